From an optimization exercise on the open Yosys and OpenROAD flow, aimed at small area; shortcuts taken in it are not production practice. Where RTL was checked, it was by simulation tests only, not by an equivalence proof against the original. Runs are listed by start time; runs that overlapped did not see each other's results, and the first one shown may already differ from the original design. The series may have gaps, and a smaller design here may also do less where the tests do not look. No functional check of the RTL was part of run 4. The clock cells of runs 6 to 9, 11, 13 to 16 and 18 come from the design's own scripts or RTL, not from TritonCTS. No driver is modelled on the clock port, so clock power and skew are understated where the tree is cut down; a real chip needs a root buffer or a tree.

## config.mk

```make
export PLATFORM = sky130hd
export DESIGN_NAME = temp
export DESIGN_NICKNAME = temp
export VERILOG_FILES = /design/flow/design.v
export SDC_FILE = /design/flow/constraint.sdc
export NUM_CORES = 4
export LEC_CHECK = 0
export CAP_MARGIN = 20
export CORE_MARGIN = 2
export CORE_UTILIZATION = 40
export SLEW_MARGIN = 20
```

## constraint.sdc

```tcl
create_clock -name core_clock -period 10.0 [get_ports {clk}]
set_input_delay 2.0000 -clock core_clock [delete_from_list [all_inputs] [get_ports {clk}]]
set_output_delay 2.0000 -clock core_clock [all_outputs]
set_load 0.01 [all_outputs]
```

## design.v

```verilog
`timescale 1ns/1ps
module temp(clk, rst_n, sda_i, sda_o, sda_oe, scl, out_led, arrange);
    input clk;
    input rst_n;
    input sda_i;
    output sda_o;
    output sda_oe;
    output scl;
    output [7:0] out_led;
    output [7:0] arrange;
    wire [15:0] adc;
    wire [15:0] in_num;
    temp_sensor ts(clk, rst_n, scl, sda_i, sda_o, sda_oe, adc[15:8], adc[7:0]);
    convert bc(adc, in_num);
    num_top nt(clk, rst_n, in_num, out_led, arrange);
endmodule
`timescale 1ns/1ps
module temp_sensor(clk,rst_n,scl,sda_i,sda_o,sda_oe,read_data,read_data1);
input clk,rst_n;
output scl;
input sda_i;
output sda_o;
output sda_oe;
output [7:0] read_data;
output [7:0] read_data1;
reg scl;
reg clk_out;
reg [32:0] counter;
always@(posedge clk or negedge rst_n)
begin
	if(!rst_n)
		begin
			clk_out <= 1'b0;
			counter <= 33'd0;
		end
	else if(counter == 9)
		begin
			clk_out <= ~clk_out;
			counter<=1'b0;
		end
	else counter <= counter + 1;
end
wire clk_out_rise = (counter == 9) && !clk_out;
wire clk_out_fall = (counter == 9) && clk_out;
always@(posedge clk or negedge rst_n)
	if(!rst_n)
		scl <= 1'b1;
	else if(clk_out_rise)
		scl <= ~scl;
parameter  ready = 4'd0;
parameter  idle  = 4'd1;
parameter  start  = 4'd2;
parameter  add1  = 4'd3;
parameter  add2  = 4'd4;
parameter  idle1  = 4'd5;
parameter  wait1 = 4'd6;
parameter  add3  = 4'd7;
parameter  add4  = 4'd8;
parameter  add5 = 4'd9;
parameter  stop  = 4'd10;
parameter  stop1 = 4'd11;
reg[3:0] state;  
reg sda_r;   
reg sda_link;  
reg [3:0] num; 
reg [7:0] mid_buf;
reg [7:0] read_data;
reg [7:0] read_data1;
reg [31:0] counter1;
always @ (posedge clk or negedge rst_n)
begin
	if(!rst_n)
	begin
		sda_r <= 1'b1;
		sda_link <= 1'b0;
		state <= ready;
		num <= 4'd0;
		read_data <= 8'b0000_0000;
		read_data1 <= 8'b0000_0000;
		mid_buf <= 8'b0000_0000;
		counter1 <= 32'd0;
	end
	else if(clk_out_fall)
		case (state)
			ready:
				if(counter1==32'd999)
					begin
						state <=idle;
						counter1 <= 32'd0;
						sda_link <= 1'b0;
					end
				else
					begin
						counter1 <= counter1 + 1'd1;
						state <= ready;
					end
			idle:
				begin
					sda_link <= 1'b1;
					state <= start;mid_buf <= 8'b10010111;
				end
			start:
				if(scl)
					begin
						sda_r <= 1'b0;
						state <= add1;
					end
				else
					state <= start;
			add1:
				begin
					if(!scl)
						begin
							if(num == 4'd8)
							begin
							num <= 4'd0;
							sda_link <= 1'b0;
							state <= add2;
							end
						     else
									begin
									   state <= add1;
									    num <= num+1'd1;
									case (num)
									4'd0: sda_r <= mid_buf[7];
									4'd1: sda_r <= mid_buf[6];
									4'd2: sda_r <= mid_buf[5];
									4'd3: sda_r <= mid_buf[4];
									4'd4: sda_r <= mid_buf[3];
									4'd5: sda_r <= mid_buf[2];
									4'd6: sda_r <= mid_buf[1];
									4'd7: sda_r <= mid_buf[0];
									default:  ;
									endcase
									end
							end
				     else state <= add1;
					end
				add2:begin state <= add4;end
					add4:begin
							if(num<=4'd7)
								begin
									state <= add4;
									if(scl)
									begin
									num <= num+1'd1;
									 case (num)
									 4'd0: read_data[7] <= sda_i;
									 4'd1: read_data[6] <= sda_i;
									 4'd2: read_data[5] <= sda_i;
									 4'd3: read_data[4] <= sda_i;
									 4'd4: read_data[3] <= sda_i;
									 4'd5: read_data[2] <= sda_i;
									 4'd6: read_data[1] <= sda_i;
									 4'd7: read_data[0] <= sda_i;
									 default:  ;
									endcase
									end
								end
							else if((!scl) && (num==4'd8))
								begin
								num <= 4'd0;
								sda_r <= 1'b0;
								state <= add3;
								sda_link <= 1'b1;
								end
							else begin state <= add4;end
						end
					add3:begin state <= add5;end
					add5:begin
							if(num<=4'd7)
								begin
									state <= add5;
									sda_link <= 1'b0;
									if(scl)
									begin
									num <= num+1'd1;
									 case (num)
									 4'd0: read_data1[7] <= sda_i;
									 4'd1: read_data1[6] <= sda_i;
									 4'd2: read_data1[5] <= sda_i;
									 4'd3: read_data1[4] <= sda_i;
									 4'd4: read_data1[3] <= sda_i;
									 4'd5: read_data1[2] <= sda_i;
									 4'd6: read_data1[1] <= sda_i;
									 4'd7: read_data1[0] <= sda_i;
									 default:  ;
									endcase
									end
								end
							else if((!scl) && (num==4'd8))
								begin
								num <= 4'd0;
								state <= wait1;
								sda_r <= 1'b1;
						      sda_link <= 1'b1;
								end
							else state <= add5;
						end
						wait1:state <=stop;
					stop: if(!scl) begin sda_r <= 1'b0;state <= stop1;end
							else state <= stop;
					stop1:if(scl)begin sda_r <= 1'b1;state <= ready;end
			endcase
end
assign sda_o = sda_r;
assign sda_oe = sda_link;
endmodule
`timescale 1ns/1ps
module convert(adc,bcd);
    input [15:0] adc;
    output [15:0] bcd;
    reg [15:0] t1;
    reg [15:0] t2;
    reg [15:0] t3;
    reg [15:0] t4;
    always @*
    begin
     t1=adc/128;
     t2=t1/10;
     t3[15:12]=t2[3:0];
     t2=t1%10;
     t3[11:8]=t2[3:0];
     t4=adc[7:0]/10;
     t3[7:4]=t4[3:0];
     t4=adc[7:0]%10;
     t3[3:0]=t4[3:0];
    end
    assign bcd=t3;
endmodule
`timescale 1ns/1ps
module num_top(clk,rst_n,in_num,out_led,arrange);
    input clk;
    input rst_n;
    input [15:0] in_num;
    wire [1:0] count;
    wire sclk_rise;
    output [7:0] out_led;
    output [7:0] arrange;
    clock_div ucd(clk, rst_n, sclk_rise);
    counter uc(clk, rst_n, sclk_rise, count);
    num un(count, in_num, out_led, arrange);
endmodule
`timescale 1ns/1ps
module clock_div(clk,rst_n,clk_sys_rise);
    input clk;
    input rst_n;
    output clk_sys_rise;
    reg clk_sys;
    reg[25:0] div_counter;
    always @(posedge clk or negedge rst_n) begin
        if (!rst_n) begin
            clk_sys <= 1'b0;
            div_counter <= 26'd0;
        end
        else if (div_counter > 124) begin
            clk_sys <= ~clk_sys;
            div_counter <= 0;
        end
        else begin
            div_counter <= div_counter+1;
        end
    end
    assign clk_sys_rise = (div_counter > 124) && !clk_sys;
endmodule
`timescale 1ns/1ps
module counter(clk, rst_n, en, count);
    input clk;
    input rst_n;
    input en;
    output reg[1:0] count;
    always @(posedge clk or negedge rst_n)
        if (!rst_n)
            count <= 2'd0;
        else if (en)
            count <= count+1;
endmodule
`timescale 1ns/1ps
module num(c_digit, in_num, out_led, arrange);
    input [1:0] c_digit;
    input [15:0] in_num;
    output reg [7:0] out_led;
    output reg [7:0] arrange;
    reg [3:0] temp;
    always@*
        case(c_digit)
            2'b00:
            begin
                temp = in_num[3:0];
                arrange = 8'b1111_1110;
                out_led[0] = 1;
            end
            2'b01:
            begin
                temp = in_num[7:4];
                arrange = 8'b1111_1101;
                out_led[0] = 1;
            end
            2'b10:
            begin
                temp = in_num[11:8];
                arrange = 8'b1111_1011;
                out_led[0] = 0;
            end
            default:
            begin
                temp = in_num[15:12];
                arrange = 8'b1111_0111;
                out_led[0] = 1;
            end
        endcase
    always @*
        case(temp)
            4'b0000: out_led[7:1] = 7'b0000_001;
            4'b0001: out_led[7:1] = 7'b1001_111;
            4'b0010: out_led[7:1] = 7'b0010_010;
            4'b0011: out_led[7:1] = 7'b0000_110;
            4'b0100: out_led[7:1] = 7'b1001_100;
            4'b0101: out_led[7:1] = 7'b0100_100;
            4'b0110: out_led[7:1] = 7'b0100_000;
            4'b0111: out_led[7:1] = 7'b0001_111;
            4'b1000: out_led[7:1] = 7'b0000_000;
            4'b1001: out_led[7:1] = 7'b0001_100;
            default: out_led[7:1] = 7'b1111_111;
        endcase
endmodule
```

## run.sh

```bash
#!/bin/bash
# synth_recipe.tcl (not shown) runs the flow's synth.tcl, then flattens the netlist and writes it again
# the make line also repeats each setting of config.mk as NAME=value (left out here)
make -C /OpenROAD-flow-scripts/flow DESIGN_CONFIG=/design/flow/config.mk WORK_HOME=/design/flow/orfs CLKGATE_MAP_FILE= SYNTH_SCRIPT=/design/flow/synth_recipe.tcl finish
```

==> results.toml, run 1 <==
[detailed_routing]
drc_errors = 0
routed_wl_mm = 14.4
first_iter_violations = 346
ant_nets = 0
vias = 5520
drt-pass1-iter-count = 4
viasPerCell = 5.30
post_drt_wl_per_cell_microns = 13.8

[logic_synthesis]
syn_inst = 774
avgSynthCellArea_sq_um = 9.48
ys.flop_type = "dfrtp_1"
synth_edf_count = 0
yosys_warnings = 5
synthArstFlopShare = 1.00
synth_seq_area_share = 0.420
ys_seq_elements = 123
syn_area_sq_um = 7340
yosys.cell_types.count = 77

[die]
ios = 22
rows = 49
dieArea_sq_um = 19400
start_util = 0.408
die_w_microns = 139
fp.dieH_microns = 139
core_sq_um = 18000

[placement]
portBuffers = 17
routabilityCongestion = 0.860
dp_hpwl_mm = 10.1
place_area_sq_um = 7720

[worst_setup_path]
cp-endpoint = "out_led[2]"
rr_startpoint = "ts.counter[1]$_DFF_PN0_"
startpoint = "nt.uc.count[0]$_DFFE_PN0P_"
cp_cell_sequence = "inv_1 > ha_1 > mux2_2 > o22ai_1 > o2bb2ai_1 > or4_4 > o22a_1 > o221a_4 > ha_1 > a21oi_1 > nand3_1 > a221oi_1 > a31oi_1 > nand3_1 > xnor2_1 > a21oi_1 > inv_1 > ha_1 > inv_1 > mux2i_1 > a2bb2oi_1 > clkdlybuf4s50_1"
start_kind = "register"
critPathArrivalTime_ps = 6530
worstReg2RegEnd = "ts.counter1[28]$_DFFE_PN0P_"
critPathKind = "reg2out"
reg2reg_slack_ps = 6820
cpPeakStageDelay_ps = 830
worstPathRequired_ps = 8000
endpoint_kind = "output pin"
path_max_fanout = 23
worst_path_max_delay_cell = "ha_1"
r2r_cells = 11

[clock_network]
clk_path_buf_depth = 2
cts.sinks = 123
post_cts_resize_count = 0
postCtsHoldBufs = 0
cts_made_buffers = 17
clock_latency_ps = 420
htreeDepth = 4
path_clk_slew_ps = 60
post_cts_buffers = 0
cts_tree = "built"
cts_root_buffer = "clkbuf_16"

[grt]
grt_first_pass_wirelength_mm = 25.1
grt_start_max_net_pins = 69
grt_overflow = 0
grtUsageTotal = 0.155
antenna_found_initial = 0
grt_pass1_vias = 5208

[outcome]
status = "no timing/DRC/antenna violations"

[layout]
fin_util = 0.460
diodes = 0
layout.nets = 826
syn_to_final_growth_pct = 12.7
final_area_sq_um = 8270
drive_gt1_frac = 0.0973

[hold_path]
min_path_type = "reg2reg"

[timing]
slew_violations = 0
max_slew_margin = 0.334
post-route-period-util = 0.853
timing.hold.ws_ps = 468
rsz0062_at_grt = "no"
fin_crit_ps = 8530
setup_viol = 0
hold_viol = 0
tightestPinTransition_ps = 999
timing.fmax_mhz = 117
fin_setup_tns_ps = 0
skew_ps = 15.9

[flow_run]
drv_cap = 0
-- per-layer routing --
layer / wire (microns) / share of wire / vias to the layer above / track usage
met1: 7450 / 0.52 / 2652 / 0.225
li1: - / - / 2789 / -
met3: 385 / 0.027 / 8 / 0.0341
met2: 6460 / 0.45 / 71 / 0.233
met4: 116 / 0.0081 / 0 / 0.0463
met5: 0 / 0 / - / 0
-- final cells by class --
cell class,instances,area [sq um]
well taps,229,287
repair buffers,20,190
inverters,29,109
clock buffers,18,439
flip-flops and latches,123,3080
fillers,1740,9700
multi-input cells,608,4050
clock inverters,14,113
-- worst min-delay path by stage --
stage / from / endpoint / slack, ps / cells past startpoint
3_3_place_gp: nt.ucd.clk_sys$_DFFE_PN0N_ / nt.ucd.clk_sys$_DFFE_PN0N_ / 450 / 1
5_1_grt: ts.mid_buf[0]$_DFFE_PN0P_ / ts.mid_buf[0]$_DFFE_PN0P_ / 500 / 1
4_1_cts: ts.counter1[31]$_DFFE_PN0P_ / ts.counter1[31]$_DFFE_PN0P_ / 470 / 1
2_1_floorplan: nt.ucd.clk_sys$_DFFE_PN0N_ / nt.ucd.clk_sys$_DFFE_PN0N_ / 430 / 1
6_report: ts.counter1[31]$_DFFE_PN0P_ / ts.counter1[31]$_DFFE_PN0P_ / 470 / 1
3_5_place_dp: nt.ucd.clk_sys$_DFFE_PN0N_ / nt.ucd.clk_sys$_DFFE_PN0N_ / 450 / 1
-- logic make-up after synthesis --
kind of cell | synth area share
simple gates | 0.208
fa+ha+maj | 0.0409
flops | 0.420
compound gates | 0.123
mux | 0.0679
other cells | 0.00102
buf+inv | 0.0384
xor+xnor | 0.101
-- layout by cell type (no fill, tap or decap), types with 21 or more instances in the layout --
cell / synthesis / layout
nand2_1: 82 / 82
conb_1: 2 / 22
ha_1: 24 / 24
nand3_1: 43 / 43
inv_1: 28 / 28
xor2_1: 29 / 29
o21ai_0: 24 / 24
a21oi_1: 21 / 21
dfrtp_1: 121 / 121
xnor2_1: 53 / 53
mux2_2: 28 / 28
nor2_1: 66 / 66
-- sequential cells by signal, indices dropped and copies added, names as in the netlist --
name,count
ts.clk_out,1
ts.read_data,8
ts.num,4
nt.ucd.div_counter,26
ts.counter1,32
ts.counter,33
ts.read_data1,8
ts.sda_r,1
nt.ucd.clk_sys,1
ts.sda_link,1
ts.scl,1
nt.uc.count,2
ts.state,4
ts.mid_buf,1
-- per-stage QoR --
stage | std cells | setup slack (ps)
floorplan | 794 | 3440
global placement | 1009 | 2070
detailed placement | 1009 | 1940
CTS | 1041 | 1490
global route | 1041 | 910
finish | 1041 | 1470
-- critical path, delay by kind of cell, from the launching register on --
family / cells / cell delay [ps]
AOI/OAI and AO/OA: 9 / 2040
adders and majority gates: 3 / 1280
buffers and inverters: 4 / 930
and+or+nand+nor: 3 / 840
muxes: 2 / 500
DFF: 1 / 410
xor gates and xnor gates: 1 / 100
-- cell usage after synthesis (all sizes together) (3+ instances only) --
cell / n / share of area
and2: 8 / 0.0068
and3: 15 / 0.013
o211a: 3 / 0.0041
nand2b: 7 / 0.0060
clkbuf: 17 / 0.0087
o22ai: 7 / 0.0060
nand4b: 4 / 0.0048
nor3: 18 / 0.012
nand2: 82 / 0.042
buf: 17 / 0.015
nor2b: 7 / 0.0060
a22oi: 5 / 0.0051
o2111ai: 4 / 0.0048
nor4b: 3 / 0.0036
and4: 3 / 0.0036
xor2: 29 / 0.035
a31oi: 8 / 0.0068
nand4: 19 / 0.016
nor4: 18 / 0.015
mux2i: 17 / 0.025
ha: 24 / 0.041
nand3b: 4 / 0.0041
xnor2: 53 / 0.063
inv: 29 / 0.015
a2bb2oi: 5 / 0.0060
dfrtp: 121 / 0.41
mux2: 28 / 0.043
nor2: 66 / 0.034
nand3: 43 / 0.029
a211oi: 5 / 0.0058
or2: 3 / 0.0029
o21ai: 29 / 0.022
a31o: 4 / 0.0048
o211ai: 6 / 0.0061
a21oi: 21 / 0.014
Power of run 1 is not shown: the default activity estimate is doubtful for this run.
==> run 2: changes to the inputs <==
==> design.v (replaced) <==
`timescale 1ns/1ps
module temp(clk, rst_n, sda_i, sda_o, sda_oe, scl, out_led, arrange);
    input clk;
    input rst_n;
    input sda_i;
    output sda_o;
    output sda_oe;
    output scl;
    output [7:0] out_led;
    output [7:0] arrange;
    reg [1:0] p;
    reg [2:0] q;
    reg [5:0] d;
    reg [9:0] n;
    reg [1:0] count;
    reg scl, sda_r, sda_link;
    reg [7:0] rd0, rd1;
    wire q4   = q[2] & ~q[1];           
    wire p1   = ~p[1] & p[0];           
    wire p3   = p[1] & ~p[0];           
    wire step = q4 & p3;                
    wire tog  = q4 & p1;                
    wire odd  = scl;                    
    wire d62  = (d == 6'b100000);       
    wire cinc = d62 & p1;               
    wire wrap = (n == 10'd528);
    always @(posedge clk or negedge rst_n)
        if (!rst_n) begin
            p <= 2'b00;
            q <= 3'b000;
            d <= 6'b000001;
            count <= 2'd0;
            scl <= 1'b1;
            n <= 10'd10;
        end else begin
            p <= {p[0], ~p[1]};
            q <= {q[1:0], ~(q[2] | q[1])};
            d <= {d[4:0], d[5] ^ d[4]};
            if (cinc) count <= count + 2'd1;
            if (tog) scl <= ~scl;
            if (step & odd) n <= wrap ? 10'd0 : n + 10'd1;
        end
    always @(posedge clk or negedge rst_n)
        if (!rst_n) begin
            sda_r <= 1'b1;
            sda_link <= 1'b0;
        end else if (step) begin
            if (!odd) begin
                case (n)
                    10'd510: sda_link <= 1'b1;
                    10'd511: sda_r <= 1'b1;
                    10'd512: sda_r <= 1'b0;
                    10'd513: sda_r <= 1'b0;
                    10'd514: sda_r <= 1'b1;
                    10'd515: sda_r <= 1'b0;
                    10'd516: sda_r <= 1'b1;
                    10'd517: sda_r <= 1'b1;
                    10'd518: sda_r <= 1'b1;
                    10'd519: sda_link <= 1'b0;
                    10'd528: begin sda_r <= 1'b0; sda_link <= 1'b1; end
                    10'd0:   sda_link <= 1'b0;
                    10'd8:   begin sda_r <= 1'b1; sda_link <= 1'b1; end
                    10'd9:   sda_r <= 1'b0;
                    default: ;
                endcase
            end else begin
                case (n)
                    10'd509: sda_link <= 1'b0;
                    10'd510: sda_r <= 1'b0;
                    10'd9:   sda_r <= 1'b1;
                    default: ;
                endcase
            end
        end
    wire rd_en = step & odd;
    wire in0 = (n[9:3] == 7'd65);
    wire in1 = (n[9:3] == 7'd0);
    integer k;
    always @(posedge clk or negedge rst_n)
        if (!rst_n) begin
            rd0 <= 8'd0;
            rd1 <= 8'd0;
        end else if (rd_en) begin
            for (k = 0; k < 8; k = k + 1) begin
                if (in0 && n[2:0] == 7 - k) rd0[k] <= sda_i;
                if (in1 && n[2:0] == 7 - k) rd1[k] <= sda_i;
            end
        end
    assign sda_o = sda_r;
    assign sda_oe = sda_link;
    wire [8:0] x = count[1] ? {rd0, rd1[7]} : {1'b0, rd1};
    function [3:0] dstep;    
        input [3:0] t;
        case (t)
            4'd0: dstep = 4'b0000;
            4'd1: dstep = 4'b0001;
            4'd2: dstep = 4'b0010;
            4'd3: dstep = 4'b0011;
            4'd4: dstep = 4'b0100;
            4'd5: dstep = 4'b1000;
            4'd6: dstep = 4'b1001;
            4'd7: dstep = 4'b1010;
            4'd8: dstep = 4'b1011;
            4'd9: dstep = 4'b1100;
            default: dstep = 4'bxxxx;
        endcase
    endfunction
    wire [7:0] y = x[8:1];
    wire [3:0] s5 = dstep({1'b0, y[7:5]});
    wire [3:0] s4 = dstep({s5[2:0], y[4]});
    wire [3:0] s3 = dstep({s4[2:0], y[3]});
    wire [3:0] s2 = dstep({s3[2:0], y[2]});
    wire [3:0] s1 = dstep({s2[2:0], y[1]});
    wire [3:0] s0 = dstep({s1[2:0], y[0]});
    wire [7:0] yq = {4'd0, s3[3], s2[3], s1[3], s0[3]};
    wire [2:0] yr = s0[2:0];
    wire [3:0] dig = count[0] ? yq[3:0] : {yr[2:0], x[0]};
    reg [6:0] seg;
    always @*
        case (dig)
            4'd0: seg = 7'b0000001;
            4'd1: seg = 7'b1001111;
            4'd2: seg = 7'b0010010;
            4'd3: seg = 7'b0000110;
            4'd4: seg = 7'b1001100;
            4'd5: seg = 7'b0100100;
            4'd6: seg = 7'b0100000;
            4'd7: seg = 7'b0001111;
            4'd8: seg = 7'b0000000;
            4'd9: seg = 7'b0001100;
            default: seg = 7'b1111111;
        endcase
    assign out_led = {seg, count != 2'd2};
    assign arrange = ~(8'd1 << count);
endmodule
--- a/config.mk
+++ b/config.mk
@@ -5,6 +5,7 @@
 export SDC_FILE = /design/flow/constraint.sdc
 export NUM_CORES = 4
 export LEC_CHECK = 0
+export ABC_AREA = 1
 export CAP_MARGIN = 20
 export CORE_MARGIN = 2
 export CORE_UTILIZATION = 40
==> run 2 against run 1 <==
Compared with the run above:
- register-to-register slack improved by 1000 ps
- fmax grew 43%
- non-clock buffer count shrank 1
- routed wire length is 60% lower
- worst hold slack lost 110 ps
- cell area decreased by 61%
- first-iteration DRC count fell by 73%
- largest cell class unchanged
- synthesized area is 60% lower
- highest routed layer unchanged
- sequential cell count fell by 81
- critical endpoint is now out_led[1]
==> results.toml, run 2 <==
[timing]
slew_violations = 0
post-route-period-util = 0.597
skew_ps = 6.34
rsz0062_at_grt = "no"
setup_viol = 0
timing.fmax_mhz = 167
tightestPinTransition_ps = 911
max_slew_margin = 0.393
fin_crit_ps = 5970
hold_viol = 0
fin_setup_tns_ps = 0

[worst_setup_path]
cpMostUsedCell = "nand2_1"
path_buf_inv = 5
startpoint = "count[1]$_DFFE_PN0P_"
worst_path_max_delay_cell = "dfrtp_1"
critPathArrivalTime_ps = 3970
path_max_fanout = 17
cpPeakStageDelay_ps = 670
worstPathRequired_ps = 8000
start_kind = "register"
endpoint_kind = "output pin"
rr_startpoint = "q[1]$_DFF_PN0_"
reg2reg_slack_ps = 7860
cpLargestDelayFamily = "simple AND/OR/NAND/NOR gates"
critPathKind = "reg2out"

[logic_synthesis]
syn_inst = 385
synth_compound_area_frac = 0.124
synth_top_family_by_area = "simple AND/OR/NAND/NOR gates"
syn_area_sq_um = 2920
avgSynthCellArea_sq_um = 7.58
synthTopCellsByCount = "59 x nand2_1, 55 x inv_1, 37 x dfrtp_1"
synth.area.top_cells = "dfrtp_1 32%, nand2_1 7.6%, inv_1 7.1%"
synthArstFlopShare = 1.00
synthDominantCellAreaShare = 0.317
synth_seq_area_share = 0.363
synth-simple-area-share = 0.317
yosysTopAreaCell = "dfrtp_1"
synthMuxAreaShare = 0
ys.flop_type = "dfrtp_1"
yosys_warnings = 1
yosys.cell_types.count = 36
synthXorXnorAreaFrac = 0.0180
ys_seq_elements = 42
synth_most_common_cell = "nand2_1"
synth_edf_count = 0
synth-adder-area-share = 0.0686

[placement]
routabilityCongestion = 0.914
dp_hpwl_mm = 4.38
portBuffers = 17

[layout]
final_common_cell = "nand2_1"
largestRegisters = "n (10), rd0 (8), rd1 (8)"
top_register = "n"
largest_reg_flops = 10
final.fill_count = 729
drive_gt1_frac = 0.173
diodes = 0
syn_to_final_growth_pct = 12.0
layout.nets = 422
final_cell_mix = "59 x nand2_1, 55 x inv_1, 37 x dfrtp_1, 30 x nor2_1, 30 x nand3_1"

[clock_network]
htreeDepth = 2
clock_latency_ps = 290
cts_tree = "built"
cts.sinks = 42
post_cts_buffers = 0
path_clk_slew_ps = 80
cts_made_buffers = 5
clk_path_buf_depth = 2
post_cts_resize_count = 0
postCtsHoldBufs = 0
cts_root_buffer = "clkbuf_8"

[die]
start_util = 0.409
fp.dieH_microns = 89.4
die_w_microns = 89.4
rows = 31
dieArea_sq_um = 7990
core_sq_um = 7140
ios = 22

[detailed_routing]
vias = 2447
post_drt_wl_per_cell_microns = 11.4
drc_errors = 0
first_iter_violations = 95
routed_wl_mm = 5.76
route.met2.wl_mm = 2.73
routed.top_layer = "met4"
wl_met3_microns = 172
ant_nets = 0
drt-pass1-iter-count = 4
viasPerCell = 4.86
m1WireLength_mm = 2.77

[flow_run]
drv_cap = 0

[hold_path]
hp-start = "q[0]$_DFF_PN0_"
min_path_type = "reg2reg"

[grt]
antenna_found_initial = 0
grtUsageTotal = 0.158
grt_start_max_net_pins = 43
grt_overflow = 0
grt_first_pass_wirelength_mm = 10.0
grt_pass1_vias = 2265

[outcome]
status = "no timing/DRC/antenna violations"
## run 2: cell count changes after synthesis, sizes merged, moves of 16 or more
cell   previous run  this run
xor2             29         6
xnor2            53         0
o21ai            29        13
dfrtp           121        37
nor2             66        39
mux2             28         0
inv              29        65
mux2i            17         0
## run 2: per-layer routing
layer | track usage | up-vias
met4 | 0.0488 | 0
met1 | 0.206 | 1124
li1 | - | 1278
met2 | 0.267 | 36
met3 | 0.0268 | 9
met5 | 0 | -
## run 2: stage by stage
step | utilization | instances | instance area (sq um) | hold slack (ps) | setup WS, ps
global placement | 0.444 | 495 | 3170 | 334 | 4470
global route | 0.458 | 503 | 3270 | 360 | 3560
detailed placement | 0.444 | 495 | 3170 | 347 | 4340
CTS | 0.458 | 503 | 3270 | 359 | 4000
finish | 0.458 | 503 | 3270 | 356 | 4030
floorplan | - | 388 | 2930 | 331 | 5330
## run 2: final timing paths
kind / endpoint / cells past startpoint
worst max register to register: rd0[3]$_DFFE_PN0P_ / 9
max in group asynchronous: rd0[7]$_DFFE_PN0P_ / 1
worst max-delay path: out_led[1] / 25
min in group asynchronous: q[0]$_DFF_PN0_ / 1
worst min register to register: q[1]$_DFF_PN0_ / 0
worst min-delay path: q[1]$_DFF_PN0_ / 0
## run 2: layout make-up
class / count / area [sq um] / area share
inverter: 66 / 248 / 0.0759
tap: 99 / 124 / 0.0379
multi-input combinational: 269 / 1560 / 0.478
sequential: 42 / 1060 / 0.324
clock inverter: 2 / 12.5 / 0.00383
timing repair buffer: 19 / 180 / 0.0552
clock buffer: 6 / 82.6 / 0.0253
## run 2: kinds of logic (layout without fill, tap and decap cells)
family	after synthesis	after routing
other cells	1	4
compound gates	62	62
fa+ha+maj	16	16
xor+xnor	6	6
buf+inv	77	93
flops	42	42
simple gates	181	181
Power of run 2 is not shown: the default activity estimate is doubtful for this run.
==> run 3: changes to the inputs <==
==> flow/run.sh (new file) <==
#!/bin/bash
# Own layout flow: the standard ORFS flow, with one change in synthesis:
# the final ABC technology mapping uses an area-oriented script (flow/abc_map.script)
# instead of ORFS's abc_area/abc_speed script. Everything else (registers, their
# names and cells, flattening, renaming, floorplan, placement, CTS, routing) is the
# standard flow, run through standard.sh.
set -euo pipefail
work=$(pwd)
abc_script=$work/flow/abc_map.script
{
    head -n 1 synth_recipe.tcl
    cat <<TCL
proc abc {args} {
    set i [lsearch -exact \$args -script]
    if {\$i >= 0} { set args [lreplace \$args [expr {\$i + 1}] [expr {\$i + 1}] $abc_script] }
    yosys abc {*}\$args
}
TCL
    tail -n +2 synth_recipe.tcl
} > own_synth.tcl
bash standard.sh SYNTH_SCRIPT=$work/own_synth.tcl finish > flow_make.log 2>&1
cp orfs/logs/*/temp/base/1_2_yosys.log synth_yosys.log 2>/dev/null || true
==> flow/abc_map.script (new file) <==
strash
balance
rewrite
refactor
balance
rewrite
rewrite -z
balance
refactor -z
rewrite -z
balance
dch -f
amap
topo
==> standard.sh (new file) <==
#!/bin/bash
# synth_recipe.tcl (not shown) runs the flow's synth.tcl, then flattens the netlist and writes it again
# the make line also repeats each setting of config.mk as NAME=value (left out here)
make -C /OpenROAD-flow-scripts/flow DESIGN_CONFIG=/design/flow/config.mk WORK_HOME=/design/flow/orfs CLKGATE_MAP_FILE= SYNTH_SCRIPT=/design/flow/synth_recipe.tcl "${@:-finish}"
removed: run.sh
==> run 3 against run 2 <==
Compared with the run above:
- setup slack got worse by 2000 ps
- sequential cell count stayed put
- global-route usage up 0.15 points
- routed wire length down 6.5%
- fmax is 25% lower
- utilization grew 2.7 points
- critical path depth stayed put
- count of clock-buffer cells in the layout fell by 1
- highest routed layer unchanged
==> results.toml, run 3 <==
[outcome]
status = "no timing/DRC/antenna violations"

[worst_setup_path]
start_kind = "register"
critPathArrivalTime_ps = 5920
critPathKind = "reg2out"
cp-endpoint = "out_led[3]"
worstPathRequired_ps = 8000
startpoint = "count[1]$_DFFE_PN0P_"
worst_path_max_delay_cell = "dfrtp_1"
path_max_fanout = 12
rr_startpoint = "q[1]$_DFF_PN0_"
cpPeakStageDelay_ps = 560
r2r_cells = 8
worstReg2RegEnd = "n[8]$_DFFE_PN0P_"
cpMostUsedCell = "o21ai_0"
reg2reg_slack_ps = 7450
endpoint_kind = "output pin"

[logic_synthesis]
yosys_warnings = 1
ys.flop_type = "dfrtp_1"
synthTopCellsByCount = "61 x nor2_1, 41 x clkinv_1, 37 x dfrtp_1"
yosysTopAreaCell = "dfrtp_1"
synth_edf_count = 0
synth_most_common_cell = "nor2_1"
avgSynthCellArea_sq_um = 7.93
synthDominantCellAreaShare = 0.367
synth.area.top_cells = "dfrtp_1 37%, nor2_1 9.1%, ha_1 7.9%"
synth_seq_area_share = 0.419
synthArstFlopShare = 1.00
syn_area_sq_um = 2520
syn_inst = 318
yosys.cell_types.count = 31
ys_seq_elements = 42

[die]
ios = 22
die_w_microns = 83.4
core_sq_um = 5990
rows = 28
start_util = 0.421
fp.dieH_microns = 83.4
dieArea_sq_um = 6960

[grt]
met2_usage = 0.268
grt_first_pass_wirelength_mm = 9.30
grt_overflow = 0
grt_start_max_net_pins = 43
grtUsageTotal = 0.159
grt_pass1_vias = 2070
use_met3 = 0.0239
antenna_found_initial = 0
grt_busiest_layer = "met2"
gr-usage-met1 = 0.212

[layout]
final_cell_mix = "61 x nor2_1, 41 x clkinv_1, 37 x dfrtp_1, 30 x o21ai_0, 27 x a21oi_1"
diodes = 0
syn_to_final_growth_pct = 15.0
final_common_cell = "nor2_1"
layout.nets = 360
top_register = "n"
drive_gt1_frac = 0.0439
fin_util = 0.484
largest_reg_flops = 10
final_area_sq_um = 2900
largestRegisters = "n (10), rd0 (8), rd1 (8)"

[timing]
rsz0062_at_grt = "no"
skew_ps = 5.00
tightestPinTransition_ps = 925
slew_violations = 0
post-route-period-util = 0.792
timing.fmax_mhz = 126
fin_setup_tns_ps = 0
max_slew_margin = 0.383
timing.hold.ws_ps = 364
setup_viol = 0
hold_viol = 0
fin_crit_ps = 7920

[detailed_routing]
first_iter_violations = 96
drt-pass1-iter-count = 4
viasPerCell = 5.32
drc_errors = 0
ant_nets = 0
vias = 2218
routed_wl_mm = 5.38
post_drt_wl_per_cell_microns = 12.9

[placement]
routabilityCongestion = 0.853
dp_hpwl_mm = 3.92
portBuffers = 17
place_area_sq_um = 2760

[clock_network]
cts.sinks = 42
postCtsHoldBufs = 0
post_cts_buffers = 0
clock_latency_ps = 300
post_cts_resize_count = 0
path_clk_slew_ps = 80
clk_path_buf_depth = 2
cts_root_buffer = "clkbuf_8"
cts_tree = "built"
cts_made_buffers = 5
htreeDepth = 2

[hold_path]
min_path_type = "reg2reg"

[flow_run]
drv_cap = 0
==> run 3: changes by cell type after synthesis, moves of 12 or more <==
cell / previous run / this run
nand2_1: 59 / 23
inv_1: 55 / 0
nor2_1: 30 / 61
clkinv_1: 1 / 41
o21ai_0: 10 / 30
nand3_1: 30 / 10
a31oi_1: 16 / 4
nand2_2: 19 / 0
o22ai_1: 2 / 17
==> run 3: cell type report <==
cell class,instances,area [sq um]
fillers,578,3090
multi-input cells,233,1280
flip-flops and latches,42,1060
repair buffers,18,173
inverters,41,154
well taps,75,93.8
clock buffers,5,68.8
clock inverters,3,68.8
==> run 3: how the worst min path moves through the flow <==
stage                                 to  cells past startpoint  slack (ps)           start
after floorplan           q[1]$_DFF_PN0_                      0         330  q[0]$_DFF_PN0_
after global placement    q[1]$_DFF_PN0_                      0         340  q[0]$_DFF_PN0_
after detailed placement  q[1]$_DFF_PN0_                      0         340  q[0]$_DFF_PN0_
after CTS                 q[1]$_DFF_PN0_                      0         370  q[0]$_DFF_PN0_
after global routing      q[1]$_DFF_PN0_                      0         380  q[0]$_DFF_PN0_
final                     q[1]$_DFF_PN0_                      0         360  q[0]$_DFF_PN0_
==> run 3: worst max-delay path: cells and delay by family (launching register included) <==
family | cells | cell delay (ps)
fa+ha+maj | 1 | 240
simple gates | 8 | 1200
compound gates | 10 | 2100
buf+inv | 6 | 1530
flops | 1 | 560
==> run 3: kinds of logic (layout without fill, tap and decap cells) <==
| logic type | Yosys count | in the layout | share of synthesized area |
|---|---|---|---|
| flip-flops | 42 | 42 | 0.419 |
| buffers and inverters | 46 | 67 | 0.0759 |
| adder cells (fa/ha/maj) | 16 | 16 | 0.0794 |
| other | 1 | 4 | 0.00149 |
| AND/OR/NAND/NOR | 121 | 121 | 0.212 |
| AO/OA/AOI/OAI | 92 | 92 | 0.212 |
==> run 3: metrics by stage <==
| step | cells | setup WS, ps |
|---|---|---|
| after floorplan | 321 | 3580 |
| after global placement | 409 | 2700 |
| after detailed placement | 409 | 2410 |
| after CTS | 417 | 2060 |
| after global routing | 417 | 1370 |
| final | 417 | 2080 |
==> run 3: metal layers <==
metal | vias to the layer above | part of all wire
li1 | 1159 | -
met1 | 1009 | 0.49
met2 | 44 | 0.47
met3 | 6 | 0.027
met4 | 0 | 0.012
met5 | - | 0
Power of run 3 is not shown: the default activity estimate is doubtful for this run.
==> run 4: changes to the inputs <==
==> design.v (replaced) <==
`timescale 1ns/1ps
module temp(clk, rst_n, sda_i, sda_o, sda_oe, scl, out_led, arrange);
    input clk;
    input rst_n;
    input sda_i;
    output sda_o;
    output sda_oe;
    output scl;
    output [7:0] out_led;
    output [7:0] arrange;
    reg [1:0] p;
    reg [2:0] q;
    reg [5:0] d;
    reg [9:0] n;
    reg [1:0] count;
    reg scl, sda_r, sda_link;
    reg [7:0] rd0, rd1;
    wire q4   = q[2] & ~q[1];           
    wire p1   = ~p[1] & p[0];           
    wire p3   = p[1] & ~p[0];           
    wire step = q4 & p3;                
    wire tog  = q4 & p1;                
    wire odd  = scl;                    
    wire inc  = step & odd;
    wire cinc = (d == 6'b100000) & p1;  
    wire [10:0] nx = {1'b0, n} + inc;
    always @(posedge clk or negedge rst_n)
        if (!rst_n) begin
            p <= 2'b00;
            q <= 3'b000;
            d <= 6'b000000;
            count <= 2'd0;
            scl <= 1'b1;
            n <= 10'd506;
        end else begin
            p <= {p[0], ~p[1]};
            q <= {q[1:0], ~(q[2] | q[1])};
            d <= {d[4:0], ~(d[5] ^ d[4])};
            count <= count + cinc;
            scl <= scl ^ tog;
            n <= nx[9:0] | (nx[10] ? 10'd495 : 10'd0);
        end
    always @(posedge clk or negedge rst_n)
        if (!rst_n) begin
            sda_r <= 1'b1;
            sda_link <= 1'b0;
        end else if (step) begin
            if (!odd) begin
                case (n)
                    10'd1006: sda_link <= 1'b1;
                    10'd1007: sda_r <= 1'b1;
                    10'd1008: sda_r <= 1'b0;
                    10'd1009: sda_r <= 1'b0;
                    10'd1010: sda_r <= 1'b1;
                    10'd1011: sda_r <= 1'b0;
                    10'd1012: sda_r <= 1'b1;
                    10'd1013: sda_r <= 1'b1;
                    10'd1014: sda_r <= 1'b1;
                    10'd1015: sda_link <= 1'b0;
                    10'd495: begin sda_r <= 1'b0; sda_link <= 1'b1; end
                    10'd496: sda_link <= 1'b0;
                    10'd504: begin sda_r <= 1'b1; sda_link <= 1'b1; end
                    10'd505: sda_r <= 1'b0;
                    default: ;
                endcase
            end else begin
                case (n)
                    10'd1005: sda_link <= 1'b0;
                    10'd1006: sda_r <= 1'b0;
                    10'd505: sda_r <= 1'b1;
                    default: ;
                endcase
            end
        end
    wire in0 = (n[9:3] == 7'b1111111);
    wire in1 = (n[9:3] == 7'b0111110);
    genvar k;
    generate
        for (k = 0; k < 8; k = k + 1) begin : g_rd
            wire hit = inc & (n[2:0] == 7 - k);
            always @(posedge clk or negedge rst_n)
                if (!rst_n) begin
                    rd0[k] <= 1'b0;
                    rd1[k] <= 1'b0;
                end else begin
                    if (hit & in0) rd0[k] <= sda_i;
                    if (hit & in1) rd1[k] <= sda_i;
                end
        end
    endgenerate
    assign sda_o = sda_r;
    assign sda_oe = sda_link;
    wire [7:0] y = count[1] ? rd0 : {1'b0, rd1[7:1]};
    wire lo = count[1] ? rd1[7] : rd1[0];
    function [3:0] dstep;
        input [2:0] r;
        input b;
        reg qb;
        begin
            qb = r[2] | (r[1] & (r[0] | b));
            dstep = {qb, r[1] & ~r[0] & ~b | r[2] & b,
                         r[0] & (~r[1] | b) | r[2] & ~b,
                         b ^ qb};
        end
    endfunction
    wire [3:0] s5 = dstep({1'b0, y[7:6]}, y[5]);
    wire [3:0] s4 = dstep(s5[2:0], y[4]);
    wire [3:0] s3 = dstep(s4[2:0], y[3]);
    wire [3:0] s2 = dstep(s3[2:0], y[2]);
    wire [3:0] s1 = dstep(s2[2:0], y[1]);
    wire [3:0] s0 = dstep(s1[2:0], y[0]);
    wire [3:0] dig = count[0] ? {s3[3], s2[3], s1[3], s0[3]} : {s0[2:0], lo};
    reg [6:0] seg;
    always @*
        case (dig)
            4'd0: seg = 7'b0000001;
            4'd1: seg = 7'b1001111;
            4'd2: seg = 7'b0010010;
            4'd3: seg = 7'b0000110;
            4'd4: seg = 7'b1001100;
            4'd5: seg = 7'b0100100;
            4'd6: seg = 7'b0100000;
            4'd7: seg = 7'b0001111;
            4'd8: seg = 7'b0000000;
            4'd9: seg = 7'b0001100;
            default: seg = 7'b1111111;
        endcase
    assign out_led = {seg, ~(count[1] & ~count[0])};
    assign arrange = {4'b1111, ~(4'b0001 << count)};
endmodule
==> flow/run.sh (replaced) <==
#!/bin/bash
# Own layout flow: the standard ORFS flow (standard.sh) with three changes:
#  1. synthesis: the final ABC technology mapping uses an area-oriented script
#     (flow/abc_map.script) instead of ORFS's abc_area/abc_speed script; the
#     rest of synthesis (registers, names, flattening, renaming) is unchanged;
#  2. port buffers are the smallest buffer (buf_1) instead of ORFS's default;
#  3. clock tree: no dummy loads, small clock buffers, large sink clusters.
# Each tool's full output stays in orfs/logs/ (one log per step) and make's
# output in flow_make.log.
set -euo pipefail
work=$(pwd)
abc_script=$work/flow/abc_map.script
{
    head -n 1 synth_recipe.tcl
    cat <<TCL
proc abc {args} {
    set i [lsearch -exact \$args -script]
    if {\$i >= 0} { set args [lreplace \$args [expr {\$i + 1}] [expr {\$i + 1}] $abc_script] }
    puts "own flow: abc {*}\$args"
    yosys abc {*}\$args
}
TCL
    tail -n +2 synth_recipe.tcl
} > own_synth.tcl
export BUFFER_PORTS_ARGS="-buffer_cell sky130_fd_sc_hd__buf_1"
export CTS_ARGS="-sink_clustering_enable -repair_clock_nets -dont_use_dummy_load -buf_list {sky130_fd_sc_hd__clkbuf_4 sky130_fd_sc_hd__clkbuf_8} -sink_clustering_size 50 -sink_clustering_max_diameter 300"
bash standard.sh SYNTH_SCRIPT=$work/own_synth.tcl finish > flow_make.log 2>&1
--- a/config.mk
+++ b/config.mk
@@ -5,7 +5,6 @@
 export SDC_FILE = /design/flow/constraint.sdc
 export NUM_CORES = 4
 export LEC_CHECK = 0
-export ABC_AREA = 1
 export CAP_MARGIN = 20
 export CORE_MARGIN = 2
 export CORE_UTILIZATION = 40
==> run 4 against run 3 <==
Compared with the run above:
- still clean
- die area is 4.7% lower
- global-route usage up 0.99 points
- count of clock-buffer cells in the layout stayed put
- critical path depth grew 2
- first-iteration DRC count down 53%
- worst hold slack lost 10 ps
- synthesized area decreased by 4.9%
- sequential cell count stayed put
- largest cell class unchanged
==> results.toml, run 4 <==
[worst_setup_path]
cp-endpoint = "out_led[3]"
start_kind = "register"
worstReg2RegEnd = "n[1]$_DFF_PN1_"
reg2reg_slack_ps = 6960
critPathKind = "reg2out"
rr_startpoint = "q[1]$_DFF_PN0_"
endpoint_kind = "output pin"
worstPathRequired_ps = 8000
r2r_cells = 13
startpoint = "count[1]$_DFF_PN0_"
path_max_fanout = 12
critPathArrivalTime_ps = 5590

[die]
core_sq_um = 5850
fp.dieH_microns = 81.4
die_w_microns = 81.4
dieArea_sq_um = 6630
rows = 28
ios = 22
start_util = 0.410

[grt]
grt_pass1_vias = 1984
gr-usage-met1 = 0.211
grt_start_max_net_pins = 43
grtUsageTotal = 0.169
antenna_found_initial = 0
met2_usage = 0.295
grt_busiest_layer = "met2"
use_met3 = 0.0308
grt_first_pass_wirelength_mm = 8.70
grt_overflow = 0

[detailed_routing]
drt-pass1-iter-count = 4
post_drt_wl_per_cell_microns = 12.3
first_iter_violations = 45
vias = 2074
routed_wl_mm = 4.90
drc_errors = 0
ant_nets = 0
viasPerCell = 5.21

[placement]
dp_hpwl_mm = 3.72
routabilityCongestion = 0.855
portBuffers = 17

[clock_network]
cts.sinks = 42
htreeDepth = 2
postCtsHoldBufs = 0
cts_made_buffers = 5
clk_path_buf_depth = 2
post_cts_buffers = 0
path_clk_slew_ps = 90
cts_root_buffer = "clkbuf_8"
cts_tree = "built"
post_cts_resize_count = 0
clock_latency_ps = 290

[layout]
layout.nets = 337
syn_to_final_growth_pct = 8.40
drive_gt1_frac = 0.0464
final.fill_count = 603
top_register = "n"
final_common_cell = "nor2_1"
ff_latch_area_sq_um = 1060
final_cell_mix = "72 x nor2_1, 37 x clkinv_1, 33 x dfrtp_1, 26 x a21oi_1, 23 x o21ai_0"
largestRegisters = "n (10), rd0 (8), rd1 (8)"
diodes = 0
largest_reg_flops = 10
multiInputGateArea_sq_um = 1170

[timing]
setup_viol = 0
slew_violations = 0
timing.fmax_mhz = 132
skew_ps = 22.2
hold_viol = 0
max_slew_margin = 0.404
rsz0062_at_grt = "no"
fin_crit_ps = 7590
tightestPinTransition_ps = 895
fin_setup_tns_ps = 0
post-route-period-util = 0.759

[logic_synthesis]
synth_edf_count = 0
synth.area.top_cells = "dfrtp_1 34%, nor2_1 11%, dfstp_2 9.9%"
synth-simple-area-share = 0.239
synth-adder-area-share = 0.0469
ys_seq_elements = 42
synthDominantCellAreaShare = 0.344
avgSynthCellArea_sq_um = 7.92
yosys_warnings = 1
synthMuxAreaShare = 0
syn_inst = 303
synthTopCellsByCount = "72 x nor2_1, 37 x clkinv_1, 33 x dfrtp_1"
synth_most_common_cell = "nor2_1"
synthArstFlopShare = 1.00
yosysTopAreaCell = "dfrtp_1"
synth_seq_area_share = 0.443
synth_top_family_by_area = "simple AND/OR/NAND/NOR gates"
synth_compound_area_frac = 0.196
yosys.cell_types.count = 33
syn_area_sq_um = 2400
synthXorXnorAreaFrac = 0
ys.flop_type = "dfrtp_1"

[hold_path]
min_path_type = "reg2reg"

[flow_run]
drv_cap = 0

[outcome]
status = "no timing/DRC/antenna violations"
-- run 4: changes by cell type in the layout (fill, tap and decap cells not counted), sizes merged, moves of 7 or more --
cell,delta
ha,-7
buf,+15
clkdlybuf4s50,-16
o21ai,-7
nor2,+11
o22ai,-7
-- run 4: kinds of logic (layout without fill, tap and decap cells) --
logic type	Yosys count	in the layout
flops	42	42
simple gates	130	130
buf+inv	42	59
other cells	1	4
compound gates	79	79
fa+ha+maj	9	9
-- run 4: per-layer routing --
metal	vias up	routed length (microns)
li1	1091	-
met1	951	2340
met2	28	2320
met3	4	165
met4	0	71
met5	-	0
-- run 4: stage by stage --
step | utilization | area (sq um) | hold slack, ps | instances | setup WS (ps)
after floorplan | - | 2410 | 331 | 306 | 3460
final | 0.444 | 2600 | 354 | 398 | 2410
after global routing | 0.444 | 2600 | 369 | 398 | 1590
after global placement | 0.433 | 2530 | 334 | 393 | 3030
after detailed placement | 0.433 | 2530 | 341 | 393 | 2750
after CTS | 0.444 | 2600 | 357 | 398 | 2390
-- run 4: area by class of cell --
type,count,share of cell area
clock buffer,5,0.0265
timing repair buffer,17,0.0250
inverter,37,0.0534
sequential,42,0.409
tap,75,0.0361
multi-input combinational,222,0.450
-- run 4: critical path: stages (launching register included) --
cell	delay [ps]
dfrtp_1	540
clkinv_1	340
o21ai_0	310
nand2_1	110
o21ai_0	230
nor2_1	60
a21oi_1	190
nor2_1	60
o21ai_0	270
nor2_1	70
a21oi_1	200
nor2b_1	70
o21ai_0	300
nor2_1	70
a21oi_1	210
a21oi_1	100
nor2_1	170
nor2_1	60
a21oi_1	220
nor2_1	60
o21ai_0	270
a21oi_1	120
o22ai_1	330
clkinv_1	210
ha_1	220
nor2b_1	150
o22ai_1	170
buf_1	170
-- run 4: worst min path at each step --
stage	startpoint	endpoint	slack [ps]	cells after the start
floorplan	q[0]$_DFF_PN0_	q[1]$_DFF_PN0_	330	0
global placement	q[0]$_DFF_PN0_	q[1]$_DFF_PN0_	330	0
detailed placement	q[0]$_DFF_PN0_	q[1]$_DFF_PN0_	340	0
CTS	q[0]$_DFF_PN0_	q[1]$_DFF_PN0_	360	0
global route	q[0]$_DFF_PN0_	q[1]$_DFF_PN0_	370	0
finish	q[0]$_DFF_PN0_	q[1]$_DFF_PN0_	350	0
Power of run 4 is not shown: the default activity estimate is doubtful for this run.
==> run 5: changes to the inputs <==
--- a/design.v
+++ b/design.v
@@ -20,10 +20,12 @@
     wire p3   = p[1] & ~p[0];           
     wire step = q4 & p3;                
     wire tog  = q4 & p1;                
-    wire odd  = scl;                    
-    wire inc  = step & odd;
+    wire inc  = step & scl;             
     wire cinc = (d == 6'b100000) & p1;  
-    wire [10:0] nx = {1'b0, n} + inc;
+    wire act  = n[9];
+    wire [4:0] a = n[4:0];
+    wire last = n[9] & n[4] & n[3] & n[2];      
+    wire [9:0] nx = n + inc;
     always @(posedge clk or negedge rst_n)
         if (!rst_n) begin
             p <= 2'b00;
@@ -31,60 +33,39 @@
             d <= 6'b000000;
             count <= 2'd0;
             scl <= 1'b1;
-            n <= 10'd506;
+            n <= 10'd12;
         end else begin
             p <= {p[0], ~p[1]};
             q <= {q[1:0], ~(q[2] | q[1])};
             d <= {d[4:0], ~(d[5] ^ d[4])};
             count <= count + cinc;
             scl <= scl ^ tog;
-            n <= nx[9:0] | (nx[10] ? 10'd495 : 10'd0);
+            n <= nx & ~({last, 4'b0000, last, 3'b000, last} & {10{inc}});
         end
+    wire link_a = ~a[4] & (~a[3] | ~(a[2] | a[1] | a[0]))
+                | a[4] & (a[3] & a[2] | a[3] & a[1] & a[0] | ~a[3] & ~a[2] & a[1] & ~a[0]);
+    wire sda_z = act & (a[1] & ~a[2] & ~a[3] | a[2] & ~a[1] & a[0]
+                        | ~a[3] & ~a[2] & ~a[1] & ~a[0] & scl | a[3] & a[2] & ~scl);
     always @(posedge clk or negedge rst_n)
         if (!rst_n) begin
             sda_r <= 1'b1;
             sda_link <= 1'b0;
-        end else if (step) begin
-            if (!odd) begin
-                case (n)
-                    10'd1006: sda_link <= 1'b1;
-                    10'd1007: sda_r <= 1'b1;
-                    10'd1008: sda_r <= 1'b0;
-                    10'd1009: sda_r <= 1'b0;
-                    10'd1010: sda_r <= 1'b1;
-                    10'd1011: sda_r <= 1'b0;
-                    10'd1012: sda_r <= 1'b1;
-                    10'd1013: sda_r <= 1'b1;
-                    10'd1014: sda_r <= 1'b1;
-                    10'd1015: sda_link <= 1'b0;
-                    10'd495: begin sda_r <= 1'b0; sda_link <= 1'b1; end
-                    10'd496: sda_link <= 1'b0;
-                    10'd504: begin sda_r <= 1'b1; sda_link <= 1'b1; end
-                    10'd505: sda_r <= 1'b0;
-                    default: ;
-                endcase
-            end else begin
-                case (n)
-                    10'd1005: sda_link <= 1'b0;
-                    10'd1006: sda_r <= 1'b0;
-                    10'd505: sda_r <= 1'b1;
-                    default: ;
-                endcase
-            end
+        end else begin
+            if (step) sda_r <= ~sda_z;
+            if (step & act) sda_link <= link_a;
+            else if (inc & n == 10'd511) sda_link <= 1'b0;
         end
-    wire in0 = (n[9:3] == 7'b1111111);
-    wire in1 = (n[9:3] == 7'b0111110);
+    wire rd_en = inc & act;
     genvar k;
     generate
         for (k = 0; k < 8; k = k + 1) begin : g_rd
-            wire hit = inc & (n[2:0] == 7 - k);
             always @(posedge clk or negedge rst_n)
                 if (!rst_n) begin
                     rd0[k] <= 1'b0;
                     rd1[k] <= 1'b0;
                 end else begin
-                    if (hit & in0) rd0[k] <= sda_i;
-                    if (hit & in1) rd1[k] <= sda_i;
+                    if (rd_en & a == 17 - k) rd0[k] <= sda_i;
+                    if (rd_en & a == 26 - k) rd1[k] <= sda_i;
                 end
         end
     endgenerate
==> run 5 against run 4 <==
Compared with the run above:
- still clean
- die area shrank 5.6%
- fmax shrank 1.5%
- worst hold slack gained 0.99 ps
- routed wire length shrank 8.5%
- largest cell class unchanged
- final cell count shrank 8.0%
- via count shrank 7.6%
- global-route usage shrank 1.4 points
- register-to-register slack gained 590 ps
- critical path depth is the same
- cell area shrank 5.6%
- first-iteration DRC count grew to 2.6 times the previous value
- count of clock-buffer cells in the layout is the same
==> results.toml, run 5 <==
[logic_synthesis]
synth_seq_area_share = 0.468
ys_seq_elements = 42
syn_area_sq_um = 2260
yosys.cell_types.count = 33
synthDominantCellAreaShare = 0.421
synth.area.top_cells = "dfrtp_1 42%, nor2_1 11%, a21oi_1 6.0%"
syn_inst = 274
synthTopCellsByCount = "64 x nor2_1, 38 x dfrtp_1, 30 x clkinv_1"
ys.flop_type = "dfrtp_1"
yosys_warnings = 1
yosysTopAreaCell = "dfrtp_1"
synthArstFlopShare = 1.00
avgSynthCellArea_sq_um = 8.24
synth_most_common_cell = "nor2_1"
synth_edf_count = 0

[grt]
grt_pass1_vias = 1691
grt_start_max_net_pins = 43
antenna_found_initial = 0
grt_overflow = 0
grt_first_pass_wirelength_mm = 7.80
grtUsageTotal = 0.155

[worst_setup_path]
start_kind = "register"
cpLargestDelayFamily = "compound AO/OA/AOI/OAI gates"
r2r_cells = 10
worstPathRequired_ps = 8000
reg2reg_slack_ps = 7550
worstReg2RegEnd = "n[4]$_DFF_PN0_"
critPathArrivalTime_ps = 5700
cpMostUsedCell = "nor2_1"
worst_path_max_delay_cell = "dfrtp_1"
endpoint_kind = "output pin"
path_buf_inv = 3
rr_startpoint = "q[1]$_DFF_PN0_"
critPathKind = "reg2out"
path_max_fanout = 12
cpPeakStageDelay_ps = 540

[flow_run]
drv_cap = 0

[timing]
max_slew_margin = 0.401
hold_viol = 0
slew_violations = 0
setup_viol = 0
rsz0062_at_grt = "no"
timing.fmax_mhz = 130
tightestPinTransition_ps = 898
post-route-period-util = 0.770
skew_ps = 27.8
fin_setup_tns_ps = 0
fin_crit_ps = 7700

[clock_network]
post_cts_buffers = 0
path_clk_slew_ps = 90
postCtsHoldBufs = 0
clk_path_buf_depth = 2
cts_root_buffer = "clkbuf_8"
post_cts_resize_count = 0
cts.sinks = 42
cts_made_buffers = 5
cts_tree = "built"
htreeDepth = 2
clock_latency_ps = 290

[placement]
routabilityCongestion = 0.853
dp_hpwl_mm = 3.36
placed_cells_incl_taps = 361
portBuffers = 17

[die]
ios = 22
core_sq_um = 5470
rows = 27
die_w_microns = 79.1
fp.dieH_microns = 79.1
dieArea_sq_um = 6260
start_util = 0.412

[layout]
diodes = 0
drive_gt1_frac = 0.0340
largest_reg_flops = 10
ff_latch_area_sq_um = 1060
top_register = "n"
final_cell_mix = "64 x nor2_1, 38 x dfrtp_1, 30 x clkinv_1, 27 x a21oi_1, 21 x o21ai_0"
final.fill_count = 584
layout.cells.non_filler = 366
multiInputGateArea_sq_um = 1060
layout.nets = 308
syn_to_final_growth_pct = 8.76
largestRegisters = "n (10), rd0 (8), rd1 (8)"
final_common_cell = "nor2_1"

[hold_path]
min_path_type = "reg2reg"
hold_path_depth = 0
hp-start = "q[0]$_DFF_PN0_"
hold-path-endpoint = "q[1]$_DFF_PN0_"

[outcome]
status = "no timing/DRC/antenna violations"

[detailed_routing]
ant_nets = 0
viasPerCell = 5.24
post_drt_wl_per_cell_microns = 12.2
vias = 1917
drt-pass1-iter-count = 4
first_iter_violations = 119
routed_wl_mm = 4.48
drc_errors = 0
[run 5: cell types whose count changed in the layout (fill, tap and decap cells not counted), moves of 3 or more]
| cell | change |
|---|---|
| o221ai_1 | -3 |
| or3_1 | -4 |
| nor2_1 | -8 |
| dfstp_2 | -5 |
| nand2_1 | -4 |
| clkinv_1 | -7 |
| or4_1 | -3 |
| dfrtp_1 | +5 |
[run 5: metrics by stage]
step | util | hold WS, ps | area [sq um] | setup slack (ps)
CTS | 0.449 | 355 | 2450 | 2380
detailed placement | 0.436 | 345 | 2390 | 2700
finish | 0.449 | 355 | 2450 | 2300
global route | 0.449 | 359 | 2450 | 1570
floorplan | - | 331 | 2270 | 3490
global placement | 0.436 | 333 | 2390 | 2850
[run 5: logic make-up (layout without fill, tap and decap cells)]
kind of cell / after synthesis / count (layout) / synth area share
AOI/OAI and AO/OA: 76 / 76 / 0.201
adders and majority gates: 9 / 9 / 0.0499
xor gates and xnor gates: 1 / 1 / 0.00388
other: 1 / 4 / 0.00166
and+or+nand+nor: 110 / 110 / 0.210
DFF: 42 / 42 / 0.468
buffers and inverters: 35 / 52 / 0.0665
[run 5: cell type report]
type / count / area share
repair buffers: 17 / 0.0265
multi-input cells: 200 / 0.433
inverters: 30 / 0.0459
well taps: 72 / 0.0367
clock buffers: 5 / 0.0280
flip-flops and latches: 42 / 0.430
[run 5: worst max path at each step]
stage	slack, ps	endpoint	cells after the start	from
floorplan	3490	out_led[2]	26	count[1]$_DFF_PN0_
global placement	2850	out_led[7]	29	count[1]$_DFF_PN0_
detailed placement	2700	out_led[2]	29	count[1]$_DFF_PN0_
CTS	2380	out_led[2]	29	count[1]$_DFF_PN0_
global route	1570	out_led[7]	27	count[1]$_DFF_PN0_
finish	2300	out_led[2]	27	count[1]$_DFF_PN0_
[run 5: routing by layer]
metal	vias to the layer above	part of all wire	track usage
li1	990	-	-
met3	6	0.038	0.0307
met5	-	0	0
met2	48	0.44	0.229
met4	0	0.014	0.0431
met1	873	0.51	0.231
Power of run 5 is not shown: the default activity estimate is doubtful for this run.
==> run 6: changes to the inputs <==
==> flow/run.sh (replaced) <==
#!/bin/bash
# Own layout flow: the standard ORFS flow (standard.sh) with these changes:
#  1. synthesis: the final ABC technology mapping uses an area-oriented script
#     (flow/abc_map.script) instead of ORFS's abc_area/abc_speed script; the
#     rest of synthesis (registers, names, flattening, renaming) is unchanged;
#  2. port buffers are the smallest buffer (buf_1) instead of ORFS's default;
#  3. clock tree: built by flow/cts_hook.tcl (a PRE_CTS hook) as a few clock
#     buffers driven by the clock port, each driving a group of nearby
#     register clock pins, in place of TritonCTS's H-tree with dummy loads.
# Each tool's full output stays in orfs/logs/ (one log per step) and make's
# output in flow_make.log.
set -euo pipefail
work=$(pwd)
abc_script=$work/flow/abc_map.script
{
    head -n 1 synth_recipe.tcl
    cat <<TCL
proc abc {args} {
    set i [lsearch -exact \$args -script]
    if {\$i >= 0} { set args [lreplace \$args [expr {\$i + 1}] [expr {\$i + 1}] $abc_script] }
    puts "own flow: abc {*}\$args"
    yosys abc {*}\$args
}
TCL
    tail -n +2 synth_recipe.tcl
} > own_synth.tcl
export BUFFER_PORTS_ARGS="-buffer_cell sky130_fd_sc_hd__buf_1"
export PRE_CTS_TCL=$work/flow/cts_hook.tcl
export OWN_CLOCK_BUFFER=${OWN_CLOCK_BUFFER:-sky130_fd_sc_hd__clkbuf_8}
export OWN_CLOCK_GROUPS=${OWN_CLOCK_GROUPS:-3}
bash standard.sh SYNTH_SCRIPT=$work/own_synth.tcl finish > flow_make.log 2>&1
==> flow/cts_hook.tcl (new file) <==
# Clock tree for a small design: the clock port drives OWN_CLOCK_GROUPS clock
# buffers (OWN_CLOCK_BUFFER) directly, each at the centre of its group of
# register clock pins; the groups split the pins by x (or y) position. This
# replaces TritonCTS's H-tree, which puts a root buffer above leaf buffers of
# at most 15 sinks each and adds dummy loads.
set cts_block [ord::get_db_block]
set cts_port_net [[$cts_block findBTerm clk] getNet]
set cts_master [[ord::get_db] findMaster $::env(OWN_CLOCK_BUFFER)]
set cts_k $::env(OWN_CLOCK_GROUPS)
set cts_pins {}
set cts_xs {}
set cts_ys {}
foreach it [$cts_port_net getITerms] {
  set box [[$it getInst] getBBox]
  set x [expr {([$box xMin] + [$box xMax]) / 2}]
  set y [expr {([$box yMin] + [$box yMax]) / 2}]
  lappend cts_pins [list $it $x $y]
  lappend cts_xs $x
  lappend cts_ys $y
}
set cts_xs [lsort -integer $cts_xs]
set cts_ys [lsort -integer $cts_ys]
set cts_dx [expr {[lindex $cts_xs end] - [lindex $cts_xs 0]}]
set cts_dy [expr {[lindex $cts_ys end] - [lindex $cts_ys 0]}]
set cts_axis [expr {$cts_dx >= $cts_dy ? 1 : 2}]
set cts_pins [lsort -integer -index $cts_axis $cts_pins]
set cts_n [llength $cts_pins]
for {set g 0} {$g < $cts_k} {incr g} {
  set lo [expr {$g * $cts_n / $cts_k}]
  set hi [expr {($g + 1) * $cts_n / $cts_k - 1}]
  set buf [odb::dbInst_create $cts_block $cts_master clkbuf_own_$g]
  set net [odb::dbNet_create $cts_block clknet_own_$g]
  $net setSigType CLOCK
  set sx 0
  set sy 0
  foreach p [lrange $cts_pins $lo $hi] {
    lassign $p it x y
    set sx [expr {$sx + $x}]
    set sy [expr {$sy + $y}]
    $it disconnect
    $it connect $net
  }
  set m [expr {$hi - $lo + 1}]
  [$buf findITerm A] connect $cts_port_net
  [$buf findITerm X] connect $net
  $buf setLocation [expr {$sx / $m}] [expr {$sy / $m}]
  $buf setPlacementStatus PLACED
  puts "own flow: clock buffer clkbuf_own_$g ($::env(OWN_CLOCK_BUFFER)) drives $m clock pins"
}
set_propagated_clock [all_clocks]
proc clock_tree_synthesis {args} {
  puts "own flow: clock_tree_synthesis skipped, clock tree built by the PRE_CTS hook"
}
==> run 6 against run 5 <==
Compared with the run above:
- register-to-register slack barely moved
- synthesized cell count unchanged
- synthesized area did not move
- fmax increased by 1.5%
- global-route usage decreased by 0.68 points
- clock skew is 25 ps lower
- critical path depth is the same
- cell area down 1.1%
- worst hold slack got worse by 2.7 ps
- critical endpoint unchanged
- largest cell class unchanged
==> results.toml, run 6 <==
[grt]
grt_pass1_vias = 1699
grtUsageTotal = 0.148
grt_first_pass_wirelength_mm = 7.84
grt_start_max_net_pins = 43
grt_overflow = 0
antenna_found_initial = 0

[timing]
timing.fmax_mhz = 132
max_slew_margin = 0.405
fin_crit_ps = 7590
hold_viol = 0
slew_violations = 0
skew_ps = 2.37
post-route-period-util = 0.759
setup_viol = 0
tightestPinTransition_ps = 893
fin_setup_tns_ps = 0
rsz0062_at_grt = "no"

[layout]
drive_gt1_frac = 0.0274
top_register = "n"
layout.nets = 306
final_common_cell = "nor2_1"
largestRegisters = "n (10), rd0 (8), rd1 (8)"
syn_to_final_growth_pct = 7.54
diodes = 0
final.fill_count = 584
final_cell_mix = "64 x nor2_1, 38 x dfrtp_1, 30 x clkinv_1, 27 x a21oi_1, 21 x o21ai_0"
largest_reg_flops = 10

[worst_setup_path]
path_max_fanout = 12
critPathKind = "reg2out"
endpoint_kind = "output pin"
start_kind = "register"
critPathArrivalTime_ps = 5590
reg2reg_slack_ps = 7560
worstPathRequired_ps = 8000

[logic_synthesis]
syn_area_sq_um = 2260
yosys.cell_types.count = 33
synthArstFlopShare = 1.00
synthTopCellsByCount = "64 x nor2_1, 38 x dfrtp_1, 30 x clkinv_1"
ys.flop_type = "dfrtp_1"
synth_edf_count = 0
avgSynthCellArea_sq_um = 8.24
syn_inst = 274
synth_seq_area_share = 0.468
synth.area.top_cells = "dfrtp_1 42%, nor2_1 11%, a21oi_1 6.0%"
yosysTopAreaCell = "dfrtp_1"
ys_seq_elements = 42
synthDominantCellAreaShare = 0.421
yosys_warnings = 1
synth_most_common_cell = "nor2_1"

[flow_run]
drv_cap = 0

[clock_network]
clock_latency_ps = 150
path_clk_slew_ps = 90
post_cts_resize_count = 0
postCtsHoldBufs = 0
post_cts_buffers = 0

[die]
dieArea_sq_um = 6260
start_util = 0.412
rows = 27
core_sq_um = 5470
ios = 22
die_w_microns = 79.1
fp.dieH_microns = 79.1

[detailed_routing]
post_drt_wl_per_cell_microns = 12.2
drc_errors = 0
first_iter_violations = 97
routed_wl_mm = 4.45
drt-pass1-iter-count = 4
ant_nets = 0
vias = 1895
viasPerCell = 5.21

[placement]
portBuffers = 17
routabilityCongestion = 0.853
dp_hpwl_mm = 3.36

[outcome]
status = "no timing/DRC/antenna violations"

[hold_path]
min_path_type = "reg2reg"
run 6: layout make-up:
class	instances	area, sq um	area share
Multi-Input combinational cell	200	1060	0.438
Sequential cell	42	1060	0.435
Inverter	30	113	0.0464
Tap cell	72	90.1	0.0371
Timing Repair Buffer	17	65.1	0.0268
Buffer	3	41.3	0.0170
run 6: stage by stage:
step / utilization / cell area [sq um] / hold slack [ps] / std cells / worst slack, ps
detailed placement: 0.436 / 2390 / 345 / 361 / 2700
global placement: 0.436 / 2390 / 333 / 361 / 2850
finish: 0.444 / 2430 / 352 / 364 / 2410
floorplan: - / 2270 / 331 / 277 / 3490
CTS: 0.444 / 2430 / 355 / 364 / 2500
global route: 0.444 / 2430 / 358 / 364 / 1680
run 6: worst max-delay path, stage by stage (launching register included):
cell and delay (ps):
dfrtp_1 550, clkinv_1 350, o21ai_0 300, nand2_1 110, o21ai_0 230, nor2_1 60
a21oi_1 200, nor2_1 60, o21ai_0 290, nor2_1 70, a21oi_1 230, nor2b_1 70
o21ai_0 270, nor2_1 70, a21oi_1 220, a21oi_1 100, nor2_1 180, nor2_1 60
a21oi_1 210, nor2_1 50, o21ai_0 310, a21oi_1 130, o22ai_1 340, clkinv_1 240
ha_1 220, nor2b_1 150, o21ai_0 180, buf_1 180
run 6: worst paths after layout:
kind,endpoint,depth (start not counted),startpoint
setup / recovery,out_led[2],27,count[1]$_DFF_PN0_
hold / removal,q[1]$_DFF_PN0_,0,q[0]$_DFF_PN0_
setup reg to reg,n[4]$_DFF_PN0_,10,q[1]$_DFF_PN0_
hold reg to reg,q[1]$_DFF_PN0_,0,q[0]$_DFF_PN0_
max in group asynchronous,rd0[7]$_DFFE_PN0P_,1,rst_n
min in group asynchronous,n[0]$_DFF_PN0_,1,rst_n
run 6: logic make-up (layout without fill, tap and decap cells):
kind of cell | Yosys count | in the layout | share of synthesized area
other cells | 1 | 4 | 0.00166
xor+xnor | 1 | 1 | 0.00388
compound gates | 76 | 76 | 0.201
simple gates | 110 | 110 | 0.210
fa+ha+maj | 9 | 9 | 0.0499
buf+inv | 35 | 50 | 0.0665
flops | 42 | 42 | 0.468
run 6: metal layers:
layer	routed length [microns]	share of wire	track usage	up-vias
li1	-	-	-	983
met1	2270	0.51	0.235	856
met2	1940	0.44	0.231	49
met3	168	0.038	0.00568	7
met4	68	0.015	0.0190	0
met5	0	0	0	-
Power of run 6 is not shown: the default activity estimate is doubtful for this run.
==> run 7: changes to the inputs <==
--- a/design.v
+++ b/design.v
@@ -53,7 +53,7 @@
         end else begin
             if (step) sda_r <= ~sda_z;
             if (step & act) sda_link <= link_a;
-            else if (inc & n == 10'd511) sda_link <= 1'b0;
+            else if (~n[9] & nx[9]) sda_link <= 1'b0;    
         end
     wire rd_en = inc & act;
     genvar k;
--- a/flow/run.sh
+++ b/flow/run.sh
@@ -1,7 +1,8 @@
 #!/bin/bash
 # Own layout flow: the standard ORFS flow (standard.sh) with these changes:
 #  1. synthesis: the final ABC technology mapping uses an area-oriented script
-#     (flow/abc_map.script) instead of ORFS's abc_area/abc_speed script; the
+#     (flow/abc_map.script: &deepsyn, then dch and amap) instead of ORFS's
+#     abc_area/abc_speed script; the
 #     rest of synthesis (registers, names, flattening, renaming) is unchanged;
 #  2. port buffers are the smallest buffer (buf_1) instead of ORFS's default;
 #  3. clock tree: built by flow/cts_hook.tcl (a PRE_CTS hook) as a few clock
==> flow/abc_map.script (replaced) <==
strash
&get -n
&deepsyn -T 60
&put
dch -f
amap
topo
==> run 7 against run 6 <==
Compared with the run above:
- first-iteration DRC count shrank 3.1%
- setup slack improved by 440 ps
- routed wire length fell by 3.6%
- global-route usage fell by 0.50 points
- register-to-register slack lost 370 ps
- largest cell class is now sequential cells
- highest routed layer unchanged
- critical path depth grew 1
- final cell count is 0.82% higher
- via count fell by 5.3%
- worst hold slack gained 0.60 ps
- synthesized area fell by 0.83%
- clock skew up 6.7 ps
==> results.toml, run 7 <==
[layout]
layout.cells.non_filler = 367
layout.nets = 309
largestRegisters = "n (10), rd0 (8), rd1 (8)"
drive_gt1_frac = 0.0271
syn_to_final_growth_pct = 7.60
final_area_sq_um = 2410
final_common_cell = "nor2_1"
top_register = "n"
diodes = 0
final_cell_mix = "60 x nor2_1, 38 x dfrtp_1, 36 x clkinv_1, 30 x nand2_1, 24 x o21ai_0"
largest_reg_flops = 10

[placement]
routabilityCongestion = 0.805
dp_hpwl_mm = 3.33
place_area_sq_um = 2370
placed_cells_incl_taps = 364
portBuffers = 17

[logic_synthesis]
synth.area.top_cells = "dfrtp_1 42%, nor2_1 10%, clkinv_1 6.0%"
syn_area_sq_um = 2240
yosysTopAreaCell = "dfrtp_1"
synth_seq_area_share = 0.472
yosys_warnings = 1
synth_edf_count = 0
synthDominantCellAreaShare = 0.425
ys_seq_elements = 42
synth_most_common_cell = "nor2_1"
ys.flop_type = "dfrtp_1"
yosys.cell_types.count = 32
avgSynthCellArea_sq_um = 8.08
syn_inst = 277
synthArstFlopShare = 1.00
synthTopCellsByCount = "60 x nor2_1, 38 x dfrtp_1, 36 x clkinv_1"

[worst_setup_path]
r2r_cells = 13
endpoint_kind = "output pin"
worst_path_max_delay_cell = "dfrtp_1"
critPathKind = "reg2out"
critPathArrivalTime_ps = 5150
worstReg2RegEnd = "n[9]$_DFF_PN0_"
cpLargestDelayFamily = "simple AND/OR/NAND/NOR gates"
cpMostUsedCell = "nor2_1"
path_max_fanout = 13
path_buf_inv = 5
reg2reg_slack_ps = 7190
cpPeakStageDelay_ps = 540
worstPathRequired_ps = 8000
start_kind = "register"
rr_startpoint = "q[1]$_DFF_PN0_"

[grt]
grt_pass1_vias = 1640
grtUsageTotal = 0.143
antenna_found_initial = 0
grt_first_pass_wirelength_mm = 7.44
grt_start_max_net_pins = 43
grt_overflow = 0

[detailed_routing]
first_iter_violations = 94
drc_errors = 0
routed_wl_mm = 4.29
ant_nets = 0
vias = 1794
drt-pass1-iter-count = 4
post_drt_wl_per_cell_microns = 11.7
viasPerCell = 4.89

[timing]
fin_setup_tns_ps = 0
skew_ps = 9.05
setup_viol = 0
fin_crit_ps = 7150
max_slew_margin = 0.394
rsz0062_at_grt = "no"
tightestPinTransition_ps = 909
hold_viol = 0
timing.fmax_mhz = 140
slew_violations = 0
post-route-period-util = 0.715

[clock_network]
post_cts_resize_count = 0
post_cts_buffers = 0
path_clk_slew_ps = 90
clock_latency_ps = 150
postCtsHoldBufs = 0

[hold_path]
hold-path-endpoint = "q[1]$_DFF_PN0_"
min_path_type = "reg2reg"
hold_path_depth = 0
hp-start = "q[0]$_DFF_PN0_"

[die]
core_sq_um = 5440
dieArea_sq_um = 6210
start_util = 0.412
die_w_microns = 78.8
rows = 27
fp.dieH_microns = 78.8
ios = 22

[flow_run]
drv_cap = 0

[outcome]
status = "no timing/DRC/antenna violations"
[run 7: kinds of logic (layout without fill, tap and decap cells)]
logic type      Yosys count  count (layout)  synth area share
simple gates            117             117             0.219
compound gates           67              67             0.181
flops                    42              42             0.472
buf+inv                  41              56            0.0771
fa+ha+maj                 9               9            0.0503
other cells               1               4           0.00168
[run 7: how the worst max path moves through the flow]
stage | from | end | slack [ps] | cells after the start
6_report | count[1]$_DFF_PN0_ | out_led[4] | 2850 | 28
2_1_floorplan | count[1]$_DFF_PN0_ | out_led[4] | 3680 | 27
3_3_place_gp | count[1]$_DFF_PN0_ | out_led[4] | 3240 | 28
4_1_cts | count[1]$_DFF_PN0_ | out_led[4] | 2840 | 28
5_1_grt | count[1]$_DFF_PN0_ | out_led[4] | 2040 | 28
3_5_place_dp | count[1]$_DFF_PN0_ | out_led[4] | 3030 | 28
[run 7: through the flow]
stage               utilization  setup slack (ps)  hold slack (ps)
finish                    0.443              2850              353
global route              0.443              2040              359
CTS                       0.443              2840              356
detailed placement        0.435              3030              345
global placement          0.435              3240              333
floorplan                     -              3680              331
[run 7: metal layers]
layer	up-vias	global-route usage	part of all wire
met5	-	0	0
met3	4	0.00455	0.023
li1	969	-	-
met1	791	0.216	0.52
met4	0	0.0140	0.013
met2	30	0.239	0.45
[run 7: cell type report]
type | count | area (sq um)
multi-input combinational | 197 | 1020
fill | 549 | 3030
sequential | 42 | 1060
inverter | 36 | 135
timing repair buffer | 17 | 65.1
tap | 72 | 90.1
buffer | 3 | 41.3
Power of run 7 is not shown: the default activity estimate is doubtful for this run.
==> run 8: changes to the inputs <==
--- a/config.mk
+++ b/config.mk
@@ -7,5 +7,5 @@
 export LEC_CHECK = 0
 export CAP_MARGIN = 20
 export CORE_MARGIN = 2
-export CORE_UTILIZATION = 40
+export CORE_UTILIZATION = 65
 export SLEW_MARGIN = 20
==> run 8 against run 7 <==
Compared with the run above:
- final cell count shrank 7.1%
- register-to-register slack gained 30 ps
- global-route usage grew 9.3 points
- die area shrank 37%
- via count grew 4.3%
- sequential share of layout area grew 0.60 points
- largest cell class unchanged
==> results.toml, run 8 <==
[detailed_routing]
viasPerCell = 5.49
vias = 1871
first_iter_violations = 181
post_drt_wl_per_cell_microns = 12.2
ant_nets = 0
routed_wl_mm = 4.15
drt-pass1-iter-count = 5
drc_errors = 0

[logic_synthesis]
synthArstFlopShare = 1.00
ys.flop_type = "dfrtp_1"
synthDominantCellAreaShare = 0.425
ys_seq_elements = 42
yosysTopAreaCell = "dfrtp_1"
synth_most_common_cell = "nor2_1"
avgSynthCellArea_sq_um = 8.08
syn_inst = 277
synth.area.top_cells = "dfrtp_1 42%, nor2_1 10%, clkinv_1 6.0%"
synth_seq_area_share = 0.472
synth_edf_count = 0
synthTopCellsByCount = "60 x nor2_1, 38 x dfrtp_1, 36 x clkinv_1"
yosys_warnings = 1
syn_area_sq_um = 2240
yosys.cell_types.count = 32

[placement]
routabilityCongestion = 0.831
placed_cells_incl_taps = 338
place_ws_ps = 3000
portBuffers = 17
dp_hpwl_mm = 3.29

[timing]
fin_crit_ps = 7210
layout_setup_ws_ps = 2790
post-route-period-util = 0.721
max_slew_margin = 0.416
slew_violations = 0
rsz0062_at_grt = "no"
fin_setup_tns_ps = 0
skew_ps = 2.33
timing.hold.ws_ps = 369
tightestPinTransition_ps = 876
timing.fmax_mhz = 139
setup_viol = 0
hold_viol = 0

[worst_setup_path]
path_max_fanout = 13
reg2reg_slack_ps = 7220
worstReg2RegEnd = "n[9]$_DFF_PN0_"
worst_path_max_delay_cell = "dfrtp_1"
cpPeakStageDelay_ps = 540
r2r_cells = 13
cp-endpoint = "out_led[4]"
startpoint = "count[1]$_DFF_PN0_"
worstPathRequired_ps = 8000
critPathKind = "reg2out"
rr_startpoint = "q[1]$_DFF_PN0_"
cpMostUsedCell = "nor2_1"
critPathArrivalTime_ps = 5210
endpoint_kind = "output pin"
start_kind = "register"

[die]
ios = 22
fp.dieH_microns = 62.7
dieArea_sq_um = 3930
rows = 21
start_util = 0.676
die_w_microns = 62.7
core_sq_um = 3310

[layout]
largestRegisters = "n (10), rd0 (8), rd1 (8)"
final.fill_count = 281
multiInputGateArea_sq_um = 1020
layout.nets = 309
largest_reg_flops = 10
ff_latch_area_sq_um = 1060
drive_gt1_frac = 0.0271
layout.cells.non_filler = 341
diodes = 0
syn_to_final_growth_pct = 6.15
top_register = "n"
final_common_cell = "nor2_1"
final_cell_mix = "60 x nor2_1, 38 x dfrtp_1, 36 x clkinv_1, 30 x nand2_1, 24 x o21ai_0"

[grt]
grtUsageTotal = 0.236
grt_pass1_vias = 1800
grt_first_pass_wirelength_mm = 7.77
antenna_found_initial = 0
grt_overflow = 0
grt_start_max_net_pins = 43

[flow_run]
drv_cap = 0

[clock_network]
post_cts_resize_count = 0
path_clk_slew_ps = 80
post_cts_buffers = 0
postCtsHoldBufs = 0
clock_latency_ps = 140

[outcome]
status = "no timing/DRC/antenna violations"

[hold_path]
min_path_type = "reg2reg"
[run 8: cell families after synthesis]
family	synth area share
AND/OR/NAND/NOR	0.219
flip-flops	0.472
buffers and inverters	0.0771
AO/OA/AOI/OAI	0.181
other	0.00168
adder cells (fa/ha/maj)	0.0503
[run 8: worst min path at each step]
stage,from,to,slack (ps),cells after the start
finish,q[0]$_DFF_PN0_,q[1]$_DFF_PN0_,370,0
global route,q[0]$_DFF_PN0_,q[1]$_DFF_PN0_,380,0
CTS,d[2]$_DFF_PN0_,d[3]$_DFF_PN0_,380,0
detailed placement,q[0]$_DFF_PN0_,q[1]$_DFF_PN0_,350,0
global placement,q[0]$_DFF_PN0_,q[1]$_DFF_PN0_,340,0
floorplan,q[0]$_DFF_PN0_,q[1]$_DFF_PN0_,330,0
[run 8: per-stage QoR]
stage / area, sq um / utilization
2_1_floorplan: 2250 / -
3_3_place_gp: 2330 / 0.705
3_5_place_dp: 2330 / 0.705
4_1_cts: 2380 / 0.718
5_1_grt: 2380 / 0.718
6_report: 2380 / 0.718
[run 8: metal layers]
metal	vias up	share of wire	routed length [microns]	track usage
li1	974	-	-	-
met1	856	0.48	1990	0.329
met2	35	0.47	1970	0.425
met3	6	0.029	122	0.0108
met4	0	0.016	68	0.0306
met5	-	0	0	0
[run 8: layout make-up]
cell class,instances,share of cell area
plain buffers,3,0.0174
inverters,36,0.0569
well taps,46,0.0242
multi-input cells,197,0.430
repair buffers,17,0.0274
flip-flops and latches,42,0.444
[run 8: worst max-delay path: cells and delay by family (launching register included)]
family	cells	cell delay [ps]
adder cells (fa/ha/maj)	1	340
buffers and inverters	5	950
AND/OR/NAND/NOR	14	1680
AO/OA/AOI/OAI	8	1560
flip-flops	1	540
Power of run 8 is not shown: the default activity estimate is doubtful for this run.
==> run 9: changes to the inputs <==
--- a/flow/run.sh
+++ b/flow/run.sh
@@ -7,7 +7,8 @@
 #  2. port buffers are the smallest buffer (buf_1) instead of ORFS's default;
 #  3. clock tree: built by flow/cts_hook.tcl (a PRE_CTS hook) as a few clock
 #     buffers driven by the clock port, each driving a group of nearby
-#     register clock pins, in place of TritonCTS's H-tree with dummy loads.
+#     register clock pins, in place of TritonCTS's H-tree with dummy loads;
+#  4. constant outputs share synthesis's tie cell (no repair_tie_fanout).
 # Each tool's full output stays in orfs/logs/ (one log per step) and make's
 # output in flow_make.log.
 set -euo pipefail
@@ -28,5 +29,6 @@
 export BUFFER_PORTS_ARGS="-buffer_cell sky130_fd_sc_hd__buf_1"
 export PRE_CTS_TCL=$work/flow/cts_hook.tcl
 export OWN_CLOCK_BUFFER=${OWN_CLOCK_BUFFER:-sky130_fd_sc_hd__clkbuf_8}
-export OWN_CLOCK_GROUPS=${OWN_CLOCK_GROUPS:-3}
+export OWN_CLOCK_GROUPS=${OWN_CLOCK_GROUPS:-2}
+export SKIP_REPAIR_TIE_FANOUT=1
 bash standard.sh SYNTH_SCRIPT=$work/own_synth.tcl finish > flow_make.log 2>&1
==> run 9 against run 8 <==
Compared with the run above:
- still clean on timing, DRC and antenna
- die area is the same
- register-to-register slack improved by 60 ps
- via count grew 0.11%
- sequential share of layout area is 0.47 points higher
- first-iteration DRC count is 16% lower
- fmax down 0.55%
- global-route usage down 1.2 points
- cell area is 1.1% lower
- final cell count fell by 1.2%
- clock skew is 5.9 ps higher
==> results.toml, run 9 <==
[placement]
routabilityCongestion = 0.840
dp_hpwl_mm = 3.25
portBuffers = 17
place_ws_ps = 3000

[die]
core_sq_um = 3310
fp.dieH_microns = 62.7
rows = 21
die_w_microns = 62.7
start_util = 0.676
dieArea_sq_um = 3930
ios = 22

[logic_synthesis]
syn_inst = 277
synthDominantCellAreaShare = 0.425
synth_most_common_cell = "nor2_1"
synthTopCellsByCount = "60 x nor2_1, 38 x dfrtp_1, 36 x clkinv_1"
yosys_warnings = 1
ys_seq_elements = 42
synth_edf_count = 0
synth.area.top_cells = "dfrtp_1 42%, nor2_1 10%, clkinv_1 6.0%"
synth_seq_area_share = 0.472
avgSynthCellArea_sq_um = 8.08
yosys.cell_types.count = 32
ys.flop_type = "dfrtp_1"
yosysTopAreaCell = "dfrtp_1"
syn_area_sq_um = 2240
synthArstFlopShare = 1.00

[hold_path]
hold_path_depth = 0
hold-path-endpoint = "q[1]$_DFF_PN0_"
hp-start = "q[0]$_DFF_PN0_"
min_path_type = "reg2reg"

[outcome]
status = "no timing/DRC/antenna violations"

[worst_setup_path]
reg2reg_slack_ps = 7280
start_kind = "register"
cpMostUsedCell = "nor2_1"
worst_path_max_delay_cell = "dfrtp_1"
r2r_cells = 13
endpoint_kind = "output pin"
rr_startpoint = "q[1]$_DFF_PN0_"
cpPeakStageDelay_ps = 540
critPathKind = "reg2out"
worstReg2RegEnd = "n[9]$_DFF_PN0_"
worstPathRequired_ps = 8000
critPathArrivalTime_ps = 5250
path_max_fanout = 13

[layout]
top_register = "n"
layout.nets = 305
diodes = 0
final.fill_count = 289
final_common_cell = "nor2_1"
largest_reg_flops = 10
largestRegisters = "n (10), rd0 (8), rd1 (8)"
syn_to_final_growth_pct = 5.03
final_cell_mix = "60 x nor2_1, 38 x dfrtp_1, 36 x clkinv_1, 30 x nand2_1, 24 x o21ai_0"
drive_gt1_frac = 0.0241

[flow_run]
drv_cap = 0

[detailed_routing]
viasPerCell = 5.56
ant_nets = 0
vias = 1873
post_drt_wl_per_cell_microns = 12.1
drc_errors = 0
drt-pass1-iter-count = 4
first_iter_violations = 152
routed_wl_mm = 4.07

[timing]
timing.hold.ws_ps = 368
fin_setup_tns_ps = 0
timing.fmax_mhz = 138
tightestPinTransition_ps = 871
fin_crit_ps = 7250
hold_viol = 0
post-route-period-util = 0.725
setup_viol = 0
layout_setup_ws_ps = 2750
rsz0062_at_grt = "no"
slew_violations = 0
skew_ps = 8.20
max_slew_margin = 0.419

[grt]
antenna_found_initial = 0
grt_pass1_vias = 1776
grtUsageTotal = 0.225
grt_overflow = 0
grt_start_max_net_pins = 43
grt_first_pass_wirelength_mm = 7.45

[clock_network]
postCtsHoldBufs = 0
clock_latency_ps = 170
path_clk_slew_ps = 120
post_cts_resize_count = 0
post_cts_buffers = 0
## run 9: layout make-up
cell class,count,area (sq um),area share
Inverter,36,135,0.0575
Sequential cell,42,1060,0.449
Timing Repair Buffer,17,65.1,0.0277
Buffer,2,27.5,0.0117
Tap cell,46,57.6,0.0245
Multi-Input combinational cell,194,1010,0.429
## run 9: stage by stage
step,instances,utilization,cell area [sq um]
4_1_cts,337,0.710,2350
6_report,337,0.710,2350
2_1_floorplan,277,-,2240
3_3_place_gp,335,0.702,2320
5_1_grt,337,0.710,2350
3_5_place_dp,335,0.702,2320
## run 9: worst max-delay path by stage
stage	from	end	slack, ps
6_report	count[1]$_DFF_PN0_	out_led[4]	2750
5_1_grt	count[1]$_DFF_PN0_	out_led[4]	1950
4_1_cts	count[1]$_DFF_PN0_	out_led[4]	2770
3_5_place_dp	count[1]$_DFF_PN0_	out_led[4]	3000
3_3_place_gp	count[1]$_DFF_PN0_	out_led[4]	3220
2_1_floorplan	count[1]$_DFF_PN0_	out_led[4]	3680
## run 9: kinds of logic after synthesis
logic type / after synthesis / synth area share
simple gates: 117 / 0.219
other cells: 1 / 0.00168
buf+inv: 41 / 0.0771
flops: 42 / 0.472
fa+ha+maj: 9 / 0.0503
compound gates: 67 / 0.181
## run 9: metal layers
metal,share of wire,routed length (microns),global-route usage
met2,0.49,2000,0.410
met5,0,0,0
met3,0.023,93,0.0144
met1,0.47,1930,0.301
met4,0.013,52,0.0361
## run 9: worst max-delay path, delay by kind of cell (launching register included)
kind | cells | cell delay, ps
simple gates | 14 | 1700
compound gates | 8 | 1570
buf+inv | 5 | 930
flops | 1 | 540
fa+ha+maj | 1 | 340
Power of run 9 is not shown: the default activity estimate is doubtful for this run.
==> run 10: changes to the inputs <==
--- a/config.mk
+++ b/config.mk
@@ -7,5 +7,5 @@
 export LEC_CHECK = 0
 export CAP_MARGIN = 20
 export CORE_MARGIN = 2
-export CORE_UTILIZATION = 65
+export CORE_UTILIZATION = 85
 export SLEW_MARGIN = 20
==> run 10 against run 9 <==
Compared with the run above:
- the run now fails in global placement without I/O (3_1_place_gp_skip_io)
- synthesized area unchanged
- synthesized cell count unchanged
==> results.toml, run 10 <==
[die]
rows = 18
die_w_microns = 55.3
start_util = 0.904
fp.dieH_microns = 55.3

[outcome]
tool.error = "[ERROR GPL-0301] Utilization 102.599 % exceeds 100%."
stop_stage = "global placement without I/O (3_1_place_gp_skip_io)"
status = "stopped before the end"

[logic_synthesis]
synth_seq_area_share = 0.472
synthArstFlopShare = 1.00
syn_inst = 277
synthDominantCellAreaShare = 0.425
syn_area_sq_um = 2240
synth.area.top_cells = "dfrtp_1 42%, nor2_1 10%, clkinv_1 6.0%"
ys_seq_elements = 42
synthTopCellsByCount = "60 x nor2_1, 38 x dfrtp_1, 36 x clkinv_1"
yosysTopAreaCell = "dfrtp_1"
synth_most_common_cell = "nor2_1"
ys.flop_type = "dfrtp_1"
yosys_warnings = 1
synth_edf_count = 0
yosys.cell_types.count = 32
avgSynthCellArea_sq_um = 8.08
[run 10: cell counts after synthesis]
Identical to the previous run, type by type.
[run 10: kinds of logic after synthesis]
kind of cell | share of synthesized area
AO/OA/AOI/OAI | 0.181
adder cells (fa/ha/maj) | 0.0503
buffers and inverters | 0.0771
flip-flops | 0.472
other | 0.00168
AND/OR/NAND/NOR | 0.219
==> run 11: changes to the inputs <==
--- a/config.mk
+++ b/config.mk
@@ -7,5 +7,5 @@
 export LEC_CHECK = 0
 export CAP_MARGIN = 20
 export CORE_MARGIN = 2
-export CORE_UTILIZATION = 85
+export CORE_UTILIZATION = 75
 export SLEW_MARGIN = 20
==> run 11 against run 10 <==
Compared with the run above:
- the run now finishes clean
- synthesized area unchanged
- synthesized cell count unchanged
==> results.toml, run 11 <==
[layout]
fin_util = 0.831
syn_to_final_growth_pct = 4.19
top_register = "n"
final_common_cell = "nor2_1"
drive_gt1_frac = 0.0241
final_area_sq_um = 2330
final_cell_mix = "60 x nor2_1, 38 x dfrtp_1, 36 x clkinv_1, 30 x nand2_1, 24 x o21ai_0"
largestRegisters = "n (10), rd0 (8), rd1 (8)"
ff_latch_area_sq_um = 1060
final.fill_count = 190
layout.nets = 305
multiInputGateArea_sq_um = 1010
diodes = 0
largest_reg_flops = 10

[outcome]
status = "no timing/DRC/antenna violations"

[logic_synthesis]
syn_area_sq_um = 2240
ys_seq_elements = 42
syn_inst = 277
avgSynthCellArea_sq_um = 8.08
synthArstFlopShare = 1.00
synth_seq_area_share = 0.472
synth_most_common_cell = "nor2_1"
synth_edf_count = 0
yosysTopAreaCell = "dfrtp_1"
ys.flop_type = "dfrtp_1"
synthTopCellsByCount = "60 x nor2_1, 38 x dfrtp_1, 36 x clkinv_1"
synth.area.top_cells = "dfrtp_1 42%, nor2_1 10%, clkinv_1 6.0%"
synthDominantCellAreaShare = 0.425
yosys.cell_types.count = 32
yosys_warnings = 1

[detailed_routing]
drc_errors = 0
first_iter_violations = 157
routed_wl_mm = 4.41
drt-pass1-iter-count = 15
post_drt_wl_per_cell_microns = 13.7
vias = 1921
viasPerCell = 5.97
ant_nets = 0

[grt]
grt_first_pass_wirelength_mm = 7.36
grtUsageTotal = 0.269
grt_busiest_layer = "met2"
met2_usage = 0.475
grt_start_max_net_pins = 43
grt_pass1_vias = 1723
gr-usage-met1 = 0.386
antenna_found_initial = 0
use_met3 = 0.00879
grt_overflow = 0

[die]
rows = 19
core_sq_um = 2810
dieArea_sq_um = 3440
fp.dieH_microns = 58.6
start_util = 0.798
ios = 22
die_w_microns = 58.6

[clock_network]
path_clk_slew_ps = 120
post_cts_resize_count = 0
postCtsHoldBufs = 0
clock_latency_ps = 170
post_cts_buffers = 0

[worst_setup_path]
worst_path_max_delay_cell = "dfrtp_1"
critPathKind = "reg2out"
worstPathRequired_ps = 8000
cpMostUsedCell = "nor2_1"
critPathArrivalTime_ps = 5440
path_max_fanout = 13
reg2reg_slack_ps = 7120
endpoint_kind = "output pin"
cpPeakStageDelay_ps = 550
start_kind = "register"

[timing]
timing.hold.ws_ps = 371
timing.fmax_mhz = 134
skew_ps = 6.98
hold_viol = 0
max_slew_margin = 0.422
slew_violations = 0
rsz0062_at_grt = "no"
fin_crit_ps = 7440
setup_viol = 0
tightestPinTransition_ps = 867
fin_setup_tns_ps = 0
post-route-period-util = 0.744

[placement]
place_area_sq_um = 2300
portBuffers = 17
routabilityCongestion = 0.892
dp_hpwl_mm = 3.37

[flow_run]
drv_cap = 0

[hold_path]
min_path_type = "reg2reg"
## run 11: cell counts after synthesis
Identical to the previous run, type by type.
## run 11: path summary, 6_finish.rpt
path,from,endpoint,cells past startpoint
setup reg to reg,q[1]$_DFF_PN0_,n[9]$_DFF_PN0_,13
hold reg to reg,q[0]$_DFF_PN0_,q[1]$_DFF_PN0_,0
hold / removal,q[0]$_DFF_PN0_,q[1]$_DFF_PN0_,0
setup / recovery,count[1]$_DFF_PN0_,out_led[4],28
min in group asynchronous,rst_n,d[2]$_DFF_PN0_,1
max in group asynchronous,rst_n,n[7]$_DFF_PN0_,1
## run 11: routing by layer
layer / share of wire / vias up
li1: - / 966
met1: 0.46 / 877
met2: 0.48 / 69
met3: 0.042 / 9
met4: 0.013 / 0
met5: 0 / -
## run 11: final cells by class
type                    instances  area share
repair buffers                 17      0.0279
inverters                      36      0.0579
flip-flops and latches         42       0.453
well taps                      31      0.0166
multi-input cells             194       0.433
plain buffers                   2      0.0118
## run 11: metrics by stage
step / instances / setup WS (ps)
2_1_floorplan: 277 / 3680
3_3_place_gp: 320 / 3260
3_5_place_dp: 320 / 2900
4_1_cts: 322 / 2690
5_1_grt: 322 / 1910
6_report: 322 / 2560
## run 11: cells by family after synthesis
kind of cell               count (synthesis)  synth area share
other                                      1           0.00168
AOI/OAI and AO/OA                         67             0.181
DFF                                       42             0.472
buffers and inverters                     41            0.0771
and+or+nand+nor                          117             0.219
adders and majority gates                  9            0.0503
## run 11: worst max-delay path: cells and delay by family, from the launching register on
kind                     cells  cell delay [ps]
buffers and inverters        5              940
AND/OR/NAND/NOR             14             1630
flip-flops                   1              550
AO/OA/AOI/OAI                8             1820
adder cells (fa/ha/maj)      1              340
Power of run 11 is not shown: the default activity estimate is doubtful for this run.
==> run 12: changes to the inputs <==
--- a/flow/run.sh
+++ b/flow/run.sh
@@ -2,8 +2,8 @@
 # Own layout flow: the standard ORFS flow (standard.sh) with these changes:
 #  1. synthesis: the final ABC technology mapping uses an area-oriented script
 #     (flow/abc_map.script: &deepsyn, then dch and amap) instead of ORFS's
-#     abc_area/abc_speed script; the
-#     rest of synthesis (registers, names, flattening, renaming) is unchanged;
+#     abc_area/abc_speed script; the rest of synthesis (registers, their
+#     names and cells, flattening, renaming) is unchanged;
 #  2. port buffers are the smallest buffer (buf_1) instead of ORFS's default;
 #  3. clock tree: built by flow/cts_hook.tcl (a PRE_CTS hook) as a few clock
 #     buffers driven by the clock port, each driving a group of nearby
@@ -28,7 +28,8 @@
 } > own_synth.tcl
 export BUFFER_PORTS_ARGS="-buffer_cell sky130_fd_sc_hd__buf_1"
 export PRE_CTS_TCL=$work/flow/cts_hook.tcl
-export OWN_CLOCK_BUFFER=${OWN_CLOCK_BUFFER:-sky130_fd_sc_hd__clkbuf_8}
-export OWN_CLOCK_GROUPS=${OWN_CLOCK_GROUPS:-2}
+export OWN_CLOCK_BUFFER=sky130_fd_sc_hd__clkbuf_8
+export OWN_CLOCK_MAX_GROUPS=4
+export OWN_CLOCK_MAX_SLEW_NS=0.112
 export SKIP_REPAIR_TIE_FANOUT=1
 bash standard.sh SYNTH_SCRIPT=$work/own_synth.tcl finish > flow_make.log 2>&1
==> flow/cts_hook.tcl (replaced) <==
set cts_block [ord::get_db_block]
set cts_port_net [[$cts_block findBTerm clk] getNet]
set cts_master [[ord::get_db] findMaster $::env(OWN_CLOCK_BUFFER)]
set cts_pins {}
foreach it [$cts_port_net getITerms] {
  set box [[$it getInst] getBBox]
  lappend cts_pins [list $it [expr {([$box xMin] + [$box xMax]) / 2}] [expr {([$box yMin] + [$box yMax]) / 2}]]
}
set cts_made {}

proc cts_build {k axis} {
  global cts_block cts_port_net cts_master cts_pins cts_made
  set pins [lsort -integer -index $axis $cts_pins]
  set n [llength $pins]
  for {set g 0} {$g < $k} {incr g} {
    set lo [expr {$g * $n / $k}]
    set hi [expr {($g + 1) * $n / $k - 1}]
    set buf [odb::dbInst_create $cts_block $cts_master clkbuf_own_$g]
    set net [odb::dbNet_create $cts_block clknet_own_$g]
    $net setSigType CLOCK
    set sx 0
    set sy 0
    foreach p [lrange $pins $lo $hi] {
      lassign $p it x y
      set sx [expr {$sx + $x}]
      set sy [expr {$sy + $y}]
      $it disconnect
      $it connect $net
    }
    set m [expr {$hi - $lo + 1}]
    [$buf findITerm A] connect $cts_port_net
    [$buf findITerm X] connect $net
    $buf setLocation [expr {$sx / $m}] [expr {$sy / $m}]
    $buf setPlacementStatus PLACED
    lappend cts_made [list $buf $net]
  }
}

proc cts_undo {} {
  global cts_port_net cts_made
  foreach bn $cts_made {
    lassign $bn buf net
    foreach it [$net getITerms] {
      if {[$it getInst] ne $buf} {
        $it disconnect
        $it connect $cts_port_net
      }
    }
    odb::dbInst_destroy $buf
    odb::dbNet_destroy $net
  }
  set cts_made {}
}

proc cts_worst_slew {} {
  global cts_pins
  estimate_parasitics -placement
  set worst 0.0
  foreach p $cts_pins {
    set it [lindex $p 0]
    set pin [get_pins [[$it getInst] getName]/[[$it getMTerm] getName]]
    foreach prop {slew_max_rise slew_max_fall} {
      set s [get_property $pin $prop]
      if {$s > $worst} { set worst $s }
    }
  }
  return $worst
}

set_propagated_clock [all_clocks]
set cts_done 0
for {set k 1} {$k <= $::env(OWN_CLOCK_MAX_GROUPS) && !$cts_done} {incr k} {
  set best {}
  foreach axis {1 2} {
    cts_build $k $axis
    set s [cts_worst_slew]
    puts "own flow: $k clock buffer(s), split on [lindex {- x y} $axis]: worst clock-pin slew $s"
    cts_undo
    if {$best eq {} || $s < [lindex $best 1]} { set best [list $axis $s] }
  }
  if {[lindex $best 1] <= $::env(OWN_CLOCK_MAX_SLEW_NS) || $k == $::env(OWN_CLOCK_MAX_GROUPS)} {
    cts_build $k [lindex $best 0]
    puts "own flow: kept $k clock buffer(s) $::env(OWN_CLOCK_BUFFER), split on [lindex {- x y} [lindex $best 0]], slew [cts_worst_slew]"
    set cts_done 1
  }
}
proc clock_tree_synthesis {args} {
  puts "own flow: clock_tree_synthesis skipped, clock tree built by the PRE_CTS hook"
}
--- a/config.mk
+++ b/config.mk
@@ -7,5 +7,5 @@
 export LEC_CHECK = 0
 export CAP_MARGIN = 20
 export CORE_MARGIN = 2
-export CORE_UTILIZATION = 75
+export CORE_UTILIZATION = 65
 export SLEW_MARGIN = 20
==> run 12 against run 11 <==
Compared with the run above:
- the run now fails in clock tree synthesis (4_1_cts)
- synthesized area unchanged
- synthesized cell count unchanged
==> results.toml, run 12 <==
[outcome]
status = "stopped before the end"
stop_stage = "clock tree synthesis (4_1_cts)"
tool.error = "Error: cts.tcl, 6 can't read \"cts_pins\": no such variable"

[die]
fp.dieH_microns = 62.7
start_util = 0.676
rows = 21
ios = 22
die_w_microns = 62.7

[logic_synthesis]
yosys_warnings = 1
synthDominantCellAreaShare = 0.425
synthTopCellsByCount = "60 x nor2_1, 38 x dfrtp_1, 36 x clkinv_1"
ys_seq_elements = 42
synthXorXnorAreaFrac = 0
synthArstFlopShare = 1.00
synth-adder-area-share = 0.0503
synth_compound_area_frac = 0.181
yosysTopAreaCell = "dfrtp_1"
synth_top_family_by_area = "simple AND/OR/NAND/NOR gates"
synth_most_common_cell = "nor2_1"
syn_area_sq_um = 2240
avgSynthCellArea_sq_um = 8.08
ys.flop_type = "dfrtp_1"
synthMuxAreaShare = 0
synth_seq_area_share = 0.472
syn_inst = 277
synth-simple-area-share = 0.219
yosys.cell_types.count = 32
synth.area.top_cells = "dfrtp_1 42%, nor2_1 10%, clkinv_1 6.0%"
synth_edf_count = 0

[placement]
dp_hpwl_mm = 3.25
portBuffers = 17
routabilityCongestion = 0.840
run 12: cell counts after synthesis:
Identical to the previous run, type by type.
run 12: logic make-up after synthesis:
kind of cell               count (synthesis)
AOI/OAI and AO/OA                         67
DFF                                       42
and+or+nand+nor                          117
adders and majority gates                  9
other                                      1
buffers and inverters                     41
run 12: how the worst max path moves through the flow:
stage	start	endpoint	slack, ps
floorplan	count[1]$_DFF_PN0_	out_led[4]	3680
global placement	count[1]$_DFF_PN0_	out_led[4]	3220
detailed placement	count[1]$_DFF_PN0_	out_led[4]	3000
run 12: per-stage QoR:
step | setup slack (ps) | area, sq um | hold slack [ps] | std cells | utilization
global placement | 3220 | 2320 | 343 | 335 | 0.702
detailed placement | 3000 | 2320 | 338 | 335 | 0.702
floorplan | 3680 | 2240 | 331 | 277 | -
==> run 13: changes to the inputs <==
--- a/flow/run.sh
+++ b/flow/run.sh
@@ -5,7 +5,7 @@
 #     abc_area/abc_speed script; the rest of synthesis (registers, their
 #     names and cells, flattening, renaming) is unchanged;
 #  2. port buffers are the smallest buffer (buf_1) instead of ORFS's default;
-#  3. clock tree: built by flow/cts_hook.tcl (a PRE_CTS hook) as a few clock
+#  3. clock tree: built by flow/cts_hook.tcl (a PRE_CTS hook) as a few
 #     buffers driven by the clock port, each driving a group of nearby
 #     register clock pins, in place of TritonCTS's H-tree with dummy loads;
 #  4. constant outputs share synthesis's tie cell (no repair_tie_fanout).
@@ -28,8 +28,7 @@
 } > own_synth.tcl
 export BUFFER_PORTS_ARGS="-buffer_cell sky130_fd_sc_hd__buf_1"
 export PRE_CTS_TCL=$work/flow/cts_hook.tcl
-export OWN_CLOCK_BUFFER=sky130_fd_sc_hd__clkbuf_8
-export OWN_CLOCK_MAX_GROUPS=4
-export OWN_CLOCK_MAX_SLEW_NS=0.112
+export OWN_CLOCK_CHOICES="{sky130_fd_sc_hd__clkbuf_8 2} {sky130_fd_sc_hd__buf_4 4} {sky130_fd_sc_hd__buf_8 2} {sky130_fd_sc_hd__buf_6 3} {sky130_fd_sc_hd__clkbuf_8 3} {sky130_fd_sc_hd__clkbuf_8 4}"
+export OWN_CLOCK_MAX_SLEW_NS=0.110
 export SKIP_REPAIR_TIE_FANOUT=1
 bash standard.sh SYNTH_SCRIPT=$work/own_synth.tcl finish > flow_make.log 2>&1
==> flow/cts_hook.tcl (replaced) <==

# groups of pins: strips along axis 1 (x) or 2 (y), or a 2 x 2 grid (axis 3)
proc cts_groups {k axis} {
  global cts_pins
  if {$axis == 3} {
    set out {}
    foreach half [cts_groups 2 1] {
      set pins [lsort -integer -index 2 $half]
      set n [llength $pins]
      lappend out [lrange $pins 0 [expr {$n / 2 - 1}]] [lrange $pins [expr {$n / 2}] end]
    }
    return $out
  }
  set pins [lsort -integer -index $axis $cts_pins]
  set n [llength $pins]
  set out {}
  for {set g 0} {$g < $k} {incr g} {
    lappend out [lrange $pins [expr {$g * $n / $k}] [expr {($g + 1) * $n / $k - 1}]]
  }
  return $out
}

proc cts_build {cell k axis} {
  global cts_block cts_port_net cts_made
  set master [[ord::get_db] findMaster $cell]
  set g 0
  foreach grp [cts_groups $k $axis] {
    set buf [odb::dbInst_create $cts_block $master clkbuf_own_$g]
    set net [odb::dbNet_create $cts_block clknet_own_$g]
    $net setSigType CLOCK
    set sx 0
    set sy 0
    foreach p $grp {
      lassign $p it x y
      set sx [expr {$sx + $x}]
      set sy [expr {$sy + $y}]
      $it disconnect
      $it connect $net
    }
    set m [llength $grp]
    [$buf findITerm A] connect $cts_port_net
    [$buf findITerm X] connect $net
    $buf setLocation [expr {$sx / $m}] [expr {$sy / $m}]
    $buf setPlacementStatus PLACED
    lappend cts_made [list $buf $net]
    incr g
  }
}

proc cts_undo {} {
  global cts_port_net cts_made
  foreach bn $cts_made {
    lassign $bn buf net
    foreach it [$net getITerms] {
      if {[$it getInst] ne $buf} {
        $it disconnect
        $it connect $cts_port_net
      }
    }
    odb::dbInst_destroy $buf
    odb::dbNet_destroy $net
  }
  set cts_made {}
}

proc cts_worst_slew {} {
  global cts_pins
  estimate_parasitics -placement
  set worst 0.0
  foreach p $cts_pins {
    set it [lindex $p 0]
    set pin [get_pins [[$it getInst] getName]/[[$it getMTerm] getName]]
    foreach prop {slew_max_rise slew_max_fall} {
      set s [get_property $pin $prop]
      if {$s > $worst} { set worst $s }
    }
  }
  return $worst
}

proc clock_tree_synthesis {args} {
  puts "own flow: clock_tree_synthesis skipped, clock tree built by the PRE_CTS hook"
}

# The hook is sourced inside a proc, so the state lives in globals.
proc cts_own_main {} {
  global cts_block cts_port_net cts_pins cts_made
  set cts_block [ord::get_db_block]
  set cts_port_net [[$cts_block findBTerm clk] getNet]
  set cts_pins {}
  foreach it [$cts_port_net getITerms] {
    set box [[$it getInst] getBBox]
    lappend cts_pins [list $it [expr {([$box xMin] + [$box xMax]) / 2}] [expr {([$box yMin] + [$box yMax]) / 2}]]
  }
  set cts_made {}
  set_propagated_clock [all_clocks]
  set cts_best {}
  foreach choice $::env(OWN_CLOCK_CHOICES) {
    lassign $choice cell k
    set axes [expr {$k == 4 ? {1 2 3} : {1 2}}]
    if {$k == 1} { set axes {1} }
    set ok 0
    foreach axis $axes {
      cts_build $cell $k $axis
      set s [cts_worst_slew]
      cts_undo
      puts "own flow: $k x $cell, split [lindex {- x y grid} $axis]: worst clock-pin slew $s"
      if {$cts_best eq {} || $s < [lindex $cts_best 3]} { set cts_best [list $cell $k $axis $s] }
      if {$s <= $::env(OWN_CLOCK_MAX_SLEW_NS)} {
        set cts_best [list $cell $k $axis $s]
        set ok 1
        break
      }
    }
    if {$ok} { break }
  }
  lassign $cts_best cell k axis s
  cts_build $cell $k $axis
  puts "own flow: kept $k x $cell, split [lindex {- x y grid} $axis], worst clock-pin slew [cts_worst_slew]"
}
cts_own_main
==> run 13 against run 12 <==
Compared with the run above:
- the run now finishes clean
- synthesized area stayed put
- synthesized cell count stayed put
==> results.toml, run 13 <==
[grt]
antenna_found_initial = 0
grt_start_max_net_pins = 43
grt_pass1_vias = 1773
grt_overflow = 0
grt_first_pass_wirelength_mm = 7.51
grtUsageTotal = 0.226

[clock_network]
postCtsHoldBufs = 0
post_cts_buffers = 0
post_cts_resize_count = 0
clock_latency_ps = 140
path_clk_slew_ps = 100

[detailed_routing]
drt-pass1-iter-count = 4
vias = 1884
ant_nets = 0
post_drt_wl_per_cell_microns = 12.2
routed_wl_mm = 4.13
viasPerCell = 5.56
drc_errors = 0
first_iter_violations = 168

[timing]
rsz0062_at_grt = "no"
setup_viol = 0
post-route-period-util = 0.722
hold_viol = 0
fin_crit_ps = 7220
slew_violations = 0
timing.fmax_mhz = 139
max_slew_margin = 0.419
skew_ps = 9.70
fin_setup_tns_ps = 0
tightestPinTransition_ps = 872

[die]
fp.dieH_microns = 62.7
core_sq_um = 3310
ios = 22
start_util = 0.676
die_w_microns = 62.7
dieArea_sq_um = 3930
rows = 21

[worst_setup_path]
worstPathRequired_ps = 8000
cpMostUsedCell = "nor2_1"
start_kind = "register"
path_max_fanout = 13
r2r_cells = 13
endpoint_kind = "output pin"
rr_startpoint = "q[1]$_DFF_PN0_"
worst_path_max_delay_cell = "dfrtp_1"
reg2reg_slack_ps = 7290
critPathArrivalTime_ps = 5220
worstReg2RegEnd = "n[9]$_DFF_PN0_"
critPathKind = "reg2out"
cpPeakStageDelay_ps = 530

[hold_path]
hold_path_depth = 0
hold-path-endpoint = "q[1]$_DFF_PN0_"
min_path_type = "reg2reg"
hp-start = "q[0]$_DFF_PN0_"

[layout]
layout.nets = 307
final_common_cell = "nor2_1"
largest_reg_flops = 10
drive_gt1_frac = 0.0307
largestRegisters = "n (10), rd0 (8), rd1 (8)"
diodes = 0
final.fill_count = 293
final_cell_mix = "60 x nor2_1, 38 x dfrtp_1, 36 x clkinv_1, 30 x nand2_1, 24 x o21ai_0"
syn_to_final_growth_pct = 5.14
top_register = "n"

[logic_synthesis]
yosys_warnings = 1
synth_most_common_cell = "nor2_1"
synth_seq_area_share = 0.472
ys_seq_elements = 42
syn_area_sq_um = 2240
yosysTopAreaCell = "dfrtp_1"
synth.area.top_cells = "dfrtp_1 42%, nor2_1 10%, clkinv_1 6.0%"
syn_inst = 277
ys.flop_type = "dfrtp_1"
synthArstFlopShare = 1.00
synthDominantCellAreaShare = 0.425
synth_edf_count = 0
synthTopCellsByCount = "60 x nor2_1, 38 x dfrtp_1, 36 x clkinv_1"
yosys.cell_types.count = 32
avgSynthCellArea_sq_um = 8.08

[outcome]
status = "no timing/DRC/antenna violations"

[placement]
dp_hpwl_mm = 3.25
portBuffers = 17
routabilityCongestion = 0.840

[flow_run]
drv_cap = 0
-- run 13: cell counts after synthesis --
No cell type changed its count.
-- run 13: layer usage --
| metal | routed length [microns] | share of wire | GRT usage | up-vias |
|---|---|---|---|---|
| li1 | - | - | - | 968 |
| met1 | 1970 | 0.48 | 0.312 | 885 |
| met2 | 2020 | 0.49 | 0.410 | 28 |
| met3 | 113 | 0.027 | 0.0144 | 3 |
| met4 | 32 | 0.0077 | 0.0250 | 0 |
| met5 | 0 | 0 | 0 | - |
-- run 13: cell families (layout without fill, tap and decap cells) --
group	Yosys count	in the layout	share of synthesized area
flip-flops	42	42	0.472
AND/OR/NAND/NOR	117	117	0.219
adder cells (fa/ha/maj)	9	9	0.0503
other	1	1	0.00168
AO/OA/AOI/OAI	67	67	0.181
buffers and inverters	41	57	0.0771
-- run 13: layout make-up --
type / instances / area (sq um) / share of cell area
Timing Repair Buffer: 17 / 65.1 / 0.0276
Buffer: 4 / 30.0 / 0.0128
Tap cell: 46 / 57.6 / 0.0245
Sequential cell: 42 / 1060 / 0.449
Inverter: 36 / 135 / 0.0574
Multi-Input combinational cell: 194 / 1010 / 0.429
-- run 13: metrics by stage --
stage,cells,util,instance area [sq um],setup WS (ps),hold WS (ps)
3_3_place_gp,335,0.702,2320,3220,343
2_1_floorplan,277,-,2240,3680,331
5_1_grt,339,0.711,2350,2000,388
3_5_place_dp,335,0.702,2320,3000,338
4_1_cts,339,0.711,2350,2810,365
6_report,339,0.711,2350,2780,366
-- run 13: worst max-delay path by stage --
stage	from	to	slack, ps	depth (start not counted)
2_1_floorplan	count[1]$_DFF_PN0_	out_led[4]	3680	27
3_3_place_gp	count[1]$_DFF_PN0_	out_led[4]	3220	28
3_5_place_dp	count[1]$_DFF_PN0_	out_led[4]	3000	28
4_1_cts	count[1]$_DFF_PN0_	out_led[4]	2810	28
5_1_grt	count[1]$_DFF_PN0_	out_led[4]	2000	28
6_report	count[1]$_DFF_PN0_	out_led[4]	2780	28
-- run 13: critical path: cells and delay by family, from the launching register on --
family / cells / cell delay (ps)
simple gates: 14 / 1700
compound gates: 8 / 1570
fa+ha+maj: 1 / 340
buf+inv: 5 / 930
flops: 1 / 530
Power of run 13 is not shown: the default activity estimate is doubtful for this run.
==> run 14: changes to the inputs <==
--- a/design.v
+++ b/design.v
@@ -91,21 +91,16 @@
     wire [3:0] s1 = dstep(s2[2:0], y[1]);
     wire [3:0] s0 = dstep(s1[2:0], y[0]);
     wire [3:0] dig = count[0] ? {s3[3], s2[3], s1[3], s0[3]} : {s0[2:0], lo};
-    reg [6:0] seg;
-    always @*
-        case (dig)
-            4'd0: seg = 7'b0000001;
-            4'd1: seg = 7'b1001111;
-            4'd2: seg = 7'b0010010;
-            4'd3: seg = 7'b0000110;
-            4'd4: seg = 7'b1001100;
-            4'd5: seg = 7'b0100100;
-            4'd6: seg = 7'b0100000;
-            4'd7: seg = 7'b0001111;
-            4'd8: seg = 7'b0000000;
-            4'd9: seg = 7'b0001100;
-            default: seg = 7'b1111111;
-        endcase
+    wire [3:0] v = dig;
+    wire blank = v[3] & (v[2] | v[1]);
+    wire [6:0] seg;
+    assign seg[6] = blank | ~v[3] & ~v[1] & (v[2] ^ v[0]);                  
+    assign seg[5] = blank | v[2] & (v[1] ^ v[0]);                           
+    assign seg[4] = blank | ~v[2] & v[1] & ~v[0];                           
+    assign seg[3] = blank | ~v[1] & (v[2] ^ v[0]) | v[2] & v[1] & v[0];     
+    assign seg[2] = v[0] | blank | v[2] & ~v[1];                            
+    assign seg[1] = blank | ~v[3] & ~v[2] & (v[1] | v[0]) | v[2] & v[1] & v[0];  
+    assign seg[0] = blank | ~v[3] & ~v[2] & ~v[1] | v[2] & v[1] & v[0];     
     assign out_led = {seg, ~(count[1] & ~count[0])};
     assign arrange = {4'b1111, ~(4'b0001 << count)};
 endmodule
--- a/flow/run.sh
+++ b/flow/run.sh
@@ -1,9 +1,10 @@
 #!/bin/bash
 # Own layout flow: the standard ORFS flow (standard.sh) with these changes:
-#  1. synthesis: the final ABC technology mapping uses an area-oriented script
-#     (flow/abc_map.script: &deepsyn, then dch and amap) instead of ORFS's
-#     abc_area/abc_speed script; the rest of synthesis (registers, their
-#     names and cells, flattening, renaming) is unchanged;
+#  1. synthesis: the final ABC technology mapping is run with each of the
+#     area-oriented scripts flow/abc_map*.script (&deepsyn or rewriting, then
+#     dch and amap) in place of ORFS's abc_area/abc_speed script, and the one
+#     giving the smallest cell area is kept; the rest of synthesis (registers,
+#     their names and cells, flattening, renaming) is unchanged;
 #  2. port buffers are the smallest buffer (buf_1) instead of ORFS's default;
 #  3. clock tree: built by flow/cts_hook.tcl (a PRE_CTS hook) as a few
 #     buffers driven by the clock port, each driving a group of nearby
@@ -13,15 +14,28 @@
 # output in flow_make.log.
 set -euo pipefail
 work=$(pwd)
-abc_script=$work/flow/abc_map.script
+scripts=$(ls $work/flow/abc_map*.script | tr '\n' ' ')
 {
     head -n 1 synth_recipe.tcl
     cat <<TCL
 proc abc {args} {
     set i [lsearch -exact \$args -script]
-    if {\$i >= 0} { set args [lreplace \$args [expr {\$i + 1}] [expr {\$i + 1}] $abc_script] }
-    puts "own flow: abc {*}\$args"
-    yosys abc {*}\$args
+    set lib [lindex \$args [expr {[lsearch -exact \$args -liberty] + 1}]]
+    yosys design -save own_pre_abc
+    set best {}
+    foreach scr {$scripts} {
+        yosys design -load own_pre_abc
+        yosys abc {*}[lreplace \$args [expr {\$i + 1}] [expr {\$i + 1}] \$scr]
+        yosys tee -q -o $work/own_abc_stat.txt stat -liberty \$lib
+        set f [open $work/own_abc_stat.txt]
+        regexp {Chip area for module[^:]*: ([0-9.]+)} [read \$f] -> area
+        close \$f
+        puts "own flow: abc script \$scr: area \$area"
+        if {\$best eq {} || \$area < [lindex \$best 1]} { set best [list \$scr \$area] }
+    }
+    yosys design -load own_pre_abc
+    puts "own flow: kept abc script [lindex \$best 0] (area [lindex \$best 1])"
+    yosys abc {*}[lreplace \$args [expr {\$i + 1}] [expr {\$i + 1}] [lindex \$best 0]]
 }
 TCL
     tail -n +2 synth_recipe.tcl
==> flow/abc_map1.script (new file) <==
strash
&get -n
&deepsyn -S 1 -T 60
&put
dch -f
amap
topo
==> flow/abc_map2.script (new file) <==
strash
&get -n
&deepsyn -S 2 -T 60
&put
dch -f
amap
strash
dch -f
amap
topo
==> flow/abc_map3.script (new file) <==
strash
&get -n
&deepsyn -S 3 -T 60
&put
dch -f
amap
topo
==> flow/abc_map4.script (new file) <==
strash
balance
rewrite
refactor
balance
rewrite
rewrite -z
balance
refactor -z
rewrite -z
balance
dch -f
amap
topo
removed: flow/abc_map.script
==> run 14 against run 13 <==
Compared with the run above:
- via count shrank 6.2%
- sequential cell count is the same
- sequential share of layout area is 2.0 points higher
- die area is 4.1% lower
- utilization increased by 1.5 points
- largest cell class unchanged
==> results.toml, run 14 <==
[grt]
grt_start_max_net_pins = 43
met2_usage = 0.404
grtUsageTotal = 0.231
use_met3 = 0.0168
gr-usage-met1 = 0.328
grt_overflow = 0
antenna_found_initial = 0
grt_first_pass_wirelength_mm = 6.83
grt_busiest_layer = "met2"
grt_pass1_vias = 1643

[clock_network]
postCtsHoldBufs = 0
path_clk_slew_ps = 100
clock_latency_ps = 140
post_cts_resize_count = 0
post_cts_buffers = 0

[timing]
tightestPinTransition_ps = 898
layout_setup_ws_ps = 2060
skew_ps = 11.1
slew_violations = 0
fin_crit_ps = 7940
setup_viol = 0
hold_viol = 0
fin_setup_tns_ps = 0
post-route-period-util = 0.794
max_slew_margin = 0.402
timing.fmax_mhz = 126
rsz0062_at_grt = "no"

[detailed_routing]
post_drt_wl_per_cell_microns = 12.1
drt-pass1-iter-count = 4
routed_wl_mm = 3.84
first_iter_violations = 79
drc_errors = 0
ant_nets = 0
vias = 1767
viasPerCell = 5.57

[layout]
syn_to_final_growth_pct = 5.26
final.fill_count = 265
final_area_sq_um = 2250
drive_gt1_frac = 0.0330
top_register = "n"
largestRegisters = "n (10), rd0 (8), rd1 (8)"
final_common_cell = "nor2_1"
multiInputGateArea_sq_um = 946
largest_reg_flops = 10
layout.cells.non_filler = 317
diodes = 0
layout.nets = 283
ff_latch_area_sq_um = 1060
final_cell_mix = "57 x nor2_1, 38 x dfrtp_1, 27 x clkinv_1, 26 x a21oi_1"

[die]
die_w_microns = 61.4
rows = 20
core_sq_um = 3100
dieArea_sq_um = 3770
fp.dieH_microns = 61.4
start_util = 0.690
ios = 22

[logic_synthesis]
synth_seq_area_share = 0.493
yosys_warnings = 1
synth_most_common_cell = "nor2_1"
synth_edf_count = 0
yosys.cell_types.count = 35
synthArstFlopShare = 1.00
yosysTopAreaCell = "dfrtp_1"
synth.area.top_cells = "dfrtp_1 44%, nor2_1 10%, a21oi_1 6.1%"
synthTopCellsByCount = "57 x nor2_1, 38 x dfrtp_1, 27 x clkinv_1"
ys_seq_elements = 42
synthDominantCellAreaShare = 0.444
syn_area_sq_um = 2140
syn_inst = 257
avgSynthCellArea_sq_um = 8.33
ys.flop_type = "dfrtp_1"

[worst_setup_path]
path_max_fanout = 12
worstPathRequired_ps = 8000
cpPeakStageDelay_ps = 580
endpoint_kind = "output pin"
worst_path_max_delay_cell = "dfrtp_1"
cpMostUsedCell = "o21ai_0"
critPathArrivalTime_ps = 5940
critPathKind = "reg2out"
start_kind = "register"

[placement]
place_area_sq_um = 2220
routabilityCongestion = 0.829
place_ws_ps = 2290
placed_cells_incl_taps = 313
portBuffers = 17
dp_hpwl_mm = 2.93

[hold_path]
min_path_type = "reg2reg"

[outcome]
status = "no timing/DRC/antenna violations"

[flow_run]
drv_cap = 0
## run 14: layout make-up
| cell class | instances | share of cell area |
|---|---|---|
| well taps | 44 | 0.0244 |
| plain buffers | 4 | 0.0133 |
| repair buffers | 17 | 0.0289 |
| inverters | 27 | 0.0450 |
| multi-input cells | 183 | 0.420 |
| flip-flops and latches | 42 | 0.469 |
## run 14: logic make-up after synthesis
kind of cell / after synthesis / synth area share
AND/OR/NAND/NOR: 105 / 0.211
buffers and inverters: 32 / 0.0649
flip-flops: 42 / 0.493
other: 1 / 0.00175
AO/OA/AOI/OAI: 72 / 0.200
adder cells (fa/ha/maj): 5 / 0.0292
## run 14: worst paths after layout
kind	start	to	slack [ps]	cells past startpoint
max in group asynchronous	rst_n	d[3]$_DFF_PN0_	7450	1
worst max-delay path	count[1]$_DFF_PN0_	out_led[2]	2060	27
min in group asynchronous	rst_n	p[0]$_DFF_PN0_	1970	1
worst max register to register	q[1]$_DFF_PN0_	sda_link$_DFFE_PN0P_	7520	12
worst min-delay path	q[0]$_DFF_PN0_	q[1]$_DFF_PN0_	360	0
worst min register to register	q[0]$_DFF_PN0_	q[1]$_DFF_PN0_	360	0
## run 14: through the flow
| stage | hold slack [ps] | utilization |
|---|---|---|
| 2_1_floorplan | 331 | - |
| 3_3_place_gp | 341 | 0.717 |
| 3_5_place_dp | 340 | 0.717 |
| 4_1_cts | 362 | 0.726 |
| 5_1_grt | 377 | 0.726 |
| 6_report | 360 | 0.726 |
## run 14: worst max-delay path: cells and delay by family (launching register included)
| kind | cells | cell delay (ps) |
|---|---|---|
| buffers and inverters | 3 | 670 |
| AND/OR/NAND/NOR | 10 | 1310 |
| AO/OA/AOI/OAI | 14 | 3270 |
| flip-flops | 1 | 580 |
## run 14: metal layers
metal  vias up  wire length, microns
met5         -                     0
met2        29                  1790
li1        918                     -
met3         3                   117
met4         0                    38
met1       817                  1900
Power of run 14 is not shown: the default activity estimate is doubtful for this run.
==> run 15: changes to the inputs <==
--- a/design.v
+++ b/design.v
@@ -25,7 +25,15 @@
     wire act  = n[9];
     wire [4:0] a = n[4:0];
     wire last = n[9] & n[4] & n[3] & n[2];      
-    wire [9:0] nx = n + inc;
+    wire [9:0] carry;
+    assign carry[0] = inc;
+    genvar c;
+    generate
+        for (c = 1; c < 10; c = c + 1) begin : g_carry
+            assign carry[c] = carry[c - 1] & n[c - 1];
+        end
+    endgenerate
+    wire [9:0] nx = n ^ carry;
     always @(posedge clk or negedge rst_n)
         if (!rst_n) begin
             p <= 2'b00;
@@ -53,7 +61,7 @@
         end else begin
             if (step) sda_r <= ~sda_z;
             if (step & act) sda_link <= link_a;
-            else if (~n[9] & nx[9]) sda_link <= 1'b0;    
+            else if (carry[9] & ~n[9]) sda_link <= 1'b0;    
         end
     wire rd_en = inc & act;
     genvar k;
--- a/flow/run.sh
+++ b/flow/run.sh
@@ -31,11 +31,13 @@
         regexp {Chip area for module[^:]*: ([0-9.]+)} [read \$f] -> area
         close \$f
         puts "own flow: abc script \$scr: area \$area"
-        if {\$best eq {} || \$area < [lindex \$best 1]} { set best [list \$scr \$area] }
+        if {\$best eq {} || \$area < [lindex \$best 1]} {
+            set best [list \$scr \$area]
+            yosys design -save own_best_abc
+        }
     }
-    yosys design -load own_pre_abc
-    puts "own flow: kept abc script [lindex \$best 0] (area [lindex \$best 1])"
-    yosys abc {*}[lreplace \$args [expr {\$i + 1}] [expr {\$i + 1}] [lindex \$best 0]]
+    yosys design -load own_best_abc
+    puts "own flow: kept the result of abc script [lindex \$best 0] (area [lindex \$best 1])"
 }
 TCL
     tail -n +2 synth_recipe.tcl
==> flow/abc_map5.script (new file) <==
strash
&get -n
&deepsyn -S 4 -T 60
&put
dch -f
amap
topo
==> run 15 against run 14 <==
Compared with the run above:
- synthesized area is 0.18% lower
- synthesized cell count is 4.3% lower
- cell area shrank 0.17%
- setup slack gained 430 ps
- fmax increased by 5.7%
- largest cell class unchanged
- final cell count decreased by 3.5%
- clock skew rose by 2.0 ps
- worst hold slack got worse by 3.5 ps
- register-to-register slack got worse by 290 ps
- highest routed layer unchanged
- sequential cell count did not move
- critical path depth fell by 2
- die area is 0.16% lower
==> results.toml, run 15 <==
[layout]
largestRegisters = "n (10), rd0 (8), rd1 (8)"
layout.nets = 279
diodes = 0
final_common_cell = "nor2_1"
drive_gt1_frac = 0.0344
largest_reg_flops = 10
top_register = "n"
final_cell_mix = "43 x nor2_1, 38 x dfrtp_1, 31 x clkinv_1, 31 x o21ai_0, 21 x nand2_1"
syn_to_final_growth_pct = 5.27
ff_latch_area_sq_um = 1060
multiInputGateArea_sq_um = 927
final_area_sq_um = 2250
final.fill_count = 259

[logic_synthesis]
synthArstFlopShare = 1.00
ys_seq_elements = 42
synthTopCellsByCount = "43 x nor2_1, 38 x dfrtp_1, 31 x clkinv_1, 31 x o21ai_0, 21 x nand2_1"
synth.area.top_cells = "dfrtp_1 44%, nor2_1 7.6%, o21ai_0 7.3%"
synthDominantCellAreaShare = 0.445
yosys.cell_types.count = 27
synth_most_common_cell = "nor2_1"
yosysTopAreaCell = "dfrtp_1"
syn_area_sq_um = 2140
synth_edf_count = 0
avgSynthCellArea_sq_um = 8.69
ys.flop_type = "dfrtp_1"
synth_seq_area_share = 0.494
yosys_warnings = 1
syn_inst = 246

[placement]
routabilityCongestion = 0.882
place_ws_ps = 2660
portBuffers = 17
dp_hpwl_mm = 3.00
place_area_sq_um = 2220

[timing]
rsz0062_at_grt = "no"
timing.hold.ws_ps = 357
hold_viol = 0
slew_violations = 0
fin_setup_tns_ps = 0
layout_setup_ws_ps = 2490
setup_viol = 0
max_slew_margin = 0.408
fin_crit_ps = 7510
skew_ps = 13.1
timing.fmax_mhz = 133
tightestPinTransition_ps = 887
post-route-period-util = 0.751

[grt]
grtUsageTotal = 0.222
grt_overflow = 0
grt_first_pass_wirelength_mm = 6.42
antenna_found_initial = 0
grt_pass1_vias = 1530
grt_start_max_net_pins = 43

[worst_setup_path]
cpPeakStageDelay_ps = 640
endpoint_kind = "output pin"
critPathArrivalTime_ps = 5510
critPathKind = "reg2out"
cpMostUsedCell = "o21ai_0"
start_kind = "register"
path_buf_inv = 5
worstPathRequired_ps = 8000
cpLargestDelayFamily = "compound AO/OA/AOI/OAI gates"
path_max_fanout = 12
worst_path_max_delay_cell = "o32ai_1"

[die]
fp.dieH_microns = 61.3
core_sq_um = 3100
start_util = 0.689
rows = 20
die_w_microns = 61.3
ios = 22
dieArea_sq_um = 3760

[detailed_routing]
drc_errors = 0
first_iter_violations = 93
post_drt_wl_per_cell_microns = 12.5
ant_nets = 0
routed_wl_mm = 3.82
drt-pass1-iter-count = 5
viasPerCell = 5.56
vias = 1700

[clock_network]
post_cts_buffers = 0
clock_latency_ps = 140
path_clk_slew_ps = 100
postCtsHoldBufs = 0
post_cts_resize_count = 0

[outcome]
status = "no timing/DRC/antenna violations"

[flow_run]
drv_cap = 0

[hold_path]
min_path_type = "reg2reg"
run 15: worst paths after layout:
kind	from	slack [ps]	endpoint	cells past startpoint
max	count[1]$_DFF_PN0_	2490	out_led[1]	25
min in group asynchronous	rst_n	1970	n[4]$_DFF_PN0_	1
max reg2reg	q[1]$_DFF_PN0_	7230	sda_link$_DFFE_PN0P_	15
min	q[0]$_DFF_PN0_	360	q[1]$_DFF_PN0_	0
max in group asynchronous	rst_n	7470	d[1]$_DFF_PN0_	1
min reg2reg	q[0]$_DFF_PN0_	360	q[1]$_DFF_PN0_	0
run 15: layout make-up:
type,count,share of cell area
Buffer,4,0.0133
Timing Repair Buffer,17,0.0289
Inverter,31,0.0517
Sequential cell,42,0.469
Tap cell,44,0.0245
Multi-Input combinational cell,168,0.412
run 15: cells by family (layout without fill, tap and decap cells):
kind of cell | after synthesis | in the layout | synth area share
flip-flops | 42 | 42 | 0.494
AO/OA/AOI/OAI | 68 | 68 | 0.187
buffers and inverters | 36 | 52 | 0.0720
other | 1 | 1 | 0.00175
adder cells (fa/ha/maj) | 12 | 12 | 0.0703
AND/OR/NAND/NOR | 87 | 87 | 0.174
run 15: layer usage:
layer / vias to the layer above / routed length, microns / part of all wire / global-route usage
met1: 775 / 1850 / 0.48 / 0.323
met4: 0 / 62 / 0.016 / 0.0426
met3: 6 / 151 / 0.040 / 0.0147
met2: 46 / 1760 / 0.46 / 0.375
li1: 873 / - / - / -
met5: - / 0 / 0 / 0
run 15: stage by stage:
stage / cells / utilization
global placement: 302 / 0.715
global route: 306 / 0.725
CTS: 306 / 0.725
detailed placement: 302 / 0.715
floorplan: 246 / -
finish: 306 / 0.725
Power of run 15 is not shown: the default activity estimate is doubtful for this run.
==> run 16: changes to the inputs <==
==> flow/abc_map6.script (new file) <==
strash
&get -n
&deepsyn -S 5 -T 60
&put
dch -f
amap
strash
dch -f
amap
topo
==> flow/abc_map7.script (new file) <==
strash
&get -n
&deepsyn -S 6 -T 60
&put
dch -f
amap
strash
dch -f
amap
topo
==> flow/abc_map8.script (new file) <==
strash
&get -n
&deepsyn -S 7 -T 60
&put
dch -f
amap
topo
==> run 16 against run 15 <==
Compared with the run above:
- still clean on timing, DRC and antenna
- clock skew down 3.2 ps
- synthesized area shrank 0.41%
- via count decreased by 2.9%
- utilization is 0.30 points higher
- routed wire length shrank 4.5%
==> results.toml, run 16 <==
[detailed_routing]
vias = 1650
drt-pass1-iter-count = 4
viasPerCell = 5.46
first_iter_violations = 84
ant_nets = 0
drc_errors = 0
routed_wl_mm = 3.65
post_drt_wl_per_cell_microns = 12.1

[layout]
final_common_cell = "nor2_1"
drive_gt1_frac = 0.0349
final.fill_count = 256
fin_util = 0.728
layout.nets = 275
diodes = 0
syn_to_final_growth_pct = 5.29
final_cell_mix = "48 x nor2_1, 38 x dfrtp_1, 30 x o21ai_0, 29 x clkinv_1, 16 x buf_1"
largestRegisters = "n (10), rd0 (8), rd1 (8)"
top_register = "n"
largest_reg_flops = 10

[worst_setup_path]
cpPeakStageDelay_ps = 560
endpoint_kind = "output pin"
start_kind = "register"
path_max_fanout = 12
worstReg2RegEnd = "sda_link$_DFFE_PN0P_"
critPathKind = "reg2out"
cpMostUsedCell = "o21ai_0"
reg2reg_slack_ps = 7200
worst_path_max_delay_cell = "dfrtp_1"
cpLargestDelayFamily = "compound AO/OA/AOI/OAI gates"
startpoint = "count[1]$_DFF_PN0_"
worstPathRequired_ps = 8000
r2r_cells = 16
rr_startpoint = "q[1]$_DFF_PN0_"
path_buf_inv = 6
critPathArrivalTime_ps = 5570

[timing]
slew_violations = 0
post-route-period-util = 0.757
fin_setup_tns_ps = 0
timing.fmax_mhz = 132
fin_crit_ps = 7570
hold_viol = 0
max_slew_margin = 0.410
tightestPinTransition_ps = 884
rsz0062_at_grt = "no"
setup_viol = 0
skew_ps = 9.89

[logic_synthesis]
yosys_warnings = 1
syn_area_sq_um = 2130
synth_edf_count = 0
syn_inst = 242
ys_seq_elements = 42
synth_seq_area_share = 0.496
yosysTopAreaCell = "dfrtp_1"
synthTopCellsByCount = "48 x nor2_1, 38 x dfrtp_1, 30 x o21ai_0"
synth.area.top_cells = "dfrtp_1 45%, nor2_1 8.5%, ha_1 7.1%"
avgSynthCellArea_sq_um = 8.79
ys.flop_type = "dfrtp_1"
synthArstFlopShare = 1.00
yosys.cell_types.count = 28
synthDominantCellAreaShare = 0.447
synth_most_common_cell = "nor2_1"

[hold_path]
min_path_type = "reg2reg"
hp-start = "q[0]$_DFF_PN0_"
hold-path-endpoint = "q[1]$_DFF_PN0_"
hold_path_depth = 0

[outcome]
status = "no timing/DRC/antenna violations"

[die]
fp.dieH_microns = 61.2
core_sq_um = 3080
die_w_microns = 61.2
rows = 20
dieArea_sq_um = 3750
ios = 22
start_util = 0.691

[flow_run]
drv_cap = 0

[grt]
grt_pass1_vias = 1452
grt_start_max_net_pins = 43
grtUsageTotal = 0.210
antenna_found_initial = 0
grt_first_pass_wirelength_mm = 6.07
grt_overflow = 0

[clock_network]
post_cts_buffers = 0
post_cts_resize_count = 0
path_clk_slew_ps = 100
postCtsHoldBufs = 0
clock_latency_ps = 140

[placement]
dp_hpwl_mm = 2.85
routabilityCongestion = 0.854
portBuffers = 17
-- run 16: changes by cell type in the layout (fill, tap and decap cells not counted), moves of 2 or more --
cell,before,now
nor2_1,43,48
clkinv_1,31,29
o31ai_1,3,0
or2_0,1,4
nand3_1,5,3
a21oi_1,13,15
nand2_1,21,12
-- run 16: layout make-up --
class | instances | area [sq um] | share of cell area
flip-flops and latches | 42 | 1060 | 0.471
multi-input cells | 166 | 926 | 0.413
inverters | 29 | 109 | 0.0486
repair buffers | 17 | 65.1 | 0.0290
well taps | 44 | 55.1 | 0.0246
plain buffers | 4 | 30.0 | 0.0134
-- run 16: logic make-up after synthesis --
group,after synthesis,share of synthesized area
buffers and inverters,34,0.0688
adder cells (fa/ha/maj),12,0.0705
flip-flops,42,0.496
AND/OR/NAND/NOR,85,0.175
other,1,0.00176
AO/OA/AOI/OAI,68,0.188
-- run 16: through the flow --
step	setup WS [ps]	cells	hold WS (ps)	instance area (sq um)
floorplan	3430	242	331	2130
detailed placement	2610	298	338	2210
global placement	2790	298	332	2210
global route	1800	302	376	2240
finish	2430	302	371	2240
CTS	2430	302	369	2240
-- run 16: routing by layer --
layer | vias up | share of wire | global-route usage
met3 | 5 | 0.040 | 0.0105
met1 | 748 | 0.48 | 0.303
li1 | 865 | - | -
met5 | - | 0 | 0
met4 | 0 | 0.016 | 0.0311
met2 | 32 | 0.46 | 0.363
-- run 16: how the worst max path moves through the flow --
stage / to / depth (start not counted)
6_report: out_led[6] / 27
5_1_grt: out_led[7] / 25
4_1_cts: out_led[7] / 25
3_5_place_dp: out_led[7] / 25
3_3_place_gp: out_led[7] / 25
2_1_floorplan: out_led[6] / 26
-- run 16: worst register-to-register path, cell delays in order (launching register included) --
cell and delay, ps:
dfrtp_1 400, nand2b_1 160, nor3_1 260, clkinv_1 140, nor2_1 110, ha_1 150, ha_1 140, ha_1 140
ha_1 150, ha_1 150, ha_1 140, ha_1 140, ha_1 140, ha_1 160, clkinv_1 70, o21ai_0 140
o32ai_1 90
Power of run 16 is not shown: the default activity estimate is doubtful for this run.
==> run 17: changes to the inputs <==
==> run.sh (new file) <==
#!/bin/bash
# synth_recipe.tcl (not shown) runs the flow's synth.tcl, then flattens the netlist and writes it again
# the make line also repeats each setting of config.mk as NAME=value (left out here)
make -C /OpenROAD-flow-scripts/flow DESIGN_CONFIG=/design/flow/config.mk WORK_HOME=/design/flow/orfs CLKGATE_MAP_FILE= SYNTH_SCRIPT=/design/flow/synth_recipe.tcl finish
--- a/config.mk
+++ b/config.mk
@@ -5,7 +5,8 @@
 export SDC_FILE = /design/flow/constraint.sdc
 export NUM_CORES = 4
 export LEC_CHECK = 0
+export ABC_AREA = 1
 export CAP_MARGIN = 20
 export CORE_MARGIN = 2
-export CORE_UTILIZATION = 65
+export CORE_UTILIZATION = 40
 export SLEW_MARGIN = 20
removed: flow/run.sh
removed: flow/abc_map1.script
removed: flow/abc_map2.script
removed: flow/abc_map3.script
removed: flow/abc_map4.script
removed: flow/abc_map5.script
removed: flow/abc_map6.script
removed: flow/abc_map7.script
removed: flow/abc_map8.script
removed: flow/cts_hook.tcl
removed: standard.sh
==> run 17 against run 16 <==
Compared with the run above:
- first-iteration DRC count is 29% lower
- routed wire length is 23% higher
- final cell count is 32% higher
- fmax is 28% higher
- sequential cell count stayed put
- setup slack better by 1700 ps
- cell area is 22% higher
- worst hold slack worse by 15 ps
- die area is 82% higher
- synthesized area is 16% higher
- critical path depth is 2 lower
- clock skew is 3.4 ps lower
- critical endpoint is now out_led[2]
==> results.toml, run 17 <==
[logic_synthesis]
ys.flop_type = "dfrtp_1"
yosys.cell_types.count = 38
ys_seq_elements = 42
synthDominantCellAreaShare = 0.386
synth_edf_count = 0
avgSynthCellArea_sq_um = 8.02
yosysTopAreaCell = "dfrtp_1"
synth_seq_area_share = 0.429
yosys_warnings = 1
syn_area_sq_um = 2460
synthArstFlopShare = 1.00
syn_inst = 307
synthTopCellsByCount = "69 x nand2_1, 38 x dfrtp_1, 35 x inv_1"
synth.area.top_cells = "dfrtp_1 39%, nand2_1 11%, ha_1 6.1%"
synth_most_common_cell = "nand2_1"

[clock_network]
path_clk_slew_ps = 70
postCtsHoldBufs = 0
cts_tree = "built"
cts_root_buffer = "clkbuf_8"
cts_made_buffers = 5
htreeDepth = 2
post_cts_resize_count = 0
clk_path_buf_depth = 2
post_cts_buffers = 0
clock_latency_ps = 280
cts.sinks = 42

[detailed_routing]
post_drt_wl_per_cell_microns = 11.2
routed_wl_mm = 4.49
vias = 1903
viasPerCell = 4.76
drc_errors = 0
ant_nets = 0
drt-pass1-iter-count = 4
first_iter_violations = 60

[placement]
routabilityCongestion = 0.812
dp_hpwl_mm = 3.50
place_area_sq_um = 2670
portBuffers = 17

[worst_setup_path]
cpLargestDelayFamily = "simple AND/OR/NAND/NOR gates"
worstPathRequired_ps = 8000
critPathArrivalTime_ps = 3910
endpoint_kind = "output pin"
start_kind = "register"
critPathKind = "reg2out"
cpPeakStageDelay_ps = 720
path_buf_inv = 1
cpMostUsedCell = "nand2_1"
path_max_fanout = 19
worst_path_max_delay_cell = "dfrtp_1"

[layout]
final_common_cell = "nand2_1"
top_register = "n"
final_cell_mix = "69 x nand2_1, 38 x dfrtp_1, 35 x inv_1, 24 x nand3_1, 23 x nor2_1"
largestRegisters = "n (10), rd0 (8), rd1 (8)"
final_area_sq_um = 2740
layout.nets = 340
drive_gt1_frac = 0.126
fin_util = 0.463
largest_reg_flops = 10
syn_to_final_growth_pct = 11.3
diodes = 0

[timing]
setup_viol = 0
max_slew_margin = 0.407
tightestPinTransition_ps = 889
hold_viol = 0
fin_setup_tns_ps = 0
post-route-period-util = 0.591
timing.fmax_mhz = 169
skew_ps = 6.48
fin_crit_ps = 5910
rsz0062_at_grt = "no"
timing.hold.ws_ps = 356
slew_violations = 0

[die]
die_w_microns = 82.5
ios = 22
rows = 28
fp.dieH_microns = 82.5
dieArea_sq_um = 6800
core_sq_um = 5920
start_util = 0.416

[grt]
grt_start_max_net_pins = 43
grt_first_pass_wirelength_mm = 8.00
grt_overflow = 0
antenna_found_initial = 0
grt_pass1_vias = 1856
grtUsageTotal = 0.151

[flow_run]
drv_cap = 0

[hold_path]
min_path_type = "reg2reg"

[outcome]
status = "no timing/DRC/antenna violations"
[run 17: area by class of cell]
class,count,area (sq um)
Timing Repair Buffer,17,165
Tap cell,75,93.8
Multi-Input combinational cell,218,1190
Inverter,41,156
Clock buffer,7,76.3
Fill cell,591,3180
Sequential cell,42,1060
[run 17: logic make-up after synthesis]
logic type,count (synthesis),synth area share
buffers and inverters,50,0.0909
adder cells (fa/ha/maj),12,0.0609
other,1,0.00152
AND/OR/NAND/NOR,154,0.297
flip-flops,42,0.429
XOR/XNOR,2,0.00711
AO/OA/AOI/OAI,46,0.114
[run 17: worst paths after layout]
kind / startpoint / endpoint / slack, ps / depth (start not counted)
worst max-delay path: count[1]$_DFF_PN0_ / out_led[2] / 4090 / 25
worst min-delay path: q[0]$_DFF_PN0_ / q[1]$_DFF_PN0_ / 360 / 0
worst max register to register: q[2]$_DFF_PN0_ / n[9]$_DFF_PN0_ / 7190 / 15
worst min register to register: q[0]$_DFF_PN0_ / q[1]$_DFF_PN0_ / 360 / 0
max in group asynchronous: rst_n / d[0]$_DFF_PN0_ / 7600 / 1
min in group asynchronous: rst_n / p[0]$_DFF_PN0_ / 1840 / 1
[run 17: per-stage QoR]
step,worst slack (ps),std cells
after global routing,3580,400
after CTS,4040,400
after global placement,4450,393
final,4090,400
after detailed placement,4370,393
after floorplan,5400,310
[run 17: worst reg2reg max path: stages, from the launching register on]
cell and delay (ps):
dfrtp_1 380, inv_1 50, nor2_1 40, nand3_1 110
nor2_1 70, ha_1 180, ha_1 180, ha_1 180
ha_1 180, ha_1 180, ha_1 190, ha_1 180
ha_1 180, ha_1 190, or2_2 290, a21oi_1 150
[run 17: per-layer routing]
metal,up-vias,GRT usage,part of all wire
met3,5,0.0283,0.030
met2,25,0.252,0.45
met1,837,0.204,0.51
met4,0,0.0350,0.0065
li1,1036,-,-
met5,-,0,0
Power of run 17 is not shown: the default activity estimate is doubtful for this run.
==> run 18: changes to the inputs <==
==> flow/run.sh (new file) <==
#!/bin/bash
# Own layout flow: the standard ORFS flow (standard.sh) with these changes:
#  1. synthesis: the final ABC technology mapping is run with each of the
#     area-oriented scripts flow/abc_map*.script (&deepsyn or rewriting, then
#     dch and amap) in place of ORFS's abc_area/abc_speed script, and the one
#     giving the smallest cell area is kept; the rest of synthesis (registers,
#     their names and cells, flattening, renaming) is unchanged;
#  2. port buffers are the smallest buffer (buf_1) instead of ORFS's default;
#  3. clock tree: built by flow/cts_hook.tcl (a PRE_CTS hook) as a few
#     buffers driven by the clock port, each driving a group of nearby
#     register clock pins, in place of TritonCTS's H-tree with dummy loads;
#  4. constant outputs share synthesis's tie cell (no repair_tie_fanout).
# Each tool's full output stays in orfs/logs/ (one log per step) and make's
# output in flow_make.log.
set -euo pipefail
work=$(pwd)
scripts=$(ls $work/flow/abc_map*.script | tr '\n' ' ')
{
    head -n 1 synth_recipe.tcl
    cat <<TCL
proc abc {args} {
    set i [lsearch -exact \$args -script]
    set lib [lindex \$args [expr {[lsearch -exact \$args -liberty] + 1}]]
    yosys design -save own_pre_abc
    set best {}
    foreach scr {$scripts} {
        yosys design -load own_pre_abc
        yosys abc {*}[lreplace \$args [expr {\$i + 1}] [expr {\$i + 1}] \$scr]
        yosys tee -q -o $work/own_abc_stat.txt stat -liberty \$lib
        set f [open $work/own_abc_stat.txt]
        regexp {Chip area for module[^:]*: ([0-9.]+)} [read \$f] -> area
        close \$f
        puts "own flow: abc script \$scr: area \$area"
        if {\$best eq {} || \$area < [lindex \$best 1]} {
            set best [list \$scr \$area]
            yosys design -save own_best_abc
        }
    }
    yosys design -load own_best_abc
    puts "own flow: kept the result of abc script [lindex \$best 0] (area [lindex \$best 1])"
}
TCL
    tail -n +2 synth_recipe.tcl
} > own_synth.tcl
export BUFFER_PORTS_ARGS="-buffer_cell sky130_fd_sc_hd__buf_1"
export PRE_CTS_TCL=$work/flow/cts_hook.tcl
export OWN_CLOCK_CHOICES="{sky130_fd_sc_hd__clkbuf_8 2} {sky130_fd_sc_hd__buf_4 4} {sky130_fd_sc_hd__buf_8 2} {sky130_fd_sc_hd__buf_6 3} {sky130_fd_sc_hd__clkbuf_8 3} {sky130_fd_sc_hd__clkbuf_8 4}"
export OWN_CLOCK_MAX_SLEW_NS=0.110
export SKIP_REPAIR_TIE_FANOUT=1
bash standard.sh SYNTH_SCRIPT=$work/own_synth.tcl finish > flow_make.log 2>&1
==> flow/abc_map01.script (new file) <==
strash
&get -n
&deepsyn -S 1 -T 60
&put
dch -f
amap
topo
==> flow/abc_map02.script (new file) <==
strash
&get -n
&deepsyn -S 1 -T 60
&put
dch -f
amap
strash
dch -f
amap
topo
==> flow/abc_map03.script (new file) <==
strash
&get -n
&deepsyn -S 2 -T 60
&put
dch -f
amap
topo
==> flow/abc_map04.script (new file) <==
strash
&get -n
&deepsyn -S 2 -T 60
&put
dch -f
amap
strash
dch -f
amap
topo
==> flow/abc_map05.script (new file) <==
strash
&get -n
&deepsyn -S 3 -T 60
&put
dch -f
amap
topo
==> flow/abc_map06.script (new file) <==
strash
&get -n
&deepsyn -S 3 -T 60
&put
dch -f
amap
strash
dch -f
amap
topo
==> flow/abc_map07.script (new file) <==
strash
&get -n
&deepsyn -S 4 -T 60
&put
dch -f
amap
topo
==> flow/abc_map08.script (new file) <==
strash
&get -n
&deepsyn -S 4 -T 60
&put
dch -f
amap
strash
dch -f
amap
topo
==> flow/abc_map09.script (new file) <==
strash
&get -n
&deepsyn -S 5 -T 60
&put
dch -f
amap
topo
==> flow/abc_map10.script (new file) <==
strash
&get -n
&deepsyn -S 5 -T 60
&put
dch -f
amap
strash
dch -f
amap
topo
==> flow/abc_map11.script (new file) <==
strash
&get -n
&deepsyn -S 6 -T 60
&put
dch -f
amap
topo
==> flow/abc_map12.script (new file) <==
strash
&get -n
&deepsyn -S 6 -T 60
&put
dch -f
amap
strash
dch -f
amap
topo
==> flow/abc_map13.script (new file) <==
strash
&get -n
&deepsyn -S 7 -T 60
&put
dch -f
amap
topo
==> flow/abc_map14.script (new file) <==
strash
&get -n
&deepsyn -S 7 -T 60
&put
dch -f
amap
strash
dch -f
amap
topo
==> flow/abc_map15.script (new file) <==
strash
&get -n
&deepsyn -S 8 -T 60
&put
dch -f
amap
topo
==> flow/abc_map16.script (new file) <==
strash
&get -n
&deepsyn -S 8 -T 60
&put
dch -f
amap
strash
dch -f
amap
topo
==> flow/abc_map17.script (new file) <==
strash
balance
rewrite
refactor
balance
rewrite
rewrite -z
balance
refactor -z
rewrite -z
balance
dch -f
amap
topo
==> flow/cts_hook.tcl: back to that of run 13 <==
==> standard.sh (new file) <==
#!/bin/bash
# synth_recipe.tcl (not shown) runs the flow's synth.tcl, then flattens the netlist and writes it again
# the make line also repeats each setting of config.mk as NAME=value (left out here)
make -C /OpenROAD-flow-scripts/flow DESIGN_CONFIG=/design/flow/config.mk WORK_HOME=/design/flow/orfs CLKGATE_MAP_FILE= SYNTH_SCRIPT=/design/flow/synth_recipe.tcl "${@:-finish}"
--- a/config.mk
+++ b/config.mk
@@ -5,8 +5,7 @@
 export SDC_FILE = /design/flow/constraint.sdc
 export NUM_CORES = 4
 export LEC_CHECK = 0
-export ABC_AREA = 1
 export CAP_MARGIN = 20
 export CORE_MARGIN = 2
-export CORE_UTILIZATION = 40
+export CORE_UTILIZATION = 65
 export SLEW_MARGIN = 20
removed: run.sh
==> run 18 against run 17 <==
Compared with the run above:
- critical path type unchanged
- critical endpoint is now out_led[6]
- first-iteration DRC count rose by 40%
- largest cell class is now sequential cells
- fmax fell by 22%
- utilization rose by 26 points
==> results.toml, run 18 <==
[logic_synthesis]
synthArstFlopShare = 1.00
synth_most_common_cell = "nor2_1"
ys.flop_type = "dfrtp_1"
yosysTopAreaCell = "dfrtp_1"
synthDominantCellAreaShare = 0.447
ys_seq_elements = 42
synth.area.top_cells = "dfrtp_1 45%, nor2_1 8.5%, ha_1 7.1%"
synthTopCellsByCount = "48 x nor2_1, 38 x dfrtp_1, 30 x o21ai_0"
yosys_warnings = 1
synth_seq_area_share = 0.496
synth_edf_count = 0
syn_inst = 242
avgSynthCellArea_sq_um = 8.79
syn_area_sq_um = 2130
yosys.cell_types.count = 28

[worst_setup_path]
path_max_fanout = 12
worstPathRequired_ps = 8000
critPathKind = "reg2out"
cpMostUsedCell = "o21ai_0"
worst_path_max_delay_cell = "dfrtp_1"
critPathArrivalTime_ps = 5570
start_kind = "register"
endpoint_kind = "output pin"
cpPeakStageDelay_ps = 560

[detailed_routing]
first_iter_violations = 84
post_drt_wl_per_cell_microns = 12.1
drt-pass1-iter-count = 4
routed_wl_mm = 3.65
drc_errors = 0
vias = 1650
viasPerCell = 5.46
ant_nets = 0

[clock_network]
post_cts_resize_count = 0
clock_latency_ps = 140
postCtsHoldBufs = 0
post_cts_buffers = 0
path_clk_slew_ps = 100

[layout]
top_register = "n"
final_cell_mix = "48 x nor2_1, 38 x dfrtp_1, 30 x o21ai_0, 29 x clkinv_1, 16 x buf_1"
drive_gt1_frac = 0.0349
layout.nets = 275
final_common_cell = "nor2_1"
diodes = 0
syn_to_final_growth_pct = 5.29
largest_reg_flops = 10
largestRegisters = "n (10), rd0 (8), rd1 (8)"

[grt]
grtUsageTotal = 0.210
grt_overflow = 0
grt_first_pass_wirelength_mm = 6.07
grt_pass1_vias = 1452
antenna_found_initial = 0
grt_start_max_net_pins = 43

[timing]
skew_ps = 9.89
tightestPinTransition_ps = 884
fin_setup_tns_ps = 0
post-route-period-util = 0.757
fin_crit_ps = 7570
hold_viol = 0
timing.fmax_mhz = 132
setup_viol = 0
slew_violations = 0
max_slew_margin = 0.410
rsz0062_at_grt = "no"

[die]
rows = 20
die_w_microns = 61.2
fp.dieH_microns = 61.2
ios = 22
core_sq_um = 3080
start_util = 0.691
dieArea_sq_um = 3750

[hold_path]
min_path_type = "reg2reg"

[flow_run]
drv_cap = 0

[placement]
dp_hpwl_mm = 2.85
portBuffers = 17
routabilityCongestion = 0.854

[outcome]
status = "no timing/DRC/antenna violations"
[run 18: cell count changes after synthesis, moves of 5 or more]
cell / previous run / this run
nand2_1: 69 / 12
inv_1: 35 / 0
clkinv_1: 1 / 29
nor2_1: 23 / 48
nand3_1: 24 / 3
o21ai_0: 13 / 30
nand2_2: 10 / 0
o22ai_1: 2 / 9
nand4_1: 5 / 0
o21ai_1: 5 / 0
or3_1: 0 / 5
[run 18: final timing paths]
check	start	cells after the start	to	slack (ps)
worst min register to register	q[0]$_DFF_PN0_	0	q[1]$_DFF_PN0_	370
worst max register to register	q[1]$_DFF_PN0_	16	sda_link$_DFFE_PN0P_	7200
min in group asynchronous	rst_n	1	n[6]$_DFF_PN0_	1970
worst min-delay path	q[0]$_DFF_PN0_	0	q[1]$_DFF_PN0_	370
max in group asynchronous	rst_n	1	n[1]$_DFF_PN0_	7470
worst max-delay path	count[1]$_DFF_PN0_	27	out_led[6]	2430
[run 18: logic make-up after synthesis]
| kind of cell | share of synthesized area |
|---|---|
| other | 0.00176 |
| adders and majority gates | 0.0705 |
| buffers and inverters | 0.0688 |
| DFF | 0.496 |
| and+or+nand+nor | 0.175 |
| AOI/OAI and AO/OA | 0.188 |
[run 18: metal layers]
| metal | share of wire | vias up | GRT usage |
|---|---|---|---|
| met5 | 0 | - | 0 |
| met4 | 0.016 | 0 | 0.0311 |
| met3 | 0.040 | 5 | 0.0105 |
| met2 | 0.46 | 32 | 0.363 |
| met1 | 0.48 | 748 | 0.303 |
| li1 | - | 865 | - |
[run 18: critical path, delay by kind of cell, from the launching register on]
kind                       cells  cell delay (ps)
buffers and inverters          6             1040
adders and majority gates      1              310
AOI/OAI and AO/OA             12             2440
and+or+nand+nor                8             1080
DFF                            1              560
[run 18: area by class of cell]
class | count | area [sq um]
well taps | 44 | 55.1
flip-flops and latches | 42 | 1060
multi-input cells | 166 | 926
repair buffers | 17 | 65.1
plain buffers | 4 | 30.0
fillers | 256 | 837
inverters | 29 | 109
[run 18: per-stage QoR]
step / cell area [sq um] / instances / util / hold slack (ps) / setup slack, ps
2_1_floorplan: 2130 / 242 / - / 331 / 3430
5_1_grt: 2240 / 302 / 0.728 / 376 / 1800
3_5_place_dp: 2210 / 298 / 0.718 / 338 / 2610
6_report: 2240 / 302 / 0.728 / 371 / 2430
3_3_place_gp: 2210 / 298 / 0.718 / 332 / 2790
4_1_cts: 2240 / 302 / 0.728 / 369 / 2430
Power of run 18 is not shown: the default activity estimate is doubtful for this run.

-- what the ideal ports hide --
No port has a modelled driver above. Below, the same layouts with a new extraction and two added sets of constraints.
Step 1, drivers: a clkbuf_16 drives clk and a buf_2 each remaining input, both assumed.
Step 2, shift: input delay + t, output delay - t, t = (earliest + latest rising clock arrival at the registers) / 2. This alone moves slack from input paths to output paths.
Three values: ideal ports, drivers, drivers and shift; two values: the first two.
run | shift t [ns] | slack for setup (ns) | slew at the worst register clock pin (ns)
run 1 | 0.451 | 1.473 / 1.432 / 1.883 | 0.06 / 0.06
run 2 | 0.319 | 4.029 / 4.002 / 4.321 | 0.08 / 0.08
run 3 | 0.322 | 2.077 / 2.053 / 2.375 | 0.08 / 0.08
run 4 | 0.310 | 2.414 / 2.386 / 2.696 | 0.09 / 0.09
run 5 | 0.305 | 2.302 / 2.276 / 2.582 | 0.09 / 0.09
run 6 | 0.190 | 2.414 / 2.368 / 2.558 | 0.09 / 0.09
run 7 | 0.191 | 2.852 / 2.807 / 2.998 | 0.09 / 0.09
run 8 | 0.187 | 2.787 / 2.743 / 2.930 | 0.08 / 0.08
run 9 | 0.202 | 2.747 / 2.712 / 2.914 | 0.12 / 0.12
run 11 | 0.202 | 2.564 / 2.530 / 2.731 | 0.12 / 0.12
run 13 | 0.173 | 2.782 / 2.743 / 2.916 | 0.10 / 0.10
run 14 | 0.175 | 2.061 / 2.021 / 2.196 | 0.10 / 0.10
run 15 | 0.175 | 2.488 / 2.448 / 2.623 | 0.10 / 0.10
run 16 | 0.176 | 2.427 / 2.387 / 2.563 | 0.10 / 0.10
run 17 | 0.304 | 4.089 / 4.066 / 4.370 | 0.07 / 0.07
run 18 | 0.176 | 2.427 / 2.387 / 2.563 | 0.10 / 0.10
After both steps setup and hold are still met in every run listed.
